Background: an optimization exercise with open tools, aiming at small area. Do not read the settings as production practice. In this exercise RTL edits were held to simulation tests only and were not proved equivalent to the original. The runs stand in the order in which they began. Some may have run side by side, so a run need not build on the results above it, and the first need not be the original design. Some runs may be left out. An edit can pass the tests and still lose a function that they never use. The clock cells of runs 7 to 11, 14 and 15 come from the design's own scripts or RTL, not from TritonCTS. The flow treats the clock pin as an ideal source. Dropping or thinning the clock tree relies on that and would not hold on a real chip. No activity file was given, so power comes from the tool's default toggle rates.

`flow/run.sh`:
```
#!/bin/bash
# synth_recipe.tcl (not shown) runs the flow's synth.tcl, then flattens the netlist and writes it again
# the make line also repeats each setting of config.mk as NAME=value (left out here)
make -C /OpenROAD-flow-scripts/flow DESIGN_CONFIG=/design/flow/config.mk WORK_HOME=/design/flow/orfs CLKGATE_MAP_FILE= SYNTH_SCRIPT=/design/flow/synth_recipe.tcl finish
```
`flow/config.mk`:
```
export PLATFORM = sky130hd
export DESIGN_NAME = chasi
export DESIGN_NICKNAME = chasi
export VERILOG_FILES = /design/flow/design.v
export SDC_FILE = /design/flow/constraint.sdc
export NUM_CORES = 4
export LEC_CHECK = 0
export CAP_MARGIN = 20
export CORE_MARGIN = 2
export CORE_UTILIZATION = 40
export SLEW_MARGIN = 20
```
`flow/constraint.sdc`:
```
create_clock -name core_clock -period 10.0 [get_ports {clk}]
set_input_delay 2.0000 -clock core_clock [delete_from_list [all_inputs] [get_ports {clk}]]
set_output_delay 2.0000 -clock core_clock [all_outputs]
set_load 0.01 [all_outputs]
```
`flow/design.v`:
```
module hex2seven_seg(
    input [3:0] hex,
    input CE,
    output [6:0] seven_segment
);
wire [6:0] temp;
assign temp =   {7{hex == 0}} & ~7'b0111111 | 
                {7{hex == 1}} & ~7'b0000110 | 
                {7{hex == 2}} & ~7'b1011011 |
                {7{hex == 3}} & ~7'b1001111 |
                {7{hex == 4}} & ~7'b1100110 |
                {7{hex == 5}} & ~7'b1101101 |
                {7{hex == 6}} & ~7'b1111101 |
                {7{hex == 7}} & ~7'b0000111 |
                {7{hex == 8}} & ~7'b1111111 |
                {7{hex == 9}} & ~7'b1101111 |
                {7{hex == 4'ha}} & ~7'b1110111 |
                {7{hex == 4'hb}} & ~7'b1111100 |
                {7{hex == 4'hc}} & ~7'b0111001 |
                {7{hex == 4'hd}} & ~7'b1011110 |
                {7{hex == 4'he}} & ~7'b1111001 |
                {7{hex == 4'hf}} & ~7'b1110001;
assign seven_segment =  {7{CE == 0}} | temp; 
endmodule
module hex2decimal(
    input [7:0] hex,
    output [11:0] decimal
);
wire m_200, m_100;
wire [7:0] temp_hex;
wire [3:0] temp_hex1;
assign m_200 = hex >= 200;
assign m_100 = hex >= 100;
assign decimal[11:10] = 2'b0;
assign decimal[9] = m_200;
assign decimal[8] = m_100 & ~m_200;
assign temp_hex = hex - (m_200 ? 200 : 0) - ((m_100 & ~m_200) ? 100 : 0);
assign decimal[7:4] =   {7{temp_hex >= 10 & temp_hex < 20}} & 4'd1 |
                        {7{temp_hex >= 20 & temp_hex < 30}} & 4'd2 |
                        {7{temp_hex >= 30 & temp_hex < 40}} & 4'd3 |
                        {7{temp_hex >= 40 & temp_hex < 50}} & 4'd4 |
                        {7{temp_hex >= 50 & temp_hex < 60}} & 4'd5 |
                        {7{temp_hex >= 60 & temp_hex < 70}} & 4'd6 |
                        {7{temp_hex >= 70 & temp_hex < 80}} & 4'd7 |
                        {7{temp_hex >= 80 & temp_hex < 90}} & 4'd8 |
                        {7{temp_hex >= 90}}                 & 4'd9;
assign temp_hex1 = temp_hex - decimal[7:4]*10;
assign decimal[3:0] = temp_hex1;
endmodule
module chasi(
    input clk,
    input reset,
    input w_button2, w_button3, w_button4,
    output [6:0] ss1, ss3, ss4, ss5, ss6, ss7, ss8
);
reg [31:0] clock_counter;
reg [7:0] counter;
reg [7:0] blink_counter;
reg [7:0] mem[2:0];      
reg [3:0] change_counter;
reg active;
reg [2:0] blink;
reg [7:0] blink_buffer;
reg __button2, __button3, __button4;
reg _button2, _button3, _button4;
wire button2, button2_up, button3, button3_up, button4, button4_up;
assign button2 = ~_button2 & __button2;
assign button2_up = _button2 & ~__button2;
assign button3 = ~_button3 & __button3;
assign button3_up = _button3 & ~__button3;
assign button4 = ~_button4 & __button4;
assign button4_up = _button4 & ~__button4;
wire [11:0] td1, td2, td3;
hex2decimal inst9(
    .hex(mem[0][7:0]),
    .decimal(td1)
);
hex2decimal inst10(
    .hex(mem[1][7:0]),
    .decimal(td2)
);
hex2decimal inst11(
    .hex(mem[2][7:0]),
    .decimal(td3)
);
hex2seven_seg inst1(
    .hex(change_counter),
    .CE(1'b1),
    .seven_segment(ss1)
);
hex2seven_seg inst3(
    .hex(td1[3:0]),
    .CE(blink[0]),
    .seven_segment(ss3)
);
hex2seven_seg inst4(
    .hex(td1[7:4]),
    .CE(blink[0]),
    .seven_segment(ss4)
);
hex2seven_seg inst5(
    .hex(td2[3:0]),
    .CE(blink[1]),
    .seven_segment(ss5)
);
hex2seven_seg inst6(
    .hex(td2[7:4]),
    .CE(blink[1]),
    .seven_segment(ss6)
);
hex2seven_seg inst7(
    .hex(td3[3:0]),
    .CE(blink[2]),
    .seven_segment(ss7)
);
hex2seven_seg inst8(
    .hex(td3[7:4]),
    .CE(blink[2]),
    .seven_segment(ss8)
);
always @(posedge clk) begin
    __button2 <= ~reset ? 0 : ~w_button2;
    _button2 <= ~reset ? 0 : __button2;
    __button3 <= ~reset ? 0 : ~w_button3;
    _button3 <= ~reset ? 0 : __button3;
    __button4 <= ~reset ? 0 : ~w_button4;
    _button4 <= ~reset ? 0 : __button4;
end
always @(posedge clk) begin
    clock_counter <= ~reset ? 0 : clock_counter >= 499 ? 0 : clock_counter + 1;
    counter <= ~reset | (~active) ? 0 : active ? clock_counter == 1 ? counter >= 99 ? 0 : counter + 1 : counter : counter;
    blink_counter <= ~reset ? 0 : clock_counter == 1 ? blink_counter >= 49 ? 0 : blink_counter + 1 : blink_counter;
end
always @(posedge clk) begin
    blink_buffer <= ~reset | button4 ? 8'd100 : (clock_counter == 1) & blink_buffer > 0 ? blink_buffer - 1'b1 : blink_buffer;
end
always @(posedge clk) begin
    blink[0] <= ~reset | button4 | active | change_counter != 0 ? 1 : (change_counter == 0) & (blink_counter == 1) & (clock_counter == 1) & (blink_buffer == 0) ? ~blink[0] : blink[0];
    blink[1] <= ~reset | button4 | active | change_counter != 1 ? 1 : (change_counter == 1) & (blink_counter == 1) & (clock_counter == 1) & (blink_buffer == 0) ? ~blink[1] : blink[1];
    blink[2] <= ~reset | button4 | active | change_counter != 2 ? 1 : (change_counter == 2) & (blink_counter == 1) & (clock_counter == 1) & (blink_buffer == 0) ? ~blink[2] : blink[2];
end
always @(posedge clk) begin
    active <= ~reset ? 1 : button2 ? ~active : active;
end
always @(posedge clk) begin
    change_counter <= ~reset ? 0 : button3 ? change_counter >= 2 ? 0 : change_counter + 1 : change_counter;
end
always @(posedge clk) begin
    mem[0] <= ~reset ? 0 : active ?  
                            (counter == 99) & (clock_counter == 1) ? ( mem[0] == 59 ? 0 : mem[0]+1 ) : mem[0] :
                            (change_counter == 0) & button4 ? mem[0] == 59 ? 0 : mem[0]+1 : mem[0];
    mem[1] <= ~reset ? 0 : active ?  
                            (mem[0] == 59)  & (counter == 99) & (clock_counter == 1) ? mem[1] == 59 ? 0 : mem[1]+1 : mem[1] :
                            (change_counter == 1) & button4 ? mem[1] == 59 ? 0 : mem[1]+1 : mem[1];
    mem[2] <= ~reset ? 0 : active ?  
                            (mem[1] == 59)  & (mem[0] == 59)  & (counter == 99) & (clock_counter == 1) ? mem[2] == 23 ? 0 : mem[2]+1 : mem[2] :
                            (change_counter == 2) & button4 ? mem[2] == 23 ? 0 : mem[2]+1 : mem[2];
end
endmodule
```
==> results of run 1 <==
## worst max-delay path, delay by kind of cell (launching register included)
| kind | cells | cell delay (ps) |
|---|---|---|
| and+or+nand+nor | 9 | 2090 |
| AOI/OAI and AO/OA | 6 | 1620 |
| adders and majority gates | 4 | 1180 |
| buffers and inverters | 4 | 640 |
| DFF | 1 | 450 |
| xor gates and xnor gates | 1 | 180 |
## cells in the mapped netlist (all sizes together), types with 14 or more instances
| library cell | count | area, µm² |
|---|---|---|
| a21oi | 41 | 209 |
| xor2 | 26 | 228 |
| nor4 | 18 | 113 |
| xnor2 | 43 | 377 |
| o21ai | 41 | 209 |
| o31ai | 14 | 110 |
| nor3 | 30 | 165 |
| inv | 68 | 255 |
| nand3 | 39 | 195 |
| ha | 45 | 563 |
| dfxtp | 94 | 1880 |
| clkbuf | 26 | 98.8 |
| nor2 | 127 | 477 |
| nand4 | 16 | 100 |
| nand2 | 94 | 353 |
## flip-flops by register name, summed over array words and instances, names as in the netlist
name and flops:
clock_counter 32, mem 24, blink_buffer 8, blink_counter 8
counter 8, change_counter 4, blink 3, __button2 1
__button3 1, __button4 1, _button2 1, _button3 1
_button4 1, active 1
## how the worst max path moves through the flow
stage          slack [ps]  cells after the start      to
2_1_floorplan        2950                     26  ss7[1]
3_3_place_gp         1990                     24  ss7[1]
3_5_place_dp         1870                     24  ss7[1]
4_1_cts              1490                     24  ss7[1]
5_1_grt               910                     24  ss7[6]
6_report             1500                     24  ss7[1]
## metrics by stage
step	area, µm²	std cells	hold WS (ps)
6_report	8300	1243	449
3_5_place_dp	8020	1227	438
2_1_floorplan	7340	980	421
5_1_grt	8300	1243	475
4_1_cts	8300	1243	455
3_3_place_gp	8020	1227	439
## cell families (layout without fill, tap and decap cells)
family                   Yosys count  after routing  share of synthesized area
other                              1             23                   0.000517
adder cells (fa/ha/maj)           50             50                     0.0886
AO/OA/AOI/OAI                    212            212                      0.213
XOR/XNOR                          69             69                     0.0833
buffers and inverters            104            138                     0.0558
flip-flops                        94             94                      0.259
multiplexers                      11             11                     0.0159
AND/OR/NAND/NOR                  417            417                      0.283
## area by class of cell
cell class	count	area [µm²]
Timing Repair Buffer	54	538
Fill cell	1819	9600
Multi-Input combinational cell	782	5050
Clock inverter	5	40.0
Sequential cell	94	1880
Clock buffer	11	243
Tap cell	229	287
Inverter	68	255
## routing by layer
| metal | up-vias | global-route usage | share of wire | wire (µm) |
|---|---|---|---|---|
| met4 | 0 | 0.0393 | 0.010 | 172 |
| met5 | - | 0 | 0 | 0 |
| met2 | 132 | 0.287 | 0.46 | 7570 |
| met1 | 3137 | 0.239 | 0.49 | 8170 |
| met3 | 19 | 0.0238 | 0.040 | 668 |
| li1 | 3509 | - | - | - |
## power breakdown
group          internal (mW)  switching (mW)  leakage, nW
combinational         0.0145          0.0188         2.28
sequential             0.381         0.00334        0.768
clock                  0.178           0.144        0.141
==> impl_metrics.env, run 1 <==
export IMPL_status="complete, no violations"
export IMPL_r2r_worst_path_cells=9
export IMPL_ys_warn_count=3
export IMPL_crit_path_max_incr_delay_ps=510
export IMPL_core_area_um2=17900
export IMPL_insertedDiodeCount=0
export IMPL_clkTransAtPathRegs_ps=60
export IMPL_first_pass_iters=7
export IMPL_critPathCaptureType="output port"
export IMPL_row_count=49
export IMPL_viasPerCell=5.47
export IMPL_setup_viol=0
export IMPL_vias=6797
export IMPL_crit_chain="nand2_1 > o21ai_0 > nor2b_1 > ha_1 > inv_1 > ha_1 > o21a_1 > nor3_1 > inv_1 > o31ai_1 > and2_1 > nor2b_1 > nand2b_1 > ha_1 > inv_1 > fa_1 > xor2_1 > nor2_1 > nor4b_2 > a211o_1 > a21oi_2 > or2_1 > a221o_1 > clkdlybuf4s50_1"
export IMPL_p_leak_nw=3.19
export IMPL_portBuffers=53
export IMPL_final_cell_mix="nor2_1 (127), nand2_1 (94), dfxtp_1 (94), inv_1 (68), clkdlybuf4s50_1 (53)"
export IMPL_synth_edff_count=0
export IMPL_drt_total_wl_um=16600
export IMPL_antenna_found_initial=0
export IMPL_cp_required_ps=8000
export IMPL_synth_cell_types=88
export IMPL_detail_route_antenna_nets=0
export IMPL_synthArstFlopShare=0
export IMPL_die_y_um=139
export IMPL_hold_depth=1
export IMPL_track_usage=0.172
export IMPL_worst_pin_slew_ps=911
export IMPL_peakVddDrop_mv=0.114
export IMPL_wl_per_cell_um=13.3
export IMPL_regToRegStartpoint="mem[0][1]"
export IMPL_setup_slack_ps=1500
export IMPL_clock_sinks=94
export IMPL_synthCells=958
export IMPL_initial_core_util=0.405
export IMPL_cp_data_arrival_time_ps=6500
export IMPL_rsz0062_at_grt="false"
export IMPL_fin_util=0.464
export IMPL_hp_class="register to register"
export IMPL_pwr_density_cell_nw_per_um2=89.2
export IMPL_grt_max_degree=21
export IMPL_hold_buffers=0
export IMPL_numCtsBuffers=9
export IMPL_clock_skew_ps=8.66
export IMPL_max_slew_margin_rel=0.377
export IMPL_grt_pass1_vias=6209
export IMPL_finalHoldViolCount=0
export IMPL_crit_start="mem[2][6]"
export IMPL_drv_slew=0
export IMPL_syn_avg_cell_area_um2=7.58
export IMPL_post_route_period_util=0.850
export IMPL_ys_ff_latch=94
export IMPL_power_mw=0.740
export IMPL_worstSetupPathType="register to output port"
export IMPL_tns_ps=0
export IMPL_cts_root_buf="clkbuf_16"
export IMPL_grt_pass1_wl_um=28900
export IMPL_final_common_cell="nor2_1"
export IMPL_synth_seq_area_share=0.259
export IMPL_cts_tree="built"
export IMPL_first_iter_violations=370
export IMPL_r2r_end="mem[2][7]"
export IMPL_fmax_ghz=0.118
export IMPL_drv_cap=0
export IMPL_ctsHtreeMaxLevel=3
export IMPL_preCtsSetupSlack_ps=1870
export IMPL_netlist_area_um2=7260
export IMPL_dieArea_um2=19200
export IMPL_cp_start_kind="register"
export IMPL_nets=1062
export IMPL_hp_start="__button2"
export IMPL_clockBufferDepth=2
export IMPL_synth_ff_type="dfxtp_1"
export IMPL_cts_resized=0
export IMPL_fin_crit_ps=8500
export IMPL_clock_latency_ps=340
export IMPL_cp_max_fo=18
export IMPL_io_pins=54
export IMPL_grt_remaining_overflow=0
export IMPL_syn_to_final_growth_pct=14.3
export IMPL_fp_dieW_um=139
export IMPL_worstHoldEndpoint="_button2"
export IMPL_routabilityCongestion=0.869
export IMPL_cp_slowest_cell="ha_1"
export IMPL_drive_gt1_frac=0.0444
export IMPL_post_cts_setup_buffers=0
export IMPL_r2r_setup_slack_ps=7000
export IMPL_dp_hpwl_um=12700
export IMPL_route_detailed_drc=0
==> run 2, diff against run 1 <==
==> flow/design.v (replaced) <==
module hex2seven_seg(
    input [3:0] hex,
    input CE,
    output [6:0] seven_segment
);
wire [6:0] temp;
assign temp =   {7{hex == 0}} & ~7'b0111111 | 
                {7{hex == 1}} & ~7'b0000110 | 
                {7{hex == 2}} & ~7'b1011011 |
                {7{hex == 3}} & ~7'b1001111 |
                {7{hex == 4}} & ~7'b1100110 |
                {7{hex == 5}} & ~7'b1101101 |
                {7{hex == 6}} & ~7'b1111101 |
                {7{hex == 7}} & ~7'b0000111 |
                {7{hex == 8}} & ~7'b1111111 |
                {7{hex == 9}} & ~7'b1101111 |
                {7{hex == 4'ha}} & ~7'b1110111 |
                {7{hex == 4'hb}} & ~7'b1111100 |
                {7{hex == 4'hc}} & ~7'b0111001 |
                {7{hex == 4'hd}} & ~7'b1011110 |
                {7{hex == 4'he}} & ~7'b1111001 |
                {7{hex == 4'hf}} & ~7'b1110001;
assign seven_segment =  {7{CE == 0}} | temp; 
endmodule
module chasi(
    input clk,
    input reset,
    input w_button2, w_button3, w_button4,
    output [6:0] ss1, ss3, ss4, ss5, ss6, ss7, ss8
);
reg __button2, __button3, __button4;
reg _button2, _button3, _button4;
wire button2 = ~_button2 & __button2;
wire button3 = ~_button3 & __button3;
wire button4 = ~_button4 & __button4;
always @(posedge clk) begin
    __button2 <= reset & ~w_button2;
    _button2  <= reset & __button2;
    __button3 <= reset & ~w_button3;
    _button3  <= reset & __button3;
    __button4 <= reset & ~w_button4;
    _button4  <= reset & __button4;
end
reg [8:0] clock_counter;
wire tick = clock_counter == 9'd1;
always @(posedge clk)
    clock_counter <= (~reset | clock_counter == 9'd499) ? 9'd0 : clock_counter + 9'd1;
reg active;
reg [6:0] counter;
wire c99 = counter == 7'd99;
always @(posedge clk)
    counter <= (~reset | ~active) ? 7'd0 : tick ? (c99 ? 7'd0 : counter + 7'd1) : counter;
reg [5:0] blink_counter;
always @(posedge clk)
    blink_counter <= ~reset ? 6'd0 : tick ? (blink_counter == 6'd49 ? 6'd0 : blink_counter + 6'd1) : blink_counter;
wire ev = tick & (blink_counter == 6'd1);
reg [1:0] holdoff;
always @(posedge clk)
    holdoff <= (~reset | button4) ? 2'd0 : (ev & ~holdoff[1]) ? holdoff + 2'd1 : holdoff;
reg [1:0] change_counter;
always @(posedge clk) begin
    active <= ~reset ? 1'b1 : active ^ button2;
    change_counter <= ~reset ? 2'd0 : button3 ? (change_counter[1] ? 2'd0 : change_counter + 2'd1) : change_counter;
end
reg [2:0] blink;
wire tog = ev & holdoff[1];
wire force1 = ~reset | button4 | active;
always @(posedge clk) begin
    blink[0] <= force1 | change_counter != 2'd0 | (blink[0] ^ tog);
    blink[1] <= force1 | change_counter != 2'd1 | (blink[1] ^ tog);
    blink[2] <= force1 | change_counter != 2'd2 | (blink[2] ^ tog);
end
reg [3:0] s0, m0, h0;
reg [2:0] s1, m1;
reg [1:0] h1;
wire s59 = (s1 == 3'd5) & (s0 == 4'd9);
wire m59 = (m1 == 3'd5) & (m0 == 4'd9);
wire run_inc = tick & c99;
wire inc_s = active ? run_inc : (change_counter == 2'd0) & button4;
wire inc_m = active ? run_inc & s59 : (change_counter == 2'd1) & button4;
wire inc_h = active ? run_inc & s59 & m59 : (change_counter == 2'd2) & button4;
wire h23 = (h1 == 2'd2) & (h0 == 4'd3);
always @(posedge clk) begin
    s0 <= ~reset ? 4'd0 : inc_s ? (s0 == 4'd9 ? 4'd0 : s0 + 4'd1) : s0;
    s1 <= ~reset ? 3'd0 : inc_s & (s0 == 4'd9) ? (s1 == 3'd5 ? 3'd0 : s1 + 3'd1) : s1;
    m0 <= ~reset ? 4'd0 : inc_m ? (m0 == 4'd9 ? 4'd0 : m0 + 4'd1) : m0;
    m1 <= ~reset ? 3'd0 : inc_m & (m0 == 4'd9) ? (m1 == 3'd5 ? 3'd0 : m1 + 3'd1) : m1;
    h0 <= ~reset ? 4'd0 : inc_h ? ((h0 == 4'd9) | h23 ? 4'd0 : h0 + 4'd1) : h0;
    h1 <= ~reset ? 2'd0 : inc_h & ((h0 == 4'd9) | h23) ? (h23 ? 2'd0 : h1 + 2'd1) : h1;
end
hex2seven_seg inst1(.hex({2'b0, change_counter}), .CE(1'b1), .seven_segment(ss1));
hex2seven_seg inst3(.hex(s0), .CE(blink[0]), .seven_segment(ss3));
hex2seven_seg inst4(.hex({1'b0, s1}), .CE(blink[0]), .seven_segment(ss4));
hex2seven_seg inst5(.hex(m0), .CE(blink[1]), .seven_segment(ss5));
hex2seven_seg inst6(.hex({1'b0, m1}), .CE(blink[1]), .seven_segment(ss6));
hex2seven_seg inst7(.hex(h0), .CE(blink[2]), .seven_segment(ss7));
hex2seven_seg inst8(.hex({2'b0, h1}), .CE(blink[2]), .seven_segment(ss8));
endmodule
--- a/flow/config.mk
+++ b/flow/config.mk
@@ -7,2 +7,3 @@
 export LEC_CHECK = 0
+export ABC_AREA = 1
 export CAP_MARGIN = 20
==> impl_metrics.env, run 2 <==
export IMPL_cts_tree="built"
export IMPL_num_fill_cells=892
export IMPL_dp_hpwl_um=5880
export IMPL_synthCells=518
export IMPL_preCtsSetupSlack_ps=6280
export IMPL_detail_route_antenna_nets=0
export IMPL_netlist_area_um2=3480
export IMPL_yosys_area_top_type="dfxtp_1"
export IMPL_io_pins=54
export IMPL_finalHoldViolCount=0
export IMPL_cp_max_fo=6
export IMPL_setup_slack_ps=5950
export IMPL_dieArea_um2=9470
export IMPL_synth_ff_type="dfxtp_1"
export IMPL_grt_remaining_overflow=0
export IMPL_ctsHtreeMaxLevel=2
export IMPL_cts_resized=0
export IMPL_rsz0062_at_grt="false"
export IMPL_largest_register="clock_counter"
export IMPL_fp_dieW_um=97.3
export IMPL_ys_warn_count=1
export IMPL_p_leak_nw=1.93
export IMPL_netlist_top_cells_count="nand2_1 (91), nor2_1 (82), inv_1 (72)"
export IMPL_tns_ps=0
export IMPL_wl_per_cell_um=11.1
export IMPL_pwr_density_cell_nw_per_um2=95.0
export IMPL_hp_class="register to register"
export IMPL_worstSetupPathType="register to output port"
export IMPL_drive_gt1_frac=0.0810
export IMPL_clockBufferDepth=2
export IMPL_route_detailed_drc=0
export IMPL_numCtsBuffers=5
export IMPL_post_route_period_util=0.405
export IMPL_largest_registers="clock_counter: 9 flops, counter: 7 flops, blink_counter: 6 flops"
export IMPL_netlist_area_leader_share=0.322
export IMPL_nets=586
export IMPL_routabilityCongestion=0.824
export IMPL_initial_core_util=0.405
export IMPL_hold_buffers=0
export IMPL_cp_required_ps=8000
export IMPL_clock_skew_ps=13.9
export IMPL_worst_pin_slew_ps=655
export IMPL_post_cts_setup_buffers=0
export IMPL_insertedDiodeCount=0
export IMPL_synth_cell_types=42
export IMPL_synth_edff_count=0
export IMPL_final_common_cell="nand2_1"
export IMPL_portBuffers=52
export IMPL_yosysMostFrequentCell="nand2_1"
export IMPL_final_cell_mix="nand2_1 (91), nor2_1 (82), inv_1 (72), dfxtp_1 (56), clkdlybuf4s50_1 (52)"
export IMPL_peakVddDrop_mv=0.0514
export IMPL_max_slew_margin_rel=0.560
export IMPL_synth_area_leaders="dfxtp_1 (32%), nand2_1 (9.8%), nor2_1 (8.8%), inv_1 (7.8%), a21oi_1 (6.5%)"
export IMPL_antenna_found_initial=0
export IMPL_vias=3320
export IMPL_syn_to_final_growth_pct=20.0
export IMPL_clock_sinks=56
export IMPL_core_area_um2=8590
export IMPL_clock_latency_ps=320
export IMPL_critPathCaptureType="output port"
export IMPL_cts_root_buf="clkbuf_8"
export IMPL_first_pass_iters=4
export IMPL_drt_total_wl_um=7520
export IMPL_status="complete, no violations"
export IMPL_drv_cap=0
export IMPL_row_count=34
export IMPL_synth_seq_area_share=0.322
export IMPL_grt_pass1_wl_um=13100
export IMPL_grt_pass1_vias=2993
export IMPL_grt_max_degree=28
export IMPL_fin_util=0.486
export IMPL_fin_crit_ps=4050
export IMPL_viasPerCell=4.91
export IMPL_die_y_um=97.3
export IMPL_ys_ff_latch=56
export IMPL_largest_reg_flops=9
export IMPL_track_usage=0.162
export IMPL_dp_cells=668
export IMPL_cp_data_arrival_time_ps=2050
export IMPL_syn_avg_cell_area_um2=6.72
export IMPL_drv_slew=0
export IMPL_first_iter_violations=102
export IMPL_cp_start_kind="register"
export IMPL_synthArstFlopShare=0
export IMPL_setup_viol=0
export IMPL_final_cells=676
export IMPL_clkTransAtPathRegs_ps=100
export IMPL_fmax_ghz=0.247
-- run 2: changes by cell type after synthesis, sizes merged, moves of 13 or more --
cell,previous run,this run
xnor2,43,0
dfxtp,94,56
nor2,127,93
ha,45,14
nor3,30,7
clkbuf,26,4
xor2,26,5
nor4,18,1
o21ai,41,24
inv,68,82
nand2b,13,0
-- run 2: cell families after synthesis --
family | synth area share
XOR/XNOR | 0.0126
AND/OR/NAND/NOR | 0.363
adder cells (fa/ha/maj) | 0.0503
AO/OA/AOI/OAI | 0.143
flip-flops | 0.322
buffers and inverters | 0.108
other | 0.00108
-- run 2: worst paths after layout --
path / from / end / slack [ps] / cells after the start
max: h0[0] / ss7[4] / 5950 / 7
min: __button3 / _button3 / 440 / 2
max reg2reg: clock_counter[0] / blink[1] / 8110 / 9
min reg2reg: __button3 / _button3 / 440 / 2
-- run 2: power breakdown --
part           switching (mW)  internal (mW)
Combinational          0.0204         0.0137
Clock                  0.0794         0.0513
Sequential            0.00450          0.228
Total                   0.104          0.293
-- run 2: layout make-up --
class	count	area (µm²)	share of cell area
clock buffer	5	68.8	0.0165
clock inverter	3	25.0	0.00599
inverter	84	317	0.0757
multi-input combinational	367	1980	0.475
sequential	56	1120	0.268
tap	108	135	0.0323
timing repair buffer	53	528	0.126
-- run 2: per-stage QoR --
stage | cell area (µm²) | hold slack (ps) | total power [mW]
2_1_floorplan | 3480 | 407 | 0.260
3_3_place_gp | 4090 | 413 | 0.271
3_5_place_dp | 4090 | 426 | 0.272
4_1_cts | 4180 | 443 | 0.405
5_1_grt | 4180 | 453 | 0.415
6_report | 4180 | 435 | 0.397
-- run 2: routing by layer --
layer	GRT usage	up-vias	wire length (µm)	share of wire
met2	0.279	69	3370	0.45
met4	0.0417	0	78	0.010
met1	0.210	1475	3710	0.49
met5	0	-	0	0
met3	0.0302	7	359	0.048
li1	-	1769	-	-
-- run 2: worst max-delay path, cell delays in order (launching register included) --
cell	delay, ps
dfxtp_1	380
inv_1	130
ha_1	190
inv_1	60
o21ai_0	240
inv_1	90
o2111ai_1	100
clkdlybuf4s50_1	570
==> run 3, diff against run 2 <==
==> flow/design.v (replaced) <==
module hex2seven_seg(
    input [3:0] hex,
    input CE,
    output [6:0] seven_segment
);
wire [6:0] temp;
assign temp =   {7{hex == 0}} & ~7'b0111111 | 
                {7{hex == 1}} & ~7'b0000110 | 
                {7{hex == 2}} & ~7'b1011011 |
                {7{hex == 3}} & ~7'b1001111 |
                {7{hex == 4}} & ~7'b1100110 |
                {7{hex == 5}} & ~7'b1101101 |
                {7{hex == 6}} & ~7'b1111101 |
                {7{hex == 7}} & ~7'b0000111 |
                {7{hex == 8}} & ~7'b1111111 |
                {7{hex == 9}} & ~7'b1101111 |
                {7{hex == 4'ha}} & ~7'b1110111 |
                {7{hex == 4'hb}} & ~7'b1111100 |
                {7{hex == 4'hc}} & ~7'b0111001 |
                {7{hex == 4'hd}} & ~7'b1011110 |
                {7{hex == 4'he}} & ~7'b1111001 |
                {7{hex == 4'hf}} & ~7'b1110001;
assign seven_segment =  {7{CE == 0}} | temp; 
endmodule
module chasi(
    input clk,
    input reset,
    input w_button2, w_button3, w_button4,
    output [6:0] ss1, ss3, ss4, ss5, ss6, ss7, ss8
);
reg __button2, __button3, __button4;
reg _button2, _button3, _button4;
wire button2 = ~_button2 & __button2;
wire button3 = ~_button3 & __button3;
wire button4 = ~_button4 & __button4;
always @(posedge clk) begin
    __button2 <= reset & ~w_button2;
    __button3 <= reset & ~w_button3;
    __button4 <= reset & ~w_button4;
    _button2 <= __button2;
    _button3 <= __button3;
    _button4 <= __button4;
end
reg [8:0] clock_counter;
always @(posedge clk) clock_counter <= ~reset ? 9'b000000001 : {clock_counter[7:0], clock_counter[1] ^ clock_counter[8] ^ (clock_counter[0] & ~clock_counter[4] & clock_counter[7])};
wire tick = (~clock_counter[0] & ~clock_counter[2] & ~clock_counter[3] & ~clock_counter[4] & ~clock_counter[5] & ~clock_counter[6] & ~clock_counter[7] & ~clock_counter[8]);
reg active;
reg [6:0] counter;
always @(posedge clk) counter <= (~reset | ~active) ? 7'b0001101 : tick ? {counter[5:0], counter[1] ^ counter[6] ^ (counter[0] & ~counter[4])} : counter;
wire c99 = (~counter[0] & counter[1] & counter[2] & ~counter[3] & ~counter[6]);
reg [5:0] blink_counter;
always @(posedge clk) blink_counter <= ~reset ? 6'b101110 : tick ? {blink_counter[4:0], blink_counter[0] ^ blink_counter[5] ^ (~blink_counter[1] & blink_counter[2])} : blink_counter;
wire ev = tick & (blink_counter[0] & ~blink_counter[1] & blink_counter[4] & ~blink_counter[5]);
reg [1:0] holdoff;
always @(posedge clk) begin
    holdoff[0] <= reset & ~button4 & (holdoff[0] | ev);
    holdoff[1] <= reset & ~button4 & (holdoff[1] | (holdoff[0] & ev));
end
wire tog = ev & holdoff[1];
reg [1:0] change_counter;
always @(posedge clk) begin
    active <= ~reset | (active ^ button2);
    change_counter <= ~reset ? 2'd0 : button3 ? {change_counter[0], ~change_counter[0] & ~change_counter[1]} : change_counter;
end
wire sel0 = ~change_counter[0] & ~change_counter[1];
wire sel1 = change_counter[0];
wire sel2 = change_counter[1];
reg [2:0] blink;
wire force1 = ~reset | button4 | active;
always @(posedge clk) begin
    blink[0] <= force1 | ~sel0 | (blink[0] ^ tog);
    blink[1] <= force1 | ~sel1 | (blink[1] ^ tog);
    blink[2] <= force1 | ~sel2 | (blink[2] ^ tog);
end
wire run_inc = tick & c99;
wire inc_s = active ? run_inc : sel0 & button4;
reg [3:0] sec0;
wire [3:0] sec0_succ = {((sec0[0] & sec0[1]) | (~sec0[1] & ~sec0[3]) | (~sec0[1] & sec0[2])), ((~sec0[0]) | (~sec0[2] & ~sec0[3])), ((sec0[1] & ~sec0[2]) | (~sec0[0] & sec0[1]) | (~sec0[1] & sec0[2])), ((sec0[2] & ~sec0[3]) | (~sec0[1] & sec0[3]))};
wire sec0_last = ((~sec0[2] & ~sec0[3]));
always @(posedge clk) sec0 <= ~reset ? 4'b1100 : inc_s ? sec0_succ : sec0;
wire inc_s1 = inc_s & sec0_last;
reg [2:0] sec1;
wire [2:0] sec1_succ = {((sec1[0])), ((sec1[2])), ((~sec1[1]))};
wire sec1_last = ((~sec1[0] & sec1[2]));
always @(posedge clk) sec1 <= ~reset ? 3'b010 : inc_s1 ? sec1_succ : sec1;
wire inc_m = active ? run_inc & sec0_last & sec1_last : sel1 & button4;
reg [3:0] min0;
wire [3:0] min0_succ = {((min0[0] & min0[1]) | (~min0[1] & ~min0[3]) | (~min0[1] & min0[2])), ((~min0[0]) | (~min0[2] & ~min0[3])), ((min0[1] & ~min0[2]) | (~min0[0] & min0[1]) | (~min0[1] & min0[2])), ((min0[2] & ~min0[3]) | (~min0[1] & min0[3]))};
wire min0_last = ((~min0[2] & ~min0[3]));
always @(posedge clk) min0 <= ~reset ? 4'b1100 : inc_m ? min0_succ : min0;
wire inc_m1 = inc_m & min0_last;
reg [2:0] min1;
wire [2:0] min1_succ = {((min1[0])), ((min1[2])), ((~min1[1]))};
wire min1_last = ((~min1[0] & min1[2]));
always @(posedge clk) min1 <= ~reset ? 3'b010 : inc_m1 ? min1_succ : min1;
wire inc_h = active ? run_inc & sec0_last & sec1_last & min0_last & min1_last : sel2 & button4;
wire hour0_is3 = ((~hour0[1] & hour0[2] & ~hour0[3]));
wire hour1_is2 = ((hour1[1]));
wire h23 = hour1_is2 & hour0_is3;
reg [3:0] hour0;
wire [3:0] hour0_succ = {((hour0[0] & hour0[1]) | (~hour0[1] & ~hour0[3]) | (~hour0[1] & hour0[2])), ((~hour0[0]) | (~hour0[2] & ~hour0[3])), ((hour0[1] & ~hour0[2]) | (~hour0[0] & hour0[1]) | (~hour0[1] & hour0[2])), ((hour0[2] & ~hour0[3]) | (~hour0[1] & hour0[3]))};
wire hour0_last = ((~hour0[2] & ~hour0[3]));
always @(posedge clk) hour0 <= ~reset ? 4'b1100 : inc_h ? (h23 ? 4'b1100 : hour0_succ) : hour0;
wire inc_h1 = inc_h & (hour0_last | h23);
reg [1:0] hour1;
wire [1:0] hour1_succ = {((hour1[0])), ((~hour1[0] & ~hour1[1]))};
wire hour1_last = ((hour1[1]));
always @(posedge clk) hour1 <= ~reset ? 2'b00 : inc_h1 ? hour1_succ : hour1;
assign ss3[0] = ~blink[0] | ((sec0[0] & sec0[1] & sec0[3]));
assign ss3[1] = ~blink[0] | ((~sec0[0] & sec0[1]));
assign ss3[2] = ~blink[0] | ((~sec0[0] & ~sec0[1] & ~sec0[2]));
assign ss3[3] = ~blink[0] | ((sec0[0] & sec0[1]));
assign ss3[4] = ~blink[0] | ((sec0[1] & sec0[3]) | (sec0[0] & ~sec0[3]));
assign ss3[5] = ~blink[0] | ((sec0[0] & sec0[2]) | (~sec0[0] & ~sec0[1] & ~sec0[2]));
assign ss3[6] = ~blink[0] | ((sec0[2] & sec0[3]) | (sec0[0] & sec0[1] & ~sec0[3]));
assign ss4[0] = ~blink[0] | ((~sec1[0] & ~sec1[1]) | (sec1[0] & sec1[1]));
assign ss4[1] = ~blink[0] | ((~sec1[0] & sec1[2]));
assign ss4[2] = ~blink[0] | ((sec1[0] & ~sec1[2]));
assign ss4[3] = ~blink[0] | ((~sec1[0] & ~sec1[1]) | (sec1[0] & sec1[1]));
assign ss4[4] = ~blink[0] | ((sec1[2]) | (~sec1[0] & ~sec1[1]));
assign ss4[5] = ~blink[0] | ((~sec1[1]));
assign ss4[6] = ~blink[0] | ((~sec1[0] & ~sec1[2]));
assign ss5[0] = ~blink[1] | ((min0[0] & min0[1] & min0[3]));
assign ss5[1] = ~blink[1] | ((~min0[0] & min0[1]));
assign ss5[2] = ~blink[1] | ((~min0[0] & ~min0[1] & ~min0[2]));
assign ss5[3] = ~blink[1] | ((min0[0] & min0[1]));
assign ss5[4] = ~blink[1] | ((min0[1] & min0[3]) | (min0[0] & ~min0[3]));
assign ss5[5] = ~blink[1] | ((min0[0] & min0[2]) | (~min0[0] & ~min0[1] & ~min0[2]));
assign ss5[6] = ~blink[1] | ((min0[2] & min0[3]) | (min0[0] & min0[1] & ~min0[3]));
assign ss6[0] = ~blink[1] | ((~min1[0] & ~min1[1]) | (min1[0] & min1[1]));
assign ss6[1] = ~blink[1] | ((~min1[0] & min1[2]));
assign ss6[2] = ~blink[1] | ((min1[0] & ~min1[2]));
assign ss6[3] = ~blink[1] | ((~min1[0] & ~min1[1]) | (min1[0] & min1[1]));
assign ss6[4] = ~blink[1] | ((min1[2]) | (~min1[0] & ~min1[1]));
assign ss6[5] = ~blink[1] | ((~min1[1]));
assign ss6[6] = ~blink[1] | ((~min1[0] & ~min1[2]));
assign ss7[0] = ~blink[2] | ((hour0[0] & hour0[1] & hour0[3]));
assign ss7[1] = ~blink[2] | ((~hour0[0] & hour0[1]));
assign ss7[2] = ~blink[2] | ((~hour0[0] & ~hour0[1] & ~hour0[2]));
assign ss7[3] = ~blink[2] | ((hour0[0] & hour0[1]));
assign ss7[4] = ~blink[2] | ((hour0[1] & hour0[3]) | (hour0[0] & ~hour0[3]));
assign ss7[5] = ~blink[2] | ((hour0[0] & hour0[2]) | (~hour0[0] & ~hour0[1] & ~hour0[2]));
assign ss7[6] = ~blink[2] | ((hour0[2] & hour0[3]) | (hour0[0] & hour0[1] & ~hour0[3]));
assign ss8[0] = ~blink[2] | ((hour1[0]));
assign ss8[1] = ~blink[2] | (1'b0);
assign ss8[2] = ~blink[2] | ((hour1[1]));
assign ss8[3] = ~blink[2] | ((hour1[0]));
assign ss8[4] = ~blink[2] | ((hour1[0]));
assign ss8[5] = ~blink[2] | ((hour1[0]) | (hour1[1]));
assign ss8[6] = ~blink[2] | ((~hour1[1]));
assign ss1[0] = ((change_counter[0]));
assign ss1[1] = (1'b0);
assign ss1[2] = ((change_counter[1]));
assign ss1[3] = ((change_counter[0]));
assign ss1[4] = ((change_counter[0]));
assign ss1[5] = ((change_counter[0]) | (change_counter[1]));
assign ss1[6] = ((~change_counter[1]));
endmodule
==> flow/flow/run.sh (new file) <==
#!/bin/bash
# Own layout flow: the standard flow (standard.sh) with three changes that only make the
# layout smaller:
#  - synthesis is the standard flow's own synthesis script, except that ABC maps with flow/abc.script
#    (area-oriented mapping, no delay-driven buffering or upsizing);
#  - ports are buffered with sky130_fd_sc_hd__buf_1 instead of the default buffer cell;
#  - clock tree synthesis uses small clock buffers and no dummy loads.
# Each tool's full output goes to the log files of ORFS (orfs/logs/...) and to make.log here.
set -euo pipefail
W=$PWD
cat > "$W/own_synth.tcl" <<EOF
proc abc {args} {
  set i [lsearch -exact \$args -script]
  if { \$i >= 0 } { lset args [expr { \$i + 1 }] $W/flow/abc.script }
  yosys abc {*}\$args
}
source $W/synth_recipe.tcl
EOF
CTS="-sink_clustering_enable -repair_clock_nets -dont_use_dummy_load"
CTS="$CTS ${CTS_EXTRA:-}"
bash "$W/standard.sh" \
  "SYNTH_SCRIPT=$W/own_synth.tcl" \
  "BUFFER_PORTS_ARGS=-buffer_cell sky130_fd_sc_hd__buf_1" \
  "CTS_ARGS=$CTS" \
  finish > "$W/make.log" 2>&1
==> flow/flow/abc.script (new file) <==
strash
dch -f
amap
topo
==> flow/standard.sh (new file) <==
#!/bin/bash
# synth_recipe.tcl (not shown) runs the flow's synth.tcl, then flattens the netlist and writes it again
# the make line also repeats each setting of config.mk as NAME=value (left out here)
make -C /OpenROAD-flow-scripts/flow DESIGN_CONFIG=/design/flow/config.mk WORK_HOME=/design/flow/orfs CLKGATE_MAP_FILE= SYNTH_SCRIPT=/design/flow/synth_recipe.tcl "${@:-finish}"
removed: flow/run.sh
==> impl_metrics.env, run 3 <==
export IMPL_synth_compound_area_share=0.251
export IMPL_preCtsSetupSlack_ps=5520
export IMPL_clock_skew_ps=8.58
export IMPL_final_cell_mix="dfxtp_1 (56), buf_1 (52), clkinv_1 (39), nor2_1 (38), nand2_1 (31)"
export IMPL_synthCells=289
export IMPL_route_detailed_drc=0
export IMPL_synth_top_family_by_area="compound AO/OA/AOI/OAI gates"
export IMPL_syn_to_final_growth_pct=12.4
export IMPL_synthArstFlopShare=0
export IMPL_largest_registers="clock_counter: 9 flops, counter: 7 flops, blink_counter: 6 flops"
export IMPL_dieArea_um2=6540
export IMPL_synth_seq_area_share=0.474
export IMPL_setup_slack_ps=5870
export IMPL_worstSetupPathType="input pin to register"
export IMPL_cts_resized=0
export IMPL_status="complete, no violations"
export IMPL_cp_start_kind="input pin"
export IMPL_drt_total_wl_um=4670
export IMPL_cp_data_arrival_time_ps=4310
export IMPL_largest_reg_flops=9
export IMPL_wl_per_cell_um=11.4
export IMPL_cp_required_ps=10180
export IMPL_io_pins=54
export IMPL_nets=347
export IMPL_clkTransAtPathRegs_ps=80
export IMPL_drive_gt1_frac=0.0178
export IMPL_insertedDiodeCount=0
export IMPL_post_route_period_util=0.413
export IMPL_cp_max_fo=32
export IMPL_ys_warn_count=1
export IMPL_synthAdderAreaFrac=0.0106
export IMPL_netlist_top_cells_count="dfxtp_1 (56), clkinv_1 (39), nor2_1 (38)"
export IMPL_grt_pass1_wl_um=7970
export IMPL_drv_slew=0
export IMPL_final_common_cell="dfxtp_1"
export IMPL_tns_ps=0
export IMPL_grt_pass1_vias=1786
export IMPL_synth_area_leaders="dfxtp_1 (47%), clkinv_1 (6.2%), nor2_1 (6.0%), o21ai_0 (5.9%), nand2_1 (4.9%)"
export IMPL_cts_tree="built"
export IMPL_synth_xor_area_frac=0
export IMPL_netlist_area_um2=2360
export IMPL_crit_chain="buf_1 > clkinv_1 > nor2_1 > clkinv_1 > a221o_1"
export IMPL_critPathCaptureType="register"
export IMPL_fin_util=0.474
export IMPL_cts_root_buf="clkbuf_8"
export IMPL_ctsHtreeMaxLevel=2
export IMPL_p_leak_nw=1.02
export IMPL_yosysMostFrequentCell="dfxtp_1"
export IMPL_largest_register="clock_counter"
export IMPL_path_buf_inv=3
export IMPL_grt_remaining_overflow=0
export IMPL_core_area_um2=5610
export IMPL_max_slew_margin_rel=0.411
export IMPL_first_iter_violations=60
export IMPL_viasPerCell=5.06
export IMPL_yosys_area_top_type="dfxtp_1"
export IMPL_finalHoldViolCount=0
export IMPL_netlist_area_leader_share=0.474
export IMPL_fmax_ghz=0.242
export IMPL_hp_class="register to register"
export IMPL_worst_path_dominant_cell_family="buffers and inverters"
export IMPL_synth_edff_count=0
export IMPL_hold_buffers=0
export IMPL_crit_path_max_incr_delay_ps=880
export IMPL_track_usage=0.151
export IMPL_first_pass_iters=4
export IMPL_ys_ff_latch=56
export IMPL_antenna_found_initial=0
export IMPL_routabilityCongestion=0.773
export IMPL_cp_slowest_cell="clkinv_1"
export IMPL_row_count=27
export IMPL_die_y_um=80.9
export IMPL_critPathMostFrequentCell="clkinv_1"
export IMPL_numCtsBuffers=5
export IMPL_synth_mux_area_frac=0
export IMPL_clockBufferDepth=2
export IMPL_post_cts_setup_buffers=0
export IMPL_synthSimpleGateAreaFrac=0.172
export IMPL_clock_sinks=56
export IMPL_vias=2074
export IMPL_fin_crit_ps=4130
export IMPL_peakVddDrop_mv=0.0952
export IMPL_detail_route_antenna_nets=0
export IMPL_drv_cap=0
export IMPL_portBuffers=52
export IMPL_synth_cell_types=32
export IMPL_initial_core_util=0.421
export IMPL_clock_latency_ps=290
export IMPL_syn_avg_cell_area_um2=8.18
export IMPL_synth_ff_type="dfxtp_1"
export IMPL_setup_viol=0
export IMPL_rsz0062_at_grt="false"
export IMPL_grt_max_degree=33
export IMPL_dp_hpwl_um=3480
export IMPL_worst_pin_slew_ps=878
export IMPL_fp_dieW_um=80.9
export IMPL_pwr_density_cell_nw_per_um2=139
[run 3: logic make-up after synthesis]
| family | Yosys count |
|---|---|
| AO/OA/AOI/OAI | 89 |
| adder cells (fa/ha/maj) | 2 |
| buffers and inverters | 48 |
| flip-flops | 56 |
| other | 1 |
| AND/OR/NAND/NOR | 93 |
[run 3: area by class of cell]
class / count / area [µm²]
Fill cell: 589 / 2950
Multi-Input combinational cell: 185 / 1030
Tap cell: 72 / 90.1
Sequential cell: 56 / 1120
Inverter: 39 / 146
Clock buffer: 5 / 68.8
Timing Repair Buffer: 53 / 203
[run 3: metrics by stage]
| stage | hold WS [ps] | power [mW] | cells | instance area, µm² |
|---|---|---|---|---|
| after floorplan | 324 | 0.260 | 289 | 2360 |
| after global placement | 332 | 0.268 | 405 | 2590 |
| after detailed placement | 336 | 0.268 | 405 | 2590 |
| after CTS | 354 | 0.375 | 410 | 2660 |
| after global routing | 357 | 0.387 | 410 | 2660 |
| final | 350 | 0.369 | 410 | 2660 |
[run 3: power by group]
part / switching [mW] / leakage, nW / internal (mW)
clock: 0.0615 / 0.0359 / 0.0454
combinational: 0.0164 / 0.524 / 0.00943
sequential: 0.00590 / 0.457 / 0.230
total: 0.0838 / 1.02 / 0.285
[run 3: metal layers]
metal	routed length (µm)	GRT usage
met2	2030	0.245
met4	30	0.0356
met3	223	0.0300
met5	0	0
met1	2380	0.209
[run 3: worst paths after layout]
path | cells past startpoint | start | slack [ps] | end
max | 5 | reset | 5870 | counter[3]
min | 0 | __button3 | 350 | _button3
max reg2reg | 13 | clock_counter[2] | 6960 | hour1[0]
min reg2reg | 0 | __button3 | 350 | _button3
==> run 4, diff against run 3 <==
--- a/flow/flow/run.sh
+++ b/flow/flow/run.sh
@@ -19,3 +19,3 @@
 CTS="-sink_clustering_enable -repair_clock_nets -dont_use_dummy_load"
-CTS="$CTS ${CTS_EXTRA:-}"
+CTS="$CTS -buf_list sky130_fd_sc_hd__clkbuf_8 -root_buf sky130_fd_sc_hd__clkbuf_8 -sink_clustering_size 60 -sink_clustering_max_diameter 200"
 bash "$W/standard.sh" \
==> impl_metrics.env, run 4 <==
export IMPL_status="complete, no violations"
export IMPL_cp_start_kind="input pin"
export IMPL_dieArea_um2=6540
export IMPL_final_cells=410
export IMPL_insertedDiodeCount=0
export IMPL_netlist_top_cells_count="dfxtp_1 (56), clkinv_1 (39), nor2_1 (38)"
export IMPL_worstSetupPathType="input pin to register"
export IMPL_detail_route_antenna_nets=0
export IMPL_drt_total_wl_um=4670
export IMPL_nets=347
export IMPL_hold_buffers=0
export IMPL_grt_pass1_wl_um=7970
export IMPL_clock_latency_ps=290
export IMPL_viasPerCell=5.06
export IMPL_synth_seq_area_share=0.474
export IMPL_tns_ps=0
export IMPL_dp_cells=405
export IMPL_fmax_ghz=0.242
export IMPL_synth_ff_type="dfxtp_1"
export IMPL_dp_hpwl_um=3480
export IMPL_synthArstFlopShare=0
export IMPL_finalHoldViolCount=0
export IMPL_hp_start="__button3"
export IMPL_ctsHtreeMaxLevel=2
export IMPL_portBuffers=52
export IMPL_hold_depth=0
export IMPL_drv_slew=0
export IMPL_largest_reg_flops=9
export IMPL_netlist_area_um2=2360
export IMPL_row_count=27
export IMPL_clkTransAtPathRegs_ps=80
export IMPL_grt_pass1_vias=1786
export IMPL_synth_cell_types=32
export IMPL_yosys_area_top_type="dfxtp_1"
export IMPL_worstHoldEndpoint="_button3"
export IMPL_grt_remaining_overflow=0
export IMPL_power_mw=0.369
export IMPL_critPathMostFrequentCell="clkinv_1"
export IMPL_first_iter_violations=60
export IMPL_r2r_worst_path_cells=13
export IMPL_post_route_period_util=0.413
export IMPL_cts_tree="built"
export IMPL_regToRegStartpoint="clock_counter[2]"
export IMPL_clockBufferDepth=2
export IMPL_ys_ff_latch=56
export IMPL_setup_viol=0
export IMPL_hp_class="register to register"
export IMPL_netlist_area_leader_share=0.474
export IMPL_cp_max_fo=32
export IMPL_peakVddDrop_mv=0.0952
export IMPL_initial_core_util=0.421
export IMPL_num_fill_cells=589
export IMPL_cp_slowest_cell="clkinv_1"
export IMPL_synth_area_leaders="dfxtp_1 (47%), clkinv_1 (6.2%), nor2_1 (6.0%), o21ai_0 (5.9%), nand2_1 (4.9%)"
export IMPL_preCtsSetupSlack_ps=5520
export IMPL_yosysMostFrequentCell="dfxtp_1"
export IMPL_cp_data_arrival_time_ps=4310
export IMPL_vias=2074
export IMPL_pwr_density_cell_nw_per_um2=139
export IMPL_io_pins=54
export IMPL_hold_slack_ps=350
export IMPL_fin_crit_ps=4130
export IMPL_regArea_um2=1120
export IMPL_clock_sinks=56
export IMPL_setup_slack_ps=5870
export IMPL_fp_dieW_um=80.9
export IMPL_route_detailed_drc=0
export IMPL_post_cts_setup_buffers=0
export IMPL_syn_to_final_growth_pct=12.4
export IMPL_drive_gt1_frac=0.0178
export IMPL_wl_per_cell_um=11.4
export IMPL_clock_skew_ps=8.58
export IMPL_cp_required_ps=10180
export IMPL_numCtsBuffers=5
export IMPL_critPathCaptureType="register"
export IMPL_antenna_found_initial=0
export IMPL_synth_edff_count=0
export IMPL_die_y_um=80.9
export IMPL_crit_chain="buf_1 > clkinv_1 > nor2_1 > clkinv_1 > a221o_1"
export IMPL_largest_registers="clock_counter: 9 flops, counter: 7 flops, blink_counter: 6 flops"
export IMPL_r2r_end="hour1[0]"
export IMPL_max_slew_margin_rel=0.411
export IMPL_worst_pin_slew_ps=878
export IMPL_r2r_setup_slack_ps=6960
export IMPL_cts_root_buf="clkbuf_8"
export IMPL_ys_warn_count=1
export IMPL_multi_input_area_um2=1030
export IMPL_p_leak_nw=1.02
export IMPL_syn_avg_cell_area_um2=8.18
export IMPL_crit_path_max_incr_delay_ps=880
export IMPL_core_area_um2=5610
export IMPL_final_cell_mix="dfxtp_1 (56), buf_1 (52), clkinv_1 (39), nor2_1 (38), nand2_1 (31)"
export IMPL_track_usage=0.151
export IMPL_synthCells=289
export IMPL_largest_register="clock_counter"
export IMPL_final_common_cell="dfxtp_1"
export IMPL_first_pass_iters=4
export IMPL_routabilityCongestion=0.773
export IMPL_cts_resized=0
export IMPL_rsz0062_at_grt="false"
export IMPL_drv_cap=0
export IMPL_grt_max_degree=33
[run 4: cell counts after synthesis]
Identical to the previous run, type by type.
[run 4: logic make-up (layout without fill, tap and decap cells)]
group           after synthesis  after routing  share of synthesized area
compound gates               89             89                      0.251
flops                        56             56                      0.474
fa+ha+maj                     2              2                     0.0106
buf+inv                      48             97                     0.0905
simple gates                 93             93                      0.172
other cells                   1              1                    0.00159
[run 4: layout make-up]
class / instances / area share
clock buffers: 5 / 0.0259
multi-input cells: 185 / 0.387
repair buffers: 53 / 0.0763
inverters: 39 / 0.0551
well taps: 72 / 0.0339
flip-flops and latches: 56 / 0.422
[run 4: how the worst max path moves through the flow]
| stage | from | end | depth (start not counted) |
|---|---|---|---|
| 2_1_floorplan | reset | counter[2] | 4 |
| 3_3_place_gp | reset | counter[2] | 5 |
| 3_5_place_dp | reset | counter[2] | 5 |
| 4_1_cts | reset | counter[2] | 5 |
| 5_1_grt | reset | counter[3] | 5 |
| 6_report | reset | counter[3] | 5 |
[run 4: critical path: cells and delay by family]
family / cells / cell delay [ps]
buffers and inverters: 3 / 1510
AO/OA/AOI/OAI: 1 / 280
AND/OR/NAND/NOR: 1 / 510
[run 4: metrics by stage]
stage	utilization	instance area, µm²
after floorplan	-	2360
after global placement	0.462	2590
after detailed placement	0.462	2590
after CTS	0.474	2660
after global routing	0.474	2660
final	0.474	2660
[run 4: routing by layer]
layer / global-route usage / routed length (µm) / up-vias
li1: - / - / 1108
met1: 0.209 / 2380 / 912
met2: 0.245 / 2030 / 52
met3: 0.0300 / 223 / 2
met4: 0.0356 / 30 / 0
met5: 0 / 0 / -
[run 4: report_power, final]
part | internal [mW] | total (mW) | switching (mW)
Sequential | 0.230 | 0.236 | 0.00590
Combinational | 0.00943 | 0.0259 | 0.0164
Clock | 0.0454 | 0.107 | 0.0615
==> run 5, diff against run 4 <==
--- a/flow/flow/run.sh
+++ b/flow/flow/run.sh
@@ -19,3 +19,2 @@
 CTS="-sink_clustering_enable -repair_clock_nets -dont_use_dummy_load"
-CTS="$CTS -buf_list sky130_fd_sc_hd__clkbuf_8 -root_buf sky130_fd_sc_hd__clkbuf_8 -sink_clustering_size 60 -sink_clustering_max_diameter 200"
 bash "$W/standard.sh" \
==> impl_metrics.env, run 5 <==
export IMPL_hold_buffers=0
export IMPL_clockBufferDepth=2
export IMPL_fmax_ghz=0.242
export IMPL_worstSetupPathType="input pin to register"
export IMPL_yosysMostFrequentCell="dfxtp_1"
export IMPL_track_usage=0.151
export IMPL_drt_total_wl_um=4670
export IMPL_finalHoldViolCount=0
export IMPL_cp_start_kind="input pin"
export IMPL_routabilityCongestion=0.773
export IMPL_synth_edff_count=0
export IMPL_clock_latency_ps=290
export IMPL_wl_per_cell_um=11.4
export IMPL_first_pass_iters=4
export IMPL_dp_cells=405
export IMPL_peakVddDrop_mv=0.0952
export IMPL_detail_route_antenna_nets=0
export IMPL_p_leak_nw=1.02
export IMPL_drive_gt1_frac=0.0178
export IMPL_post_cts_setup_buffers=0
export IMPL_dieArea_um2=6540
export IMPL_critPathCaptureType="register"
export IMPL_final_common_cell="dfxtp_1"
export IMPL_post_route_period_util=0.413
export IMPL_status="complete, no violations"
export IMPL_antenna_found_initial=0
export IMPL_row_count=27
export IMPL_pwr_density_cell_nw_per_um2=139
export IMPL_yosys_area_top_type="dfxtp_1"
export IMPL_cts_resized=0
export IMPL_core_area_um2=5610
export IMPL_ys_warn_count=1
export IMPL_tns_ps=0
export IMPL_grt_remaining_overflow=0
export IMPL_die_y_um=80.9
export IMPL_setup_viol=0
export IMPL_netlist_area_leader_share=0.474
export IMPL_syn_to_final_growth_pct=12.4
export IMPL_ctsHtreeMaxLevel=2
export IMPL_fin_crit_ps=4130
export IMPL_final_cell_mix="dfxtp_1 (56), buf_1 (52), clkinv_1 (39), nor2_1 (38), nand2_1 (31)"
export IMPL_synthArstFlopShare=0
export IMPL_netlist_area_um2=2360
export IMPL_synth_cell_types=32
export IMPL_ys_ff_latch=56
export IMPL_dp_hpwl_um=3480
export IMPL_largest_register="clock_counter"
export IMPL_grt_max_degree=33
export IMPL_portBuffers=52
export IMPL_viasPerCell=5.06
export IMPL_drv_slew=0
export IMPL_cts_root_buf="clkbuf_8"
export IMPL_clkTransAtPathRegs_ps=80
export IMPL_vias=2074
export IMPL_io_pins=54
export IMPL_cts_tree="built"
export IMPL_max_slew_margin_rel=0.411
export IMPL_first_iter_violations=60
export IMPL_synth_seq_area_share=0.474
export IMPL_nets=347
export IMPL_route_detailed_drc=0
export IMPL_power_mw=0.369
export IMPL_clock_skew_ps=8.58
export IMPL_grt_pass1_wl_um=7970
export IMPL_fp_dieW_um=80.9
export IMPL_synth_ff_type="dfxtp_1"
export IMPL_cp_max_fo=32
export IMPL_netlist_top_cells_count="dfxtp_1 (56), clkinv_1 (39), nor2_1 (38)"
export IMPL_drv_cap=0
export IMPL_clock_sinks=56
export IMPL_rsz0062_at_grt="false"
export IMPL_worst_pin_slew_ps=878
export IMPL_cp_data_arrival_time_ps=4310
export IMPL_largest_reg_flops=9
export IMPL_initial_core_util=0.421
export IMPL_grt_pass1_vias=1786
export IMPL_syn_avg_cell_area_um2=8.18
export IMPL_synthCells=289
export IMPL_final_cells=410
export IMPL_numCtsBuffers=5
export IMPL_hp_class="register to register"
export IMPL_synth_area_leaders="dfxtp_1 (47%), clkinv_1 (6.2%), nor2_1 (6.0%), o21ai_0 (5.9%), nand2_1 (4.9%)"
export IMPL_num_fill_cells=589
export IMPL_cp_required_ps=10180
export IMPL_insertedDiodeCount=0
export IMPL_largest_registers="clock_counter: 9 flops, counter: 7 flops, blink_counter: 6 flops"
-- run 5: cell counts after synthesis --
No cell type changed its count.
-- run 5: layout make-up --
cell class	count	area, µm²	share of cell area
multi-input combinational	185	1030	0.387
clock buffer	5	68.8	0.0259
timing repair buffer	53	203	0.0763
tap	72	90.1	0.0339
inverter	39	146	0.0551
sequential	56	1120	0.422
-- run 5: worst paths after layout --
check	slack [ps]	to	cells past startpoint	from
max	5870	counter[3]	5	reset
min	350	_button3	0	__button3
max reg2reg	6960	hour1[0]	13	clock_counter[2]
min reg2reg	350	_button3	0	__button3
-- run 5: logic make-up (layout without fill, tap and decap cells) --
kind of cell	count (synthesis)	count (layout)	synth area share
adders and majority gates	2	2	0.0106
AOI/OAI and AO/OA	89	89	0.251
and+or+nand+nor	93	93	0.172
DFF	56	56	0.474
buffers and inverters	48	97	0.0905
other	1	1	0.00159
-- run 5: per-layer routing --
layer / up-vias / track usage / routed length (µm)
met5: - / 0 / 0
met4: 0 / 0.0356 / 30
met2: 52 / 0.245 / 2030
met1: 912 / 0.209 / 2380
met3: 2 / 0.0300 / 223
li1: 1108 / - / -
-- run 5: worst max-delay path: stages --
cell and delay (ps):
buf_1 430, clkinv_1 880, nor2_1 510, clkinv_1 200, a221o_1 280
-- run 5: power by group --
group | leakage (nW) | switching (mW) | internal (mW)
combinational | 0.524 | 0.0164 | 0.00943
sequential | 0.457 | 0.00590 | 0.230
clock | 0.0359 | 0.0615 | 0.0454
total | 1.02 | 0.0838 | 0.285
-- run 5: through the flow --
stage	hold WS, ps	area (µm²)	utilization	worst slack, ps
2_1_floorplan	324	2360	-	6700
3_5_place_dp	336	2590	0.462	5520
5_1_grt	357	2660	0.474	5620
4_1_cts	354	2660	0.474	5860
6_report	350	2660	0.474	5870
3_3_place_gp	332	2590	0.462	5600
==> run 6, diff against run 5 <==
--- a/flow/design.v
+++ b/flow/design.v
@@ -44,4 +44,5 @@
 reg [8:0] clock_counter;
-always @(posedge clk) clock_counter <= ~reset ? 9'b000000001 : {clock_counter[7:0], clock_counter[1] ^ clock_counter[8] ^ (clock_counter[0] & ~clock_counter[4] & clock_counter[7])};
-wire tick = (~clock_counter[0] & ~clock_counter[2] & ~clock_counter[3] & ~clock_counter[4] & ~clock_counter[5] & ~clock_counter[6] & ~clock_counter[7] & ~clock_counter[8]);
+wire [8:0] pc = clock_counter ^ 9'b010101010;
+always @(posedge clk) clock_counter <= (~reset ? 9'b000000001 : {pc[7:0], pc[1] ^ pc[8] ^ (pc[0] & ~pc[4] & pc[7])}) ^ 9'b010101010;
+wire tick = (~pc[0] & ~pc[2] & ~pc[3] & ~pc[4] & ~pc[5] & ~pc[6] & ~pc[7] & ~pc[8]);
 reg active;
@@ -53,8 +54,2 @@
 wire ev = tick & (blink_counter[0] & ~blink_counter[1] & blink_counter[4] & ~blink_counter[5]);
-reg [1:0] holdoff;
-always @(posedge clk) begin
-    holdoff[0] <= reset & ~button4 & (holdoff[0] | ev);
-    holdoff[1] <= reset & ~button4 & (holdoff[1] | (holdoff[0] & ev));
-end
-wire tog = ev & holdoff[1];
 reg [1:0] change_counter;
@@ -67,10 +62,16 @@
 wire sel2 = change_counter[1];
-reg [2:0] blink;
-wire force1 = ~reset | button4 | active;
+wire run_inc = tick & c99;
+reg [1:0] blink_state;
+reg sel_changed;
+wire blank_on = blink_state[1] & ~blink_state[0];
+wire clr_blink = ~reset | button4;
 always @(posedge clk) begin
-    blink[0] <= force1 | ~sel0 | (blink[0] ^ tog);
-    blink[1] <= force1 | ~sel1 | (blink[1] ^ tog);
-    blink[2] <= force1 | ~sel2 | (blink[2] ^ tog);
+    blink_state[1] <= ~clr_blink & (blink_state[1] | (blink_state[0] & ev));
+    blink_state[0] <= ~clr_blink & (blink_state[1] ? (active | ((blink_state[0] | sel_changed) ^ ev)) : (blink_state[0] | ev));
+    sel_changed <= button3;
 end
-wire run_inc = tick & c99;
+wire [2:0] blink;
+assign blink[0] = ~blank_on | ~(sel_changed ? sel1 : sel0);
+assign blink[1] = ~blank_on | ~(sel_changed ? sel2 : sel1);
+assign blink[2] = ~blank_on | ~(sel_changed ? sel0 : sel2);
 wire inc_s = active ? run_inc : sel0 & button4;
==> impl_metrics.env, run 6 <==
export IMPL_drt_total_wl_um=4660
export IMPL_largest_reg_flops=9
export IMPL_final_cell_area_um2=2610
export IMPL_hold_slack_ps=350
export IMPL_core_area_um2=5570
export IMPL_cp_slowest_cell="clkinv_1"
export IMPL_preCtsSetupSlack_ps=5410
export IMPL_final_common_cell="dfxtp_1"
export IMPL_routabilityCongestion=0.782
export IMPL_peakVddDrop_mv=0.0987
export IMPL_clockBufferDepth=2
export IMPL_track_usage=0.154
export IMPL_critPathMostFrequentCell="clkinv_1"
export IMPL_ys_warn_count=1
export IMPL_drive_gt1_frac=0.0147
export IMPL_final_cells=411
export IMPL_power_mw=0.362
export IMPL_fin_util=0.469
export IMPL_netlist_top_cells_count="dfxtp_1 (54), clkinv_1 (42), nor2_1 (36)"
export IMPL_tns_ps=0
export IMPL_fin_crit_ps=4220
export IMPL_insertedDiodeCount=0
export IMPL_initial_core_util=0.417
export IMPL_nets=348
export IMPL_numCtsBuffers=5
export IMPL_detail_route_antenna_nets=0
export IMPL_dpl_cell_area_um2=2540
export IMPL_antenna_found_initial=0
export IMPL_crit_path_max_incr_delay_ps=910
export IMPL_die_y_um=80.3
export IMPL_cp_max_fo=28
export IMPL_post_route_period_util=0.422
export IMPL_clock_sinks=54
export IMPL_drv_cap=0
export IMPL_rsz0062_at_grt="false"
export IMPL_io_pins=54
export IMPL_fmax_ghz=0.237
export IMPL_route_detailed_drc=0
export IMPL_synth_area_leaders="dfxtp_1 (46%), clkinv_1 (6.8%), o21ai_0 (6.7%), nor2_1 (5.8%), nand2_1 (5.2%)"
export IMPL_post_cts_setup_buffers=0
export IMPL_cp_start_kind="input pin"
export IMPL_largest_register="clock_counter"
export IMPL_clkTransAtPathRegs_ps=90
export IMPL_cts_tree="built"
export IMPL_max_slew_margin_rel=0.447
export IMPL_dp_cells=406
export IMPL_final_cell_mix="dfxtp_1 (54), buf_1 (52), clkinv_1 (42), nor2_1 (36), nand2_1 (32)"
export IMPL_first_iter_violations=113
export IMPL_cts_root_buf="clkbuf_8"
export IMPL_status="complete, no violations"
export IMPL_row_count=27
export IMPL_grt_remaining_overflow=0
export IMPL_worst_pin_slew_ps=825
export IMPL_fp_dieW_um=80.3
export IMPL_cp_required_ps=10200
export IMPL_p_leak_nw=0.968
export IMPL_dp_hpwl_um=3460
export IMPL_worstSetupPathType="input pin to register"
export IMPL_grt_pass1_wl_um=7870
export IMPL_cp_data_arrival_time_ps=4410
export IMPL_hp_class="register to register"
export IMPL_vias=2133
export IMPL_clock_latency_ps=300
export IMPL_wl_per_cell_um=11.3
export IMPL_grt_max_degree=29
export IMPL_crit_chain="buf_1 > clkinv_1 > nor2_1 > clkinv_1 > a221o_1"
export IMPL_setup_slack_ps=5780
export IMPL_ctsHtreeMaxLevel=2
export IMPL_synth_edff_count=0
export IMPL_netlist_area_um2=2330
export IMPL_viasPerCell=5.19
export IMPL_syn_to_final_growth_pct=12.3
export IMPL_pwr_density_cell_nw_per_um2=139
export IMPL_syn_avg_cell_area_um2=7.99
export IMPL_portBuffers=52
export IMPL_clock_skew_ps=11.1
export IMPL_finalHoldViolCount=0
export IMPL_netlist_area_leader_share=0.465
export IMPL_setup_viol=0
export IMPL_ys_ff_latch=54
export IMPL_cts_resized=0
export IMPL_drv_slew=0
export IMPL_grt_pass1_vias=1801
export IMPL_largest_registers="clock_counter: 9 flops, counter: 7 flops, blink_counter: 6 flops"
export IMPL_yosysMostFrequentCell="dfxtp_1"
export IMPL_synthArstFlopShare=0
export IMPL_critPathCaptureType="register"
export IMPL_synth_ff_type="dfxtp_1"
export IMPL_synth_cell_types=33
export IMPL_first_pass_iters=4
export IMPL_synthCells=291
export IMPL_yosys_area_top_type="dfxtp_1"
export IMPL_dieArea_um2=6440
export IMPL_synth_seq_area_share=0.465
export IMPL_hold_buffers=0
run 6: changes by cell type in the layout (fill, tap and decap cells not counted), sizes merged, moves of 3 or more:
cell,delta
o21ai,+3
a22oi,+3
nor2b,-5
o221ai,+3
a21oi,+4
clkinv,+3
run 6: area by class of cell:
type,count,area [µm²]
fillers,592,2960
flip-flops and latches,54,1080
multi-input cells,186,1020
repair buffers,52,195
inverters,42,158
well taps,72,90.1
clock buffers,5,68.8
run 6: path summary, 6_finish.rpt:
check / from / endpoint / slack [ps] / cells past startpoint
hold reg to reg: __button3 / _button3 / 350 / 0
hold / removal: __button3 / _button3 / 350 / 0
setup reg to reg: clock_counter[8] / hour1[0] / 6390 / 11
setup / recovery: reset / counter[2] / 5780 / 5
run 6: routing by layer:
layer / up-vias / global-route usage / wire length, µm
met1: 963 / 0.198 / 2330
li1: 1123 / - / -
met2: 40 / 0.255 / 2120
met4: 0 / 0.0356 / 45
met3: 7 / 0.0449 / 167
met5: - / 0 / 0
run 6: worst max-delay path: cells and delay by family:
kind	cells	cell delay [ps]
AOI/OAI and AO/OA	1	280
buffers and inverters	3	1690
and+or+nand+nor	1	430
run 6: cell families (layout without fill, tap and decap cells):
logic type               Yosys count  count (layout)  share of synthesized area
AO/OA/AOI/OAI                     93              93                      0.258
AND/OR/NAND/NOR                   90              90                      0.168
flip-flops                        54              54                      0.465
buffers and inverters             51              99                     0.0968
adder cells (fa/ha/maj)            2               2                     0.0108
other                              1               1                    0.00161
run 6: report_power, final:
part | leakage (nW) | switching, mW | internal, mW
Combinational | 0.491 | 0.0174 | 0.00900
Clock | 0.0359 | 0.0615 | 0.0453
Sequential | 0.441 | 0.00616 | 0.223
Total | 0.968 | 0.0851 | 0.277
==> run 7, diff against run 6 <==
--- a/flow/flow/run.sh
+++ b/flow/flow/run.sh
@@ -6,3 +6,5 @@
 #  - ports are buffered with sky130_fd_sc_hd__buf_1 instead of the default buffer cell;
-#  - clock tree synthesis uses small clock buffers and no dummy loads.
+#  - after clock tree synthesis, flow/post_cts.tcl (POST_CTS_TCL) replaces the clock tree with
+#    four buffers fed from the clock port, each driving a cluster of flip-flops
+#    (flow/clock_tree.tcl).
 # Each tool's full output goes to the log files of ORFS (orfs/logs/...) and to make.log here.
@@ -23,2 +25,3 @@
   "CTS_ARGS=$CTS" \
+  "POST_CTS_TCL=$W/flow/post_cts.tcl" \
   finish > "$W/make.log" 2>&1
==> flow/flow/clock_tree.tcl (new file) <==
# Build a two-level clock tree by hand: K leaf buffers, each driving a cluster of the flip-flops
# (k-means on their positions), fed either straight from the clock port or from one root buffer.
proc out_iterm { inst } {
  foreach it [$inst getITerms] {
    if { [$it isOutputSignal] } { return $it }
  }
  error "no output on [$inst getName]"
}
proc build_tree { K leaf_master root_master } {
  set block [ord::get_db_block]
  set db [ord::get_db]
  set clknet [$block findNet clk]
  set sinks {}
  foreach it [$clknet getITerms] {
    set i [$it getInst]
    set bb [$i getBBox]
    lappend sinks [list $it [expr {([$bb xMin] + [$bb xMax]) / 2}] [expr {([$bb yMin] + [$bb yMax]) / 2}]]
  }
  set n [llength $sinks]
  # initial centres: sinks sorted by x, evenly spaced
  set sorted [lsort -integer -index 1 $sinks]
  set cx {}; set cy {}
  for {set k 0} {$k < $K} {incr k} {
    set s [lindex $sorted [expr {int(($k + 0.5) * $n / $K)}]]
    lappend cx [lindex $s 1]; lappend cy [lindex $s 2]
  }
  for {set iter 0} {$iter < 30} {incr iter} {
    set asg {}
    foreach s $sinks {
      set best 0; set bd 1e30
      for {set k 0} {$k < $K} {incr k} {
        set d [expr {abs([lindex $s 1] - [lindex $cx $k]) + abs([lindex $s 2] - [lindex $cy $k])}]
        if {$d < $bd} { set bd $d; set best $k }
      }
      lappend asg $best
    }
    set nx {}; set ny {}
    for {set k 0} {$k < $K} {incr k} {
      set sx 0; set sy 0; set c 0
      foreach s $sinks a $asg { if {$a == $k} { set sx [expr {$sx + [lindex $s 1]}]; set sy [expr {$sy + [lindex $s 2]}]; incr c } }
      if {$c > 0} { lappend nx [expr {$sx / $c}]; lappend ny [expr {$sy / $c}] } else { lappend nx [lindex $cx $k]; lappend ny [lindex $cy $k] }
    }
    set cx $nx; set cy $ny
  }
  set lm [$db findMaster $leaf_master]
  if {$root_master ne "none"} {
    set rm [$db findMaster $root_master]
    set rnet [odb::dbNet_create $block clknet_root]
    $rnet setSigType CLOCK
    set rinst [odb::dbInst_create $block $rm clkbuf_root]
    set sx 0; set sy 0
    foreach x $cx y $cy { set sx [expr {$sx + $x}]; set sy [expr {$sy + $y}] }
    $rinst setLocation [expr {$sx / $K}] [expr {$sy / $K}]
    $rinst setPlacementStatus PLACED
    [$rinst findITerm A] connect $clknet
    [out_iterm $rinst] connect $rnet
    set feed $rnet
  } else {
    set feed $clknet
  }
  for {set k 0} {$k < $K} {incr k} {
    set net [odb::dbNet_create $block clknet_leaf_$k]
    $net setSigType CLOCK
    set inst [odb::dbInst_create $block $lm clkbuf_leaf_$k]
    $inst setLocation [expr {int([lindex $cx $k])}] [expr {int([lindex $cy $k])}]
    $inst setPlacementStatus PLACED
    foreach s $sinks a $asg {
      if {$a == $k} { set it [lindex $s 0]; $it disconnect; $it connect $net }
    }
    [$inst findITerm A] connect $feed
    [out_iterm $inst] connect $net
  }
  set cnt {}
  for {set k 0} {$k < $K} {incr k} { set c 0; foreach a $asg { if {$a == $k} { incr c } }; lappend cnt $c }
  puts "clock tree: $K leaves ($leaf_master), fanouts $cnt, root $root_master"
}

# Take out the clock tree that clock_tree_synthesis built (its buffers and their nets) and put
# every flip-flop clock pin back on the clock port's net.
proc remove_clock_tree { } {
  set block [ord::get_db_block]
  set clknet [$block findNet clk]
  set bufs {}
  set nets {}
  set sinks {}
  set todo [list $clknet]
  while { [llength $todo] } {
    set net [lindex $todo 0]
    set todo [lrange $todo 1 end]
    foreach it [$net getITerms] {
      if { [$it isOutputSignal] } { continue }
      set inst [$it getInst]
      set m [[$inst getMaster] getName]
      if { [regexp {__(clk)?buf_[0-9]+$} $m] } {
        lappend bufs $inst
        set o [out_iterm $inst]
        set onet [$o getNet]
        if { $onet ne "NULL" } { lappend nets $onet; lappend todo $onet }
      } else {
        lappend sinks $it
      }
    }
  }
  foreach it $sinks {
    if { [$it getNet] ne $clknet } { $it disconnect; $it connect $clknet }
  }
  foreach inst $bufs { odb::dbInst_destroy $inst }
  foreach net $nets { odb::dbNet_destroy $net }
  puts "removed [llength $bufs] clock buffers, [llength $sinks] clock sinks back on clk"
}
==> flow/flow/post_cts.tcl (new file) <==
# POST_CTS_TCL hook: replace the clock tree with a smaller one of the same shape (one level of
# buffers, each driving a cluster of nearby flip-flops, all fed from the clock port), then
# legalise the new buffers.
source [file join [file dirname [info script]] clock_tree.tcl]
remove_clock_tree
build_tree 4 sky130_fd_sc_hd__buf_6 none
detailed_placement
estimate_parasitics -placement
report_clock_skew
==> impl_metrics.env, run 7 <==
export IMPL_synthArstFlopShare=0
export IMPL_netlist_area_leader_share=0.465
export IMPL_rsz0062_at_grt="false"
export IMPL_track_usage=0.152
export IMPL_ys_warn_count=1
export IMPL_largest_register="clock_counter"
export IMPL_grt_pass1_wl_um=7830
export IMPL_synthCells=291
export IMPL_tns_ps=0
export IMPL_drv_cap=0
export IMPL_route_detailed_drc=0
export IMPL_regToRegStartpoint="clock_counter[8]"
export IMPL_vias=2142
export IMPL_r2r_worst_path_cells=11
export IMPL_synth_ff_type="dfxtp_1"
export IMPL_hp_class="register to register"
export IMPL_largest_reg_flops=9
export IMPL_drt_total_wl_um=4630
export IMPL_p_leak_nw=0.956
export IMPL_netlist_top_cells_count="dfxtp_1 (54), clkinv_1 (42), nor2_1 (36)"
export IMPL_syn_avg_cell_area_um2=7.99
export IMPL_peakVddDrop_mv=0.0953
export IMPL_pwr_density_cell_nw_per_um2=131
export IMPL_clock_latency_ps=130
export IMPL_die_y_um=80.3
export IMPL_clkTransAtPathRegs_ps=100
export IMPL_max_slew_margin_rel=0.442
export IMPL_fp_dieW_um=80.3
export IMPL_cp_start_kind="input pin"
export IMPL_cp_required_ps=10030
export IMPL_cp_data_arrival_time_ps=4440
export IMPL_routabilityCongestion=0.782
export IMPL_critPathCaptureType="register"
export IMPL_initial_core_util=0.417
export IMPL_insertedDiodeCount=0
export IMPL_worst_pin_slew_ps=837
export IMPL_synth_seq_area_share=0.465
export IMPL_cp_max_fo=28
export IMPL_synth_edff_count=0
export IMPL_final_common_cell="dfxtp_1"
export IMPL_portBuffers=52
export IMPL_status="complete, no violations"
export IMPL_final_cells=410
export IMPL_final_cell_mix="dfxtp_1 (54), buf_1 (52), clkinv_1 (42), nor2_1 (36), nand2_1 (32)"
export IMPL_yosysMostFrequentCell="dfxtp_1"
export IMPL_drive_gt1_frac=0.0118
export IMPL_r2r_setup_slack_ps=6370
export IMPL_netlist_area_um2=2330
export IMPL_yosys_area_top_type="dfxtp_1"
export IMPL_r2r_end="hour1[0]"
export IMPL_nets=347
export IMPL_setup_viol=0
export IMPL_grt_remaining_overflow=0
export IMPL_fin_crit_ps=4410
export IMPL_wl_per_cell_um=11.3
export IMPL_finalHoldViolCount=0
export IMPL_row_count=27
export IMPL_first_pass_iters=5
export IMPL_antenna_found_initial=0
export IMPL_dieArea_um2=6440
export IMPL_cp_endpoint="counter[2]"
export IMPL_dp_cells=406
export IMPL_power_mw=0.339
export IMPL_viasPerCell=5.22
export IMPL_synth_area_leaders="dfxtp_1 (46%), clkinv_1 (6.8%), o21ai_0 (6.7%), nor2_1 (5.8%), nand2_1 (5.2%)"
export IMPL_io_pins=54
export IMPL_clock_sinks=54
export IMPL_grt_max_degree=29
export IMPL_num_fill_cells=595
export IMPL_core_area_um2=5570
export IMPL_drv_slew=0
export IMPL_worstSetupPathType="input pin to register"
export IMPL_detail_route_antenna_nets=0
export IMPL_synth_cell_types=33
export IMPL_largest_registers="clock_counter: 9 flops, counter: 7 flops, blink_counter: 6 flops"
export IMPL_post_route_period_util=0.441
export IMPL_ys_ff_latch=54
export IMPL_crit_start="reset"
export IMPL_first_iter_violations=92
export IMPL_fmax_ghz=0.227
export IMPL_grt_pass1_vias=1792
export IMPL_clock_skew_ps=22.2
export IMPL_syn_to_final_growth_pct=11.3
export IMPL_dp_hpwl_um=3460
run 7: worst max-delay path, stage by stage:
cell	delay (ps)
buf_1	610
clkinv_1	920
nor2_1	440
clkinv_1	180
a221o_1	280
run 7: per-stage QoR:
step	hold WS, ps	util	area [µm²]	worst slack, ps
6_report	344	0.464	2590	5590
5_1_grt	350	0.464	2590	5330
3_5_place_dp	335	0.456	2540	5410
3_3_place_gp	328	0.456	2540	5410
2_1_floorplan	324	-	2330	6290
run 7: kinds of logic after synthesis:
group / after synthesis / synth area share
AO/OA/AOI/OAI: 93 / 0.258
AND/OR/NAND/NOR: 90 / 0.168
flip-flops: 54 / 0.465
buffers and inverters: 51 / 0.0968
adder cells (fa/ha/maj): 2 / 0.0108
other: 1 / 0.00161
run 7: area by class of cell:
| cell class | count | area (µm²) | share of cell area |
|---|---|---|---|
| plain buffers | 4 | 45.0 | 0.0174 |
| inverters | 42 | 158 | 0.0609 |
| repair buffers | 52 | 195 | 0.0754 |
| well taps | 72 | 90.1 | 0.0348 |
| flip-flops and latches | 54 | 1080 | 0.418 |
| multi-input cells | 186 | 1020 | 0.394 |
run 7: power breakdown:
group	internal, mW	switching [mW]
logic	0.00900	0.0174
clock network	0.0320	0.0506
registers	0.223	0.00617
run 7: worst min-delay path by stage:
| stage | startpoint | endpoint | slack [ps] | cells past startpoint |
|---|---|---|---|---|
| finish | __button3 | _button3 | 340 | 0 |
| global route | __button3 | _button3 | 350 | 0 |
| detailed placement | __button2 | _button2 | 340 | 0 |
| global placement | __button3 | _button3 | 330 | 0 |
| floorplan | __button2 | _button2 | 320 | 0 |
run 7: layer usage:
metal,share of wire,GRT usage
met5,0,0
met4,0.013,0.0508
met3,0.038,0.0247
met2,0.46,0.257
met1,0.49,0.197
==> run 8, diff against run 7 <==
--- a/flow/flow/post_cts.tcl
+++ b/flow/flow/post_cts.tcl
@@ -5,3 +5,3 @@
 remove_clock_tree
-build_tree 4 sky130_fd_sc_hd__buf_6 none
+build_tree 4 sky130_fd_sc_hd__buf_4 none
 detailed_placement
--- a/flow/config.mk
+++ b/flow/config.mk
@@ -10,3 +10,3 @@
 export CORE_MARGIN = 2
-export CORE_UTILIZATION = 40
+export CORE_UTILIZATION = 70
 export SLEW_MARGIN = 20
==> impl_metrics.env, run 8 <==
export IMPL_io_pins=54
export IMPL_dpl_cell_area_um2=2510
export IMPL_ys_ff_latch=54
export IMPL_grt_remaining_overflow=0
export IMPL_nets=347
export IMPL_vias=2109
export IMPL_synth_xor_area_frac=0
export IMPL_antenna_found_initial=0
export IMPL_synth_ff_type="dfxtp_1"
export IMPL_fmax_ghz=0.229
export IMPL_final_cell_area_um2=2540
export IMPL_initial_core_util=0.750
export IMPL_cp_start_kind="input pin"
export IMPL_synth_top_family_by_area="compound AO/OA/AOI/OAI gates"
export IMPL_fin_crit_ps=4360
export IMPL_ys_warn_count=1
export IMPL_worstSetupPathType="input pin to register"
export IMPL_final_cell_mix="dfxtp_1 (54), buf_1 (52), clkinv_1 (42), nor2_1 (36), nand2_1 (32)"
export IMPL_first_iter_violations=141
export IMPL_row_count=20
export IMPL_drive_gt1_frac=0.0118
export IMPL_hp_start="__button2"
export IMPL_syn_avg_cell_area_um2=7.99
export IMPL_regToRegStartpoint="clock_counter[8]"
export IMPL_cp_max_fo=28
export IMPL_setup_viol=0
export IMPL_synth_compound_area_share=0.258
export IMPL_core_area_um2=3100
export IMPL_synth_edff_count=0
export IMPL_route_detailed_drc=0
export IMPL_netlist_area_leader_share=0.465
export IMPL_drv_slew=0
export IMPL_num_fill_cells=227
export IMPL_largest_reg_flops=9
export IMPL_die_y_um=61.6
export IMPL_finalHoldViolCount=0
export IMPL_synth_mux_area_frac=0
export IMPL_first_pass_iters=4
export IMPL_clock_sinks=54
export IMPL_drv_cap=0
export IMPL_max_slew_margin_rel=0.461
export IMPL_cp_data_arrival_time_ps=4400
export IMPL_tns_ps=0
export IMPL_crit_start="reset"
export IMPL_portBuffers=52
export IMPL_insertedDiodeCount=0
export IMPL_track_usage=0.260
export IMPL_r2r_setup_slack_ps=6330
export IMPL_wl_per_cell_um=11.8
export IMPL_post_route_period_util=0.436
export IMPL_peakVddDrop_mv=0.121
export IMPL_yosys_area_top_type="dfxtp_1"
export IMPL_hp_class="register to register"
export IMPL_critPathCaptureType="register"
export IMPL_yosysMostFrequentCell="dfxtp_1"
export IMPL_grt_pass1_wl_um=7390
export IMPL_largest_register="clock_counter"
export IMPL_clock_skew_ps=18.7
export IMPL_viasPerCell=5.52
export IMPL_grt_max_degree=29
export IMPL_routabilityCongestion=0.819
export IMPL_largest_registers="clock_counter: 9 flops, counter: 7 flops, blink_counter: 6 flops"
export IMPL_detail_route_antenna_nets=0
export IMPL_synth_area_leaders="dfxtp_1 (46%), clkinv_1 (6.8%), o21ai_0 (6.7%), nor2_1 (5.8%), nand2_1 (5.2%)"
export IMPL_synthArstFlopShare=0
export IMPL_syn_to_final_growth_pct=9.14
export IMPL_netlist_area_um2=2330
export IMPL_fp_dieW_um=61.6
export IMPL_p_leak_nw=0.951
export IMPL_worst_pin_slew_ps=804
export IMPL_synth_seq_area_share=0.465
export IMPL_dieArea_um2=3800
export IMPL_drt_total_wl_um=4490
export IMPL_clock_latency_ps=160
export IMPL_worstHoldEndpoint="_button2"
export IMPL_dp_hpwl_um=3400
export IMPL_rsz0062_at_grt="false"
export IMPL_cp_required_ps=10040
export IMPL_clkTransAtPathRegs_ps=100
export IMPL_synth_cell_types=33
export IMPL_r2r_end="hour1[0]"
export IMPL_status="complete, no violations"
export IMPL_synthAdderAreaFrac=0.0108
export IMPL_pwr_density_cell_nw_per_um2=128
export IMPL_synthSimpleGateAreaFrac=0.168
export IMPL_synthCells=291
export IMPL_grt_pass1_vias=1805
export IMPL_netlist_top_cells_count="dfxtp_1 (54), clkinv_1 (42), nor2_1 (36)"
export IMPL_hold_slack_ps=353
export IMPL_hold_depth=0
export IMPL_power_mw=0.325
export IMPL_final_common_cell="dfxtp_1"
export IMPL_r2r_worst_path_cells=11
## run 8: changes by cell type in the layout (fill, tap and decap cells not counted)
| cell | before | now |
|---|---|---|
| buf_6 | 4 | 0 |
| buf_4 | 0 | 4 |
## run 8: layer usage
| layer | track usage | wire [µm] | vias up |
|---|---|---|---|
| met5 | 0 | 0 | - |
| met4 | 0.0973 | 40 | 0 |
| met3 | 0.0525 | 202 | 5 |
| met2 | 0.435 | 2200 | 60 |
| met1 | 0.331 | 2050 | 934 |
| li1 | - | - | 1110 |
## run 8: critical path: stages
cell	delay, ps
buf_1	590
clkinv_1	890
nor2_1	430
clkinv_1	190
a221o_1	280
## run 8: final cells by class
type | instances | area, µm² | share of cell area
inverter | 42 | 158 | 0.0621
buffer | 4 | 30.0 | 0.0118
tap | 44 | 55.1 | 0.0217
multi-input combinational | 186 | 1020 | 0.402
timing repair buffer | 52 | 195 | 0.0769
sequential | 54 | 1080 | 0.426
## run 8: how the worst max path moves through the flow
stage	cells after the start	slack, ps	endpoint
2_1_floorplan	5	6290	ss8[3]
6_report	5	5640	counter[3]
3_5_place_dp	5	5520	counter[3]
5_1_grt	5	5380	counter[2]
3_3_place_gp	5	5590	counter[2]
## run 8: cell families (layout without fill, tap and decap cells)
family | Yosys count | count (layout)
buffers and inverters | 51 | 98
AOI/OAI and AO/OA | 93 | 93
adders and majority gates | 2 | 2
other | 1 | 1
and+or+nand+nor | 90 | 90
DFF | 54 | 54
## run 8: stage by stage
stage          setup WS (ps)  cells  utilization
2_1_floorplan           6290    291            -
3_3_place_gp            5590    378        0.808
3_5_place_dp            5520    378        0.808
5_1_grt                 5380    382        0.818
6_report                5640    382        0.818
## run 8: power by group
part	internal [mW]	total (mW)	switching (mW)
combinational	0.00899	0.0264	0.0174
sequential	0.223	0.229	0.00630
clock	0.0212	0.0696	0.0485
==> run 9, diff against run 8 <==
--- a/flow/flow/post_cts.tcl
+++ b/flow/flow/post_cts.tcl
@@ -5,3 +5,3 @@
 remove_clock_tree
-build_tree 4 sky130_fd_sc_hd__buf_4 none
+build_tree 4 sky130_fd_sc_hd__buf_6 none
 detailed_placement
==> impl_metrics.env, run 9 <==
export IMPL_status="complete, no violations"
export IMPL_netlist_top_cells_count="dfxtp_1 (54), clkinv_1 (42), nor2_1 (36)"
export IMPL_row_count=20
export IMPL_power_mw=0.337
export IMPL_final_common_cell="dfxtp_1"
export IMPL_regArea_um2=1080
export IMPL_pwr_share_clk=0.240
export IMPL_track_usage=0.269
export IMPL_setup_viol=0
export IMPL_syn_to_final_growth_pct=9.79
export IMPL_r2r_worst_path_cells=11
export IMPL_antenna_found_initial=0
export IMPL_pwr_share_comb=0.079
export IMPL_fin_util=0.823
export IMPL_worst_pin_slew_ps=810
export IMPL_r2r_setup_slack_ps=6320
export IMPL_dp_hpwl_um=3400
export IMPL_core_area_um2=3100
export IMPL_ys_warn_count=1
export IMPL_synth_cell_types=33
export IMPL_drv_slew=0
export IMPL_insertedDiodeCount=0
export IMPL_wl_per_cell_um=12.1
export IMPL_syn_avg_cell_area_um2=7.99
export IMPL_pwr_density_cell_nw_per_um2=132
export IMPL_seqPwrFrac=0.681
export IMPL_fmax_ghz=0.229
export IMPL_synthArstFlopShare=0
export IMPL_synthCells=291
export IMPL_critPathCaptureType="register"
export IMPL_yosysMostFrequentCell="dfxtp_1"
export IMPL_grt_remaining_overflow=0
export IMPL_first_iter_violations=128
export IMPL_worstSetupPathType="input pin to register"
export IMPL_clock_latency_ps=120
export IMPL_portBuffers=52
export IMPL_grt_pass1_wl_um=7620
export IMPL_largest_registers="clock_counter: 9 flops, counter: 7 flops, blink_counter: 6 flops"
export IMPL_drive_gt1_frac=0.0118
export IMPL_ys_ff_latch=54
export IMPL_clock_sinks=54
export IMPL_clock_skew_ps=15.4
export IMPL_cp_required_ps=10000
export IMPL_cp_start_kind="input pin"
export IMPL_grt_max_degree=29
export IMPL_num_fill_cells=229
export IMPL_routabilityCongestion=0.819
export IMPL_dieArea_um2=3800
export IMPL_vias=2162
export IMPL_largest_reg_flops=9
export IMPL_io_pins=54
export IMPL_post_route_period_util=0.437
export IMPL_switching_share=0.216
export IMPL_detail_route_antenna_nets=0
export IMPL_p_leak_nw=0.956
export IMPL_first_pass_iters=4
export IMPL_drv_cap=0
export IMPL_cp_max_fo=28
export IMPL_route_detailed_drc=0
export IMPL_preCtsSetupSlack_ps=5520
export IMPL_finalHoldViolCount=0
export IMPL_synth_area_leaders="dfxtp_1 (46%), clkinv_1 (6.8%), o21ai_0 (6.7%), nor2_1 (5.8%), nand2_1 (5.2%)"
export IMPL_hold_depth=0
export IMPL_drt_total_wl_um=4620
export IMPL_nets=347
export IMPL_power_switching_mw=0.0728
export IMPL_grt_pass1_vias=1846
export IMPL_max_slew_margin_rel=0.457
export IMPL_viasPerCell=5.66
export IMPL_cp_data_arrival_time_ps=4370
export IMPL_fin_crit_ps=4370
export IMPL_peakVddDrop_mv=0.130
export IMPL_die_y_um=61.6
export IMPL_synth_seq_area_share=0.465
export IMPL_intPower_mw=0.264
export IMPL_synth_edff_count=0
export IMPL_largest_register="clock_counter"
export IMPL_netlist_area_leader_share=0.465
export IMPL_worstHoldEndpoint="_button2"
export IMPL_rsz0062_at_grt="false"
export IMPL_hp_class="register to register"
export IMPL_r2r_end="hour1[0]"
export IMPL_setup_slack_ps=5630
export IMPL_synth_ff_type="dfxtp_1"
export IMPL_netlist_area_um2=2330
export IMPL_clkTransAtPathRegs_ps=80
export IMPL_initial_core_util=0.750
export IMPL_multi_input_area_um2=1020
export IMPL_regToRegStartpoint="clock_counter[8]"
export IMPL_fp_dieW_um=61.6
export IMPL_yosys_area_top_type="dfxtp_1"
export IMPL_hp_start="__button2"
export IMPL_final_cell_mix="dfxtp_1 (54), buf_1 (52), clkinv_1 (42), nor2_1 (36), nand2_1 (32)"
export IMPL_tns_ps=0
export IMPL_dpl_cell_area_um2=2510
export IMPL_final_cell_area_um2=2550
## run 9: cell types whose count changed in the layout (fill, tap and decap cells not counted)
cell and delta:
buf_4 -4, buf_6 +4
## run 9: worst max path at each step
stage | startpoint | end | slack, ps | cells after the start
floorplan | change_counter[0] | ss8[3] | 6290 | 5
global placement | reset | counter[2] | 5590 | 5
detailed placement | reset | counter[3] | 5520 | 5
global route | reset | counter[2] | 5340 | 5
finish | reset | counter[3] | 5630 | 5
## run 9: critical path, stage by stage
cell and delay [ps]:
buf_1 570, clkinv_1 890, nor2_1 440, clkinv_1 190
a221o_1 280
## run 9: area by class of cell
type / count / share of cell area
Buffer: 4 / 0.0176
Inverter: 42 / 0.0617
Multi-Input combinational cell: 186 / 0.399
Sequential cell: 54 / 0.423
Tap cell: 44 / 0.0216
Timing Repair Buffer: 52 / 0.0764
## run 9: cell families (layout without fill, tap and decap cells)
family,count (synthesis),count (layout),share of synthesized area
AND/OR/NAND/NOR,90,90,0.168
flip-flops,54,54,0.465
AO/OA/AOI/OAI,93,93,0.258
buffers and inverters,51,98,0.0968
adder cells (fa/ha/maj),2,2,0.0108
other,1,1,0.00161
## run 9: stage by stage
step / hold WS, ps / cells
after floorplan: 324 / 291
after global placement: 326 / 378
after detailed placement: 331 / 378
after global routing: 351 / 382
final: 349 / 382
## run 9: layer usage
layer  routed length, µm  GRT usage  part of all wire
met1                1960      0.336              0.42
met2                2360      0.457              0.51
met3                 261     0.0609             0.056
met4                  42     0.0942            0.0091
met5                   0          0                 0
## run 9: power by group through the flow
| stage | clock network (mW) | logic (mW) | registers, mW |
|---|---|---|---|
| floorplan | 0 | 0.0208 | 0.233 |
| global placement | 0 | 0.0253 | 0.234 |
| detailed placement | 0 | 0.0262 | 0.234 |
| global route | 0.0900 | 0.0308 | 0.231 |
| finish | 0.0810 | 0.0266 | 0.230 |
==> run 10, diff against run 9 <==
--- a/flow/flow/clock_tree.tcl
+++ b/flow/flow/clock_tree.tcl
@@ -8,3 +8,3 @@
 }
-proc build_tree { K leaf_master root_master } {
+proc build_tree { K leaf_master root_master {small_master ""} {small_max 0} } {
   set block [ord::get_db_block]
@@ -61,5 +61,9 @@
   for {set k 0} {$k < $K} {incr k} {
+    set c 0
+    foreach a $asg { if {$a == $k} { incr c } }
+    set m $lm
+    if { $small_master ne "" && $c <= $small_max } { set m [$db findMaster $small_master] }
     set net [odb::dbNet_create $block clknet_leaf_$k]
     $net setSigType CLOCK
-    set inst [odb::dbInst_create $block $lm clkbuf_leaf_$k]
+    set inst [odb::dbInst_create $block $m clkbuf_leaf_$k]
     $inst setLocation [expr {int([lindex $cx $k])}] [expr {int([lindex $cy $k])}]
--- a/flow/flow/post_cts.tcl
+++ b/flow/flow/post_cts.tcl
@@ -5,3 +5,3 @@
 remove_clock_tree
-build_tree 4 sky130_fd_sc_hd__buf_6 none
+build_tree 4 sky130_fd_sc_hd__buf_6 none sky130_fd_sc_hd__buf_4 12
 detailed_placement
==> impl_metrics.env, run 10 <==
export IMPL_status="complete, no violations"
export IMPL_dp_hpwl_um=3400
export IMPL_first_iter_violations=146
export IMPL_drv_cap=0
export IMPL_track_usage=0.262
export IMPL_met3_usage=0.0483
export IMPL_largest_reg_flops=9
export IMPL_netlist_area_leader_share=0.465
export IMPL_vias=2153
export IMPL_detail_route_antenna_nets=0
export IMPL_cp_max_fo=28
export IMPL_die_y_um=61.6
export IMPL_cp_data_arrival_time_ps=4430
export IMPL_grt_pass1_wl_um=7510
export IMPL_wl_per_cell_um=12.1
export IMPL_cp_required_ps=10040
export IMPL_worst_pin_slew_ps=834
export IMPL_grt_pass1_vias=1816
export IMPL_netlist_top_cells_count="dfxtp_1 (54), clkinv_1 (42), nor2_1 (36)"
export IMPL_critPathCaptureType="register"
export IMPL_grt_max_degree=29
export IMPL_grt_busiest_layer="met2"
export IMPL_peakVddDrop_mv=0.123
export IMPL_setup_viol=0
export IMPL_use_met1=0.337
export IMPL_syn_to_final_growth_pct=9.47
export IMPL_syn_avg_cell_area_um2=7.99
export IMPL_worstSetupPathType="input pin to register"
export IMPL_yosysMostFrequentCell="dfxtp_1"
export IMPL_hold_slack_ps=353
export IMPL_rsz0062_at_grt="false"
export IMPL_drt_total_wl_um=4630
export IMPL_synthArstFlopShare=0
export IMPL_netlist_area_um2=2330
export IMPL_clock_skew_ps=22.6
export IMPL_tns_ps=0
export IMPL_drive_gt1_frac=0.0118
export IMPL_pwr_density_cell_nw_per_um2=130
export IMPL_largest_registers="clock_counter: 9 flops, counter: 7 flops, blink_counter: 6 flops"
export IMPL_route_detailed_drc=0
export IMPL_max_slew_margin_rel=0.444
export IMPL_first_pass_iters=4
export IMPL_core_area_um2=3100
export IMPL_ys_ff_latch=54
export IMPL_synth_edff_count=0
export IMPL_synth_ff_type="dfxtp_1"
export IMPL_clock_latency_ps=140
export IMPL_cp_start_kind="input pin"
export IMPL_hp_class="register to register"
export IMPL_synthCells=291
export IMPL_grt_remaining_overflow=0
export IMPL_portBuffers=52
export IMPL_use_met2=0.444
export IMPL_r2r_setup_slack_ps=6340
export IMPL_initial_core_util=0.750
export IMPL_yosys_area_top_type="dfxtp_1"
export IMPL_fmax_ghz=0.228
export IMPL_dieArea_um2=3800
export IMPL_row_count=20
export IMPL_routabilityCongestion=0.819
export IMPL_fp_dieW_um=61.6
export IMPL_nets=347
export IMPL_final_cell_mix="dfxtp_1 (54), buf_1 (52), clkinv_1 (42), nor2_1 (36), nand2_1 (32)"
export IMPL_p_leak_nw=0.954
export IMPL_viasPerCell=5.64
export IMPL_fin_crit_ps=4390
export IMPL_insertedDiodeCount=0
export IMPL_clkTransAtPathRegs_ps=100
export IMPL_antenna_found_initial=0
export IMPL_clock_sinks=54
export IMPL_drv_slew=0
export IMPL_synth_cell_types=33
export IMPL_largest_register="clock_counter"
export IMPL_ys_warn_count=1
export IMPL_synth_seq_area_share=0.465
export IMPL_synth_area_leaders="dfxtp_1 (46%), clkinv_1 (6.8%), o21ai_0 (6.7%), nor2_1 (5.8%), nand2_1 (5.2%)"
export IMPL_io_pins=54
export IMPL_finalHoldViolCount=0
export IMPL_final_common_cell="dfxtp_1"
export IMPL_post_route_period_util=0.439
## run 10: cell counts after synthesis
No cell type changed its count.
## run 10: logic make-up after synthesis
logic type                 after synthesis  share of synthesized area
adders and majority gates                2                     0.0108
and+or+nand+nor                         90                      0.168
buffers and inverters                   51                     0.0968
AOI/OAI and AO/OA                       93                      0.258
other                                    1                    0.00161
DFF                                     54                      0.465
## run 10: path summary, 6_finish.rpt
path | startpoint | end | depth (start not counted)
max | reset | counter[3] | 5
min | __button2 | _button2 | 0
max reg2reg | clock_counter[8] | hour1[0] | 11
min reg2reg | __button2 | _button2 | 0
## run 10: worst max-delay path: stages
cell and delay, ps:
buf_1 610, clkinv_1 910, nor2_1 440, clkinv_1 190, a221o_1 280
## run 10: per-layer routing
layer  vias to the layer above  wire [µm]
met1                       969       2110
met3                         5        193
met2                        65       2290
met4                         0         37
met5                         -          0
li1                       1114          -
## run 10: stage by stage
stage / std cells / power (mW) / utilization / cell area (µm²) / worst slack, ps
after floorplan: 291 / 0.253 / - / 2330 / 6290
after global placement: 378 / 0.259 / 0.808 / 2510 / 5590
after detailed placement: 378 / 0.260 / 0.808 / 2510 / 5520
after global routing: 382 / 0.345 / 0.821 / 2550 / 5390
final: 382 / 0.332 / 0.821 / 2550 / 5610
## run 10: layout make-up
cell class | instances | area [µm²]
inverters | 42 | 158
well taps | 44 | 55.1
flip-flops and latches | 54 | 1080
multi-input cells | 186 | 1020
fillers | 228 | 557
plain buffers | 4 | 37.5
repair buffers | 52 | 195
## run 10: power by group
part           leakage (nW)  switching, mW  internal (mW)
combinational         0.491         0.0176        0.00900
sequential            0.441        0.00627          0.223
clock                0.0217         0.0495         0.0266
total                 0.954         0.0734          0.259
==> run 11, diff against run 10 <==
--- a/flow/design.v
+++ b/flow/design.v
@@ -44,15 +44,15 @@
 reg [8:0] clock_counter;
-wire [8:0] pc = clock_counter ^ 9'b010101010;
-always @(posedge clk) clock_counter <= (~reset ? 9'b000000001 : {pc[7:0], pc[1] ^ pc[8] ^ (pc[0] & ~pc[4] & pc[7])}) ^ 9'b010101010;
-wire tick = (~pc[0] & ~pc[2] & ~pc[3] & ~pc[4] & ~pc[5] & ~pc[6] & ~pc[7] & ~pc[8]);
+wire [8:0] pc = clock_counter ^ 9'b101010101;
+always @(posedge clk) clock_counter <= (~reset ? 9'b000111011 : {pc[7:0], ~(pc[1] ^ pc[8] ^ (pc[4] & pc[5] & pc[6]))}) ^ 9'b101010101;
+wire tick = (~pc[0] & pc[1] & pc[2] & ~pc[3] & pc[4] & pc[5] & pc[6] & ~pc[8]);
+reg [6:0] counter;
 reg active;
-reg [6:0] counter;
-always @(posedge clk) counter <= (~reset | ~active) ? 7'b0001101 : tick ? {counter[5:0], counter[1] ^ counter[6] ^ (counter[0] & ~counter[4])} : counter;
-wire c99 = (~counter[0] & counter[1] & counter[2] & ~counter[3] & ~counter[6]);
+always @(posedge clk) counter <= (~reset | ~active) ? 7'b1100100 : tick ? {counter[5:0], counter[1] ^ counter[6] ^ (counter[0] | ~counter[4])} : counter;
+wire c99 = (~counter[0] & counter[1] & ~counter[2] & ~counter[3] & counter[4]);
 reg [5:0] blink_counter;
-always @(posedge clk) blink_counter <= ~reset ? 6'b101110 : tick ? {blink_counter[4:0], blink_counter[0] ^ blink_counter[5] ^ (~blink_counter[1] & blink_counter[2])} : blink_counter;
-wire ev = tick & (blink_counter[0] & ~blink_counter[1] & blink_counter[4] & ~blink_counter[5]);
+always @(posedge clk) blink_counter <= ~reset ? 6'b001001 : tick ? {blink_counter[4:0], ~(blink_counter[0] ^ blink_counter[5] ^ (blink_counter[1] | ~blink_counter[2]))} : blink_counter;
+wire ev = tick & (blink_counter[0] & blink_counter[1] & ~blink_counter[2] & ~blink_counter[3] & blink_counter[4]);
 reg [1:0] change_counter;
+always @(posedge clk) active <= ~reset | (active ^ button2);
 always @(posedge clk) begin
-    active <= ~reset | (active ^ button2);
     change_counter <= ~reset ? 2'd0 : button3 ? {change_counter[0], ~change_counter[0] & ~change_counter[1]} : change_counter;
@@ -78,5 +78,5 @@
 reg [3:0] sec0;
-wire [3:0] sec0_succ = {((sec0[0] & sec0[1]) | (~sec0[1] & ~sec0[3]) | (~sec0[1] & sec0[2])), ((~sec0[0]) | (~sec0[2] & ~sec0[3])), ((sec0[1] & ~sec0[2]) | (~sec0[0] & sec0[1]) | (~sec0[1] & sec0[2])), ((sec0[2] & ~sec0[3]) | (~sec0[1] & sec0[3]))};
-wire sec0_last = ((~sec0[2] & ~sec0[3]));
-always @(posedge clk) sec0 <= ~reset ? 4'b1100 : inc_s ? sec0_succ : sec0;
+wire [3:0] sec0_succ = {((sec0[1]) | (sec0[2] & ~sec0[3])), ((~sec0[2])), ((sec0[0] & ~sec0[1]) | (~sec0[0] & sec0[1])), ((~sec0[0] & sec0[3]) | (sec0[0] & ~sec0[3]))};
+wire sec0_last = ((~sec0[0] & ~sec0[3]));
+always @(posedge clk) sec0 <= ~reset ? 4'b1010 : inc_s ? sec0_succ : sec0;
 wire inc_s1 = inc_s & sec0_last;
@@ -88,5 +88,5 @@
 reg [3:0] min0;
-wire [3:0] min0_succ = {((min0[0] & min0[1]) | (~min0[1] & ~min0[3]) | (~min0[1] & min0[2])), ((~min0[0]) | (~min0[2] & ~min0[3])), ((min0[1] & ~min0[2]) | (~min0[0] & min0[1]) | (~min0[1] & min0[2])), ((min0[2] & ~min0[3]) | (~min0[1] & min0[3]))};
-wire min0_last = ((~min0[2] & ~min0[3]));
-always @(posedge clk) min0 <= ~reset ? 4'b1100 : inc_m ? min0_succ : min0;
+wire [3:0] min0_succ = {((min0[1]) | (min0[2] & ~min0[3])), ((~min0[2])), ((min0[0] & ~min0[1]) | (~min0[0] & min0[1])), ((~min0[0] & min0[3]) | (min0[0] & ~min0[3]))};
+wire min0_last = ((~min0[0] & ~min0[3]));
+always @(posedge clk) min0 <= ~reset ? 4'b1010 : inc_m ? min0_succ : min0;
 wire inc_m1 = inc_m & min0_last;
@@ -97,21 +97,21 @@
 wire inc_h = active ? run_inc & sec0_last & sec1_last & min0_last & min1_last : sel2 & button4;
-wire hour0_is3 = ((~hour0[1] & hour0[2] & ~hour0[3]));
-wire hour1_is2 = ((hour1[1]));
+wire hour0_is3 = ((hour0[2] & ~hour0[3]));
+wire hour1_is2 = ((~hour1[0] & ~hour1[1]));
 wire h23 = hour1_is2 & hour0_is3;
 reg [3:0] hour0;
-wire [3:0] hour0_succ = {((hour0[0] & hour0[1]) | (~hour0[1] & ~hour0[3]) | (~hour0[1] & hour0[2])), ((~hour0[0]) | (~hour0[2] & ~hour0[3])), ((hour0[1] & ~hour0[2]) | (~hour0[0] & hour0[1]) | (~hour0[1] & hour0[2])), ((hour0[2] & ~hour0[3]) | (~hour0[1] & hour0[3]))};
-wire hour0_last = ((~hour0[2] & ~hour0[3]));
-always @(posedge clk) hour0 <= ~reset ? 4'b1100 : inc_h ? (h23 ? 4'b1100 : hour0_succ) : hour0;
+wire [3:0] hour0_succ = {((hour0[1]) | (hour0[0] & ~hour0[3])), ((hour0[1] & ~hour0[2]) | (hour0[0] & ~hour0[2] & ~hour0[3]) | (~hour0[0] & ~hour0[2] & hour0[3])), ((~hour0[3])), ((~hour0[0]) | (hour0[1] & ~hour0[3]) | (hour0[2] & ~hour0[3]))};
+wire hour0_last = ((~hour0[0] & ~hour0[3]));
+always @(posedge clk) hour0 <= ~reset ? 4'b0011 : inc_h ? (h23 ? 4'b0011 : hour0_succ) : hour0;
 wire inc_h1 = inc_h & (hour0_last | h23);
 reg [1:0] hour1;
-wire [1:0] hour1_succ = {((hour1[0])), ((~hour1[0] & ~hour1[1]))};
-wire hour1_last = ((hour1[1]));
-always @(posedge clk) hour1 <= ~reset ? 2'b00 : inc_h1 ? hour1_succ : hour1;
+wire [1:0] hour1_succ = {((~hour1[0] & ~hour1[1])), ((hour1[1]))};
+wire hour1_last = ((~hour1[0] & ~hour1[1]));
+always @(posedge clk) hour1 <= ~reset ? 2'b10 : inc_h1 ? hour1_succ : hour1;
 assign ss3[0] = ~blink[0] | ((sec0[0] & sec0[1] & sec0[3]));
-assign ss3[1] = ~blink[0] | ((~sec0[0] & sec0[1]));
+assign ss3[1] = ~blink[0] | ((~sec0[2] & ~sec0[3]) | (~sec0[0] & ~sec0[1] & sec0[2]));
 assign ss3[2] = ~blink[0] | ((~sec0[0] & ~sec0[1] & ~sec0[2]));
 assign ss3[3] = ~blink[0] | ((sec0[0] & sec0[1]));
-assign ss3[4] = ~blink[0] | ((sec0[1] & sec0[3]) | (sec0[0] & ~sec0[3]));
+assign ss3[4] = ~blink[0] | ((sec0[2]) | (sec0[0] & sec0[1]));
 assign ss3[5] = ~blink[0] | ((sec0[0] & sec0[2]) | (~sec0[0] & ~sec0[1] & ~sec0[2]));
-assign ss3[6] = ~blink[0] | ((sec0[2] & sec0[3]) | (sec0[0] & sec0[1] & ~sec0[3]));
+assign ss3[6] = ~blink[0] | ((sec0[0] & sec0[1] & sec0[2]) | (~sec0[0] & sec0[1] & ~sec0[2]));
 assign ss4[0] = ~blink[0] | ((~sec1[0] & ~sec1[1]) | (sec1[0] & sec1[1]));
@@ -124,8 +124,8 @@
 assign ss5[0] = ~blink[1] | ((min0[0] & min0[1] & min0[3]));
-assign ss5[1] = ~blink[1] | ((~min0[0] & min0[1]));
+assign ss5[1] = ~blink[1] | ((~min0[2] & ~min0[3]) | (~min0[0] & ~min0[1] & min0[2]));
 assign ss5[2] = ~blink[1] | ((~min0[0] & ~min0[1] & ~min0[2]));
 assign ss5[3] = ~blink[1] | ((min0[0] & min0[1]));
-assign ss5[4] = ~blink[1] | ((min0[1] & min0[3]) | (min0[0] & ~min0[3]));
+assign ss5[4] = ~blink[1] | ((min0[2]) | (min0[0] & min0[1]));
 assign ss5[5] = ~blink[1] | ((min0[0] & min0[2]) | (~min0[0] & ~min0[1] & ~min0[2]));
-assign ss5[6] = ~blink[1] | ((min0[2] & min0[3]) | (min0[0] & min0[1] & ~min0[3]));
+assign ss5[6] = ~blink[1] | ((min0[0] & min0[1] & min0[2]) | (~min0[0] & min0[1] & ~min0[2]));
 assign ss6[0] = ~blink[1] | ((~min1[0] & ~min1[1]) | (min1[0] & min1[1]));
@@ -138,15 +138,15 @@
 assign ss7[0] = ~blink[2] | ((hour0[0] & hour0[1] & hour0[3]));
-assign ss7[1] = ~blink[2] | ((~hour0[0] & hour0[1]));
-assign ss7[2] = ~blink[2] | ((~hour0[0] & ~hour0[1] & ~hour0[2]));
-assign ss7[3] = ~blink[2] | ((hour0[0] & hour0[1]));
-assign ss7[4] = ~blink[2] | ((hour0[1] & hour0[3]) | (hour0[0] & ~hour0[3]));
-assign ss7[5] = ~blink[2] | ((hour0[0] & hour0[2]) | (~hour0[0] & ~hour0[1] & ~hour0[2]));
-assign ss7[6] = ~blink[2] | ((hour0[2] & hour0[3]) | (hour0[0] & hour0[1] & ~hour0[3]));
+assign ss7[1] = ~blink[2] | ((~hour0[0] & ~hour0[1] & hour0[2]) | (hour0[0] & ~hour0[1] & ~hour0[2] & ~hour0[3]));
+assign ss7[2] = ~blink[2] | ((~hour0[0] & ~hour0[2] & hour0[3]));
+assign ss7[3] = ~blink[2] | ((hour0[1] & hour0[3]));
+assign ss7[4] = ~blink[2] | ((hour0[2]) | (hour0[1] & hour0[3]) | (~hour0[0] & ~hour0[3]));
+assign ss7[5] = ~blink[2] | ((hour0[2] & ~hour0[3]) | (hour0[1] & hour0[2]) | (~hour0[0] & ~hour0[2] & hour0[3]));
+assign ss7[6] = ~blink[2] | ((hour0[1] & ~hour0[3]) | (hour0[1] & hour0[2]));
 assign ss8[0] = ~blink[2] | ((hour1[0]));
 assign ss8[1] = ~blink[2] | (1'b0);
-assign ss8[2] = ~blink[2] | ((hour1[1]));
+assign ss8[2] = ~blink[2] | ((~hour1[0] & ~hour1[1]));
 assign ss8[3] = ~blink[2] | ((hour1[0]));
 assign ss8[4] = ~blink[2] | ((hour1[0]));
-assign ss8[5] = ~blink[2] | ((hour1[0]) | (hour1[1]));
-assign ss8[6] = ~blink[2] | ((~hour1[1]));
+assign ss8[5] = ~blink[2] | ((~hour1[1]));
+assign ss8[6] = ~blink[2] | ((hour1[0]) | (hour1[1]));
 assign ss1[0] = ((change_counter[0]));
--- a/flow/flow/run.sh
+++ b/flow/flow/run.sh
@@ -1,6 +1,7 @@
 #!/bin/bash
-# Own layout flow: the standard flow (standard.sh) with three changes that only make the
+# Own layout flow: the standard flow (standard.sh) with these changes, which only make the
 # layout smaller:
 #  - synthesis is the standard flow's own synthesis script, except that ABC maps with flow/abc.script
-#    (area-oriented mapping, no delay-driven buffering or upsizing);
+#    (area-oriented mapping, no delay-driven buffering or upsizing) and that Yosys does not
+#    extract half/full adders before ABC (ADDER_MAP_FILE empty);
 #  - ports are buffered with sky130_fd_sc_hd__buf_1 instead of the default buffer cell;
@@ -8,3 +9,3 @@
 #    four buffers fed from the clock port, each driving a cluster of flip-flops
-#    (flow/clock_tree.tcl).
+#    (flow/clock_tree.tcl); buf_6, or buf_4 for a cluster of at most 12.
 # Each tool's full output goes to the log files of ORFS (orfs/logs/...) and to make.log here.
@@ -23,2 +24,3 @@
   "SYNTH_SCRIPT=$W/own_synth.tcl" \
+  "ADDER_MAP_FILE=" \
   "BUFFER_PORTS_ARGS=-buffer_cell sky130_fd_sc_hd__buf_1" \
==> impl_metrics.env, run 11 <==
export IMPL_path_buf_inv=3
export IMPL_cp_data_arrival_time_ps=4430
export IMPL_ys_warn_count=1
export IMPL_antenna_found_initial=0
export IMPL_io_pins=54
export IMPL_fmax_ghz=0.225
export IMPL_insertedDiodeCount=0
export IMPL_fp_dieW_um=61.0
export IMPL_final_cell_mix="dfxtp_1 (54), buf_1 (52), nor2_1 (42), clkinv_1 (35), nand2_1 (34)"
export IMPL_row_count=20
export IMPL_route_detailed_drc=0
export IMPL_yosysMostFrequentCell="dfxtp_1"
export IMPL_num_fill_cells=228
export IMPL_pwr_share_comb=0.064
export IMPL_drt_total_wl_um=4760
export IMPL_intPower_mw=0.254
export IMPL_fin_crit_ps=4440
export IMPL_clock_latency_ps=140
export IMPL_hold_depth=0
export IMPL_yosys_area_top_type="dfxtp_1"
export IMPL_track_usage=0.261
export IMPL_grt_max_degree=27
export IMPL_cp_slowest_cell="clkinv_1"
export IMPL_synth_area_leaders="dfxtp_1 (48%), nor2_1 (6.9%), o21ai_0 (6.8%), clkinv_1 (5.8%), nand2_1 (5.6%)"
export IMPL_netlist_area_leader_share=0.475
export IMPL_portBuffers=52
export IMPL_clkTransAtPathRegs_ps=90
export IMPL_hp_class="register to register"
export IMPL_status="complete, no violations"
export IMPL_netlist_top_cells_count="dfxtp_1 (54), nor2_1 (42), clkinv_1 (35)"
export IMPL_nets=342
export IMPL_first_pass_iters=5
export IMPL_cp_max_fo=26
export IMPL_clock_skew_ps=10.2
export IMPL_max_slew_margin_rel=0.291
export IMPL_detail_route_antenna_nets=0
export IMPL_tns_ps=0
export IMPL_cp_required_ps=9980
export IMPL_worst_pin_slew_ps=1050
export IMPL_synthCells=288
export IMPL_first_iter_violations=109
export IMPL_critPathCaptureType="register"
export IMPL_crit_path_max_incr_delay_ps=850
export IMPL_p_leak_nw=0.946
export IMPL_hp_start="__button3"
export IMPL_wl_per_cell_um=12.6
export IMPL_syn_avg_cell_area_um2=7.90
export IMPL_r2r_end="hour1[1]"
export IMPL_grt_remaining_overflow=0
export IMPL_crit_chain="buf_1 > clkinv_1 > nor2_1 > clkinv_1 > a21oi_1 > o21ai_0"
export IMPL_setup_viol=0
export IMPL_r2r_worst_path_cells=11
export IMPL_drive_gt1_frac=0.0119
export IMPL_grt_pass1_wl_um=7360
export IMPL_vias=2147
export IMPL_synth_edff_count=0
export IMPL_largest_register="clock_counter"
export IMPL_peakVddDrop_mv=0.121
export IMPL_cp_start_kind="input pin"
export IMPL_pwr_density_cell_nw_per_um2=129
export IMPL_ys_ff_latch=54
export IMPL_rsz0062_at_grt="false"
export IMPL_post_route_period_util=0.444
export IMPL_worstSetupPathType="input pin to register"
export IMPL_viasPerCell=5.66
export IMPL_core_area_um2=3080
export IMPL_largest_registers="clock_counter: 9 flops, counter: 7 flops, blink_counter: 6 flops"
export IMPL_pwr_share_clk=0.237
export IMPL_seqPwrFrac=0.699
export IMPL_switching_share=0.211
export IMPL_synth_cell_types=30
export IMPL_grt_pass1_vias=1698
export IMPL_clock_sinks=54
export IMPL_power_switching_mw=0.0676
export IMPL_synth_seq_area_share=0.475
export IMPL_largest_reg_flops=9
export IMPL_dp_hpwl_um=3570
export IMPL_finalHoldViolCount=0
export IMPL_worst_path_dominant_cell_family="buffers and inverters"
export IMPL_die_y_um=61.0
export IMPL_drv_cap=0
export IMPL_hold_slack_ps=351
export IMPL_netlist_area_um2=2270
export IMPL_final_common_cell="dfxtp_1"
export IMPL_power_mw=0.321
export IMPL_synth_ff_type="dfxtp_1"
export IMPL_r2r_setup_slack_ps=6830
export IMPL_path_depth=6
export IMPL_synthArstFlopShare=0
export IMPL_critPathMostFrequentCell="clkinv_1"
export IMPL_worstHoldEndpoint="_button3"
export IMPL_initial_core_util=0.739
export IMPL_routabilityCongestion=0.944
export IMPL_dieArea_um2=3720
export IMPL_syn_to_final_growth_pct=9.68
export IMPL_regToRegStartpoint="clock_counter[1]"
export IMPL_drv_slew=0
==> run 11: changes by cell type after synthesis, sizes merged, moves of 3 or more <==
cell / change
nor3: +4
o31ai: -3
nor2: +6
nand3: +5
a22oi: -5
clkinv: -7
==> run 11: cell families (layout without fill, tap and decap cells) <==
family	after synthesis	after routing	synth area share
other	1	1	0.00165
AOI/OAI and AO/OA	83	83	0.235
buffers and inverters	44	91	0.0875
DFF	54	54	0.475
and+or+nand+nor	106	106	0.201
==> run 11: power by group through the flow <==
stage               clock network, mW  registers (mW)  logic, mW
floorplan                           0           0.228     0.0152
global placement                    0           0.229     0.0191
detailed placement                  0           0.229     0.0203
global route                   0.0844           0.225     0.0229
finish                         0.0762           0.225     0.0204
==> run 11: worst register-to-register path: stages, from the launching register on <==
cell and delay [ps]:
dfxtp_1 350, nand2_1 80, nor4b_1 290, nand3_1 520, clkinv_1 380, nand4_1 210
nor3_1 240, nand3_1 130, o21ai_0 220, o21ai_0 290, a21oi_1 210, o21ai_0 120
==> run 11: per-layer routing <==
| metal | GRT usage | routed length, µm | up-vias |
|---|---|---|---|
| li1 | - | - | 1098 |
| met1 | 0.352 | 2230 | 975 |
| met2 | 0.441 | 2240 | 69 |
| met3 | 0.0405 | 242 | 5 |
| met4 | 0.0652 | 46 | 0 |
| met5 | 0 | 0 | - |
==> run 11: worst max-delay path by stage <==
| stage | startpoint | endpoint | slack, ps |
|---|---|---|---|
| after floorplan | change_counter[0] | ss3[5] | 6110 |
| after detailed placement | reset | counter[2] | 5440 |
| final | reset | counter[2] | 5560 |
| after global placement | reset | counter[5] | 5620 |
| after global routing | reset | counter[2] | 5320 |
==> run 11: area by class of cell <==
class	instances	area [µm²]	area share
Buffer	4	37.5	0.0150
Inverter	35	131	0.0527
Multi-Input combinational cell	190	995	0.399
Sequential cell	54	1080	0.433
Tap cell	44	55.1	0.0221
Timing Repair Buffer	52	195	0.0782
==> run 11: metrics by stage <==
step / instance area (µm²) / instances / setup slack, ps / util
after global routing: 2490 / 379 / 5320 / 0.811
after detailed placement: 2460 / 375 / 5440 / 0.798
after floorplan: 2270 / 288 / 6110 / -
after global placement: 2460 / 375 / 5620 / 0.798
final: 2490 / 379 / 5560 / 0.811
==> run 12, diff against run 11 <==
--- a/flow/flow/post_cts.tcl
+++ b/flow/flow/post_cts.tcl
@@ -5,3 +5,3 @@
 remove_clock_tree
-build_tree 4 sky130_fd_sc_hd__buf_6 none sky130_fd_sc_hd__buf_4 12
+build_tree 4 sky130_fd_sc_hd__buf_6 none sky130_fd_sc_hd__buf_4 16
 detailed_placement
--- a/flow/config.mk
+++ b/flow/config.mk
@@ -10,3 +10,3 @@
 export CORE_MARGIN = 2
-export CORE_UTILIZATION = 70
+export CORE_UTILIZATION = 85
 export SLEW_MARGIN = 20
==> impl_metrics.env, run 12 <==
export IMPL_netlist_area_um2=2270
export IMPL_synthSimpleGateAreaFrac=0.201
export IMPL_initial_core_util=0.910
export IMPL_fp_dieW_um=55.7
export IMPL_netlist_top_cells_count="dfxtp_1 (54), nor2_1 (42), clkinv_1 (35)"
export IMPL_haltStage="global placement without I/O (3_1_place_gp_skip_io)"
export IMPL_synth_cell_types=30
export IMPL_synthArstFlopShare=0
export IMPL_synthCells=288
export IMPL_netlist_area_leader_share=0.475
export IMPL_ys_ff_latch=54
export IMPL_firstError="[ERROR GPL-0301] Utilization 104.798 % exceeds 100%."
export IMPL_syn_avg_cell_area_um2=7.90
export IMPL_synth_compound_area_share=0.235
export IMPL_synth_area_leaders="dfxtp_1 (48%), nor2_1 (6.9%), o21ai_0 (6.8%), clkinv_1 (5.8%), nand2_1 (5.6%)"
export IMPL_synth_xor_area_frac=0
export IMPL_status="did not finish"
export IMPL_row_count=18
export IMPL_yosys_area_top_type="dfxtp_1"
export IMPL_synth_mux_area_frac=0
export IMPL_synthAdderAreaFrac=0
export IMPL_die_y_um=55.7
export IMPL_synth_seq_area_share=0.475
export IMPL_synth_edff_count=0
export IMPL_synth_ff_type="dfxtp_1"
export IMPL_yosysMostFrequentCell="dfxtp_1"
export IMPL_synth_top_family_by_area="compound AO/OA/AOI/OAI gates"
export IMPL_ys_warn_count=1
[run 12: cell counts after synthesis]
No cell type changed its count.
[run 12: logic make-up after synthesis]
kind of cell / after synthesis
compound gates: 83
buf+inv: 44
flops: 54
other cells: 1
simple gates: 106
==> run 13, diff against run 12 <==
--- a/flow/flow/post_cts.tcl
+++ b/flow/flow/post_cts.tcl
@@ -5,3 +5,3 @@
 remove_clock_tree
-build_tree 4 sky130_fd_sc_hd__buf_6 none sky130_fd_sc_hd__buf_4 16
+build_tree 4 sky130_fd_sc_hd__buf_6 none sky130_fd_sc_hd__buf_4 14
 detailed_placement
==> impl_metrics.env, run 13 <==
export IMPL_status="did not finish"
export IMPL_haltStage="global placement without I/O (3_1_place_gp_skip_io)"
export IMPL_firstError="[ERROR GPL-0301] Utilization 104.798 % exceeds 100%."
export IMPL_initial_core_util=0.910
export IMPL_synth_cell_types=30
export IMPL_netlist_area_um2=2270
export IMPL_yosys_area_top_type="dfxtp_1"
export IMPL_ys_ff_latch=54
export IMPL_synthArstFlopShare=0
export IMPL_yosysMostFrequentCell="dfxtp_1"
export IMPL_netlist_top_cells_count="dfxtp_1 (54), nor2_1 (42), clkinv_1 (35)"
export IMPL_synth_ff_type="dfxtp_1"
export IMPL_fp_dieW_um=55.7
export IMPL_ys_warn_count=1
export IMPL_synth_area_leaders="dfxtp_1 (48%), nor2_1 (6.9%), o21ai_0 (6.8%), clkinv_1 (5.8%), nand2_1 (5.6%)"
export IMPL_netlist_area_leader_share=0.475
export IMPL_synth_edff_count=0
export IMPL_row_count=18
export IMPL_synthCells=288
export IMPL_syn_avg_cell_area_um2=7.90
export IMPL_synth_seq_area_share=0.475
export IMPL_die_y_um=55.7
## run 13: cell counts after synthesis
Identical to the previous run, type by type.
## run 13: logic make-up after synthesis
family,synth area share
flops,0.475
other cells,0.00165
compound gates,0.235
simple gates,0.201
buf+inv,0.0875
==> run 14, diff against run 13 <==
--- a/flow/design.v
+++ b/flow/design.v
@@ -45,19 +45,17 @@
 wire [8:0] pc = clock_counter ^ 9'b101010101;
-always @(posedge clk) clock_counter <= (~reset ? 9'b000111011 : {pc[7:0], ~(pc[1] ^ pc[8] ^ (pc[4] & pc[5] & pc[6]))}) ^ 9'b101010101;
-wire tick = (~pc[0] & pc[1] & pc[2] & ~pc[3] & pc[4] & pc[5] & pc[6] & ~pc[8]);
+always @(posedge clk) clock_counter <= (~reset ? 9'b110000001 : {pc[7:0], ~(pc[6] ^ pc[8] ^ (pc[1] | pc[2] | pc[3]))}) ^ 9'b101010101;
+wire tick = (~pc[0] & pc[1] & ~pc[2] & ~pc[4] & ~pc[5] & ~pc[6] & ~pc[7] & pc[8]);
 reg [6:0] counter;
 reg active;
-always @(posedge clk) counter <= (~reset | ~active) ? 7'b1100100 : tick ? {counter[5:0], counter[1] ^ counter[6] ^ (counter[0] | ~counter[4])} : counter;
-wire c99 = (~counter[0] & counter[1] & ~counter[2] & ~counter[3] & counter[4]);
+always @(posedge clk) counter <= (~reset | ~active) ? 7'b1100000 : tick ? {counter[5:0], counter[4] ^ counter[6] ^ (~counter[1] & counter[5])} : counter;
+wire c99 = (~counter[0] & ~counter[3] & counter[4] & counter[5] & ~counter[6]);
 reg [5:0] blink_counter;
-always @(posedge clk) blink_counter <= ~reset ? 6'b001001 : tick ? {blink_counter[4:0], ~(blink_counter[0] ^ blink_counter[5] ^ (blink_counter[1] | ~blink_counter[2]))} : blink_counter;
-wire ev = tick & (blink_counter[0] & blink_counter[1] & ~blink_counter[2] & ~blink_counter[3] & blink_counter[4]);
+always @(posedge clk) blink_counter <= ~reset ? 6'b011110 : tick ? {blink_counter[4:0], blink_counter[0] ^ blink_counter[5] ^ (~blink_counter[1] & blink_counter[2])} : blink_counter;
+wire ev = tick & (~blink_counter[0] & ~blink_counter[1] & blink_counter[2] & blink_counter[4] & blink_counter[5]);
 reg [1:0] change_counter;
 always @(posedge clk) active <= ~reset | (active ^ button2);
-always @(posedge clk) begin
-    change_counter <= ~reset ? 2'd0 : button3 ? {change_counter[0], ~change_counter[0] & ~change_counter[1]} : change_counter;
-end
-wire sel0 = ~change_counter[0] & ~change_counter[1];
-wire sel1 = change_counter[0];
-wire sel2 = change_counter[1];
+always @(posedge clk) change_counter <= ~reset ? 2'b11 : button3 ? {((~change_counter[1]) | (change_counter[0])), ((~change_counter[1]))} : change_counter;
+wire sel0 = ((change_counter[0]));
+wire sel1 = ((~change_counter[0] & change_counter[1]));
+wire sel2 = ((~change_counter[1]));
 wire run_inc = tick & c99;
@@ -97,3 +95,3 @@
 wire inc_h = active ? run_inc & sec0_last & sec1_last & min0_last & min1_last : sel2 & button4;
-wire hour0_is3 = ((hour0[2] & ~hour0[3]));
+wire hour0_is3 = ((~hour0[0] & hour0[1] & ~hour0[3]));
 wire hour1_is2 = ((~hour1[0] & ~hour1[1]));
@@ -101,4 +99,4 @@
 reg [3:0] hour0;
-wire [3:0] hour0_succ = {((hour0[1]) | (hour0[0] & ~hour0[3])), ((hour0[1] & ~hour0[2]) | (hour0[0] & ~hour0[2] & ~hour0[3]) | (~hour0[0] & ~hour0[2] & hour0[3])), ((~hour0[3])), ((~hour0[0]) | (hour0[1] & ~hour0[3]) | (hour0[2] & ~hour0[3]))};
-wire hour0_last = ((~hour0[0] & ~hour0[3]));
+wire [3:0] hour0_succ = {((hour0[1]) | (hour0[0] & ~hour0[3])), ((hour0[0] & ~hour0[3]) | (hour0[0] & hour0[1] & ~hour0[2])), ((~hour0[3]) | (~hour0[0] & ~hour0[2])), ((~hour0[0] & hour0[2]) | (hour0[1] & ~hour0[3]) | (~hour0[0] & ~hour0[3]))};
+wire hour0_last = ((~hour0[0] & ~hour0[1] & ~hour0[3]));
 always @(posedge clk) hour0 <= ~reset ? 4'b0011 : inc_h ? (h23 ? 4'b0011 : hour0_succ) : hour0;
@@ -138,3 +136,3 @@
 assign ss7[0] = ~blink[2] | ((hour0[0] & hour0[1] & hour0[3]));
-assign ss7[1] = ~blink[2] | ((~hour0[0] & ~hour0[1] & hour0[2]) | (hour0[0] & ~hour0[1] & ~hour0[2] & ~hour0[3]));
+assign ss7[1] = ~blink[2] | ((~hour0[1] & hour0[2]) | (hour0[0] & ~hour0[1] & ~hour0[3]));
 assign ss7[2] = ~blink[2] | ((~hour0[0] & ~hour0[2] & hour0[3]));
@@ -142,4 +140,4 @@
 assign ss7[4] = ~blink[2] | ((hour0[2]) | (hour0[1] & hour0[3]) | (~hour0[0] & ~hour0[3]));
-assign ss7[5] = ~blink[2] | ((hour0[2] & ~hour0[3]) | (hour0[1] & hour0[2]) | (~hour0[0] & ~hour0[2] & hour0[3]));
-assign ss7[6] = ~blink[2] | ((hour0[1] & ~hour0[3]) | (hour0[1] & hour0[2]));
+assign ss7[5] = ~blink[2] | ((~hour0[0] & hour0[1]) | (hour0[1] & hour0[2]) | (~hour0[0] & ~hour0[2] & hour0[3]));
+assign ss7[6] = ~blink[2] | ((hour0[1] & hour0[2]) | (hour0[0] & hour0[1] & ~hour0[3]));
 assign ss8[0] = ~blink[2] | ((hour1[0]));
@@ -151,9 +149,9 @@
 assign ss8[6] = ~blink[2] | ((hour1[0]) | (hour1[1]));
-assign ss1[0] = ((change_counter[0]));
+assign ss1[0] = ((~change_counter[0] & change_counter[1]));
 assign ss1[1] = (1'b0);
-assign ss1[2] = ((change_counter[1]));
-assign ss1[3] = ((change_counter[0]));
-assign ss1[4] = ((change_counter[0]));
-assign ss1[5] = ((change_counter[0]) | (change_counter[1]));
-assign ss1[6] = ((~change_counter[1]));
+assign ss1[2] = ((~change_counter[1]));
+assign ss1[3] = ((~change_counter[0] & change_counter[1]));
+assign ss1[4] = ((~change_counter[0] & change_counter[1]));
+assign ss1[5] = ((~change_counter[0]));
+assign ss1[6] = ((change_counter[1]));
 endmodule
--- a/flow/flow/run.sh
+++ b/flow/flow/run.sh
@@ -3,5 +3,6 @@
 # layout smaller:
-#  - synthesis is the standard flow's own synthesis script, except that ABC maps with flow/abc.script
-#    (area-oriented mapping, no delay-driven buffering or upsizing) and that Yosys does not
-#    extract half/full adders before ABC (ADDER_MAP_FILE empty);
+#  - synthesis is the standard flow's own synthesis script, except that ABC maps the logic with each of
+#    flow/abc*.script (area-oriented mapping, no delay-driven buffering or upsizing) and keeps
+#    the smallest result (flow/abc_best.tcl), and that Yosys does not extract half/full adders
+#    before ABC (ADDER_MAP_FILE empty);
 #  - ports are buffered with sky130_fd_sc_hd__buf_1 instead of the default buffer cell;
@@ -14,7 +15,4 @@
 cat > "$W/own_synth.tcl" <<EOF
-proc abc {args} {
-  set i [lsearch -exact \$args -script]
-  if { \$i >= 0 } { lset args [expr { \$i + 1 }] $W/flow/abc.script }
-  yosys abc {*}\$args
-}
+set ::own_abc_scripts [list $W/flow/abc.script $W/flow/abc_deep1.script $W/flow/abc_deep2.script]
+source $W/flow/abc_best.tcl
 source $W/synth_recipe.tcl
==> flow/flow/abc_best.tcl (new file) <==
# Yosys's abc command, replaced for this flow: map the logic once with each ABC script in
# abc_scripts (the -script argument the standard flow's synthesis passes is replaced) and keep the result
# with the smallest cell area.
proc abc {args} {
  set i [lsearch -exact $args -script]
  set lib [lindex $args [expr { [lsearch -exact $args -liberty] + 1 }]]
  yosys design -save own_abc_in
  set best -1
  set best_area 1e30
  set n 0
  foreach scr $::own_abc_scripts {
    yosys design -load own_abc_in
    set a $args
    if { $i >= 0 } { lset a [expr { $i + 1 }] $scr }
    if { [catch { yosys abc {*}$a } err] } {
      puts "own abc: script $scr failed: $err"
      incr n
      continue
    }
    set s [tee -q -s result.string stat -liberty $lib]
    regexp {Chip area for module [^:]*: ([0-9.]+)} $s -> area
    puts "own abc: script $scr gives cell area $area"
    if { $area < $best_area } { set best_area $area; set best $n }
    yosys design -save own_abc_out_$n
    incr n
  }
  if { $best < 0 } { error "own abc: every script failed" }
  yosys design -load own_abc_out_$best
  puts "own abc: kept [lindex $::own_abc_scripts $best] ($best_area)"
}
==> flow/flow/abc_deep1.script (new file) <==
strash
&get -n
&deepsyn -T 60 -S 1
&put
dch -f
amap
topo
==> flow/flow/abc_deep2.script (new file) <==
strash
&get -n
&deepsyn -T 60 -S 2
&put
dch -f
amap
topo
--- a/flow/flow/post_cts.tcl
+++ b/flow/flow/post_cts.tcl
@@ -5,3 +5,3 @@
 remove_clock_tree
-build_tree 4 sky130_fd_sc_hd__buf_6 none sky130_fd_sc_hd__buf_4 14
+build_tree 4 sky130_fd_sc_hd__buf_6 none sky130_fd_sc_hd__buf_4 12
 detailed_placement
--- a/flow/config.mk
+++ b/flow/config.mk
@@ -10,3 +10,3 @@
 export CORE_MARGIN = 2
-export CORE_UTILIZATION = 85
+export CORE_UTILIZATION = 70
 export SLEW_MARGIN = 20
==> impl_metrics.env, run 14 <==
export IMPL_row_count=20
export IMPL_clock_sinks=54
export IMPL_insertedDiodeCount=0
export IMPL_io_pins=54
export IMPL_syn_avg_cell_area_um2=8.02
export IMPL_num_fill_cells=246
export IMPL_final_common_cell="dfxtp_1"
export IMPL_clkTransAtPathRegs_ps=90
export IMPL_fmax_ghz=0.225
export IMPL_synthCells=281
export IMPL_drv_cap=0
export IMPL_post_route_period_util=0.445
export IMPL_dieArea_um2=3690
export IMPL_synth_seq_area_share=0.479
export IMPL_clock_skew_ps=32.0
export IMPL_grt_remaining_overflow=0
export IMPL_largest_reg_flops=9
export IMPL_clock_latency_ps=140
export IMPL_regArea_um2=1080
export IMPL_finalHoldViolCount=0
export IMPL_first_pass_iters=4
export IMPL_track_usage=0.266
export IMPL_drv_slew=0
export IMPL_peakVddDrop_mv=0.129
export IMPL_initial_core_util=0.739
export IMPL_drive_gt1_frac=0.0122
export IMPL_r2r_worst_path_cells=11
export IMPL_routabilityCongestion=0.829
export IMPL_ys_warn_count=1
export IMPL_wl_per_cell_um=12.9
export IMPL_yosysMostFrequentCell="dfxtp_1"
export IMPL_detail_route_antenna_nets=0
export IMPL_synth_area_leaders="dfxtp_1 (48%), o21ai_0 (6.9%), nand2_1 (6.3%), clkinv_1 (5.8%), o221ai_1 (5.4%)"
export IMPL_largest_register="clock_counter"
export IMPL_grt_pass1_wl_um=7420
export IMPL_cp_start_kind="input pin"
export IMPL_multi_input_area_um2=975
export IMPL_final_cell_mix="dfxtp_1 (54), buf_1 (52), nand2_1 (38), clkinv_1 (35)"
export IMPL_tns_ps=0
export IMPL_worst_pin_slew_ps=1000
export IMPL_cp_max_fo=24
export IMPL_die_y_um=60.8
export IMPL_hold_depth=0
export IMPL_drt_total_wl_um=4790
export IMPL_grt_max_degree=25
export IMPL_synth_cell_types=27
export IMPL_first_iter_violations=115
export IMPL_pwr_density_cell_nw_per_um2=131
export IMPL_regToRegStartpoint="clock_counter[1]"
export IMPL_fp_dieW_um=60.8
export IMPL_syn_to_final_growth_pct=9.93
export IMPL_grt_pass1_vias=1808
export IMPL_hp_start="__button2"
export IMPL_netlist_top_cells_count="dfxtp_1 (54), nand2_1 (38), clkinv_1 (35)"
export IMPL_nets=335
export IMPL_cp_data_arrival_time_ps=4490
export IMPL_fin_crit_ps=4450
export IMPL_worstSetupPathType="input pin to register"
export IMPL_fin_util=0.812
export IMPL_worstHoldEndpoint="_button2"
export IMPL_antenna_found_initial=0
export IMPL_largest_registers="clock_counter: 9 flops, counter: 7 flops, blink_counter: 6 flops"
export IMPL_route_detailed_drc=0
export IMPL_yosys_area_top_type="dfxtp_1"
export IMPL_p_leak_nw=0.948
export IMPL_synth_edff_count=0
export IMPL_portBuffers=52
export IMPL_hp_class="register to register"
export IMPL_status="complete, no violations"
export IMPL_netlist_area_leader_share=0.479
export IMPL_cp_required_ps=10040
export IMPL_synth_ff_type="dfxtp_1"
export IMPL_critPathCaptureType="register"
export IMPL_r2r_end="hour0[2]"
export IMPL_viasPerCell=5.85
export IMPL_rsz0062_at_grt="false"
export IMPL_netlist_area_um2=2250
export IMPL_synthArstFlopShare=0
export IMPL_vias=2176
export IMPL_max_slew_margin_rel=0.333
export IMPL_ys_ff_latch=54
export IMPL_setup_viol=0
export IMPL_r2r_setup_slack_ps=6960
export IMPL_core_area_um2=3050
export IMPL_dp_hpwl_um=3480
==> run 14: cell types whose count changed after synthesis, sizes merged, moves of 2 or more <==
cell,change
a211oi,-3
a21oi,+3
a221o,-2
a22oi,-3
nand2,+4
nor2,-11
nor3,-3
o221a,+2
o221ai,+5
o22ai,+4
or3,-2
==> run 14: where the power goes <==
group / total, mW / internal, mW / leakage [nW] / switching [mW]
combinational: 0.0202 / 0.00616 / 0.485 / 0.0141
sequential: 0.225 / 0.221 / 0.440 / 0.00382
clock: 0.0805 / 0.0294 / 0.0230 / 0.0512
total: 0.325 / 0.256 / 0.948 / 0.0691
==> run 14: cell families (layout without fill, tap and decap cells) <==
kind of cell    count (synthesis)  count (layout)  share of synthesized area
compound gates                 89              89                      0.255
other cells                     1               1                    0.00166
flops                          54              54                      0.479
simple gates                   93              93                      0.175
buf+inv                        44              91                     0.0882
==> run 14: metrics by stage <==
| stage | setup slack [ps] | instances | power (mW) | cell area (µm²) | hold WS [ps] |
|---|---|---|---|---|---|
| floorplan | 6160 | 281 | 0.243 | 2250 | 324 |
| global placement | 5610 | 368 | 0.248 | 2440 | 329 |
| detailed placement | 5500 | 368 | 0.249 | 2440 | 333 |
| global route | 5320 | 372 | 0.336 | 2480 | 355 |
| finish | 5550 | 372 | 0.325 | 2480 | 352 |
==> run 14: worst max path at each step <==
stage / start / to / slack [ps]
after floorplan: change_counter[1] / ss7[4] / 6160
after global placement: reset / counter[4] / 5610
after detailed placement: reset / counter[4] / 5500
after global routing: reset / counter[4] / 5320
final: reset / counter[4] / 5550
==> run 14: critical path, stage by stage <==
cell and delay, ps:
buf_1 720, clkinv_1 830, nor2_1 580, o21ai_0 170, a21oi_1 180
==> run 14: final cells by class <==
cell class / instances / share of cell area
plain buffers: 4 / 0.0167
inverters: 35 / 0.0530
multi-input cells: 183 / 0.393
flip-flops and latches: 54 / 0.436
well taps: 44 / 0.0222
repair buffers: 52 / 0.0787
==> run 14: routing by layer <==
layer | up-vias | share of wire | GRT usage
met3 | 11 | 0.049 | 0.0426
met5 | - | 0 | 0
met2 | 77 | 0.51 | 0.470
met4 | 0 | 0.020 | 0.127
li1 | 1099 | - | -
met1 | 989 | 0.43 | 0.313
==> run 15, diff against run 14 <==
--- a/flow/design.v
+++ b/flow/design.v
@@ -49,4 +49,4 @@
 reg active;
-always @(posedge clk) counter <= (~reset | ~active) ? 7'b1100000 : tick ? {counter[5:0], counter[4] ^ counter[6] ^ (~counter[1] & counter[5])} : counter;
-wire c99 = (~counter[0] & ~counter[3] & counter[4] & counter[5] & ~counter[6]);
+always @(posedge clk) counter <= (~reset | ~active) ? 7'b0111001 : tick ? {counter[5:0], ~(counter[4] ^ counter[6] ^ (counter[1] & ~counter[5]))} : counter;
+wire c99 = (~counter[0] & ~counter[1] & counter[2] & counter[4] & counter[6]);
 reg [5:0] blink_counter;
@@ -95,2 +95,4 @@
 wire inc_h = active ? run_inc & sec0_last & sec1_last & min0_last & min1_last : sel2 & button4;
+reg [3:0] hour0;
+reg [1:0] hour1;
 wire hour0_is3 = ((~hour0[0] & hour0[1] & ~hour0[3]));
@@ -98,3 +100,2 @@
 wire h23 = hour1_is2 & hour0_is3;
-reg [3:0] hour0;
 wire [3:0] hour0_succ = {((hour0[1]) | (hour0[0] & ~hour0[3])), ((hour0[0] & ~hour0[3]) | (hour0[0] & hour0[1] & ~hour0[2])), ((~hour0[3]) | (~hour0[0] & ~hour0[2])), ((~hour0[0] & hour0[2]) | (hour0[1] & ~hour0[3]) | (~hour0[0] & ~hour0[3]))};
@@ -103,3 +104,2 @@
 wire inc_h1 = inc_h & (hour0_last | h23);
-reg [1:0] hour1;
 wire [1:0] hour1_succ = {((~hour1[0] & ~hour1[1])), ((hour1[1]))};
--- a/flow/flow/run.sh
+++ b/flow/flow/run.sh
@@ -9,4 +9,4 @@
 #  - after clock tree synthesis, flow/post_cts.tcl (POST_CTS_TCL) replaces the clock tree with
-#    four buffers fed from the clock port, each driving a cluster of flip-flops
-#    (flow/clock_tree.tcl); buf_6, or buf_4 for a cluster of at most 12.
+#    two buf_12 buffers fed from the clock port, each driving a cluster of nearby flip-flops
+#    (flow/clock_tree.tcl).
 # Each tool's full output goes to the log files of ORFS (orfs/logs/...) and to make.log here.
--- a/flow/flow/post_cts.tcl
+++ b/flow/flow/post_cts.tcl
@@ -5,3 +5,3 @@
 remove_clock_tree
-build_tree 4 sky130_fd_sc_hd__buf_6 none sky130_fd_sc_hd__buf_4 12
+build_tree 2 sky130_fd_sc_hd__buf_12 none
 detailed_placement
==> impl_metrics.env, run 15 <==
export IMPL_synth_seq_area_share=0.480
export IMPL_synth_edff_count=0
export IMPL_cp_data_arrival_time_ps=4540
export IMPL_vias=2108
export IMPL_r2r_worst_path_cells=11
export IMPL_largest_registers="clock_counter: 9 flops, counter: 7 flops, blink_counter: 6 flops"
export IMPL_rsz0062_at_grt="false"
export IMPL_netlist_top_cells_count="dfxtp_1 (54), nand2_1 (38), clkinv_1 (33)"
export IMPL_synth_cell_types=28
export IMPL_crit_path_max_incr_delay_ps=870
export IMPL_worstSetupPathType="input pin to register"
export IMPL_setup_viol=0
export IMPL_synth_ff_type="dfxtp_1"
export IMPL_yosysMostFrequentCell="dfxtp_1"
export IMPL_first_pass_iters=4
export IMPL_track_usage=0.254
export IMPL_largest_reg_flops=9
export IMPL_cp_start_kind="input pin"
export IMPL_worst_path_dominant_cell_family="buffers and inverters"
export IMPL_viasPerCell=5.74
export IMPL_yosys_area_top_type="dfxtp_1"
export IMPL_r2r_setup_slack_ps=7020
export IMPL_status="complete, no violations"
export IMPL_initial_core_util=0.738
export IMPL_portBuffers=52
export IMPL_die_y_um=60.7
export IMPL_synthCells=278
export IMPL_insertedDiodeCount=0
export IMPL_netlist_area_um2=2250
export IMPL_detail_route_antenna_nets=0
export IMPL_power_mw=0.328
export IMPL_hp_start="__button2"
export IMPL_drv_slew=0
export IMPL_worst_pin_slew_ps=1040
export IMPL_post_route_period_util=0.452
export IMPL_ys_ff_latch=54
export IMPL_fp_dieW_um=60.7
export IMPL_cp_max_fo=23
export IMPL_nets=330
export IMPL_crit_start="reset"
export IMPL_grt_max_degree=28
export IMPL_first_iter_violations=162
export IMPL_dieArea_um2=3690
export IMPL_final_cells=367
export IMPL_fin_util=0.811
export IMPL_regArea_um2=1080
export IMPL_fin_crit_ps=4520
export IMPL_core_area_um2=3050
export IMPL_crit_chain="buf_1 > clkinv_1 > nor2_1 > clkinv_1 > a221o_1"
export IMPL_wl_per_cell_um=12.7
export IMPL_hp_class="register to register"
export IMPL_p_leak_nw=0.941
export IMPL_final_cell_mix="dfxtp_1 (54), buf_1 (52), nand2_1 (38), clkinv_1 (33), nor2_1 (31)"
export IMPL_route_detailed_drc=0
export IMPL_synth_area_leaders="dfxtp_1 (48%), o21ai_0 (6.4%), nand2_1 (6.3%), clkinv_1 (5.5%), nor2_1 (5.2%)"
export IMPL_grt_pass1_vias=1715
export IMPL_grt_remaining_overflow=0
export IMPL_drt_total_wl_um=4670
export IMPL_syn_avg_cell_area_um2=8.10
export IMPL_multi_input_area_um2=980
export IMPL_path_buf_inv=3
export IMPL_grt_pass1_wl_um=7260
export IMPL_drive_gt1_frac=0.00619
export IMPL_io_pins=54
export IMPL_tns_ps=0
export IMPL_routabilityCongestion=0.777
export IMPL_drv_cap=0
export IMPL_cp_slowest_cell="clkinv_1"
export IMPL_clock_skew_ps=5.72
export IMPL_netlist_area_leader_share=0.480
export IMPL_final_common_cell="dfxtp_1"
export IMPL_antenna_found_initial=0
export IMPL_clkTransAtPathRegs_ps=100
export IMPL_max_slew_margin_rel=0.307
export IMPL_clock_sinks=54
export IMPL_critPathCaptureType="register"
export IMPL_r2r_end="hour0[2]"
export IMPL_regToRegStartpoint="clock_counter[1]"
export IMPL_critPathMostFrequentCell="clkinv_1"
export IMPL_ys_warn_count=1
export IMPL_largest_register="clock_counter"
export IMPL_row_count=20
export IMPL_synthArstFlopShare=0
export IMPL_worstHoldEndpoint="_button2"
export IMPL_finalHoldViolCount=0
export IMPL_clock_latency_ps=130
export IMPL_dp_hpwl_um=3300
export IMPL_syn_to_final_growth_pct=9.89
export IMPL_pwr_density_cell_nw_per_um2=133
export IMPL_num_fill_cells=240
export IMPL_fmax_ghz=0.221
export IMPL_path_depth=5
export IMPL_peakVddDrop_mv=0.105
export IMPL_cp_required_ps=10030
export IMPL_hold_depth=0
export IMPL_dp_cells=365
-- run 15: cell count changes after synthesis --
| cell | before | now |
|---|---|---|
| clkinv_1 | 35 | 33 |
| a22oi_1 | 2 | 3 |
| o221ai_1 | 14 | 12 |
| o221a_1 | 4 | 3 |
| a21oi_1 | 19 | 17 |
| o21ai_0 | 31 | 29 |
| nor2b_1 | 6 | 7 |
| a221o_1 | 0 | 4 |
-- run 15: kinds of logic (layout without fill, tap and decap cells) --
kind of cell    count (synthesis)  count (layout)  synth area share
compound gates                 87              87             0.255
buf+inv                        42              87            0.0850
flops                          54              54             0.480
other cells                     1               1           0.00167
simple gates                   94              94             0.178
-- run 15: how the worst max path moves through the flow --
stage	slack, ps	endpoint
after floorplan	6160	ss7[4]
after global placement	5490	counter[5]
after detailed placement	5370	counter[4]
after global routing	5270	counter[3]
final	5480	counter[5]
-- run 15: layout make-up --
| class | count | share of cell area |
|---|---|---|
| plain buffers | 2 | 0.0162 |
| inverters | 33 | 0.0501 |
| multi-input cells | 182 | 0.396 |
| flip-flops and latches | 54 | 0.437 |
| well taps | 44 | 0.0222 |
| repair buffers | 52 | 0.0789 |
-- run 15: routing by layer --
| layer | global-route usage | wire, µm | up-vias |
|---|---|---|---|
| li1 | - | - | 1073 |
| met1 | 0.332 | 2120 | 964 |
| met2 | 0.453 | 2300 | 65 |
| met3 | 0.0235 | 196 | 6 |
| met4 | 0.0683 | 53 | 0 |
| met5 | 0 | 0 | - |
-- run 15: stage by stage --
| stage | area (µm²) | setup slack (ps) | hold slack (ps) |
|---|---|---|---|
| 6_report | 2470 | 5480 | 350 |
| 5_1_grt | 2470 | 5270 | 363 |
| 3_5_place_dp | 2430 | 5370 | 332 |
| 3_3_place_gp | 2430 | 5490 | 331 |
| 2_1_floorplan | 2250 | 6160 | 324 |
-- run 15: power breakdown --
part           internal, mW  switching, mW  leakage (nW)
registers             0.221        0.00382         0.440
clock network        0.0326         0.0511        0.0188
logic               0.00612         0.0138         0.482
total                 0.259         0.0687         0.941

==> port drivers added, routing unchanged <==
How much do the figures lean on ideal ports? The routed layouts below were timed once more, with nothing changed but the port constraints.
Step 1 (the two cells are an assumption about what drives the block):
set clk [get_ports {clk}]
set_driving_cell -lib_cell sky130_fd_sc_hd__clkbuf_16 $clk
set_driving_cell -lib_cell sky130_fd_sc_hd__buf_2 [delete_from_list [all_inputs] $clk]
Step 2 also shifts input and output timing later by t, the mid clock arrival at the registers, as if the neighbouring blocks saw the same clock.
a / b / c = no drivers / after step 1 / after step 2; a / b = the first two.
run	t (ns)	setup WS [ns]	clock arrival spread, ns
run 1	0.368	1.499 / 1.464 / 1.832	0.009 / 0.009
run 2	0.343	5.946 / 5.918 / 6.260	0.014 / 0.015
run 3	0.314	5.868 / 5.872 / 5.559	0.009 / 0.009
run 4	0.314	5.868 / 5.872 / 5.559	0.009 / 0.009
run 5	0.314	5.868 / 5.872 / 5.559	0.009 / 0.009
run 6	0.320	5.784 / 5.783 / 5.463	0.012 / 0.012
run 7	0.173	5.589 / 5.620 / 5.447	0.022 / 0.023
run 8	0.191	5.636 / 5.654 / 5.464	0.019 / 0.019
run 9	0.169	5.630 / 5.658 / 5.489	0.016 / 0.017
run 10	0.179	5.608 / 5.632 / 5.452	0.023 / 0.023
run 11	0.178	5.555 / 5.577 / 5.399	0.010 / 0.011
run 14	0.180	5.546 / 5.569 / 5.389	0.033 / 0.032
run 15	0.179	5.485 / 5.504 / 5.325	0.006 / 0.005
After both steps setup and hold are still met in every run listed. The setup slack of run 6, which loses most, moves by -0.001 ns with the drivers and by -0.321 ns with both steps.
